What follows belongs to an exercise in optimizing a design on an open flow for small area; a production flow would make more cautious choices.
RTL that was checked went through simulation tests only; none was proved equivalent to the original.
Runs are listed by start time; runs that overlapped did not see each other's results, and the first one shown may already differ from the original design.
Some runs may be left out. An edit can pass the tests and still lose a function that they never use.
Function not checked in runs 3 to 5: the RTL went through the layout flow alone.
No activity file was given, so power comes from the tool's default toggle rates.

[config.mk]
export PLATFORM = sky130hd
export DESIGN_NAME = xc3s_uart
export DESIGN_NICKNAME = xc3s_uart
export VERILOG_FILES = /design/flow/design.v
export SDC_FILE = /design/flow/constraint.sdc
export NUM_CORES = 4
export LEC_CHECK = 0
export CAP_MARGIN = 20
export CORE_MARGIN = 2
export CORE_UTILIZATION = 40
export SLEW_MARGIN = 20
[constraint.sdc]
create_clock -name core_clock -period 20.0 [get_ports {CLK_50M}]
set_input_delay 4.0000 -clock core_clock [delete_from_list [all_inputs] [get_ports {CLK_50M}]]
set_output_delay 4.0000 -clock core_clock [all_outputs]
set_load 0.01 [all_outputs]
[design.v]
`resetall
`timescale 1ns / 1ps
`default_nettype none
module uart #(
    parameter integer CLK_FREQ = 100000000,
    parameter integer BAUD_RATE = 115200,
    parameter [4:0] NR_BITS = 8,
    parameter PARITY = "NONE",  
    parameter [1:0] STOP_BITS = 1 )
    (
    input  wire clk,
    input  wire rst_n,  
    output wire [NR_BITS-1:0] uart_rx_d,
    output reg uart_rx_dv,
    output reg parity_ok,
    input  wire [NR_BITS-1:0] uart_tx_d,
    input  wire uart_tx_dv,
    output wire uart_tx_dr,
    input  wire uart_rx,
    output reg  uart_tx
    );
initial begin : parameter_check
    if ( BAUD_RATE < 50 || CLK_FREQ < 200 || ( CLK_FREQ / BAUD_RATE ) < 4 ) begin
        $display( "BAUD_RATE < 50 || CLK_FREQ < 200 || ( CLK_FREQ / BAUD_RATE ) < 4!" );
        $finish;
    end
    if ( NR_BITS < 2 || NR_BITS > 16 ) begin
        $display( "NR_BITS < 2 || NR_BITS > 16!" );
        $finish;
    end
    if (( "NONE" != PARITY ) && ( "EVEN" != PARITY ) && ( "ODD" != PARITY )) begin
        $display( "PARITY not defined!" );
        $finish;
    end
    if ( STOP_BITS < 1 || STOP_BITS > 2 ) begin
        $display( "STOP_BITS < 1 || STOP_BITS > 2!" );
        $finish;
    end
end  
function integer clog2( input [31:0] value );
    reg [31:0] depth;
begin
    clog2 = 1;  
    if ( value > 1 ) begin
        depth = value - 1;
        clog2 = 0;
        while ( depth > 0 ) begin
            depth = depth >> 1;
            clog2 = clog2 + 1;
        end
    end
end
endfunction  
localparam [0:0] START_BITS = 1;
localparam [0:0] PARITY_BITS = ( "NONE" == PARITY ) ? 0 : 1;
localparam [4:0] START_STOP_WIDTH = START_BITS + NR_BITS + PARITY_BITS + STOP_BITS;
localparam [4:0] STSTW = clog2( START_STOP_WIDTH );
localparam integer CLK_DIV_BAUD = (( CLK_FREQ + ( BAUD_RATE / 2 )) / BAUD_RATE );  
localparam CLK_COUNT_WIDTH = clog2( CLK_DIV_BAUD );
localparam CLKW = CLK_COUNT_WIDTH;
localparam [CLKW-1:0] RX_SAMPLE = ( CLK_DIV_BAUD >> 1 ) - 1;
reg [1:0] uart_rx_i;  
reg [CLKW-1:0] rx_clk_count;
reg [STSTW-1:0] rx_bit_count;
reg [NR_BITS-1:0] uart_rx_d_i;
reg [CLKW-1:0] tx_clk_count;
reg [STSTW-1:0] tx_bit_count;
reg [NR_BITS-1:0] uart_tx_d_i;
reg uart_tx_dr_i;
reg tx_d_parity;
assign uart_rx_d = uart_rx_d_i;
always @(posedge clk) begin : process_rx
    uart_rx_i <= {uart_rx_i[0], uart_rx};
    rx_clk_count <= rx_clk_count + 1;
    uart_rx_dv <= 0;
    if ( CLK_DIV_BAUD == rx_clk_count ) begin
        rx_clk_count <= 0;
    end
    if (( 0 == rx_bit_count ) && ( 2'b10 == uart_rx_i )) begin
        rx_clk_count <= 0;
    end else if ( RX_SAMPLE == rx_clk_count ) begin
        if (( 0 == rx_bit_count ) && ( 0 == uart_rx )) begin
            rx_bit_count <= 1;  
        end
        if ( rx_bit_count > 0 ) begin
            rx_bit_count <= rx_bit_count + 1;
            if ( rx_bit_count <= NR_BITS ) begin
                uart_rx_d_i <= {uart_rx, uart_rx_d_i[NR_BITS-1:1]};
            end
            if (( NR_BITS + 1 ) == rx_bit_count ) begin
                uart_rx_dv <= 1;
                if ( "EVEN" == PARITY ) begin  
                    parity_ok <= ( ^uart_rx_d_i == uart_rx );
                end else if ( "ODD" == PARITY ) begin  
                    parity_ok <= ( ^uart_rx_d_i != uart_rx );
                end
                rx_bit_count <= 0;
            end
        end
    end
    if ( !rst_n ) begin
        uart_rx_i <= ~0;
        uart_rx_d_i <= 0;
        uart_rx_dv <= 0;
        rx_clk_count <= 0;
        rx_bit_count <= 0;
        parity_ok <= 0;
    end
end
assign uart_tx_dr = uart_tx_dr_i & ~uart_tx_dv;
always @(posedge clk) begin : process_tx
    tx_clk_count <= tx_clk_count + 1;
    if ( CLK_DIV_BAUD == tx_clk_count ) begin
        tx_clk_count <= 0;
        if ( START_STOP_WIDTH == tx_bit_count ) begin
            tx_bit_count <= 0;
            uart_tx_dr_i <= 1;
        end
    end
    if ( uart_tx_dv && uart_tx_dr_i ) begin
        uart_tx_dr_i <= 0;
        uart_tx_d_i <= uart_tx_d;
        if ( "EVEN" == PARITY ) begin  
            tx_d_parity <= ^uart_tx_d;
        end else if ( "ODD" == PARITY ) begin  
            tx_d_parity <= ~( ^uart_tx_d );
        end
        tx_clk_count <= 0;
        tx_bit_count <= 0;
        uart_tx <= 1;
    end
    if ( !uart_tx_dr_i ) begin
        if ( 0 == tx_clk_count ) begin
            tx_bit_count <= tx_bit_count + 1;
            uart_tx <= 1;
            if ( 0 == tx_bit_count ) begin
                uart_tx <= 0;  
            end else if ( tx_bit_count <= NR_BITS ) begin
                uart_tx <= uart_tx_d_i[0];
                uart_tx_d_i <= uart_tx_d_i >> 1;
            end
            if (( NR_BITS + 1 ) == tx_bit_count ) begin
                if ( "NONE" != PARITY ) begin  
                    uart_tx <= tx_d_parity;
                end
            end
        end
    end
    if ( !rst_n ) begin
        uart_tx <= 1;
        uart_tx_d_i <= 0;
        uart_tx_dr_i <= 1;
        tx_clk_count <= 0;
        tx_bit_count <= 0;
        tx_d_parity <= 0;
    end
end
endmodule  
`resetall
`timescale 1ns / 1ps
`default_nettype none
module uart_io #(
    parameter PROMPT = "FDK>",  
    parameter [4:0] NR_BITS = 8,
    parameter [0:0] SKIP_SPACE = 0,  
    parameter RX_FIFO = 8 )
    (
    input  wire clk,
    input  wire rst_n,  
    output reg  [NR_BITS-1:0] uart_io_rx_d,
    output reg  uart_io_rx_dv,
    input  wire uart_io_rx_dr,
    output reg  parity_io_ok,
    output wire rx_fifo_nz,  
    input  wire [NR_BITS-1:0] uart_io_tx_d,
    input  wire uart_io_tx_dv,
    output wire uart_io_tx_dr,
    input  wire [NR_BITS-1:0] uart_rx_d,
    input  wire uart_rx_dv,
    input  wire parity_ok,
    output reg  [NR_BITS-1:0] uart_tx_d,
    output reg  uart_tx_dv,
    input  wire uart_tx_dr
    );
initial begin : parameter_check
    if ( NR_BITS != 8 ) begin
        $display( "NR_BITS = 8 expected for console interaction!" );
        $finish;
    end
    if ( RX_FIFO < 2 ) begin
        $display( "RX_FIFO < 2!" );
        $finish;
    end
end  
function integer clog2( input [31:0] value );
reg [31:0] depth;
begin
    clog2 = 1;  
    if ( value > 1 ) begin
        depth = value - 1;
        clog2 = 0;
        while ( depth > 0 ) begin
            depth = depth >> 1;
            clog2 = clog2 + 1;
        end
    end
end
endfunction  
function integer strlen( input [( 10 * 8 )-1:0] prompt );
begin
    strlen = 0;
    while (( prompt >> ( strlen * 8 )) != 0 ) begin
        strlen = strlen + 1;
    end
end
endfunction  
localparam [7:0] BS = 8'h08;
localparam [7:0] CR = 8'h0D;
localparam [7:0] LF = 8'h0A;
localparam [7:0] XON = 8'h11;
localparam [7:0] XOFF = 8'h13;
localparam [7:0] SPACE = 8'h20;
localparam PROMPT_SIZE = strlen( PROMPT );
localparam TX_PROMPT_SIZE = strlen( PROMPT ) + 1;  
localparam RXFW = clog2( RX_FIFO );
localparam TXCW = clog2(( RX_FIFO > TX_PROMPT_SIZE ) ? RX_FIFO : TX_PROMPT_SIZE );
reg [7:0] fifo [0:RX_FIFO-1];
reg [RXFW:0] rx_count;  
reg rx_enable;
reg [TXCW:0] tx_count;  
reg tx_prompt;
reg tx_bs;
reg tx_space;
reg tx_xon;
assign rx_fifo_nz = |rx_count;
assign uart_io_tx_dr = uart_tx_dr & tx_xon & ~( tx_prompt | tx_space | tx_bs );
reg [7:0] prompt [0:TX_PROMPT_SIZE-1];
reg [TXCW:0] i;
initial begin : init_prompt
    prompt[0] = LF;
    for ( i = 1; i < TX_PROMPT_SIZE; i = i + 1 ) begin
        prompt[i] = ( PROMPT >> (( PROMPT_SIZE - i ) * 8 ));
    end
end  
always @(posedge clk) begin : uart_handler
    uart_io_rx_dv <= 0;
    uart_tx_dv <= 0;
    if ( uart_rx_dv ) begin
        uart_tx_d <= uart_rx_d;  
        if ( |uart_rx_d[7:5] ) begin  
            if ( !( SKIP_SPACE && ( SPACE[4:0] == uart_rx_d[4:0] ))) begin
                if ( rx_count < RX_FIFO ) begin
                    fifo[rx_count] <= uart_rx_d;
                    rx_count <= rx_count + 1;
                end
            end
            uart_tx_dv <= 1;
        end
        if ( BS == uart_rx_d ) begin
            if ( rx_fifo_nz ) begin
                rx_count <= rx_count - 1;
                uart_tx_dv <= 1;
                tx_space <= 1;
            end
        end
        if ( CR == uart_rx_d ) begin
            rx_enable <= 1;
            tx_prompt <= 1;  
            tx_count <= 0;
            uart_tx_dv <= 1;
        end
        if ( XON == uart_rx_d ) begin
            tx_xon <= 1;
        end
        if ( XOFF == uart_rx_d ) begin
            tx_xon <= 0;
        end
        parity_io_ok <= rx_fifo_nz ? ( parity_io_ok & parity_ok ) : parity_ok;
    end else if ( uart_io_rx_dr ) begin
        if ( rx_fifo_nz ) begin
            if ( rx_enable ) begin
                uart_io_rx_d <= fifo[0];
                uart_io_rx_dv <= 1;
                for ( i = 0; i < ( RX_FIFO - 1 ); i = i + 1 ) begin
                    fifo[i] <= fifo[i+1];
                end
                rx_count <= rx_count - 1;
            end
        end else begin
            rx_enable <= 0;  
        end
    end
    if ( uart_tx_dr ) begin
        if ( tx_prompt ) begin
            uart_tx_d <= prompt[tx_count];
            uart_tx_dv <= 1;
            if (( TX_PROMPT_SIZE - 1 ) == tx_count ) begin
                tx_prompt <= 0;  
            end else begin
                tx_count <= tx_count + 1;
            end
        end
        if ( tx_space ) begin
            tx_space <= 0;
            tx_bs <= 1;
            uart_tx_d <= SPACE;
            uart_tx_dv <= 1;
        end
        if ( tx_bs ) begin
            tx_bs <= 0;
            uart_tx_d <= BS;
            uart_tx_dv <= 1;
        end
        if ( uart_io_tx_dr && uart_io_tx_dv ) begin
            uart_tx_d <= uart_io_tx_d;
            uart_tx_dv <= 1;
            if ( CR == uart_io_tx_d ) begin
                tx_prompt <= 1;  
                tx_count <= 0;
            end
        end
    end
    if ( !rst_n ) begin
        uart_io_rx_d <= 0;
        uart_io_rx_dv <= 0;
        parity_io_ok <= 0;
        uart_tx_d <= 0;
        uart_tx_dv <= 0;
        rx_count <= 0;
        rx_enable <= 0;
        tx_count <= 0;
        tx_prompt <= 0;
        tx_bs <= 0;
        tx_space <= 0;
        tx_xon <= 1;
    end
end
endmodule  
`resetall
`timescale 1ns / 1ps
`default_nettype none
module xc3s_uart(
    input  wire CLK_50M,  
    input  wire ARST,  
    input wire UART_RX,  
    output wire UART_TX,  
    input wire UART_RX_A,  
    output wire UART_TX_A,  
    input wire [2:0] BTN,
    input wire [7:0] SWT,
    output wire [7:0] LED,
    output wire [3:0] SSG_AN_n,  
    output wire [6:0] SSG_n,  
    output wire SSG_DP_n  
    );
function integer clog2( input [31:0] value );
    reg [31:0] depth;
begin
    clog2 = 1;  
    if ( value > 1 ) begin
        depth = value - 1;
        clog2 = 0;
        while ( depth > 0 ) begin
            depth = depth >> 1;
            clog2 = clog2 + 1;
        end
    end
end
endfunction  
localparam RSTW = 4;  
localparam NR_BITS = 8;
localparam RX_FIFO = 8;
wire clk;
wire rst_n;
reg [RSTW-1:0] rst_delay;
wire [7:0] uart1_rx_d;
wire uart1_rx_dv;
wire parity1_ok;
wire [7:0] uart1_tx_d;
wire uart1_tx_dv;
wire uart1_tx_dr;
uart #(
    .CLK_FREQ(50000000),
    .BAUD_RATE(115200),
    .NR_BITS(NR_BITS),
    .PARITY("NONE"),
    .STOP_BITS(1))
uart1(
    .clk(clk),
    .rst_n(rst_n),
    .uart_rx_d(uart1_rx_d),
    .uart_rx_dv(uart1_rx_dv),
    .parity_ok(parity1_ok),
    .uart_tx_d(uart1_tx_d),
    .uart_tx_dv(uart1_tx_dv),
    .uart_tx_dr(uart1_tx_dr),
    .uart_rx(UART_RX),
    .uart_tx(UART_TX)
    );
wire [7:0] uart2_rx_d;
wire uart2_rx_dv;
wire parity2_ok;
uart #(
    .CLK_FREQ(50000000),
    .BAUD_RATE(115200),
    .NR_BITS(NR_BITS),
    .PARITY("NONE"),
    .STOP_BITS(1))
uart2(
    .clk(clk),
    .rst_n(rst_n),
    .uart_rx_d(uart2_rx_d),
    .uart_rx_dv(uart2_rx_dv),
    .parity_ok(parity2_ok),
    .uart_tx_d(uart1_rx_d),
    .uart_tx_dv(uart1_rx_dv),
    .uart_tx_dr(),
    .uart_rx(UART_RX_A),
    .uart_tx(UART_TX_A)
    );
wire [7:0] uart_io_rx_d;
wire uart_io_rx_dv;
reg uart_io_rx_dr;
wire parity_io_ok;
wire rx_fifo_nz;
reg [7:0] uart_io_tx_d;
reg uart_io_tx_dv;
wire uart_io_tx_dr;
uart_io #(
    .PROMPT("XC3S>"),
    .NR_BITS(NR_BITS),
    .SKIP_SPACE(0),
    .RX_FIFO(RX_FIFO))
console (
    .clk(clk),
    .rst_n(rst_n),
    .uart_io_rx_d(uart_io_rx_d),
    .uart_io_rx_dv(uart_io_rx_dv),
    .uart_io_rx_dr(uart_io_rx_dr),
    .parity_io_ok(parity_io_ok),
    .rx_fifo_nz(rx_fifo_nz),
    .uart_io_tx_d(uart_io_tx_d),
    .uart_io_tx_dv(uart_io_tx_dv),
    .uart_io_tx_dr(uart_io_tx_dr),
    .uart_rx_d(uart1_rx_d),
    .uart_rx_dv(uart1_rx_dv),
    .parity_ok(parity1_ok),
    .uart_tx_d(uart1_tx_d),
    .uart_tx_dv(uart1_tx_dv),
    .uart_tx_dr(uart1_tx_dr)
    );
assign clk = CLK_50M;
assign rst_n = &rst_delay;
always @(posedge clk) begin : synchronized_reset
    rst_delay <= {rst_delay[RSTW-2:0], 1'b1};
    if ( ARST ) begin
        rst_delay <= 0;
    end
end  
localparam CCW = 13;
reg [CCW-1:0] clk_count;
always @(posedge clk) begin : clk_counter
    clk_count <= clk_count + 1;
    if ( !rst_n ) begin
        clk_count <= 0;
    end
end  
reg [6:0] ssg_disp[0:15];
initial begin : init_seven_segment
    ssg_disp[0]  = 7'b1000000;  
    ssg_disp[1]  = 7'b1111001;  
    ssg_disp[2]  = 7'b0100100;  
    ssg_disp[3]  = 7'b0110000;  
    ssg_disp[4]  = 7'b0011001;  
    ssg_disp[5]  = 7'b0010010;  
    ssg_disp[6]  = 7'b0000010;  
    ssg_disp[7]  = 7'b1111000;  
    ssg_disp[8]  = 7'b0000000;  
    ssg_disp[9]  = 7'b0010000;  
    ssg_disp[10] = 7'b0001000;  
    ssg_disp[11] = 7'b0000011;  
    ssg_disp[12] = 7'b1000110;  
    ssg_disp[13] = 7'b0100001;  
    ssg_disp[14] = 7'b0000110;  
    ssg_disp[15] = 7'b0001110;  
end  
reg [3:0] ssg_on;  
wire [1:0] ssg_an_sel;
assign ssg_an_sel = clk_count[CCW-1:CCW-2];
wire ssg_an_on;
assign ssg_an_on = ssg_on[ssg_an_sel];
assign SSG_AN_n[0] = ssg_an_on | ~( ssg_an_sel == 2'd0 );
assign SSG_AN_n[1] = ssg_an_on | ~( ssg_an_sel == 2'd1 );
assign SSG_AN_n[2] = ssg_an_on | ~( ssg_an_sel == 2'd2 );
assign SSG_AN_n[3] = ssg_an_on | ~( ssg_an_sel == 2'd3 );
reg [3:0] ssg_dp;  
assign SSG_DP_n = ssg_dp[ssg_an_sel];
reg [3:0] ssg_digit[0:3];
wire [3:0] ssg_digit_sel;
assign ssg_digit_sel = ssg_digit[ssg_an_sel];
assign SSG_n = ssg_dp[ssg_an_sel] ? ssg_disp[ssg_digit_sel] : 7'h7F;
assign LED[0] = uart2_rx_d[0] | ~rst_n;
assign LED[3:1] = uart2_rx_d[3:1];
assign LED[4] = uart2_rx_d[4] | BTN[0];
assign LED[5] = uart2_rx_d[5] | BTN[1];
assign LED[6] = uart2_rx_d[6] | BTN[2];
assign LED[7] = uart2_rx_d[7] | ARST;
localparam RXFW = clog2( RX_FIFO );
reg [RXFW:0] u_rx_count;  
reg [7:0] u_rxd;
reg [7:0] u_rxd_cmd;
reg [15:0] u_rxd_param;
reg [15:0] u_txd;
reg [2:0] u_tx_count;
reg u_rx_end;
reg u_tx_enable;
wire u_rxd_0_9;
assign u_rxd_0_9 = (( uart_io_rx_d >= "0" ) && ( uart_io_rx_d <= "9" ));
wire u_rxd_a_f;
assign u_rxd_a_f = (( uart_io_rx_d >= "a" ) && ( uart_io_rx_d <= "f" ));
wire u_rxd_A_F;
assign u_rxd_A_F = (( uart_io_rx_d >= "A" ) && ( uart_io_rx_d <= "F" ));
wire u_txd_0_9;
assign u_txd_0_9 = ( u_txd[15:12] < 4'hA );
always @(*) begin : atoi_uart_rxd
    u_rxd = 0;
    if ( u_rxd_0_9 ) begin
        u_rxd = uart_io_rx_d - "0";
    end
    if ( u_rxd_a_f ) begin
        u_rxd = uart_io_rx_d - "a" + 8'h0A;
    end
    if ( u_rxd_A_F ) begin
        u_rxd = uart_io_rx_d - "A" + 8'h0A;
    end
end  
localparam [7:0] CR = 8'h0D;
always @(posedge clk) begin : uart_cmd
    u_rx_end <= 0;
    if ( uart_io_rx_dv && uart_io_rx_dr ) begin
        ssg_dp <= {1'b0, ssg_dp[3:1]};
        if ( u_rxd_0_9 || u_rxd_a_f || u_rxd_A_F ) begin
            ssg_on <= {1'b0, ssg_on[3:1]};
            ssg_dp <= {1'b1, ssg_dp[3:1]};
            if ( 0 == u_rx_count ) begin
                u_rxd_cmd[7:4] <= u_rxd[3:0];  
            end
            if ( 1 == u_rx_count ) begin
                u_rxd_cmd[3:0] <= u_rxd[3:0];  
            end
            if ( 2 == u_rx_count ) begin
                u_rxd_param[15:12] <= u_rxd[3:0];  
            end
            if ( 3 == u_rx_count ) begin
                u_rxd_param[11:8] <= u_rxd[3:0];  
            end
            if ( 4 == u_rx_count ) begin
                u_rxd_param[7:4] <= u_rxd[3:0];  
            end
            if ( 5 == u_rx_count ) begin
                u_rxd_param[3:0] <= u_rxd[3:0];  
            end
            u_rx_count <= u_rx_count + 1;
        end
        u_rx_end <= ~rx_fifo_nz;
        ssg_digit[0] <= ssg_digit[1];
        ssg_digit[1] <= ssg_digit[2];
        ssg_digit[2] <= ssg_digit[3];
        ssg_digit[3] <= u_rxd[3:0];
    end
    if ( u_rx_end ) begin
        case ( u_rxd_cmd[7:4] )
        4'h0 : begin
            if ( 1 == u_rx_count ) begin
                u_txd <= {SWT, uart1_rx_d};
                u_tx_enable <= 1;
            end
            if ( 5 == u_rx_count ) begin
                ssg_on <= 4'b1111;  
                u_txd <= u_rxd_param;
                u_tx_enable <= 1;
            end
        end
        endcase
        u_rx_count <= 0;
        u_tx_count <= 0;
    end
    uart_io_tx_dv <= 0;
    if ( u_tx_enable ) begin
        if ( uart_io_tx_dr && !uart_io_tx_dv ) begin
            uart_io_tx_d <= {4'h0, u_txd[15:12]} + ( u_txd_0_9 ? "0" : ( "A" - 8'h0A ));
            uart_io_tx_dv <= 1;
            if ( 4 == u_tx_count ) begin
                uart_io_tx_d <= CR;
                u_tx_enable <= 0;
            end else begin
                u_tx_count <= u_tx_count + 1;
            end
            u_txd <= {u_txd[11:0], 4'h0};
        end
    end
    if ( !rst_n ) begin
        ssg_on <= 4'b1111;
        ssg_dp <= 4'b1111;
        ssg_digit[0] <= 0;
        ssg_digit[1] <= 0;
        ssg_digit[2] <= 0;
        ssg_digit[3] <= 0;
        u_rx_count <= 0;
        u_rxd_cmd <= 0;
        u_rxd_param <= 0;
        u_txd <= 0;
        u_tx_count <= 0;
        u_rx_end <= 0;
        uart_io_tx_d <= 0;
        uart_io_tx_dv <= 0;
        uart_io_rx_dr <= 1;
        u_tx_enable <= 0;
    end
end  
endmodule  
[run.sh]
#!/bin/bash
# synth_recipe.tcl (not shown) runs the flow's synth.tcl, then flattens the netlist and writes it again
# the make line also repeats each setting of config.mk as NAME=value (left out here)
make -C /OpenROAD-flow-scripts/flow DESIGN_CONFIG=/design/flow/config.mk WORK_HOME=/design/flow/orfs CLKGATE_MAP_FILE= SYNTH_SCRIPT=/design/flow/synth_recipe.tcl finish
==> qor.yml, run 1 <==
layout:
  nets: 1431
  layout_common_cells: "dfxtp_1, nor2_1, nand2_1, mux2i_1, edfxtp_1"
  final_common_cell: "dfxtp_1"
  stdcell_count: 1841
  drive_gt1_share_pct: 8.149
  antenna_cells: 0
  area_growth_pct: 14.33
synthesis:
  synth_top_family_by_area: "simple AND/OR/NAND/NOR gates"
  yosys_warnings: 4
  synthCells: 1361
  syn_area_per_cell_um2: 9.706
  netlist_area_um2: 13210
  synth_compound_area_share_pct: 13.11
  synthXorXnorAreaFrac_pct: 3.182
  async_reset_ff_share_pct: 0
  synth-edff-count: 64
  synth_top_cell_by_area: "dfxtp_1"
  ys_seq_area_share_pct: 48.65
  yosysUniqueCellTypes: 75
  yosys.area_share.simple_pct: 18.95
  yosys.area.top_type_share_pct: 34.10
  synth_nets: 1419
  synth_mux_area_share_pct: 7.653
  synthAdderAreaFrac_pct: 4.281
  synthTopCellsByArea: "dfxtp_1, edfxtp_1, mux2i_1"
  ys.flop_type: "dfxtp_1"
  synth_seq_cells: 289
setup_path:
  crit_family: "buffers and inverters"
  crit_required_ns: 16.00
  crit_type: "input port to output port"
  critPathLaunchType: "input port"
  arrival_ns: 5.29
  crit_start: "ARST"
  crit_path_max_fanout: 5
  cpMaxStageDelayCell: "clkdlybuf4s50_1"
  path_buf_inv: 2
  end_kind: "output port"
  reg2reg_from: "uart1.uart_tx_dr_i"
  crit_chain: "clkdlybuf4s50_1 -> or2_2 -> clkdlybuf4s50_1"
  critical-path-max-stage-delay_ns: 0.50
  critPathMostFrequentCell: "clkdlybuf4s50_1"
timing:
  setup_violations: 0
  layout_min_cycle_time_ns: 9.290
  worstMarginPinSlew_ns: 1.012
  final.setup.tns_ns: 0
  final-hold-violation-count: 0
  postLayoutSetupSlackWorst_ns: 10.71
  fmax_mhz: 107.6
  finalClockSkew_ns: 0.01641
  fin_crit_sh_pct: 46.45
  rsz0062_at_grt: "no"
  maxSlewHeadroom_pct: 32.47
  slew_viol_final: 0
detailed_routing:
  routed_wl_um: 26390
  drc: 0
  drt_iter0_markers: 623
  routedWlPerCell_um: 14.33
  vias_per_cell: 5.090
  dr.pass1.iters: 5
  via_count: 9371
  postRouteAntennaNets: 0
cts:
  root_buffer: "clkbuf_16"
  cts_setup_buffers: 0
  htree_levels: 2
  cts_tree: "yes"
  clk_latency_ns: 0.52
  cts_sinks: 289
  cts_buffers: 35
  clk_pin_slew_worst_paths_ns: 0.05
  cts_hold_buf: 0
  postCtsResizedCells: 0
  clk_path_buf_depth: 3
global_routing:
  grt_max_degree: 67
  grt_pass1_wl_um: 43990
  antenna_found_initial: 0
  overflow: 0
  grt_util_all_layers_pct: 15.42
  first_global_vias: 8747
placement:
  dp_slack_ns: 10.70
  routabilityCongestion: 0.8100
  portBuffers: 36
  post-place-cells: 1776
  place_hpwl_um: 17340
job:
  maxCapViolations: 0
min_path:
  hold_path_class: "flip-flop to flip-flop"
  hp-start: "uart1.uart_rx_i[0]"
die:
  die_w_um: 185.7
  fp-row-count: 66
  dieArea_um2: 34500
  start_util_pct: 40.60
  core_area_um2: 32540
  die_h_um: 185.7
  ios: 37
status:
  status: "timing/DRC/antenna clean"
[layer usage]
layer,vias to the layer above,routed length [um],GRT usage (%)
met5,-,0,0
met4,0,460,4.000
met3,36,938,2.583
met2,125,11710,24.43
met1,4397,13270,21.80
li1,4813,-,-
[worst paths after layout]
check / end / slack (ns) / cells after the start
worst min register to register: uart1.uart_rx_i[1] / 0.42 / 2
worst max register to register: flip-flop / 17.43 / 7
worst min-delay path: uart1.uart_rx_i[1] / 0.42 / 2
worst max-delay path: LED[7] / 10.71 / 3
[through the flow]
step	instance area (um2)	utilization, %	hold slack [ns]
2_1_floorplan	13210	-	0.4037
5_1_grt	15100	46.42	0.4598
3_5_place_dp	13880	42.67	0.4144
4_1_cts	15080	46.35	0.4271
3_3_place_gp	13880	42.67	0.4115
6_report	15100	46.42	0.4247
[final cells by class]
cell class	count	area [um2]
Sequential cell	289	6426
Fill cell	3110	17430
Timing Repair Buffer	52	488.0
Multi-Input combinational cell	942	6240
Clock inverter	15	171.4
Tap cell	442	553.0
Inverter	53	198.9
Clock buffer	48	1026
[kinds of logic after synthesis]
family	after synthesis
DFF	289
xor gates and xnor gates	48
and+or+nand+nor	512
AOI/OAI and AO/OA	243
muxes	94
adders and majority gates	45
buffers and inverters	130
[worst min-delay path, stage by stage (launching register included)]
cell and delay, ns:
dfxtp_1 0.30, inv_1 0.05, nand2_1 0.05
[state kept, by name, indices dropped and copies added (netlist names), 7 cells and up, named ones only]
| name | flops |
|---|---|
| clk_count | 13 |
| console.fifo | 64 |
| console.uart_io_rx_d | 8 |
| console.uart_tx_d | 8 |
| ssg_digit | 16 |
| u_rxd_param | 16 |
| u_txd | 16 |
| uart1.rx_clk_count | 9 |
| uart1.tx_clk_count | 9 |
| uart1.uart_rx_d_i | 8 |
| uart1.uart_tx_d_i | 8 |
| uart2.rx_clk_count | 9 |
| uart2.tx_clk_count | 9 |
| uart2.uart_rx_d_i | 8 |
| uart2.uart_tx_d_i | 8 |
| uart_io_tx_d | 7 |
[cell usage after synthesis (all sizes together) (17+ instances only)]
library cell  number
a21o              58
a21oi             56
buf               35
clkbuf            42
dfxtp            225
edfxtp            64
ha                42
inv               53
mux2i             83
nand2            128
nand2b            17
nand3             59
nand4             17
nor2             165
nor3              31
o211ai            24
o21ai             34
xnor2             28
xor2              20
Power of run 1 is not shown: the default activity estimate is doubtful for this run.
==> run 2: changes to the inputs <==
==> design.v (replaced) <==
`resetall
`timescale 1ns / 1ps
`default_nettype none
module uart_rx #(
    parameter [0:0] RESET_DATA = 1 )
    (
    input  wire clk,
    input  wire rst,  
    input  wire rx,
    output reg  [7:0] d,
    output reg  dv
    );
reg [1:0] rx_i;  
reg [8:0] clk_count;  
reg [3:0] bit_count;  
wire clk_wrap = clk_count[8] & clk_count[7] & clk_count[5] & clk_count[4] & clk_count[1];
wire clk_sample = ( 9'd216 == clk_count );
wire idle = ( 0 == bit_count );
always @(posedge clk) begin
    rx_i <= {rx_i[0], rx};
    clk_count <= clk_wrap ? 9'd0 : clk_count + 9'd1;
    dv <= 0;
    if ( idle && ( 2'b10 == rx_i )) begin
        clk_count <= 0;
    end else if ( clk_sample ) begin
        if ( idle ) begin
            if ( !rx ) begin
                bit_count <= 1;  
            end
        end else begin
            bit_count <= bit_count + 4'd1;
            if ( !bit_count[3] | ( 4'd8 == bit_count )) begin
                d <= {rx, d[7:1]};
            end
            if ( 4'd9 == bit_count ) begin
                dv <= 1;
                bit_count <= 0;
            end
        end
    end
    if ( rst ) begin
        rx_i <= 2'b11;
        clk_count <= 0;
        bit_count <= 0;
        if ( RESET_DATA ) begin
            d <= 0;
        end
    end
end
endmodule  
module uart_tx (
    input  wire clk,
    input  wire rst,  
    input  wire [7:0] din,
    input  wire ld,  
    input  wire dv,  
    output reg  dr,  
    output wire dr_next,  
    output reg  tx
    );
reg [8:0] clk_count;  
reg [3:0] bit_count;  
reg [7:0] d;
wire clk_wrap = clk_count[8] & clk_count[7] & clk_count[5] & clk_count[4] & clk_count[1];
wire frame_end = clk_wrap & ( 4'd10 == bit_count );
assign dr_next = ( dv & dr ) ? 1'b0 : ( frame_end | dr );
always @(posedge clk) begin
    clk_count <= clk_wrap ? 9'd0 : clk_count + 9'd1;
    if ( frame_end ) begin
        bit_count <= 0;
        dr <= 1;
    end
    if ( ld ) begin
        d <= din;
    end
    if ( dv && dr ) begin
        dr <= 0;
        clk_count <= 0;
        bit_count <= 0;
        tx <= 1;
    end
    if ( !dr && ( 0 == clk_count )) begin
        bit_count <= bit_count + 4'd1;
        tx <= 1;
        if ( 0 == bit_count ) begin
            tx <= 0;  
        end else if ( !bit_count[3] | ( 4'd8 == bit_count )) begin
            tx <= d[0];
            d <= d >> 1;
        end
    end
    if ( rst ) begin
        tx <= 1;
        dr <= 1;
    end
end
endmodule  
`resetall
`timescale 1ns / 1ps
`default_nettype none
module uart_io (
    input  wire clk,
    input  wire rst,  
    output reg  [4:0] io_rx_d,  
    output reg  io_rx_dv,
    output wire rx_fifo_nz,
    input  wire [7:0] io_tx_d,
    input  wire io_tx_dv,
    output wire io_tx_dr,
    input  wire [7:0] rx_d,
    input  wire rx_dv,
    output reg  [7:0] tx_d,  
    output reg  tx_ld,  
    output reg  tx_dv,
    input  wire tx_dr_i,  
    input  wire tx_dr_next  
    );
localparam [7:0] BS = 8'h08;
localparam [7:0] CR = 8'h0D;
localparam [7:0] LF = 8'h0A;
localparam [7:0] XON = 8'h11;
localparam [7:0] XOFF = 8'h13;
localparam [7:0] SPACE = 8'h20;
reg [4:0] fifo [0:7];
reg [3:0] rx_count;  
reg rx_enable;
reg [2:0] tx_count;  
reg tx_prompt;
reg tx_bs;
reg tx_space;
reg tx_xon;
reg tx_next;  
wire tx_dr = tx_dr_i & ~tx_dv;
assign rx_fifo_nz = |rx_count;
assign io_tx_dr = tx_dr & tx_xon & ~( tx_prompt | tx_space | tx_bs );
wire rx_0_9 = ( 4'h3 == rx_d[7:4] ) && ( rx_d[3:0] <= 4'h9 );
wire rx_a_f = ( 3'b010 == {rx_d[7:6], rx_d[4]} ) && ( rx_d[3:0] != 4'h0 ) && ( rx_d[3:0] <= 4'h6 );
wire [4:0] rx_hex = {rx_0_9 | rx_a_f, rx_d[6] ? rx_d[3:0] + 4'h9 : rx_d[3:0]};
reg [7:0] prompt_d;
always @(*) begin
    case ( tx_count )
    3'd0 : prompt_d = LF;
    3'd1 : prompt_d = "X";
    3'd2 : prompt_d = "C";
    3'd3 : prompt_d = "3";
    3'd4 : prompt_d = "S";
    default : prompt_d = ">";
    endcase
end
integer i;
always @(posedge clk) begin
    io_rx_dv <= 0;
    tx_dv <= 0;
    if ( rx_dv ) begin
        if ( |rx_d[7:5] ) begin  
            if ( !rx_count[3] ) begin
                fifo[rx_count[2:0]] <= rx_hex;
                rx_count <= rx_count + 4'd1;
            end
        end
        if ( BS == rx_d ) begin
            if ( rx_fifo_nz ) begin
                rx_count <= rx_count - 4'd1;
                tx_space <= 1;
            end
        end
        if ( CR == rx_d ) begin
            rx_enable <= 1;
            tx_prompt <= 1;
            tx_count <= 0;
        end
        if ( XON == rx_d ) begin
            tx_xon <= 1;
        end
        if ( XOFF == rx_d ) begin
            tx_xon <= 0;
        end
    end else if ( rx_fifo_nz ) begin
        if ( rx_enable ) begin
            io_rx_d <= fifo[0];
            io_rx_dv <= 1;
            for ( i = 0; i < 7; i = i + 1 ) begin
                fifo[i] <= fifo[i+1];
            end
            rx_count <= rx_count - 4'd1;
        end
    end else begin
        rx_enable <= 0;  
    end
    if ( tx_dr ) begin
        if ( tx_prompt ) begin
            if ( 3'd5 == tx_count ) begin
                tx_prompt <= 0;
            end else begin
                tx_count <= tx_count + 3'd1;
            end
        end
        if ( tx_space ) begin
            tx_space <= 0;
            tx_bs <= 1;
        end
        if ( tx_bs ) begin
            tx_bs <= 0;
        end
        if ( io_tx_dr && io_tx_dv ) begin
            if ( CR == io_tx_d ) begin
                tx_prompt <= 1;
                tx_count <= 0;
            end
        end
    end
    tx_dv <= tx_next;
    if ( rst ) begin
        io_rx_dv <= 0;
        tx_dv <= 0;
        rx_count <= 0;
        rx_enable <= 0;
        tx_prompt <= 0;
        tx_bs <= 0;
        tx_space <= 0;
        tx_xon <= 1;
    end
end
always @(*) begin
    tx_d = rx_d;  
    tx_next = 0;
    if ( rx_dv ) begin
        if ( |rx_d[7:5] ) begin
            tx_next = 1;
        end
        if (( BS == rx_d ) && rx_fifo_nz ) begin
            tx_next = 1;
        end
        if ( CR == rx_d ) begin
            tx_next = 1;
        end
    end
    if ( tx_dr ) begin
        if ( tx_prompt ) begin
            tx_d = prompt_d;
            tx_next = 1;
        end
        if ( tx_space ) begin
            tx_d = SPACE;
            tx_next = 1;
        end
        if ( tx_bs ) begin
            tx_d = BS;
            tx_next = 1;
        end
        if ( io_tx_dr && io_tx_dv ) begin
            tx_d = io_tx_d;
            tx_next = 1;
        end
    end
    tx_ld = tx_next & tx_dr_next;
end
endmodule  
`resetall
`timescale 1ns / 1ps
`default_nettype none
module xc3s_uart(
    input  wire CLK_50M,  
    input  wire ARST,  
    input wire UART_RX,  
    output wire UART_TX,  
    input wire UART_RX_A,  
    output wire UART_TX_A,  
    input wire [2:0] BTN,
    input wire [7:0] SWT,
    output wire [7:0] LED,
    output wire [3:0] SSG_AN_n,  
    output wire [6:0] SSG_n,  
    output wire SSG_DP_n  
    );
localparam [7:0] CR = 8'h0D;
wire clk = CLK_50M;
reg [3:0] rst_delay;
wire rst = ~&rst_delay;
always @(posedge clk) begin
    rst_delay <= {rst_delay[2:0], 1'b1};
    if ( ARST ) begin
        rst_delay <= 0;
    end
end
wire [7:0] uart1_rx_d;
wire uart1_rx_dv;
wire [7:0] uart1_tx_d;
wire uart1_tx_ld;
wire uart1_tx_dv;
wire uart1_tx_dr;
wire uart1_tx_dr_next;
uart_rx #(.RESET_DATA(0)) uart1_rx(
    .clk(clk),
    .rst(rst),
    .rx(UART_RX),
    .d(uart1_rx_d),
    .dv(uart1_rx_dv)
    );
uart_tx uart1_tx(
    .clk(clk),
    .rst(rst),
    .din(uart1_tx_d),
    .ld(uart1_tx_ld),
    .dv(uart1_tx_dv),
    .dr(uart1_tx_dr),
    .dr_next(uart1_tx_dr_next),
    .tx(UART_TX)
    );
wire [7:0] uart2_rx_d;
wire uart2_rx_dv;
wire uart2_tx_dr;
wire uart2_tx_dr_next;
uart_rx #(.RESET_DATA(1)) uart2_rx(
    .clk(clk),
    .rst(rst),
    .rx(UART_RX_A),
    .d(uart2_rx_d),
    .dv(uart2_rx_dv)
    );
uart_tx uart2_tx(
    .clk(clk),
    .rst(rst),
    .din(uart1_rx_d),
    .ld(uart1_rx_dv & uart2_tx_dr),
    .dv(uart1_rx_dv),
    .dr(uart2_tx_dr),
    .dr_next(uart2_tx_dr_next),
    .tx(UART_TX_A)
    );
wire [4:0] io_rx_d;
wire io_rx_dv;
wire rx_fifo_nz;
wire [7:0] io_tx_d;
reg io_tx_dv;
wire io_tx_dr;
uart_io console(
    .clk(clk),
    .rst(rst),
    .io_rx_d(io_rx_d),
    .io_rx_dv(io_rx_dv),
    .rx_fifo_nz(rx_fifo_nz),
    .io_tx_d(io_tx_d),
    .io_tx_dv(io_tx_dv),
    .io_tx_dr(io_tx_dr),
    .rx_d(uart1_rx_d),
    .rx_dv(uart1_rx_dv),
    .tx_d(uart1_tx_d),
    .tx_ld(uart1_tx_ld),
    .tx_dv(uart1_tx_dv),
    .tx_dr_i(uart1_tx_dr),
    .tx_dr_next(uart1_tx_dr_next)
    );
reg [12:0] clk_count;
always @(posedge clk) begin
    clk_count <= clk_count + 13'd1;
    if ( rst ) begin
        clk_count <= 0;
    end
end
reg [6:0] ssg_seg;
reg [3:0] ssg_on;  
reg [3:0] ssg_dp;  
reg [3:0] ssg_digit [0:3];
wire [1:0] ssg_an_sel = clk_count[12:11];
wire ssg_an_on = ssg_on[ssg_an_sel];
wire [3:0] ssg_digit_sel = ssg_digit[ssg_an_sel];
always @(*) begin
    case ( ssg_digit_sel )
    4'h0 : ssg_seg = 7'b1000000;
    4'h1 : ssg_seg = 7'b1111001;
    4'h2 : ssg_seg = 7'b0100100;
    4'h3 : ssg_seg = 7'b0110000;
    4'h4 : ssg_seg = 7'b0011001;
    4'h5 : ssg_seg = 7'b0010010;
    4'h6 : ssg_seg = 7'b0000010;
    4'h7 : ssg_seg = 7'b1111000;
    4'h8 : ssg_seg = 7'b0000000;
    4'h9 : ssg_seg = 7'b0010000;
    4'hA : ssg_seg = 7'b0001000;
    4'hB : ssg_seg = 7'b0000011;
    4'hC : ssg_seg = 7'b1000110;
    4'hD : ssg_seg = 7'b0100001;
    4'hE : ssg_seg = 7'b0000110;
    default : ssg_seg = 7'b0001110;
    endcase
end
assign SSG_AN_n[0] = ssg_an_on | ~( ssg_an_sel == 2'd0 );
assign SSG_AN_n[1] = ssg_an_on | ~( ssg_an_sel == 2'd1 );
assign SSG_AN_n[2] = ssg_an_on | ~( ssg_an_sel == 2'd2 );
assign SSG_AN_n[3] = ssg_an_on | ~( ssg_an_sel == 2'd3 );
assign SSG_DP_n = ssg_dp[ssg_an_sel];
assign SSG_n = ssg_dp[ssg_an_sel] ? ssg_seg : 7'h7F;
assign LED[0] = uart2_rx_d[0] | rst;
assign LED[3:1] = uart2_rx_d[3:1];
assign LED[4] = uart2_rx_d[4] | BTN[0];
assign LED[5] = uart2_rx_d[5] | BTN[1];
assign LED[6] = uart2_rx_d[6] | BTN[2];
assign LED[7] = uart2_rx_d[7] | ARST;
reg [2:0] u_rx_count;  
reg [3:0] u_rxd_cmd;  
reg [15:0] u_rxd_param;
reg [15:0] u_txd;  
reg [2:0] u_tx_count;  
reg u_rx_end;
reg u_tx_enable;
wire u_hex = io_rx_d[4];
wire [3:0] u_nib = io_rx_d[3:0];
wire [3:0] u_tx_nib = u_txd[15:12];
assign io_tx_d = !u_tx_enable ? CR :
    {4'h0, u_tx_nib} + (( u_tx_nib < 4'hA ) ? "0" : ( "A" - 8'h0A ));
wire u_tx_send = u_tx_enable && io_tx_dr && !io_tx_dv;
always @(posedge clk) begin
    u_rx_end <= 0;
    if ( io_rx_dv ) begin
        ssg_dp <= {u_hex, ssg_dp[3:1]};
        if ( u_hex ) begin
            ssg_on <= {1'b0, ssg_on[3:1]};
            if ( 3'd0 == u_rx_count ) begin
                u_rxd_cmd <= u_nib;
            end
            if ( 3'd2 == u_rx_count ) begin
                u_rxd_param[15:12] <= u_nib;
            end
            if ( 3'd3 == u_rx_count ) begin
                u_rxd_param[11:8] <= u_nib;
            end
            if ( 3'd4 == u_rx_count ) begin
                u_rxd_param[7:4] <= u_nib;
            end
            if ( 3'd5 == u_rx_count ) begin
                u_rxd_param[3:0] <= u_nib;
            end
            if ( 3'd6 != u_rx_count ) begin
                u_rx_count <= u_rx_count + 3'd1;
            end
        end
        u_rx_end <= ~rx_fifo_nz;
        ssg_digit[0] <= ssg_digit[1];
        ssg_digit[1] <= ssg_digit[2];
        ssg_digit[2] <= ssg_digit[3];
        ssg_digit[3] <= u_nib;
    end
    if ( u_rx_end ) begin
        if ( 4'h0 == u_rxd_cmd ) begin
            if ( 3'd1 == u_rx_count ) begin
                if ( !u_tx_send ) begin
                    u_txd <= {SWT, uart1_rx_d};
                end
                u_tx_enable <= 1;
            end
            if ( 3'd5 == u_rx_count ) begin
                ssg_on <= 4'b1111;  
                if ( !u_tx_send ) begin
                    u_txd <= u_rxd_param;
                end
                u_tx_enable <= 1;
            end
        end
        u_rx_count <= 0;
        u_tx_count <= 0;
    end
    if ( io_tx_dv && !( u_rx_end && ( 4'h0 == u_rxd_cmd ) &&
            (( 3'd1 == u_rx_count ) || ( 3'd5 == u_rx_count )))) begin
        u_txd <= {u_txd[11:0], 4'h0};
    end
    io_tx_dv <= 0;
    if ( u_tx_send ) begin
        io_tx_dv <= 1;
        if ( 3'd4 == u_tx_count ) begin
            u_tx_enable <= 0;
        end else begin
            u_tx_count <= u_tx_count + 3'd1;
        end
    end
    if ( rst ) begin
        ssg_on <= 4'b1111;
        ssg_dp <= 4'b1111;
        ssg_digit[0] <= 0;
        ssg_digit[1] <= 0;
        ssg_digit[2] <= 0;
        ssg_digit[3] <= 0;
        u_rx_count <= 0;
        u_rxd_param[3:0] <= 0;
        u_rx_end <= 0;
        io_tx_dv <= 0;
        u_tx_enable <= 0;
    end
end
endmodule  
==> run 2 against run 1 <==
Sequential share of layout area grew 2.6 points. Critical endpoint unchanged. Final area down 17%. Global-route usage fell by 0.86 points. Non-clock buffer count is 11 lower. Clock skew shrank 0.0037 ns. Critical path type unchanged. Synthesized cell count down 19%. Worst hold slack got worse by 0.013 ns. Highest routed layer unchanged.
==> qor.yml, run 2 <==
setup_path:
  crit_chain: "clkdlybuf4s50_1 -> or2_2 -> clkdlybuf4s50_1"
  critPathMostFrequentCell: "clkdlybuf4s50_1"
  crit_family: "buffers and inverters"
  arrival_ns: 5.24
  critical-path-max-stage-delay_ns: 0.48
  path_buf_inv: 2
  cpMaxStageDelayCell: "clkdlybuf4s50_1"
  critPathLaunchType: "input port"
  r2r_slack_ns: 16.88
  crit_required_ns: 16.00
  end_kind: "output port"
  crit_type: "input port to output port"
  crit_path_max_fanout: 5
synthesis:
  yosysUniqueCellTypes: 67
  synthCells: 1096
  synthTopCellsByArea: "dfxtp_1, edfxtp_1, mux2i_1"
  ys_seq_area_share_pct: 51.35
  synth_seq_cells: 238
  synth_nets: 1154
  netlist_area_um2: 11010
  synth_top_cell_by_area: "dfxtp_1"
  synth-edff-count: 89
  ys.flop_type: "dfxtp_1"
  syn_area_per_cell_um2: 10.05
  synth_common_cells: "dfxtp_1, nor2_1, edfxtp_1"
  synth.most_common_cell: "dfxtp_1"
  async_reset_ff_share_pct: 0
  yosys_warnings: 6
  yosys.area.top_type_share_pct: 27.08
placement:
  post-place-cells: 1432
  portBuffers: 36
  routabilityCongestion: 0.8406
  dpl-instance-area_um2: 11640
  place_hpwl_um: 14070
cts:
  root_buffer: "clkbuf_16"
  postCtsResizedCells: 0
  cts_setup_buffers: 0
  cts_buffers: 26
  clk_latency_ns: 0.54
  cts_tree: "yes"
  clk_pin_slew_worst_paths_ns: 0.06
  clk_path_buf_depth: 3
  htree_levels: 1
  cts_hold_buf: 0
  cts_sinks: 238
global_routing:
  busiest_layer: "met2"
  antenna_found_initial: 0
  grt_use_met3_pct: 2.419
  grt_pass1_wl_um: 35160
  gr-usage-met2_pct: 24.37
  met1_usage_pct: 19.60
  grt_util_all_layers_pct: 14.56
  first_global_vias: 7296
  grt_max_degree: 65
  overflow: 0
detailed_routing:
  via_count: 7645
  drt_iter0_markers: 420
  drc: 0
  routed_wl_um: 20890
  vias_per_cell: 5.166
  postRouteAntennaNets: 0
  dr.pass1.iters: 5
  routedWlPerCell_um: 14.11
timing:
  fin_crit_sh_pct: 46.18
  finalClockSkew_ns: 0.01276
  worstMarginPinSlew_ns: 0.9933
  final-hold-violation-count: 0
  final.setup.tns_ns: 0
  fmax_mhz: 108.3
  rsz0062_at_grt: "no"
  setup_violations: 0
  layout_min_cycle_time_ns: 9.236
  slew_viol_final: 0
  maxSlewHeadroom_pct: 33.78
layout:
  nets: 1177
  regMostFlops: "console.fifo"
  area_growth_pct: 13.86
  largest_reg_flops: 40
  drive_gt1_share_pct: 6.234
  antenna_cells: 0
  stdcell_count: 1480
  fin_area_um2: 12540
  layout_common_cells: "nor2_1, dfxtp_1, edfxtp_1, nand2_1, mux2i_1"
die:
  fp-row-count: 60
  dieArea_um2: 28880
  core_area_um2: 27030
  die_w_um: 169.9
  start_util_pct: 40.75
  ios: 37
  die_h_um: 169.9
status:
  status: "timing/DRC/antenna clean"
job:
  maxCapViolations: 0
min_path:
  hold_path_class: "flip-flop to flip-flop"
## run 2: path summary, 6_finish.rpt
kind	cells past startpoint	start	endpoint
setup / recovery	3	ARST	LED[7]
hold / removal	0	console.fifo[0][0]	console.io_rx_d[0]
setup reg to reg	8	console.rx_count[0]	console.fifo[7][4]
hold reg to reg	0	console.fifo[0][0]	console.io_rx_d[0]
## run 2: cell type report
| class | instances | area (um2) |
|---|---|---|
| clock buffers | 34 | 700.7 |
| clock inverters | 14 | 192.7 |
| fillers | 2529 | 14490 |
| inverters | 41 | 153.9 |
| multi-input cells | 771 | 5011 |
| flip-flops and latches | 238 | 5657 |
| well taps | 341 | 426.7 |
| repair buffers | 41 | 397.9 |
## run 2: kinds of logic after synthesis
kind of cell             Yosys count  synth area share, %
AND/OR/NAND/NOR                  411                18.00
flip-flops                       238                51.35
AO/OA/AOI/OAI                    195                11.45
buffers and inverters             87                3.147
multiplexers                      72                7.180
XOR/XNOR                          49                3.897
adder cells (fa/ha/maj)           44                4.976
## run 2: metrics by stage
| step | hold slack, ns | setup slack (ns) | util [%] |
|---|---|---|---|
| floorplan | 0.4003 | 11.71 | - |
| global placement | 0.4057 | 10.77 | 43.09 |
| detailed placement | 0.4045 | 10.75 | 43.09 |
| CTS | 0.4153 | 10.75 | 46.39 |
| global route | 0.4361 | 10.69 | 46.40 |
| finish | 0.4119 | 10.76 | 46.40 |
## run 2: per-layer routing
metal / wire, um / part of all wire, %
met2: 9667 / 46
met3: 813 / 3.9
met5: 0 / 0
met4: 346 / 1.7
met1: 10060 / 48
## run 2: worst register-to-register path: cells and delay by family, from the launching register on
family,cells,cell delay [ns]
adder cells (fa/ha/maj),1,0.20
buffers and inverters,3,1.10
AND/OR/NAND/NOR,2,0.17
flip-flops,1,0.34
AO/OA/AOI/OAI,2,1.17
Power of run 2 is not shown: the default activity estimate is doubtful for this run.
==> run 3: changes to the inputs <==
--- a/design.v
+++ b/design.v
@@ -14,10 +14,13 @@
 reg [8:0] clk_count;  
 reg [3:0] bit_count;  
-wire clk_wrap = clk_count[8] & clk_count[7] & clk_count[5] & clk_count[4] & clk_count[1];
-wire clk_sample = ( 9'd216 == clk_count );
-wire idle = ( 0 == bit_count );
+wire [8:0] clk_next = {clk_count[7:0], ~( clk_count[8] ^ clk_count[4] )};
+wire [3:0] bit_next = {bit_count[2:0], ~( bit_count[3] ^ bit_count[2] )};
+wire clk_wrap = ( 9'b101101100 == clk_count );  
+wire clk_sample = ( 9'b000100110 == clk_count );  
+wire idle = ~bit_count[2] & ~bit_count[0];  
+wire last = bit_count[3] & ~bit_count[2] & ~bit_count[1];  
 always @(posedge clk) begin
     rx_i <= {rx_i[0], rx};
-    clk_count <= clk_wrap ? 9'd0 : clk_count + 9'd1;
+    clk_count <= clk_wrap ? 9'd0 : clk_next;
     dv <= 0;
     if ( idle && ( 2'b10 == rx_i )) begin
@@ -26,12 +29,11 @@
         if ( idle ) begin
             if ( !rx ) begin
-                bit_count <= 1;  
+                bit_count <= 4'b0001;  
             end
         end else begin
-            bit_count <= bit_count + 4'd1;
-            if ( !bit_count[3] | ( 4'd8 == bit_count )) begin
+            bit_count <= bit_next;
+            if ( !last ) begin
                 d <= {rx, d[7:1]};
-            end
-            if ( 4'd9 == bit_count ) begin
+            end else begin
                 dv <= 1;
                 bit_count <= 0;
@@ -62,9 +64,15 @@
 reg [3:0] bit_count;  
 reg [7:0] d;
-wire clk_wrap = clk_count[8] & clk_count[7] & clk_count[5] & clk_count[4] & clk_count[1];
-wire frame_end = clk_wrap & ( 4'd10 == bit_count );
+wire [8:0] clk_next = {clk_count[7:0], ~( clk_count[8] ^ clk_count[4] )};
+wire [3:0] bit_next = {bit_count[2:0], ~( bit_count[3] ^ bit_count[2] )};
+wire clk_wrap = ( 9'b101101100 == clk_count );  
+wire clk_zero = ( 9'd0 == clk_count );
+wire bit_zero = ~bit_count[2] & ~bit_count[1] & ~bit_count[0];  
+wire bit_stop = bit_count[3] & ~bit_count[2] & ~bit_count[1];  
+wire bit_end = ~bit_count[2] & bit_count[1] & ~bit_count[0];  
+wire frame_end = clk_wrap & bit_end;
 assign dr_next = ( dv & dr ) ? 1'b0 : ( frame_end | dr );
 always @(posedge clk) begin
-    clk_count <= clk_wrap ? 9'd0 : clk_count + 9'd1;
+    clk_count <= clk_wrap ? 9'd0 : clk_next;
     if ( frame_end ) begin
         bit_count <= 0;
@@ -80,10 +88,10 @@
         tx <= 1;
     end
-    if ( !dr && ( 0 == clk_count )) begin
-        bit_count <= bit_count + 4'd1;
+    if ( !dr && clk_zero ) begin
+        bit_count <= bit_next;
         tx <= 1;
-        if ( 0 == bit_count ) begin
+        if ( bit_zero ) begin
             tx <= 0;  
-        end else if ( !bit_count[3] | ( 4'd8 == bit_count )) begin
+        end else if ( !bit_stop && !bit_end ) begin
             tx <= d[0];
             d <= d >> 1;
@@ -151,5 +159,4 @@
 always @(posedge clk) begin
     io_rx_dv <= 0;
-    tx_dv <= 0;
     if ( rx_dv ) begin
         if ( |rx_d[7:5] ) begin  
@@ -212,6 +219,4 @@
     tx_dv <= tx_next;
     if ( rst ) begin
-        io_rx_dv <= 0;
-        tx_dv <= 0;
         rx_count <= 0;
         rx_enable <= 0;
@@ -276,8 +281,10 @@
 localparam [7:0] CR = 8'h0D;
 wire clk = CLK_50M;
-reg [3:0] rst_delay;
-wire rst = ~&rst_delay;
+reg [2:0] rst_delay;  
+wire rst = ~rst_delay[2];
 always @(posedge clk) begin
-    rst_delay <= {rst_delay[2:0], 1'b1};
+    if ( !rst_delay[2] ) begin
+        rst_delay <= rst_delay + 3'd1;
+    end
     if ( ARST ) begin
         rst_delay <= 0;
@@ -352,9 +359,16 @@
     .tx_dr_next(uart1_tx_dr_next)
     );
-reg [12:0] clk_count;
+reg [10:0] clk_count;
+reg [1:0] ssg_an_sel;
+wire clk_ones = &clk_count[9:0];
+wire clk_tick = clk_ones & clk_count[10];  
 always @(posedge clk) begin
-    clk_count <= clk_count + 13'd1;
+    clk_count <= {clk_count[9:0], ~( clk_count[10] ^ clk_count[8] ) ^ clk_ones};
+    if ( clk_tick ) begin
+        ssg_an_sel <= ssg_an_sel + 2'd1;
+    end
     if ( rst ) begin
-        clk_count <= 0;
+        clk_count <= 11'b11111111110;
+        ssg_an_sel <= 0;
     end
 end
@@ -363,5 +377,4 @@
 reg [3:0] ssg_dp;  
 reg [3:0] ssg_digit [0:3];
-wire [1:0] ssg_an_sel = clk_count[12:11];
 wire ssg_an_on = ssg_on[ssg_an_sel];
 wire [3:0] ssg_digit_sel = ssg_digit[ssg_an_sel];
@@ -483,6 +496,4 @@
         u_rx_count <= 0;
         u_rxd_param[3:0] <= 0;
-        u_rx_end <= 0;
-        io_tx_dv <= 0;
         u_tx_enable <= 0;
     end
==> flow/run.sh (new file) <==
#!/bin/bash
# Standard layout, with buf_1 port buffers and a clock tree of small buffers
# without dummy loads.
set -euo pipefail
export BUFFER_PORTS_ARGS="-buffer_cell sky130_fd_sc_hd__buf_1"
export CTS_ARGS="-sink_clustering_enable -repair_clock_nets -dont_use_dummy_load -buf_list sky130_fd_sc_hd__clkbuf_8 -sink_clustering_size 16 -sink_clustering_max_diameter 100"
bash standard.sh > standard.log 2>&1
==> standard.sh (new file) <==
#!/bin/bash
# synth_recipe.tcl (not shown) runs the flow's synth.tcl, then flattens the netlist and writes it again
# the make line also repeats each setting of config.mk as NAME=value (left out here)
make -C /OpenROAD-flow-scripts/flow DESIGN_CONFIG=/design/flow/config.mk WORK_HOME=/design/flow/orfs CLKGATE_MAP_FILE= SYNTH_SCRIPT=/design/flow/synth_recipe.tcl "${@:-finish}"
--- a/config.mk
+++ b/config.mk
@@ -8,4 +8,4 @@
 export CAP_MARGIN = 20
 export CORE_MARGIN = 2
-export CORE_UTILIZATION = 40
+export CORE_UTILIZATION = 65
 export SLEW_MARGIN = 20
removed: run.sh
==> run 3 against run 2 <==
Still clean. Clock-buffer cell count is 16 lower. Flip-flop and latch count is 1 lower. Critical path depth stayed put. Register-to-register slack worse by 0.08 ns. Non-clock buffer count is 1 lower. Fmax is 8.6% higher. Final area is 12% lower. Sequential share of layout area is 6.0 points higher. Worst setup slack better by 0.73 ns. Routed wire length is 6.7% lower.
==> qor.yml, run 3 <==
synthesis:
  yosys.area_share.simple_pct: 16.92
  synth_nets: 1042
  synthXorXnorAreaFrac_pct: 1.083
  synthAdderAreaFrac_pct: 4.595
  yosys_warnings: 6
  synth_top_cell_by_area: "dfxtp_1"
  synth_common_cells: "dfxtp_1, edfxtp_1, nand2_1"
  synthCells: 989
  ys.flop_type: "dfxtp_1"
  synth-edff-count: 89
  syn_area_per_cell_um2: 10.63
  synth_mux_area_share_pct: 8.452
  synth.most_common_cell: "dfxtp_1"
  ys_seq_area_share_pct: 53.62
  yosys.area.top_type_share_pct: 28.19
  netlist_area_um2: 10510
  async_reset_ff_share_pct: 0
  synth_compound_area_share_pct: 12.18
  synth_seq_cells: 237
  synthTopCellsByArea: "dfxtp_1, edfxtp_1, mux2i_1"
  synth_top_family_by_area: "simple AND/OR/NAND/NOR gates"
  yosysUniqueCellTypes: 71
global_routing:
  first_global_vias: 7071
  grt_max_degree: 47
  overflow: 0
  antenna_found_initial: 0
  grt_util_all_layers_pct: 22.93
  grt_pass1_wl_um: 33380
setup_path:
  crit_path_max_fanout: 4
  critPathLaunchType: "input port"
  crit_chain: "buf_1 -> or2_2 -> buf_1"
  crit_family: "simple AND/OR/NAND/NOR gates"
  crit_required_ns: 16.00
  critPathMostFrequentCell: "buf_1"
  critical-path-max-stage-delay_ns: 0.27
  arrival_ns: 4.51
  cpMaxStageDelayCell: "or2_2"
  end_kind: "output port"
  crit_start: "ARST"
  crit_type: "input port to output port"
  reg2reg_from: "console.rx_count[0]"
  path_buf_inv: 2
die:
  start_util_pct: 66.40
  die_h_um: 131.2
  dieArea_um2: 17200
  ios: 37
  core_area_um2: 15830
  die_w_um: 131.2
  fp-row-count: 46
cts:
  clk_path_buf_depth: 3
  cts_sinks: 237
  clk_pin_slew_worst_paths_ns: 0.09
  postCtsResizedCells: 0
  cts_setup_buffers: 0
  cts_hold_buf: 0
  clk_latency_ns: 0.52
  cts_buffers: 18
  htree_levels: 1
  root_buffer: "clkbuf_8"
  cts_tree: "yes"
pwr:
  p_per_area_nw_per_um2: 70.24
  sw_frac_of_total_pct: 21.45
  intPower_uw: 608.1
  seq_power_share_pct: 67.3
  p_leak_nw: 4.092
  p_clk_share_pct: 28.3
  power_uw: 774.1
  p_comb_share_pct: 4.4
  switching_power_uw: 166.0
  ir_drop_mv: 0.05413
job:
  maxCapViolations: 0
layout:
  area_growth_pct: 4.857
  layout_common_cells: "dfxtp_1, edfxtp_1, nand2_1, nor2_1, mux2i_1"
  nets: 1060
  stdcell_count: 1221
  fin_util_pct: 69.63
  drive_gt1_share_pct: 5.771
  final_common_cell: "dfxtp_1"
  antenna_cells: 0
  largest_reg_flops: 40
  regMostFlops: "console.fifo"
timing:
  fmax_mhz: 117.6
  setup_violations: 0
  rsz0062_at_grt: "no"
  slew_viol_final: 0
  maxSlewHeadroom_pct: 35.00
  layout_min_cycle_time_ns: 8.505
  finalClockSkew_ns: 0.04570
  final.setup.tns_ns: 0
  final-hold-violation-count: 0
  whs_ns: 0.4266
  worstMarginPinSlew_ns: 0.9751
  fin_crit_sh_pct: 42.53
placement:
  post-place-cells: 1203
  routabilityCongestion: 0.8509
  portBuffers: 36
  place_hpwl_um: 13800
detailed_routing:
  routedWlPerCell_um: 15.97
  via_count: 7219
  drt_iter0_markers: 591
  vias_per_cell: 5.912
  dr.pass1.iters: 5
  postRouteAntennaNets: 0
  drc: 0
  routed_wl_um: 19500
min_path:
  hold_path_class: "flip-flop to flip-flop"
  hp-start: "console.fifo[0][2]"
status:
  status: "timing/DRC/antenna clean"
## run 3: area by class of cell
class                   count  area [um2]
inverters                  41       153.9
fillers                  1205        4807
flip-flops and latches    237        5635
multi-input cells         669        4548
well taps                 216       270.3
repair buffers             40       165.2
clock buffers              18       247.7
## run 3: final timing paths
kind	to	slack, ns	depth (start not counted)
max	LED[7]	11.50	3
min	console.io_rx_d[2]	0.43	0
max reg2reg	console.fifo[7][4]	16.80	9
min reg2reg	console.io_rx_d[2]	0.43	0
## run 3: cell families after synthesis
group | after synthesis
simple gates | 341
flops | 237
compound gates | 193
mux | 84
buf+inv | 83
fa+ha+maj | 38
xor+xnor | 13
## run 3: power by group through the flow
stage / logic (mW) / clock network, mW / registers [mW]
floorplan: 0.0262 / 0 / 0.529
global placement: 0.0319 / 0 / 0.531
detailed placement: 0.0341 / 0 / 0.532
CTS: 0.0343 / 0.227 / 0.521
global route: 0.0385 / 0.245 / 0.523
finish: 0.0338 / 0.219 / 0.521
## run 3: worst register-to-register path, delay by kind of cell (launching register included)
kind | cells | cell delay (ns)
compound gates | 2 | 1.00
fa+ha+maj | 1 | 0.16
buf+inv | 4 | 0.93
flops | 1 | 0.36
simple gates | 2 | 0.61
## run 3: metal layers
| metal | vias up | share of wire (%) | GRT usage (%) |
|---|---|---|---|
| met2 | 172 | 48 | 38.68 |
| met3 | 44 | 4.6 | 3.588 |
| met4 | 0 | 2.5 | 6.884 |
| met1 | 3472 | 45 | 30.80 |
| li1 | 3531 | - | - |
| met5 | - | 0 | 0 |
## run 3: metrics by stage
step	setup slack [ns]	instance area (um2)
5_1_grt	11.47	11020
3_3_place_gp	11.50	10770
4_1_cts	11.50	11020
2_1_floorplan	11.71	10510
6_report	11.50	11020
3_5_place_dp	11.50	10770
==> run 4: changes to the inputs <==
--- a/config.mk
+++ b/config.mk
@@ -8,4 +8,4 @@
 export CAP_MARGIN = 20
 export CORE_MARGIN = 2
-export CORE_UTILIZATION = 65
+export CORE_UTILIZATION = 40
 export SLEW_MARGIN = 20
==> run 4 against run 3 <==
Routed wire length is 0.81% higher. Utilization down 26 points. Total power rose by 0.62%. Final cell count is 9.8% higher. Non-clock buffer count grew 1. Combinational power about the same. First-iteration DRC count down 30%. Global-route usage fell by 8.7 points. Critical endpoint unchanged.
==> qor.yml, run 4 <==
synthesis:
  synthXorXnorAreaFrac_pct: 1.083
  syn_area_per_cell_um2: 10.63
  synth_common_cells: "dfxtp_1, edfxtp_1, nand2_1"
  synth_top_family_by_area: "simple AND/OR/NAND/NOR gates"
  async_reset_ff_share_pct: 0
  netlist_area_um2: 10510
  synth.most_common_cell: "dfxtp_1"
  synthTopCellsByArea: "dfxtp_1, edfxtp_1, mux2i_1"
  synth_top_cell_by_area: "dfxtp_1"
  synth_seq_cells: 237
  synthCells: 989
  yosys.area_share.simple_pct: 16.92
  yosysUniqueCellTypes: 71
  yosys_warnings: 6
  synth_compound_area_share_pct: 12.18
  yosys.area.top_type_share_pct: 28.19
  ys.flop_type: "dfxtp_1"
  synth-edff-count: 89
  synth_mux_area_share_pct: 8.452
  synth_nets: 1042
  ys_seq_area_share_pct: 53.62
  synthAdderAreaFrac_pct: 4.595
detailed_routing:
  vias_per_cell: 5.183
  routedWlPerCell_um: 14.66
  drc: 0
  via_count: 6951
  drt_iter0_markers: 412
  postRouteAntennaNets: 0
  dr.pass1.iters: 5
  routed_wl_um: 19650
job:
  maxCapViolations: 0
setup_path:
  crit_chain: "buf_1 -> or2_2 -> buf_1"
  crit_required_ns: 16.00
  crit_family: "simple AND/OR/NAND/NOR gates"
  cpMaxStageDelayCell: "or2_2"
  reg2reg_depth: 9
  path_buf_inv: 2
  critical-path-max-stage-delay_ns: 0.27
  arrival_ns: 4.50
  crit_path_max_fanout: 4
  critPathMostFrequentCell: "buf_1"
  crit_type: "input port to output port"
  path_depth: 3
  critPathLaunchType: "input port"
  end_kind: "output port"
global_routing:
  first_global_vias: 6818
  grt_util_all_layers_pct: 14.27
  grt_pass1_wl_um: 33750
  grt_max_degree: 34
  antenna_found_initial: 0
  overflow: 0
placement:
  post-place-cells: 1323
  portBuffers: 36
  routabilityCongestion: 0.8048
  place_hpwl_um: 13430
  dpl-instance-area_um2: 10920
timing:
  setup_violations: 0
  layout_min_cycle_time_ns: 8.499
  final.setup.tns_ns: 0
  fin_crit_sh_pct: 42.49
  whs_ns: 0.4317
  slew_viol_final: 0
  maxSlewHeadroom_pct: 34.80
  finalClockSkew_ns: 0.02813
  worstMarginPinSlew_ns: 0.9780
  final-hold-violation-count: 0
  fmax_mhz: 117.7
  rsz0062_at_grt: "no"
die:
  fp-row-count: 59
  die_h_um: 166.1
  core_area_um2: 25910
  ios: 37
  die_w_um: 166.1
  dieArea_um2: 27590
  start_util_pct: 40.56
layout:
  largest_reg_flops: 40
  layout_common_cells: "dfxtp_1, edfxtp_1, nand2_1, nor2_1, mux2i_1"
  fin_util_pct: 43.16
  stdcell_count: 1341
  nFillCells: 2505
  nets: 1061
  fin_area_um2: 11180
  drive_gt1_share_pct: 5.964
  final_common_cell: "dfxtp_1"
  regMostFlops: "console.fifo"
  area_growth_pct: 6.405
  antenna_cells: 0
cts:
  cts_tree: "yes"
  postCtsResizedCells: 0
  cts_sinks: 237
  root_buffer: "clkbuf_8"
  clk_path_buf_depth: 3
  cts_hold_buf: 0
  cts_setup_buffers: 0
  clk_pin_slew_worst_paths_ns: 0.10
  htree_levels: 1
  clk_latency_ns: 0.52
  cts_buffers: 18
pwr:
  p_leak_nw: 4.097
  p_per_area_nw_per_um2: 69.65
  ir_drop_mv: 0.03358
min_path:
  min_path_cells: 0
  hold_path_class: "flip-flop to flip-flop"
status:
  status: "timing/DRC/antenna clean"
run 4: cells by family after synthesis:
group,Yosys count
buffers and inverters,83
AND/OR/NAND/NOR,341
AO/OA/AOI/OAI,193
flip-flops,237
multiplexers,84
adder cells (fa/ha/maj),38
XOR/XNOR,13
run 4: final cells by class:
class	count	area [um2]	share of cell area [%]
clock buffers	18	247.7	2.215
inverters	41	153.9	1.376
multi-input cells	669	4554	40.73
flip-flops and latches	237	5635	50.39
well taps	335	419.2	3.748
repair buffers	41	172.7	1.544
run 4: final timing paths:
kind                       start            endpoint  slack, ns
min reg2reg   console.fifo[0][1]  console.io_rx_d[1]       0.43
max reg2reg  console.rx_count[0]  console.fifo[5][4]      16.69
min           console.fifo[0][1]  console.io_rx_d[1]       0.43
max                         ARST              LED[7]      11.50
run 4: report_power, final:
group	total, mW	switching, mW	internal, mW
clock	0.225	0.144	0.0814
combinational	0.0339	0.0179	0.0160
sequential	0.520	0.00907	0.511
total	0.779	0.171	0.608
run 4: through the flow:
step	setup slack (ns)	total power, mW
after floorplan	11.71	0.5547
after global placement	11.50	0.5647
after detailed placement	11.49	0.5650
after CTS	11.49	0.7918
after global routing	11.47	0.8157
final	11.50	0.7789
run 4: routing by layer:
metal / share of wire (%) / vias to the layer above / GRT usage [%]
met4: 1.4 / 0 / 3.138
met1: 50 / 3318 / 20.20
met5: 0 / - / 0
met2: 46 / 59 / 23.63
met3: 2.7 / 22 / 1.621
li1: - / 3552 / -
==> run 5: changes to the inputs <==
==> flow/run.sh (replaced) <==
#!/bin/bash
# The standard layout (standard.sh), with three changes to how it is made:
# - synthesis maps the logic with an area-oriented ABC script (flow/abc.script:
#   &deepsyn, then delay-relaxed &nf), in place of ORFS's abc_speed.script;
# - port buffers are buf_1 cells;
# - the clock tree uses clkbuf_8 cells in clusters of up to 16 sinks, without
#   dummy loads.
set -euo pipefail
rm -rf scripts_abc
cp -r "$FLOW_HOME/scripts" scripts_abc
cp flow/abc.script scripts_abc/abc_speed.script
export BUFFER_PORTS_ARGS="-buffer_cell sky130_fd_sc_hd__buf_1"
export CTS_ARGS="-sink_clustering_enable -repair_clock_nets -dont_use_dummy_load -buf_list sky130_fd_sc_hd__clkbuf_8 -sink_clustering_size 16 -sink_clustering_max_diameter 100"
SCRIPTS_DIR="$PWD/scripts_abc" bash standard.sh synth > synth.log 2>&1
bash standard.sh > layout.log 2>&1
==> flow/abc.script (new file) <==
&get -n
&st
&deepsyn -T 30
&dch -f
&nf -R 1000 -p -F 8 -A 4
&put
topo
stime -c
dnsize -c
==> run 5 against run 4 <==
Flip-flop and latch count unchanged. Worst hold slack worse by 0.0053 ns. Non-clock buffer count down 2. Largest cell class unchanged. Die area fell by 8.2%.
==> qor.yml, run 5 <==
synthesis:
  synth.most_common_cell: "dfxtp_1"
  yosys_warnings: 6
  yosys.area.top_type_share_pct: 30.77
  synth_nets: 930
  ys.flop_type: "dfxtp_1"
  syn_area_per_cell_um2: 10.98
  async_reset_ff_share_pct: 0
  synthTopCellsByArea: "dfxtp_1, edfxtp_1, ha_1"
  synth_seq_cells: 237
  netlist_area_um2: 9629
  synth_common_cells: "dfxtp_1, nand2_1, edfxtp_1"
  ys_seq_area_share_pct: 58.52
  synth_top_cell_by_area: "dfxtp_1"
  yosysUniqueCellTypes: 54
  synthCells: 877
  synth-edff-count: 89
min_path:
  hp-start: "console.fifo[0][2]"
  hold_path_class: "flip-flop to flip-flop"
  min_path_cells: 0
layout:
  nets: 986
  regMostFlops: "console.fifo"
  drive_gt1_share_pct: 2.578
  nFillCells: 2280
  final_common_cell: "dfxtp_1"
  largest_reg_flops: 40
  layout_common_cells: "dfxtp_1, nand2_1, edfxtp_1, nor2_1, clkinv_1"
  antenna_cells: 0
  area_growth_pct: 8.134
detailed_routing:
  via_count: 6516
  drt_iter0_markers: 533
  dr.pass1.iters: 7
  routedWlPerCell_um: 14.60
  vias_per_cell: 5.213
  routed_wl_um: 18260
  postRouteAntennaNets: 0
  drc: 0
setup_path:
  reg2reg_depth: 9
  crit_path_max_fanout: 4
  end_kind: "output port"
  crit_chain: "buf_1 -> or2_0 -> buf_1"
  arrival_ns: 4.43
  critPathMostFrequentCell: "buf_1"
  path_depth: 3
  crit_family: "buffers and inverters"
  reg2reg_from: "u_txd[14]"
  critPathLaunchType: "input port"
  crit_type: "input port to output port"
  cpMaxStageDelayCell: "or2_0"
  crit_start: "ARST"
  path_buf_inv: 2
  crit_required_ns: 16.00
  critical-path-max-stage-delay_ns: 0.20
timing:
  worstMarginPinSlew_ns: 1.083
  final.setup.tns_ns: 0
  fmax_mhz: 118.6
  postLayoutSetupSlackWorst_ns: 11.57
  setup_violations: 0
  layout_min_cycle_time_ns: 8.433
  finalClockSkew_ns: 0.01536
  slew_viol_final: 0
  rsz0062_at_grt: "no"
  final-hold-violation-count: 0
  fin_crit_sh_pct: 42.16
  maxSlewHeadroom_pct: 27.51
placement:
  routabilityCongestion: 0.8097
  portBuffers: 36
  place_hpwl_um: 12440
  dp_slack_ns: 11.57
cts:
  postCtsResizedCells: 0
  clk_pin_slew_worst_paths_ns: 0.10
  clk_latency_ns: 0.51
  htree_levels: 1
  cts_setup_buffers: 0
  cts_tree: "yes"
  cts_hold_buf: 0
  root_buffer: "clkbuf_8"
  clk_path_buf_depth: 3
  cts_buffers: 18
  cts_sinks: 237
die:
  die_w_um: 159.2
  die_h_um: 159.2
  ios: 37
  start_util_pct: 40.90
  core_area_um2: 23540
  dieArea_um2: 25330
  fp-row-count: 56
pwr:
  ir_drop_mv: 0.03050
  p_leak_nw: 3.807
  power_uw: 772.3
  p_per_area_nw_per_um2: 74.17
global_routing:
  overflow: 0
  antenna_found_initial: 0
  grt_pass1_wl_um: 30840
  grt_max_degree: 46
  grt_util_all_layers_pct: 14.39
  first_global_vias: 6126
status:
  status: "timing/DRC/antenna clean"
job:
  maxCapViolations: 0
==> run 5: worst paths after layout <==
kind / to / slack (ns)
setup / recovery: LED[7] / 11.57
hold reg to reg: console.io_rx_d[2] / 0.43
hold / removal: console.io_rx_d[2] / 0.43
setup reg to reg: uart1_tx.d[2] / 17.00
==> run 5: area by class of cell <==
| type | count | area [um2] | share of cell area [%] |
|---|---|---|---|
| clock buffer | 18 | 247.7 | 2.379 |
| tap | 319 | 399.1 | 3.833 |
| inverter | 44 | 165.2 | 1.586 |
| timing repair buffer | 39 | 157.7 | 1.514 |
| sequential | 237 | 5637 | 54.13 |
| multi-input combinational | 593 | 3806 | 36.55 |
==> run 5: layer usage <==
metal / global-route usage, % / share of wire [%]
met1: 20.80 / 50
met2: 22.77 / 44
met3: 2.188 / 4.1
met4: 3.512 / 1.4
met5: 0 / 0
==> run 5: per-stage QoR <==
| step | utilization [%] | instances | cell area (um2) | hold WS (ns) |
|---|---|---|---|---|
| after CTS | 44.23 | 1250 | 10410 | 0.4278 |
| final | 44.23 | 1250 | 10410 | 0.4263 |
| after floorplan | - | 877 | 9629 | 0.4003 |
| after detailed placement | 43.18 | 1232 | 10160 | 0.4045 |
| after global placement | 43.18 | 1232 | 10160 | 0.4014 |
| after global routing | 44.23 | 1250 | 10410 | 0.4497 |
==> run 5: logic make-up after synthesis <==
group / share of synthesized area (%)
AND/OR/NAND/NOR: 17.10
flip-flops: 58.52
AO/OA/AOI/OAI: 15.53
buffers and inverters: 1.949
adder cells (fa/ha/maj): 5.016
XOR/XNOR: 1.000
multiplexers: 0.8836
==> run 5: report_power, final <==
part	internal [mW]	switching [mW]	leakage, nW
registers	0.511	0.00838	1.97
clock network	0.0814	0.142	0.129
logic	0.0128	0.0172	1.70
total	0.605	0.167	3.81
==> run 6: changes to the inputs <==
--- a/design.v
+++ b/design.v
@@ -412,5 +412,5 @@
 assign LED[7] = uart2_rx_d[7] | ARST;
 reg [2:0] u_rx_count;  
-reg [3:0] u_rxd_cmd;  
+reg u_rxd_cmd_0;  
 reg [15:0] u_rxd_param;
 reg [15:0] u_txd;  
@@ -431,5 +431,5 @@
             ssg_on <= {1'b0, ssg_on[3:1]};
             if ( 3'd0 == u_rx_count ) begin
-                u_rxd_cmd <= u_nib;
+                u_rxd_cmd_0 <= ( 4'h0 == u_nib );
             end
             if ( 3'd2 == u_rx_count ) begin
@@ -456,5 +456,5 @@
     end
     if ( u_rx_end ) begin
-        if ( 4'h0 == u_rxd_cmd ) begin
+        if ( u_rxd_cmd_0 ) begin
             if ( 3'd1 == u_rx_count ) begin
                 if ( !u_tx_send ) begin
@@ -474,5 +474,5 @@
         u_tx_count <= 0;
     end
-    if ( io_tx_dv && !( u_rx_end && ( 4'h0 == u_rxd_cmd ) &&
+    if ( io_tx_dv && !( u_rx_end && u_rxd_cmd_0 &&
             (( 3'd1 == u_rx_count ) || ( 3'd5 == u_rx_count )))) begin
         u_txd <= {u_txd[11:0], 4'h0};
==> run 6 against run 5 <==
Clock-buffer cell count stayed put. Total power decreased by 5.2%. Global-route usage grew 0.063 points. Combinational power down 46%. Largest cell class unchanged. Largest power group unchanged.
==> qor.yml, run 6 <==
layout:
  stdcell_count: 1247
  fin_util_pct: 44.02
  nFillCells: 2191
  layout_common_cells: "dfxtp_1, nand2_1, edfxtp_1, nor2_1, clkinv_1"
  fin_area_um2: 10330
  regMostFlops: "console.fifo"
  ff_latch_area_um2: 5547
  largest_reg_flops: 40
  area_growth_pct: 8.202
  final_common_cell: "dfxtp_1"
  multiInputGateArea_um2: 3832
  drive_gt1_share_pct: 2.478
  antenna_cells: 0
  nets: 983
cts:
  postCtsResizedCells: 0
  clk_path_buf_depth: 3
  cts_sinks: 234
  cts_tree: "yes"
  htree_levels: 1
  cts_hold_buf: 0
  clk_latency_ns: 0.51
  root_buffer: "clkbuf_8"
  cts_buffers: 18
  cts_setup_buffers: 0
  clk_pin_slew_worst_paths_ns: 0.10
setup_path:
  critPathMostFrequentCell: "buf_1"
  crit_required_ns: 16.00
  crit_start: "ARST"
  critical-path-max-stage-delay_ns: 0.20
  crit_chain: "buf_1 -> or2_0 -> buf_1"
  crit_path_max_fanout: 4
  reg2reg_from: "uart1_tx.dr"
  cpMaxStageDelayCell: "or2_0"
  r2r_slack_ns: 16.89
  worstSetupEndpoint: "LED[7]"
  critPathLaunchType: "input port"
  end_kind: "output port"
  reg2reg_depth: 8
  r2r-end: "u_txd[14]"
  crit_type: "input port to output port"
  arrival_ns: 4.43
placement:
  routabilityCongestion: 0.7917
  dp_slack_ns: 11.56
  portBuffers: 36
  post-place-cells: 1229
  dpl-instance-area_um2: 10090
  place_hpwl_um: 12130
pwr:
  ir_drop_mv: 0.03472
  p_leak_nw: 3.796
  power_uw: 731.9
  p_per_area_nw_per_um2: 70.83
global_routing:
  grt_max_degree: 62
  overflow: 0
  grt_pass1_wl_um: 29840
  antenna_found_initial: 0
  first_global_vias: 6109
  grt_util_all_layers_pct: 14.45
synthesis:
  yosysUniqueCellTypes: 50
  yosys.area.top_type_share_pct: 31.02
  yosys_warnings: 6
  async_reset_ff_share_pct: 0
  synth.most_common_cell: "dfxtp_1"
  synth_top_cell_by_area: "dfxtp_1"
  netlist_area_um2: 9550
  synth_common_cells: "dfxtp_1, nand2_1, edfxtp_1"
  syn_area_per_cell_um2: 10.93
  synthCells: 874
  synth_seq_cells: 234
  synth-edff-count: 86
  synth_nets: 927
  ys.flop_type: "dfxtp_1"
  ys_seq_area_share_pct: 58.06
  synthTopCellsByArea: "dfxtp_1, edfxtp_1, ha_1"
timing:
  postLayoutSetupSlackWorst_ns: 11.57
  final.setup.tns_ns: 0
  fin_crit_sh_pct: 42.16
  slew_viol_final: 0
  layout_min_cycle_time_ns: 8.432
  finalClockSkew_ns: 0.01870
  worstMarginPinSlew_ns: 1.048
  rsz0062_at_grt: "no"
  final-hold-violation-count: 0
  whs_ns: 0.4265
  setup_violations: 0
  fmax_mhz: 118.6
  maxSlewHeadroom_pct: 29.90
job:
  maxCapViolations: 0
detailed_routing:
  drc: 0
  routedWlPerCell_um: 14.32
  dr.pass1.iters: 6
  via_count: 6462
  routed_wl_um: 17860
  drt_iter0_markers: 455
  postRouteAntennaNets: 0
  vias_per_cell: 5.182
die:
  die_w_um: 158.5
  fp-row-count: 56
  ios: 37
  die_h_um: 158.5
  dieArea_um2: 25130
  core_area_um2: 23470
  start_util_pct: 40.69
status:
  status: "timing/DRC/antenna clean"
min_path:
  min_path_cells: 0
  hold_path_class: "flip-flop to flip-flop"
-- run 6: cell types whose count changed after synthesis, sizes merged, moves of 8 or more --
cell and delta:
and2 +16, o21a +23, and3 +13, a21o -13, a21oi +8, nor2 -17
nor2b -18
-- run 6: where the power goes --
part           internal [mW]  total [mW]  leakage [nW]  switching [mW]
registers              0.492       0.493          1.99         0.00123
logic                0.00531      0.0162          1.68          0.0109
clock network         0.0814       0.223         0.129           0.141
total                  0.579       0.732          3.80           0.153
-- run 6: worst min path at each step --
stage	startpoint	end	slack [ns]
2_1_floorplan	console.fifo[0][0]	console.io_rx_d[0]	0.40
3_3_place_gp	console.fifo[0][2]	console.io_rx_d[2]	0.40
3_5_place_dp	console.fifo[0][1]	console.io_rx_d[1]	0.40
4_1_cts	console.fifo[0][1]	console.io_rx_d[1]	0.42
5_1_grt	console.fifo[0][2]	console.io_rx_d[2]	0.43
6_report	console.fifo[0][4]	console.io_rx_d[4]	0.43
-- run 6: kinds of logic after synthesis --
family / Yosys count / synth area share (%)
buf+inv: 43 / 1.808
compound gates: 221 / 16.65
xor+xnor: 10 / 0.9171
simple gates: 324 / 16.94
flops: 234 / 58.06
fa+ha+maj: 38 / 5.057
mux: 4 / 0.5633
-- run 6: cell type report --
type,instances,share of cell area [%]
Clock buffer,18,2.397
Inverter,40,1.453
Multi-Input combinational cell,597,37.09
Sequential cell,234,53.67
Tap cell,319,3.862
Timing Repair Buffer,39,1.526
-- run 6: critical path: cells and delay by family --
kind                   cells  cell delay, ns
and+or+nand+nor            1            0.20
buffers and inverters      2            0.23
-- run 6: metal layers --
metal	vias to the layer above	wire length, um	track usage [%]
li1	3307	-	-
met1	3063	9086	20.89
met2	79	7996	23.17
met3	13	593	2.014
met4	0	187	3.132
met5	-	0	0
==> run 7: changes to the inputs <==
==> flow/run.sh (replaced) <==
#!/bin/bash
# The standard layout (standard.sh), with three changes to how it is made:
# - synthesis leaves adders to ABC (no half/full adder cell extraction) and
#   maps the logic with an area-oriented ABC script (flow/abc.script: &deepsyn,
#   then delay-relaxed &nf), in place of ORFS's abc_speed.script;
# - port buffers are buf_1 cells;
# - the clock tree uses clkbuf_8 cells in clusters of up to 16 sinks, without
#   dummy loads.
set -euo pipefail
rm -rf scripts_abc
cp -r "$FLOW_HOME/scripts" scripts_abc
cp flow/abc.script scripts_abc/abc_speed.script
export BUFFER_PORTS_ARGS="-buffer_cell sky130_fd_sc_hd__buf_1"
export CTS_ARGS="-sink_clustering_enable -repair_clock_nets -dont_use_dummy_load -buf_list sky130_fd_sc_hd__clkbuf_8 -sink_clustering_size 16 -sink_clustering_max_diameter 100"
ADDER_MAP_FILE= SCRIPTS_DIR="$PWD/scripts_abc" bash standard.sh synth > synth.log 2>&1
bash standard.sh > layout.log 2>&1
==> run 7 against run 6 <==
Total power grew 2.7%. Clock skew rose by 0.040 ns. Non-clock buffer count fell by 1. Synthesized cell count fell by 8.2%. Routed wire length is 4.9% lower. Clock power about the same. Via count is 5.1% lower. Synthesized area decreased by 5.5%. Final area decreased by 5.4%. Largest power group unchanged.
==> qor.yml, run 7 <==
timing:
  final-hold-violation-count: 0
  maxSlewHeadroom_pct: 24.91
  layout_min_cycle_time_ns: 8.428
  worstMarginPinSlew_ns: 1.122
  fin_crit_sh_pct: 42.14
  finalClockSkew_ns: 0.05903
  whs_ns: 0.4273
  slew_viol_final: 0
  fmax_mhz: 118.7
  rsz0062_at_grt: "no"
  setup_violations: 0
  final.setup.tns_ns: 0
pwr:
  p_comb_share_pct: 2.6
  p_clk_share_pct: 29.8
  intPower_uw: 591.8
  ir_drop_mv: 0.04610
  sw_frac_of_total_pct: 21.28
  p_per_area_nw_per_um2: 76.92
  seq_power_share_pct: 67.6
  switching_power_uw: 160.0
  p_leak_nw: 3.537
min_path:
  hold_end: "console.io_rx_d[0]"
  hold_path_class: "flip-flop to flip-flop"
  min_path_cells: 0
  hp-start: "console.fifo[0][0]"
synthesis:
  async_reset_ff_share_pct: 0
  synthCells: 802
  ys_seq_area_share_pct: 61.47
  synth_seq_cells: 234
  netlist_area_um2: 9021
  ys.flop_type: "dfxtp_1"
  synth-edff-count: 86
  yosysUniqueCellTypes: 55
  syn_area_per_cell_um2: 11.25
  synth_nets: 817
  synth_top_cell_by_area: "dfxtp_1"
  yosys.area.top_type_share_pct: 32.84
  synth_common_cells: "dfxtp_1, edfxtp_1, nand2_1"
  synth.most_common_cell: "dfxtp_1"
  yosys_warnings: 6
  synthTopCellsByArea: "dfxtp_1, edfxtp_1, nand2_1"
detailed_routing:
  routedWlPerCell_um: 14.96
  vias_per_cell: 5.403
  via_count: 6132
  routed_wl_um: 16980
  dr.pass1.iters: 7
  postRouteAntennaNets: 0
  drt_iter0_markers: 464
  drc: 0
cts:
  cts_sinks: 234
  htree_levels: 1
  cts_buffers: 18
  cts_tree: "yes"
  clk_path_buf_depth: 3
  cts_setup_buffers: 0
  cts_hold_buf: 0
  clk_pin_slew_worst_paths_ns: 0.10
  postCtsResizedCells: 0
  root_buffer: "clkbuf_8"
  clk_latency_ns: 0.53
setup_path:
  reg2reg_depth: 7
  crit_type: "input port to output port"
  crit_path_max_fanout: 4
  r2r_slack_ns: 15.96
  critPathLaunchType: "input port"
  reg2reg_from: "console.rx_count[1]"
  end_kind: "output port"
  crit_required_ns: 16.00
  r2r-end: "console.fifo[4][4]"
  arrival_ns: 4.43
layout:
  stdcell_count: 1135
  regMostFlops: "console.fifo"
  nets: 872
  final_common_cell: "dfxtp_1"
  antenna_cells: 0
  fin_util_pct: 44.51
  nFillCells: 2091
  layout_common_cells: "dfxtp_1, edfxtp_1, nand2_1, nor2_1, o21ai_0"
  fin_area_um2: 9773
  drive_gt1_share_pct: 3.392
  area_growth_pct: 8.336
  largest_reg_flops: 40
global_routing:
  antenna_found_initial: 0
  grt_pass1_wl_um: 28660
  grt_max_degree: 63
  first_global_vias: 5839
  overflow: 0
  grt_util_all_layers_pct: 14.30
die:
  core_area_um2: 21960
  die_h_um: 154.2
  start_util_pct: 41.08
  die_w_um: 154.2
  dieArea_um2: 23770
  fp-row-count: 54
  ios: 37
placement:
  portBuffers: 36
  post-place-cells: 1117
  routabilityCongestion: 0.8083
  place_hpwl_um: 11150
  dpl-instance-area_um2: 9507
job:
  maxCapViolations: 0
status:
  status: "timing/DRC/antenna clean"
## run 7: cell types whose count changed in the layout (fill, tap and decap cells not counted), sizes merged, moves of 5 or more
| cell | before | now |
|---|---|---|
| and3 | 23 | 10 |
| nand2 | 100 | 81 |
| nor2b | 19 | 32 |
| clkinv | 40 | 23 |
| ha | 37 | 0 |
| xnor2 | 7 | 2 |
| nor2 | 58 | 45 |
| o21ai | 39 | 44 |
| a21o | 16 | 31 |
| a21oi | 36 | 30 |
| o21a | 27 | 12 |
## run 7: how the worst max path moves through the flow
stage           start  endpoint  slack (ns)  cells after the start
3_3_place_gp     ARST    LED[7]       11.58                      3
6_report         ARST    LED[7]       11.57                      3
2_1_floorplan  BTN[0]    LED[4]       11.76                      1
3_5_place_dp     ARST    LED[7]       11.56                      3
4_1_cts          ARST    LED[7]       11.57                      3
5_1_grt          ARST    LED[7]       11.54                      3
## run 7: power by group through the flow
| stage | combinational, mW | clock [mW] | sequential [mW] |
|---|---|---|---|
| 2_1_floorplan | 0.0135 | 0 | 0.519 |
| 4_1_cts | 0.0203 | 0.234 | 0.509 |
| 5_1_grt | 0.0229 | 0.253 | 0.510 |
| 3_3_place_gp | 0.0195 | 0 | 0.520 |
| 3_5_place_dp | 0.0202 | 0 | 0.519 |
| 6_report | 0.0196 | 0.224 | 0.508 |
## run 7: layer usage
layer	up-vias	global-route usage [%]	wire, um
met1	2920	20.55	8521
met2	103	22.61	7456
met5	-	0	0
met3	21	2.298	746
li1	3088	-	-
met4	0	3.783	256
## run 7: through the flow
stage	power [mW]	setup WS (ns)
after detailed placement	0.5397	11.56
final	0.7518	11.57
after global placement	0.5392	11.58
after floorplan	0.5324	11.76
after global routing	0.7858	11.54
after CTS	0.7630	11.57
## run 7: critical path, stage by stage
cell   delay, ns
buf_1       0.11
or2_0       0.20
buf_1       0.12
## run 7: cell families after synthesis
group,share of synthesized area [%]
AOI/OAI and AO/OA,17.07
xor gates and xnor gates,0.8738
buffers and inverters,1.207
DFF,61.47
muxes,0.9987
and+or+nand+nor,18.38
## run 7: area by class of cell
class,instances,area (um2),area share (%)
flip-flops and latches,234,5547,56.75
multi-input cells,542,3392,34.71
well taps,280,350.3,3.585
clock buffers,18,247.7,2.535
repair buffers,38,150.1,1.536
inverters,23,86.33,0.8834
==> run 8: changes to the inputs <==
--- a/design.v
+++ b/design.v
@@ -9,5 +9,5 @@
     input  wire rx,
     output reg  [7:0] d,
-    output reg  dv
+    output wire dv
     );
 reg [1:0] rx_i;  
@@ -20,8 +20,8 @@
 wire idle = ~bit_count[2] & ~bit_count[0];  
 wire last = bit_count[3] & ~bit_count[2] & ~bit_count[1];  
+assign dv = ~bit_count[2] & bit_count[1] & ~bit_count[0];  
 always @(posedge clk) begin
     rx_i <= {rx_i[0], rx};
     clk_count <= clk_wrap ? 9'd0 : clk_next;
-    dv <= 0;
     if ( idle && ( 2'b10 == rx_i )) begin
         clk_count <= 0;
@@ -32,13 +32,13 @@
             end
         end else begin
-            bit_count <= bit_next;
+            bit_count <= bit_next;  
             if ( !last ) begin
                 d <= {rx, d[7:1]};
-            end else begin
-                dv <= 1;
-                bit_count <= 0;
             end
         end
     end
+    if ( dv ) begin
+        bit_count <= 0;
+    end
     if ( rst ) begin
         rx_i <= 2'b11;
@@ -57,25 +57,27 @@
     input  wire ld,  
     input  wire dv,  
-    output reg  dr,  
+    output wire dr,  
     output wire dr_next,  
-    output reg  tx
+    output wire tx
     );
 reg [8:0] clk_count;  
 reg [3:0] bit_count;  
-reg [7:0] d;
+reg [7:0] d;  
 wire [8:0] clk_next = {clk_count[7:0], ~( clk_count[8] ^ clk_count[4] )};
 wire [3:0] bit_next = {bit_count[2:0], ~( bit_count[3] ^ bit_count[2] )};
 wire clk_wrap = ( 9'b101101100 == clk_count );  
 wire clk_zero = ( 9'd0 == clk_count );
-wire bit_zero = ~bit_count[2] & ~bit_count[1] & ~bit_count[0];  
+assign dr = &bit_count;
+wire bit_start = ~bit_count[3] & ~bit_count[2] & ~bit_count[1] & bit_count[0];  
 wire bit_stop = bit_count[3] & ~bit_count[2] & ~bit_count[1];  
 wire bit_end = ~bit_count[2] & bit_count[1] & ~bit_count[0];  
+wire bit_zero = ~bit_count[2] & ~bit_count[1] & ~bit_count[0];  
 wire frame_end = clk_wrap & bit_end;
 assign dr_next = ( dv & dr ) ? 1'b0 : ( frame_end | dr );
+assign tx = bit_start ? 1'b0 : ( dr | bit_zero | bit_end | d[0] );
 always @(posedge clk) begin
     clk_count <= clk_wrap ? 9'd0 : clk_next;
     if ( frame_end ) begin
-        bit_count <= 0;
-        dr <= 1;
+        bit_count <= 4'b1111;
     end
     if ( ld ) begin
@@ -83,22 +85,15 @@
     end
     if ( dv && dr ) begin
-        dr <= 0;
         clk_count <= 0;
         bit_count <= 0;
-        tx <= 1;
     end
     if ( !dr && clk_zero ) begin
         bit_count <= bit_next;
-        tx <= 1;
-        if ( bit_zero ) begin
-            tx <= 0;  
-        end else if ( !bit_stop && !bit_end ) begin
-            tx <= d[0];
-            d <= d >> 1;
+        if ( !bit_zero && !bit_start && !bit_stop && !bit_end ) begin
+            d <= d >> 1;  
         end
     end
     if ( rst ) begin
-        tx <= 1;
-        dr <= 1;
+        bit_count <= 4'b1111;
     end
 end
@@ -134,9 +129,9 @@
 reg rx_enable;
 reg [2:0] tx_count;  
-reg tx_prompt;
 reg tx_bs;
 reg tx_space;
 reg tx_xon;
 reg tx_next;  
+wire tx_prompt = ~( tx_count[2] & tx_count[1] );
 wire tx_dr = tx_dr_i & ~tx_dv;
 assign rx_fifo_nz = |rx_count;
@@ -174,5 +169,4 @@
         if ( CR == rx_d ) begin
             rx_enable <= 1;
-            tx_prompt <= 1;
             tx_count <= 0;
         end
@@ -197,6 +191,6 @@
     if ( tx_dr ) begin
         if ( tx_prompt ) begin
-            if ( 3'd5 == tx_count ) begin
-                tx_prompt <= 0;
+            if ( tx_count[2] & tx_count[0] ) begin  
+                tx_count <= 3'd7;
             end else begin
                 tx_count <= tx_count + 3'd1;
@@ -212,5 +206,4 @@
         if ( io_tx_dr && io_tx_dv ) begin
             if ( CR == io_tx_d ) begin
-                tx_prompt <= 1;
                 tx_count <= 0;
             end
@@ -221,5 +214,5 @@
         rx_count <= 0;
         rx_enable <= 0;
-        tx_prompt <= 0;
+        tx_count <= 3'd7;
         tx_bs <= 0;
         tx_space <= 0;
@@ -417,5 +410,5 @@
 reg [2:0] u_tx_count;  
 reg u_rx_end;
-reg u_tx_enable;
+wire u_tx_enable = ~( u_tx_count[2] & u_tx_count[0] );
 wire u_hex = io_rx_d[4];
 wire [3:0] u_nib = io_rx_d[3:0];
@@ -424,4 +417,5 @@
     {4'h0, u_tx_nib} + (( u_tx_nib < 4'hA ) ? "0" : ( "A" - 8'h0A ));
 wire u_tx_send = u_tx_enable && io_tx_dr && !io_tx_dv;
+wire u_reply = u_rxd_cmd_0 && (( 3'd1 == u_rx_count ) || ( 3'd5 == u_rx_count ));
 always @(posedge clk) begin
     u_rx_end <= 0;
@@ -461,5 +455,4 @@
                     u_txd <= {SWT, uart1_rx_d};
                 end
-                u_tx_enable <= 1;
             end
             if ( 3'd5 == u_rx_count ) begin
@@ -468,12 +461,12 @@
                     u_txd <= u_rxd_param;
                 end
-                u_tx_enable <= 1;
             end
         end
         u_rx_count <= 0;
-        u_tx_count <= 0;
+        if ( u_tx_enable || u_reply ) begin
+            u_tx_count <= 0;
+        end
     end
-    if ( io_tx_dv && !( u_rx_end && u_rxd_cmd_0 &&
-            (( 3'd1 == u_rx_count ) || ( 3'd5 == u_rx_count )))) begin
+    if ( io_tx_dv && !( u_rx_end && u_reply )) begin
         u_txd <= {u_txd[11:0], 4'h0};
     end
@@ -481,6 +474,6 @@
     if ( u_tx_send ) begin
         io_tx_dv <= 1;
-        if ( 3'd4 == u_tx_count ) begin
-            u_tx_enable <= 0;
+        if ( u_tx_count[2] ) begin  
+            u_tx_count <= 3'd7;
         end else begin
             u_tx_count <= u_tx_count + 3'd1;
@@ -496,5 +489,5 @@
         u_rx_count <= 0;
         u_rxd_param[3:0] <= 0;
-        u_tx_enable <= 0;
+        u_tx_count <= 3'd7;
     end
 end
==> run 8 against run 7 <==
Critical path type unchanged. Largest cell class unchanged. Largest power group unchanged. First-iteration DRC count grew 14%. Clock skew shrank 0.0052 ns. Combinational power grew 65%. Fmax is essentially flat. Highest routed layer unchanged. Sequential share of layout area shrank 0.97 points. Still clean. Final cell count grew 1.4%. Register-to-register slack gained 0.24 ns. Via count grew 1.3%. Worst setup slack lost 0.0039 ns. Total power grew 1.3%.
==> qor.yml, run 8 <==
status:
  status: "timing/DRC/antenna clean"
setup_path:
  critPathMostFrequentCell: "buf_1"
  cpMaxStageDelayCell: "or2_0"
  arrival_ns: 4.43
  crit_required_ns: 16.00
  crit_chain: "buf_1 -> or2_0 -> buf_1"
  end_kind: "output port"
  critical-path-max-stage-delay_ns: 0.20
  crit_path_max_fanout: 4
  critPathLaunchType: "input port"
  crit_type: "input port to output port"
layout:
  largest_reg_flops: 40
  drive_gt1_share_pct: 2.985
  nFillCells: 2045
  regMostFlops: "console.fifo"
  area_growth_pct: 8.503
  fin_util_pct: 44.02
  nets: 888
  layout_common_cells: "dfxtp_1, nand2_1, edfxtp_1, nor2_1, a21oi_1"
  final_common_cell: "dfxtp_1"
  antenna_cells: 0
  ff_latch_area_um2: 5326
  multiInputGateArea_um2: 3383
job:
  maxCapViolations: 0
synthesis:
  synth_nets: 831
  ys_seq_area_share_pct: 60.51
  synth_common_cells: "dfxtp_1, nand2_1, edfxtp_1"
  synthAdderAreaFrac_pct: 0
  synth_seq_cells: 227
  synthTopCellsByArea: "dfxtp_1, edfxtp_1, nand2_1"
  yosysUniqueCellTypes: 52
  netlist_area_um2: 8800
  synth-edff-count: 78
  async_reset_ff_share_pct: 0
  synthXorXnorAreaFrac_pct: 1.095
  yosys.area.top_type_share_pct: 33.90
  yosys_warnings: 6
  synth_mux_area_share_pct: 0.6256
  synth_compound_area_share_pct: 17.39
  ys.flop_type: "dfxtp_1"
  syn_area_per_cell_um2: 10.78
  synth.most_common_cell: "dfxtp_1"
  synth_top_family_by_area: "simple AND/OR/NAND/NOR gates"
  yosys.area_share.simple_pct: 19.27
  synthCells: 816
  synth_top_cell_by_area: "dfxtp_1"
detailed_routing:
  routedWlPerCell_um: 14.92
  via_count: 6211
  dr.pass1.iters: 7
  drt_iter0_markers: 528
  routed_wl_um: 17170
  vias_per_cell: 5.396
  postRouteAntennaNets: 0
  drc: 0
timing:
  setup_violations: 0
  fmax_mhz: 118.6
  finalClockSkew_ns: 0.05384
  slew_viol_final: 0
  layout_min_cycle_time_ns: 8.432
  worstMarginPinSlew_ns: 1.092
  maxSlewHeadroom_pct: 27.05
  final-hold-violation-count: 0
  rsz0062_at_grt: "no"
  fin_crit_sh_pct: 42.16
  final.setup.tns_ns: 0
  postLayoutSetupSlackWorst_ns: 11.57
cts:
  cts_buffers: 18
  clk_path_buf_depth: 3
  clk_pin_slew_worst_paths_ns: 0.09
  clk_latency_ns: 0.52
  root_buffer: "clkbuf_8"
  cts_sinks: 227
  cts_tree: "yes"
  htree_levels: 1
  cts_hold_buf: 0
  cts_setup_buffers: 0
  postCtsResizedCells: 0
die:
  start_util_pct: 40.57
  fp-row-count: 54
  ios: 37
  core_area_um2: 21690
  die_h_um: 152.3
  die_w_um: 152.3
  dieArea_um2: 23200
global_routing:
  grt_pass1_wl_um: 28840
  overflow: 0
  grt_util_all_layers_pct: 14.46
  first_global_vias: 5720
  antenna_found_initial: 0
  grt_max_degree: 50
placement:
  portBuffers: 36
  routabilityCongestion: 0.8287
  place_hpwl_um: 11620
  dp_slack_ns: 11.58
pwr:
  p_leak_nw: 3.459
  power_uw: 761.8
  ir_drop_mv: 0.04525
  p_per_area_nw_per_um2: 79.78
min_path:
  hold_path_class: "flip-flop to flip-flop"
## run 8: final cells by class
cell class,count,share of cell area [%]
Multi-Input combinational cell,566,35.43
Tap cell,280,3.669
Clock buffer,18,2.595
Inverter,20,0.7863
Sequential cell,227,55.79
Timing Repair Buffer,40,1.730
## run 8: worst paths after layout
path,start,to,slack (ns),cells past startpoint
worst max register to register,console.rx_count[1],console.fifo[7][4],16.20,5
worst max-delay path,ARST,LED[7],11.57,3
worst min-delay path,clk_count[9],clk_count[10],0.43,1
worst min register to register,clk_count[9],clk_count[10],0.43,1
## run 8: worst max-delay path: cells and delay by family
kind          cells  cell delay [ns]
buf+inv           2             0.23
simple gates      1             0.20
## run 8: power by group
part	leakage (nW)	internal (mW)	switching, mW	total, mW
clock network	0.129	0.0811	0.135	0.217
logic	1.44	0.0170	0.0155	0.0324
registers	1.89	0.497	0.0153	0.513
total	3.46	0.595	0.166	0.762
## run 8: kinds of logic after synthesis
family | Yosys count
flip-flops | 227
buffers and inverters | 23
XOR/XNOR | 11
AO/OA/AOI/OAI | 219
AND/OR/NAND/NOR | 333
multiplexers | 3
## run 8: layer usage
layer / GRT usage, % / routed length, um / vias to the layer above
met2: 22.80 / 7607 / 110
met4: 3.427 / 289 / 0
met3: 2.332 / 708 / 20
met1: 20.96 / 8566 / 2936
met5: 0 / 0 / -
li1: - / - / 3145
## run 8: per-stage QoR
step                      instance area (um2)  std cells  hold WS [ns]
after floorplan                          8800        816        0.4003
after global placement                   9300       1133        0.4008
after detailed placement                 9300       1133        0.4045
after CTS                                9548       1151        0.4133
after global routing                     9548       1151        0.4289
final                                    9548       1151        0.4255
==> run 9: changes to the inputs <==
--- a/design.v
+++ b/design.v
@@ -51,10 +51,11 @@
 end
 endmodule  
-module uart_tx (
+module uart_tx #(
+    parameter [0:0] EARLY = 0 )
+    (
     input  wire clk,
     input  wire rst,  
     input  wire [7:0] din,
     input  wire ld,  
-    input  wire dv,  
     output wire dr,  
     output wire dr_next,  
@@ -69,11 +70,12 @@
 wire clk_zero = ( 9'd0 == clk_count );
 assign dr = &bit_count;
-wire bit_start = ~bit_count[3] & ~bit_count[2] & ~bit_count[1] & bit_count[0];  
+wire bit_acc = EARLY & ( 4'b0101 == bit_count );
+wire bit_start = ( 4'b0001 == bit_count );  
 wire bit_stop = bit_count[3] & ~bit_count[2] & ~bit_count[1];  
 wire bit_end = ~bit_count[2] & bit_count[1] & ~bit_count[0];  
 wire bit_zero = ~bit_count[2] & ~bit_count[1] & ~bit_count[0];  
 wire frame_end = clk_wrap & bit_end;
-assign dr_next = ( dv & dr ) ? 1'b0 : ( frame_end | dr );
-assign tx = bit_start ? 1'b0 : ( dr | bit_zero | bit_end | d[0] );
+assign dr_next = frame_end | dr;
+assign tx = bit_start ? 1'b0 : ( dr | bit_zero | bit_end | bit_acc | d[0] );
 always @(posedge clk) begin
     clk_count <= clk_wrap ? 9'd0 : clk_next;
@@ -83,15 +85,21 @@
     if ( ld ) begin
         d <= din;
-    end
-    if ( dv && dr ) begin
-        clk_count <= 0;
-        bit_count <= 0;
+        if ( EARLY ) begin
+            bit_count <= 4'b0101;
+        end else begin
+            clk_count <= 0;
+            bit_count <= 0;
+        end
     end
     if ( !dr && clk_zero ) begin
         bit_count <= bit_next;
-        if ( !bit_zero && !bit_start && !bit_stop && !bit_end ) begin
+        if ( !bit_zero && !bit_start && !bit_stop && !bit_end && !bit_acc ) begin
             d <= d >> 1;  
         end
     end
+    if ( bit_acc ) begin
+        clk_count <= 0;
+        bit_count <= 0;
+    end
     if ( rst ) begin
         bit_count <= 4'b1111;
@@ -115,6 +123,5 @@
     output reg  [7:0] tx_d,  
     output reg  tx_ld,  
-    output reg  tx_dv,
-    input  wire tx_dr_i,  
+    input  wire tx_dr,  
     input  wire tx_dr_next  
     );
@@ -134,5 +141,4 @@
 reg tx_next;  
 wire tx_prompt = ~( tx_count[2] & tx_count[1] );
-wire tx_dr = tx_dr_i & ~tx_dv;
 assign rx_fifo_nz = |rx_count;
 assign io_tx_dr = tx_dr & tx_xon & ~( tx_prompt | tx_space | tx_bs );
@@ -210,5 +216,4 @@
         end
     end
-    tx_dv <= tx_next;
     if ( rst ) begin
         rx_count <= 0;
@@ -288,5 +293,4 @@
 wire [7:0] uart1_tx_d;
 wire uart1_tx_ld;
-wire uart1_tx_dv;
 wire uart1_tx_dr;
 wire uart1_tx_dr_next;
@@ -298,10 +302,9 @@
     .dv(uart1_rx_dv)
     );
-uart_tx uart1_tx(
+uart_tx #(.EARLY(1)) uart1_tx(
     .clk(clk),
     .rst(rst),
     .din(uart1_tx_d),
     .ld(uart1_tx_ld),
-    .dv(uart1_tx_dv),
     .dr(uart1_tx_dr),
     .dr_next(uart1_tx_dr_next),
@@ -319,10 +322,9 @@
     .dv(uart2_rx_dv)
     );
-uart_tx uart2_tx(
+uart_tx #(.EARLY(0)) uart2_tx(
     .clk(clk),
     .rst(rst),
     .din(uart1_rx_d),
     .ld(uart1_rx_dv & uart2_tx_dr),
-    .dv(uart1_rx_dv),
     .dr(uart2_tx_dr),
     .dr_next(uart2_tx_dr_next),
@@ -348,6 +350,5 @@
     .tx_d(uart1_tx_d),
     .tx_ld(uart1_tx_ld),
-    .tx_dv(uart1_tx_dv),
-    .tx_dr_i(uart1_tx_dr),
+    .tx_dr(uart1_tx_dr),
     .tx_dr_next(uart1_tx_dr_next)
     );
==> run 9 against run 8 <==
Synthesized cell count fell by 2.5%. Final area shrank 0.13%. Flip-flop and latch count decreased by 1. Die area shrank 0.36%. Critical endpoint unchanged.
==> qor.yml, run 9 <==
timing:
  rsz0062_at_grt: "no"
  finalClockSkew_ns: 0.05754
  fin_crit_sh_pct: 42.16
  worstMarginPinSlew_ns: 1.035
  whs_ns: 0.4250
  layout_min_cycle_time_ns: 8.432
  maxSlewHeadroom_pct: 30.73
  slew_viol_final: 0
  final.setup.tns_ns: 0
  fmax_mhz: 118.6
  final-hold-violation-count: 0
  setup_violations: 0
min_path:
  hold_path_class: "flip-flop to flip-flop"
  min_path_cells: 0
layout:
  antenna_cells: 0
  drive_gt1_share_pct: 3.517
  nFillCells: 2042
  regMostFlops: "console.fifo"
  largest_reg_flops: 40
  multiInputGateArea_um2: 3373
  stdcell_count: 1133
  fin_area_um2: 9535
  nets: 870
  final_common_cell: "dfxtp_1"
  area_growth_pct: 8.763
  ff_latch_area_um2: 5305
  layout_common_cells: "dfxtp_1, nand2_1, edfxtp_1, nor2_1, a21oi_1"
synthesis:
  yosysUniqueCellTypes: 54
  synth.most_common_cell: "dfxtp_1"
  async_reset_ff_share_pct: 0
  ys.flop_type: "dfxtp_1"
  synth_nets: 811
  syn_area_per_cell_um2: 11.01
  synthTopCellsByArea: "dfxtp_1, edfxtp_1, nand2_1"
  yosys_warnings: 7
  synth-edff-count: 78
  synth_seq_cells: 226
  synth_common_cells: "dfxtp_1, nand2_1, edfxtp_1"
  synthCells: 796
  ys_seq_area_share_pct: 60.51
  netlist_area_um2: 8767
  yosys.area.top_type_share_pct: 33.79
  synth_top_cell_by_area: "dfxtp_1"
pwr:
  ir_drop_mv: 0.04264
  p_leak_nw: 3.421
  p_per_area_nw_per_um2: 78.73
cts:
  clk_path_buf_depth: 3
  root_buffer: "clkbuf_8"
  cts_setup_buffers: 0
  cts_hold_buf: 0
  htree_levels: 1
  cts_buffers: 18
  clk_latency_ns: 0.49
  cts_sinks: 226
  postCtsResizedCells: 0
  cts_tree: "yes"
  clk_pin_slew_worst_paths_ns: 0.09
placement:
  routabilityCongestion: 0.8305
  dpl-instance-area_um2: 9283
  portBuffers: 36
  post-place-cells: 1115
  place_hpwl_um: 11390
global_routing:
  grt_pass1_wl_um: 28920
  overflow: 0
  antenna_found_initial: 0
  first_global_vias: 5830
  grt_max_degree: 44
  grt_util_all_layers_pct: 14.64
detailed_routing:
  drt_iter0_markers: 372
  dr.pass1.iters: 5
  routed_wl_um: 17190
  routedWlPerCell_um: 15.17
  drc: 0
  vias_per_cell: 5.394
  postRouteAntennaNets: 0
  via_count: 6111
die:
  ios: 37
  core_area_um2: 21690
  fp-row-count: 54
  die_w_um: 152.0
  dieArea_um2: 23120
  die_h_um: 152.0
  start_util_pct: 40.42
setup_path:
  crit_type: "input port to output port"
  crit_chain: "buf_1 -> or2_0 -> buf_1"
  crit_path_max_fanout: 4
  arrival_ns: 4.43
  crit_required_ns: 16.00
  critPathMostFrequentCell: "buf_1"
  reg2reg_depth: 9
  critical-path-max-stage-delay_ns: 0.20
  cpMaxStageDelayCell: "or2_0"
  end_kind: "output port"
  critPathLaunchType: "input port"
job:
  maxCapViolations: 0
status:
  status: "timing/DRC/antenna clean"
## run 9: per-stage QoR
| step | total power [mW] | util [%] | setup slack, ns |
|---|---|---|---|
| 6_report | 0.7507 | 43.97 | 11.57 |
| 5_1_grt | 0.7852 | 43.97 | 11.49 |
| 4_1_cts | 0.7599 | 43.94 | 11.57 |
| 3_5_place_dp | 0.5431 | 42.80 | 11.57 |
| 3_3_place_gp | 0.5427 | 42.80 | 11.57 |
| 2_1_floorplan | 0.5331 | - | 11.76 |
## run 9: layout make-up
cell class,count,area share [%]
clock buffers,18,2.598
inverters,21,0.8267
multi-input cells,546,35.38
flip-flops and latches,226,55.64
well taps,280,3.674
repair buffers,42,1.890
## run 9: worst max-delay path, delay by kind of cell
kind / cells / cell delay, ns
buf+inv: 2 / 0.23
simple gates: 1 / 0.20
## run 9: worst paths after layout
kind	slack (ns)	startpoint	endpoint
max	11.57	ARST	LED[7]
max reg2reg	16.51	uart1_tx.bit_count[2]	u_txd[5]
min	0.42	console.fifo[0][2]	console.io_rx_d[2]
min reg2reg	0.42	console.fifo[0][2]	console.io_rx_d[2]
## run 9: layer usage
| metal | up-vias | wire, um | global-route usage, % |
|---|---|---|---|
| met1 | 2873 | 8481 | 20.55 |
| met3 | 24 | 694 | 2.367 |
| met5 | - | 0 | 0 |
| met2 | 115 | 7722 | 24.00 |
| li1 | 3099 | - | - |
| met4 | 0 | 288 | 3.204 |
## run 9: logic make-up (layout without fill, tap and decap cells)
logic type	after synthesis	in the layout	share of synthesized area, %
buffers and inverters	24	81	1.156
flip-flops	226	226	60.51
AO/OA/AOI/OAI	227	227	18.42
AND/OR/NAND/NOR	307	307	18.08
XOR/XNOR	8	8	0.7992
multiplexers	4	4	1.028
## run 9: report_power, final
part / switching [mW] / total [mW] / internal, mW
registers: 0.0124 / 0.504 / 0.491
logic: 0.0144 / 0.0290 / 0.0146
clock network: 0.137 / 0.218 / 0.0812
==> run 10: changes to the inputs <==
==> flow/run.sh (replaced) <==
#!/bin/bash
# The standard layout (standard.sh), with three changes to how it is made:
# - synthesis leaves adders to ABC (no half/full adder cell extraction) and
#   maps the logic with an area-oriented ABC script (flow/abc.script: &deepsyn,
#   then delay-relaxed &nf), in place of ORFS's abc_speed.script;
# - port buffers are buf_1 cells;
# - the clock tree uses clkbuf_4 cells in clusters of up to 10 sinks, without
#   dummy loads.
set -euo pipefail
rm -rf scripts_abc
cp -r "$FLOW_HOME/scripts" scripts_abc
cp flow/abc.script scripts_abc/abc_speed.script
export BUFFER_PORTS_ARGS="-buffer_cell sky130_fd_sc_hd__buf_1"
export CTS_ARGS="-sink_clustering_enable -repair_clock_nets -dont_use_dummy_load -buf_list sky130_fd_sc_hd__clkbuf_4 -sink_clustering_size 10 -sink_clustering_max_diameter 60"
ADDER_MAP_FILE= SCRIPTS_DIR="$PWD/scripts_abc" bash standard.sh synth > synth.log 2>&1
bash standard.sh > layout.log 2>&1
==> run 10 against run 9 <==
Non-clock buffer count shrank 1. Final cell count grew 2.0%. Die area grew 0.30%. Clock power shrank 8%. Worst hold slack gained 0.0064 ns. Worst setup slack gained 0.0014 ns. Fmax is essentially flat. Synthesized cell count grew 1.8%. Sequential power shrank 4.8%. Global-route usage grew 0.24 points. Total power shrank 7.2%.
==> qor.yml, run 10 <==
layout:
  final_common_cell: "dfxtp_1"
  nets: 892
  layout_common_cells: "dfxtp_1, nand2_1, edfxtp_1, nor2_1, a21oi_1"
  multiInputGateArea_um2: 3407
  regMostFlops: "console.fifo"
  area_growth_pct: 8.125
  largest_reg_flops: 40
  nFillCells: 2051
  ff_latch_area_um2: 5305
  drive_gt1_share_pct: 3.886
die:
  core_area_um2: 21690
  die_w_um: 152.3
  die_h_um: 152.3
  start_util_pct: 40.54
  fp-row-count: 54
  dieArea_um2: 23190
  ios: 37
global_routing:
  antenna_found_initial: 1
  overflow: 0
  grt_util_all_layers_pct: 14.87
  first_global_vias: 5810
  grt_pass1_wl_um: 29440
  grt_max_degree: 48
synthesis:
  syn_area_per_cell_um2: 10.86
  netlist_area_um2: 8793
  ys.flop_type: "dfxtp_1"
  synthCells: 810
  synth_seq_cells: 226
  synth_top_family_by_area: "simple AND/OR/NAND/NOR gates"
  synth_top_cell_by_area: "dfxtp_1"
  synth_compound_area_share_pct: 18.61
  yosys.area.top_type_share_pct: 33.69
  yosys.area_share.simple_pct: 18.77
  synth_mux_area_share_pct: 0.4696
  yosys_warnings: 7
  synthAdderAreaFrac_pct: 0
  synth_nets: 825
  synth-edff-count: 78
  synthXorXnorAreaFrac_pct: 0.7968
  async_reset_ff_share_pct: 0
  ys_seq_area_share_pct: 60.33
  synthTopCellsByArea: "dfxtp_1, edfxtp_1, nand2_1"
  synth.most_common_cell: "dfxtp_1"
  synth_common_cells: "dfxtp_1, nand2_1, edfxtp_1"
  yosysUniqueCellTypes: 55
job:
  maxCapViolations: 0
setup_path:
  crit_path_max_fanout: 4
  critPathLaunchType: "input port"
  crit_required_ns: 16.00
  cpMaxStageDelayCell: "or2_0"
  arrival_ns: 4.43
  crit_type: "input port to output port"
  crit_chain: "buf_1 -> or2_0 -> buf_1"
  end_kind: "output port"
  critPathMostFrequentCell: "buf_1"
  critical-path-max-stage-delay_ns: 0.20
placement:
  routabilityCongestion: 0.8133
  place_hpwl_um: 11640
  dp_slack_ns: 11.57
  portBuffers: 36
detailed_routing:
  routedWlPerCell_um: 15.13
  via_count: 6282
  postRouteAntennaNets: 0
  routed_wl_um: 17490
  drt_iter0_markers: 534
  vias_per_cell: 5.434
  dr.pass1.iters: 12
  drc: 0
cts:
  clk_latency_ns: 0.65
  clk_pin_slew_worst_paths_ns: 0.09
  postCtsResizedCells: 0
  cts_buffers: 27
  root_buffer: "clkbuf_4"
  cts_hold_buf: 0
  cts_sinks: 226
  cts_tree: "yes"
  clk_path_buf_depth: 3
  htree_levels: 1
  cts_setup_buffers: 0
timing:
  setup_violations: 0
  finalClockSkew_ns: 0.04818
  slew_viol_final: 0
  layout_min_cycle_time_ns: 8.430
  postLayoutSetupSlackWorst_ns: 11.57
  fin_crit_sh_pct: 42.15
  maxSlewHeadroom_pct: 32.69
  fmax_mhz: 118.6
  worstMarginPinSlew_ns: 1.006
  final.setup.tns_ns: 0
  final-hold-violation-count: 0
  whs_ns: 0.4314
  rsz0062_at_grt: "no"
pwr:
  p_leak_nw: 3.443
  p_per_area_nw_per_um2: 73.25
  power_uw: 696.5
  ir_drop_mv: 0.03393
min_path:
  hold_path_class: "flip-flop to flip-flop"
status:
  status: "timing/DRC/antenna clean"
run 10: cell count changes in the layout (fill, tap and decap cells not counted), moves of 8 or more:
| cell | delta |
|---|---|
| clkbuf_8 | -18 |
| a21o_1 | -15 |
| o21a_1 | +14 |
| clkbuf_4 | +27 |
| nand2_1 | +8 |
run 10: kinds of logic (layout without fill, tap and decap cells):
family,count (synthesis),in the layout
AOI/OAI and AO/OA,229,229
xor gates and xnor gates,8,8
buffers and inverters,21,86
DFF,226,226
muxes,4,4
other,0,1
and+or+nand+nor,322,322
run 10: critical path: cells and delay by family:
| family | cells | cell delay (ns) |
|---|---|---|
| buffers and inverters | 2 | 0.24 |
| and+or+nand+nor | 1 | 0.20 |
run 10: metal layers:
layer / track usage [%] / part of all wire, % / up-vias
met5: 0 / 0 / -
li1: - / - / 3182
met4: 4.495 / 2.2 / 0
met1: 21.27 / 50 / 2962
met3: 2.474 / 3.7 / 35
met2: 23.25 / 44 / 103
run 10: report_power, final:
group / switching [mW] / internal, mW / total, mW
sequential: 0.00346 / 0.477 / 0.480
clock: 0.139 / 0.0620 / 0.201
combinational: 0.00898 / 0.00619 / 0.0152
total: 0.151 / 0.545 / 0.696
run 10: final timing paths:
| path | start | endpoint | slack [ns] | cells after the start |
|---|---|---|---|---|
| min | console.fifo[0][1] | console.io_rx_d[1] | 0.43 | 0 |
| max | ARST | LED[7] | 11.57 | 3 |
| min reg2reg | console.fifo[0][1] | console.io_rx_d[1] | 0.43 | 0 |
| max reg2reg | console.rx_count[1] | console.fifo[5][3] | 16.04 | 6 |
run 10: final cells by class:
class                   count  share of cell area [%]
multi-input cells         563                   35.83
well taps                 280                   3.685
flip-flops and latches    226                   55.80
diodes                      1                 0.02632
inverters                  18                  0.7106
repair buffers             41                   1.816
clock buffers              27                   2.132
run 10: through the flow:
stage | utilization [%] | cell area [um2] | cells
after CTS | 43.82 | 9503 | 1155
after global routing | 43.84 | 9508 | 1156
after global placement | 42.88 | 9300 | 1128
after floorplan | - | 8793 | 810
after detailed placement | 42.88 | 9300 | 1128
final | 43.84 | 9508 | 1156
==> run 11: changes to the inputs <==
--- a/config.mk
+++ b/config.mk
@@ -9,3 +9,4 @@
 export CORE_MARGIN = 2
 export CORE_UTILIZATION = 40
+export PLACE_DENSITY = 0.85
 export SLEW_MARGIN = 20
==> run 11 against run 10 <==
Still clean. Clock power is 4% lower. Sequential power about the same. First-iteration DRC count increased by 0.75%. Synthesized area did not move. Critical path depth stayed put. Flip-flop and latch count unchanged. Worst setup slack about the same. Die area did not move. Via count grew 1.9%. Critical endpoint unchanged. Largest cell class unchanged.
==> qor.yml, run 11 <==
setup_path:
  critPathLaunchType: "input port"
  crit_required_ns: 16.00
  crit_start: "ARST"
  crit_type: "input port to output port"
  reg2reg_from: "console.rx_count[1]"
  reg2reg_depth: 6
  end_kind: "output port"
  arrival_ns: 4.43
  crit_path_max_fanout: 4
timing:
  postLayoutSetupSlackWorst_ns: 11.57
  rsz0062_at_grt: "no"
  slew_viol_final: 0
  worstMarginPinSlew_ns: 0.9877
  fin_crit_sh_pct: 42.15
  finalClockSkew_ns: 0.03024
  fmax_mhz: 118.6
  final-hold-violation-count: 0
  whs_ns: 0.4289
  setup_violations: 0
  layout_min_cycle_time_ns: 8.430
  final.setup.tns_ns: 0
  maxSlewHeadroom_pct: 33.91
layout:
  final_common_cell: "dfxtp_1"
  largest_reg_flops: 40
  area_growth_pct: 8.011
  drive_gt1_share_pct: 3.666
  stdcell_count: 1154
  layout_common_cells: "dfxtp_1, nand2_1, edfxtp_1, nor2_1, a21oi_1"
  nets: 890
  regMostFlops: "console.fifo"
detailed_routing:
  routed_wl_um: 16790
  via_count: 6404
  dr.pass1.iters: 6
  highest_layer: "met4"
  routedWlPerCell_um: 14.55
  drc: 0
  postRouteAntennaNets: 0
  drt_iter0_markers: 538
  route.met2.wl_um: 8072
  wl_met3_um: 865
  vias_per_cell: 5.549
  met1Wirelength_um: 7556
cts:
  cts_hold_buf: 0
  cts_sinks: 226
  clk_latency_ns: 0.64
  cts_setup_buffers: 0
  clk_pin_slew_worst_paths_ns: 0.11
  cts_buffers: 26
  htree_levels: 1
  clk_path_buf_depth: 3
  root_buffer: "clkbuf_4"
  postCtsResizedCells: 0
  cts_tree: "yes"
pwr:
  power_uw: 688.3
  p_clk_share_pct: 28.0
  p_comb_share_pct: 2.2
  sw_frac_of_total_pct: 21.14
  ir_drop_mv: 0.03290
  p_per_area_nw_per_um2: 72.47
  seq_power_share_pct: 69.8
  intPower_uw: 542.8
  p_leak_nw: 3.438
  switching_power_uw: 145.5
synthesis:
  synth_top_cell_by_area: "dfxtp_1"
  yosysUniqueCellTypes: 55
  synthTopCellsByArea: "dfxtp_1, edfxtp_1, nand2_1"
  synth-edff-count: 78
  synth.most_common_cell: "dfxtp_1"
  syn_area_per_cell_um2: 10.86
  yosys_warnings: 7
  yosys.area.top_type_share_pct: 33.69
  netlist_area_um2: 8793
  ys.flop_type: "dfxtp_1"
  synth_nets: 825
  synth_common_cells: "dfxtp_1, nand2_1, edfxtp_1"
  synthCells: 810
  async_reset_ff_share_pct: 0
  synth_seq_cells: 226
  ys_seq_area_share_pct: 60.33
global_routing:
  grt_pass1_wl_um: 28400
  grt_util_all_layers_pct: 14.17
  overflow: 0
  first_global_vias: 6119
  grt_max_degree: 48
  antenna_found_initial: 1
die:
  ios: 37
  die_h_um: 152.3
  core_area_um2: 21690
  start_util_pct: 40.54
  dieArea_um2: 23190
  die_w_um: 152.3
  fp-row-count: 54
placement:
  place_hpwl_um: 11440
  routabilityCongestion: 0.8520
  portBuffers: 36
  post-place-cells: 1126
  dp_slack_ns: 11.56
min_path:
  hp-start: "console.fifo[0][0]"
  hold_path_class: "flip-flop to flip-flop"
  min_path_cells: 0
status:
  status: "timing/DRC/antenna clean"
job:
  maxCapViolations: 0
[run 11: final timing paths]
kind                        end  slack, ns
max reg2reg  console.fifo[5][4]      16.07
max                      LED[7]      11.57
min          console.io_rx_d[0]       0.43
min reg2reg  console.io_rx_d[0]       0.43
[run 11: cell type report]
| cell class | instances | area, um2 |
|---|---|---|
| diodes | 1 | 2.502 |
| clock buffers | 26 | 195.2 |
| fillers | 1952 | 12190 |
| inverters | 18 | 67.56 |
| multi-input cells | 563 | 3412 |
| flip-flops and latches | 226 | 5305 |
| well taps | 280 | 350.3 |
| repair buffers | 40 | 165.2 |
[run 11: stage by stage]
stage / area [um2] / utilization [%]
finish: 9498 / 43.79
global route: 9498 / 43.79
CTS: 9480 / 43.71
detailed placement: 9285 / 42.81
global placement: 9285 / 42.81
floorplan: 8793 / -
[run 11: cells by family (layout without fill, tap and decap cells)]
kind of cell / Yosys count / count (layout) / share of synthesized area, %
simple gates: 322 / 322 / 18.77
mux: 4 / 4 / 0.4696
other cells: 0 / 1 / 0
buf+inv: 21 / 84 / 1.024
compound gates: 229 / 229 / 18.61
xor+xnor: 8 / 8 / 0.7968
flops: 226 / 226 / 60.33
[run 11: power groups by stage]
stage	registers (mW)	clock network, mW	logic (mW)
6_report	0.480	0.193	0.0151
2_1_floorplan	0.491	0	0.00949
3_3_place_gp	0.491	0	0.0146
4_1_cts	0.480	0.199	0.0152
3_5_place_dp	0.491	0	0.0152
5_1_grt	0.481	0.215	0.0173
[run 11: layer usage]
metal	vias to the layer above	GRT usage, %
met4	0	4.450
met3	34	2.645
met5	-	0
met1	3027	18.52
met2	160	23.92
li1	3183	-
[run 11: critical path, stage by stage]
cell,delay [ns]
buf_1,0.10
or2_0,0.20
buf_1,0.13
==> run 12: changes to the inputs <==
--- a/design.v
+++ b/design.v
@@ -490,4 +490,5 @@
         u_rx_count <= 0;
         u_rxd_param[3:0] <= 0;
+        u_txd <= 0;
         u_tx_count <= 3'd7;
     end
==> run 12 against run 11 <==
Total power fell by 0.75%. Clock skew rose by 0.029 ns. Still clean on timing, DRC and antenna. Flip-flop and latch count did not move. Die area fell by 0.86%. Combinational power barely moved. Non-clock buffer count did not move. Fmax barely moved. Final area fell by 0.94%. Routed wire length fell by 0.80%. Via count fell by 0.42%. Worst setup slack got worse by 0.0048 ns.
==> qor.yml, run 12 <==
status:
  status: "timing/DRC/antenna clean"
global_routing:
  grt_util_all_layers_pct: 14.13
  overflow: 0
  first_global_vias: 5841
  grt_pass1_wl_um: 26950
  antenna_found_initial: 1
  grt_max_degree: 57
setup_path:
  critPathLaunchType: "input port"
  crit_start: "ARST"
  r2r_slack_ns: 16.31
  r2r-end: "console.fifo[7][1]"
  crit_chain: "buf_1 -> or2_0 -> buf_1"
  crit_path_max_fanout: 4
  critical-path-max-stage-delay_ns: 0.20
  crit_required_ns: 16.00
  reg2reg_from: "console.rx_count[1]"
  arrival_ns: 4.44
  cpMaxStageDelayCell: "or2_0"
  end_kind: "output port"
  crit_type: "input port to output port"
  critPathMostFrequentCell: "buf_1"
  reg2reg_depth: 5
cts:
  clk_pin_slew_worst_paths_ns: 0.10
  cts_tree: "yes"
  clk_path_buf_depth: 3
  postCtsResizedCells: 0
  cts_buffers: 26
  htree_levels: 1
  clk_latency_ns: 0.64
  cts_hold_buf: 0
  cts_sinks: 226
  cts_setup_buffers: 0
  root_buffer: "clkbuf_4"
layout:
  final_common_cell: "dfxtp_1"
  multiInputGateArea_um2: 3438
  drive_gt1_share_pct: 3.729
  nets: 902
  area_growth_pct: 7.953
  largest_reg_flops: 40
  ff_latch_area_um2: 5186
  layout_common_cells: "dfxtp_1, nand2_1, edfxtp_1, nor2_1, a21oi_1"
  regMostFlops: "console.fifo"
  fin_area_um2: 9409
  nFillCells: 1997
  fin_util_pct: 43.52
timing:
  layout_min_cycle_time_ns: 8.435
  final-hold-violation-count: 0
  slew_viol_final: 0
  fin_crit_sh_pct: 42.18
  maxSlewHeadroom_pct: 30.21
  setup_violations: 0
  finalClockSkew_ns: 0.05883
  final.setup.tns_ns: 0
  rsz0062_at_grt: "no"
  whs_ns: 0.4300
  fmax_mhz: 118.6
  worstMarginPinSlew_ns: 1.043
synthesis:
  synthTopCellsByArea: "dfxtp_1, edfxtp_1, nand2_1"
  synthCells: 822
  synth_top_cell_by_area: "dfxtp_1"
  async_reset_ff_share_pct: 0
  yosys.area.top_type_share_pct: 36.75
  synth.most_common_cell: "dfxtp_1"
  synth_seq_cells: 226
  synth-edff-count: 66
  synth_common_cells: "dfxtp_1, nand2_1, edfxtp_1"
  synth_nets: 837
  ys_seq_area_share_pct: 59.49
  netlist_area_um2: 8716
  yosysUniqueCellTypes: 54
  yosys_warnings: 7
  ys.flop_type: "dfxtp_1"
  syn_area_per_cell_um2: 10.60
detailed_routing:
  drt_iter0_markers: 411
  routedWlPerCell_um: 14.29
  routed_wl_um: 16660
  dr.pass1.iters: 7
  drc: 0
  vias_per_cell: 5.469
  postRouteAntennaNets: 0
  via_count: 6377
placement:
  dpl-instance-area_um2: 9211
  portBuffers: 36
  place_hpwl_um: 11190
  routabilityCongestion: 0.8975
die:
  start_util_pct: 40.31
  die_h_um: 151.6
  fp-row-count: 54
  dieArea_um2: 22990
  ios: 37
  core_area_um2: 21620
  die_w_um: 151.6
min_path:
  min_path_cells: 0
  hold_path_class: "flip-flop to flip-flop"
  hp-start: "console.fifo[0][4]"
  hold_end: "console.io_rx_d[4]"
job:
  maxCapViolations: 0
pwr:
  ir_drop_mv: 0.03418
  p_leak_nw: 3.452
  p_per_area_nw_per_um2: 72.60
[run 12: cell count changes after synthesis, moves of 5 or more]
cell      delta
edfxtp_1    -12
xor2_1       +5
o21a_1      -15
or2_0        +5
a21o_1      +15
dfxtp_1     +12
nor2_1      +13
[run 12: per-stage QoR]
| stage | total power [mW] | cells | setup slack [ns] |
|---|---|---|---|
| 6_report | 0.6831 | 1166 | 11.56 |
| 5_1_grt | 0.7120 | 1166 | 11.54 |
| 4_1_cts | 0.6905 | 1165 | 11.56 |
| 3_5_place_dp | 0.5006 | 1139 | 11.56 |
| 3_3_place_gp | 0.5000 | 1139 | 11.59 |
| 2_1_floorplan | 0.4951 | 822 | 11.76 |
[run 12: critical path: cells and delay by family]
family / cells / cell delay [ns]
buf+inv: 2 / 0.24
simple gates: 1 / 0.20
[run 12: cells by family (layout without fill, tap and decap cells)]
group	count (synthesis)	in the layout	synth area share [%]
multiplexers	2	2	0.5168
other	0	1	0
flip-flops	226	226	59.49
XOR/XNOR	12	12	1.206
AO/OA/AOI/OAI	219	219	17.82
buffers and inverters	22	85	1.077
AND/OR/NAND/NOR	341	341	19.90
[run 12: worst max-delay path by stage]
stage | slack [ns] | endpoint | cells after the start
5_1_grt | 11.54 | LED[7] | 3
6_report | 11.56 | LED[7] | 3
2_1_floorplan | 11.76 | LED[4] | 1
4_1_cts | 11.56 | LED[7] | 3
3_5_place_dp | 11.56 | LED[7] | 3
3_3_place_gp | 11.59 | LED[7] | 3
[run 12: layout make-up]
| type | count | share of cell area [%] |
|---|---|---|
| Antenna cell | 1 | 0.02660 |
| Tap cell | 280 | 3.723 |
| Sequential cell | 226 | 55.12 |
| Multi-Input combinational cell | 574 | 36.54 |
| Timing Repair Buffer | 40 | 1.755 |
| Clock buffer | 26 | 2.074 |
| Inverter | 19 | 0.7580 |
[run 12: where the power goes]
group | switching, mW | internal [mW]
registers | 0.00252 | 0.472
clock network | 0.133 | 0.0599
logic | 0.00989 | 0.00553
[run 12: layer usage]
metal,vias to the layer above,GRT usage (%),wire [um]
li1,3189,-,-
met1,3019,18.91,7677
met2,141,23.08,7888
met3,28,2.335,713
met4,0,5.324,380
met5,-,0,0
==> run 13: changes to the inputs <==
--- a/design.v
+++ b/design.v
@@ -113,5 +113,5 @@
     input  wire clk,
     input  wire rst,  
-    output reg  [4:0] io_rx_d,  
+    output wire [4:0] io_rx_d,  
     output reg  io_rx_dv,
     output wire rx_fifo_nz,
@@ -134,4 +134,5 @@
 reg [4:0] fifo [0:7];
 reg [3:0] rx_count;  
+assign io_rx_d = fifo[0];
 reg rx_enable;
 reg [2:0] tx_count;  
@@ -160,4 +161,9 @@
 always @(posedge clk) begin
     io_rx_dv <= 0;
+    if ( io_rx_dv ) begin
+        for ( i = 0; i < 7; i = i + 1 ) begin
+            fifo[i] <= fifo[i+1];
+        end
+    end
     if ( rx_dv ) begin
         if ( |rx_d[7:5] ) begin  
@@ -185,9 +191,5 @@
     end else if ( rx_fifo_nz ) begin
         if ( rx_enable ) begin
-            io_rx_d <= fifo[0];
             io_rx_dv <= 1;
-            for ( i = 0; i < 7; i = i + 1 ) begin
-                fifo[i] <= fifo[i+1];
-            end
             rx_count <= rx_count - 4'd1;
         end
@@ -279,10 +281,8 @@
 localparam [7:0] CR = 8'h0D;
 wire clk = CLK_50M;
-reg [2:0] rst_delay;  
-wire rst = ~rst_delay[2];
+reg [3:0] rst_delay;
+wire rst = ~&rst_delay;
 always @(posedge clk) begin
-    if ( !rst_delay[2] ) begin
-        rst_delay <= rst_delay + 3'd1;
-    end
+    rst_delay <= {rst_delay[2:0], 1'b1};
     if ( ARST ) begin
         rst_delay <= 0;
==> run 13 against run 12 <==
Still clean. Clock skew up 0.043 ns. Synthesized cell count increased by 5.1%. Clock-buffer cell count stayed put. Register-to-register slack improved by 0.60 ns. Critical path type unchanged. Largest cell class unchanged.
==> qor.yml, run 13 <==
synthesis:
  async_reset_ff_share_pct: 0
  yosys.area.top_type_share_pct: 37.34
  netlist_area_um2: 8631
  synth_nets: 879
  synth-edff-count: 61
  ys.flop_type: "dfxtp_1"
  ys_seq_area_share_pct: 58.57
  syn_area_per_cell_um2: 9.989
  synthCells: 864
  yosysUniqueCellTypes: 49
  synth.most_common_cell: "dfxtp_1"
  synthTopCellsByArea: "dfxtp_1, edfxtp_1, nand2_1"
  synth_top_cell_by_area: "dfxtp_1"
  synth_common_cells: "dfxtp_1, nand2_1, nor2_1"
  yosys_warnings: 7
  synth_seq_cells: 222
cts:
  clk_path_buf_depth: 3
  postCtsResizedCells: 0
  cts_setup_buffers: 0
  cts_tree: "yes"
  cts_hold_buf: 0
  htree_levels: 1
  clk_latency_ns: 0.64
  clk_pin_slew_worst_paths_ns: 0.10
  cts_sinks: 222
  cts_buffers: 26
  root_buffer: "clkbuf_4"
die:
  fp-row-count: 53
  die_h_um: 150.9
  ios: 37
  core_area_um2: 21090
  start_util_pct: 40.93
  dieArea_um2: 22770
  die_w_um: 150.9
setup_path:
  critPathLaunchType: "input port"
  cpMaxStageDelayCell: "or2_0"
  arrival_ns: 4.47
  end_kind: "output port"
  crit_chain: "buf_1 -> or2_0 -> buf_1"
  critical-path-max-stage-delay_ns: 0.21
  crit_path_max_fanout: 5
  crit_required_ns: 16.00
  crit_type: "input port to output port"
  critPathMostFrequentCell: "buf_1"
global_routing:
  first_global_vias: 6143
  grt_pass1_wl_um: 28140
  overflow: 0
  grt_util_all_layers_pct: 14.72
  antenna_found_initial: 1
  grt_max_degree: 37
timing:
  final-hold-violation-count: 0
  slew_viol_final: 0
  maxSlewHeadroom_pct: 33.42
  setup_violations: 0
  fmax_mhz: 118.1
  postLayoutSetupSlackWorst_ns: 11.53
  rsz0062_at_grt: "no"
  worstMarginPinSlew_ns: 0.9883
  finalClockSkew_ns: 0.1015
  layout_min_cycle_time_ns: 8.467
  final.setup.tns_ns: 0
  fin_crit_sh_pct: 42.33
status:
  status: "timing/DRC/antenna clean"
detailed_routing:
  via_count: 6620
  vias_per_cell: 5.503
  drt_iter0_markers: 481
  dr.pass1.iters: 5
  routed_wl_um: 16960
  drc: 0
  postRouteAntennaNets: 0
  routedWlPerCell_um: 14.10
placement:
  dp_slack_ns: 11.53
  portBuffers: 36
  routabilityCongestion: 0.9094
  place_hpwl_um: 11390
job:
  maxCapViolations: 0
layout:
  fin_util_pct: 44.20
  nets: 944
  final_common_cell: "dfxtp_1"
  area_growth_pct: 8.002
  largest_reg_flops: 40
  regMostFlops: "console.fifo"
  layout_common_cells: "dfxtp_1, nand2_1, nor2_1, edfxtp_1, o21ai_0"
  drive_gt1_share_pct: 3.344
min_path:
  hold_path_class: "flip-flop to flip-flop"
==> run 13: changes by cell type after synthesis, sizes merged, moves of 4 or more <==
cell,before,now
a21o,37,2
a22oi,10,40
nor2,61,84
o21ai,35,54
a222oi,16,1
a21oi,40,51
nand2,94,105
edfxtp,66,61
o22ai,8,12
==> run 13: cell families (layout without fill, tap and decap cells) <==
kind of cell | after synthesis | in the layout | synth area share, %
AOI/OAI and AO/OA | 225 | 225 | 16.96
and+or+nand+nor | 385 | 385 | 22.19
buffers and inverters | 19 | 82 | 0.9568
other | 0 | 1 | 0
xor gates and xnor gates | 13 | 13 | 1.319
DFF | 222 | 222 | 58.57
==> run 13: layout make-up <==
class,instances,area [um2]
Fill cell,1940,11770
Antenna cell,1,2.502
Inverter,16,60.06
Timing Repair Buffer,40,165.2
Tap cell,275,344.1
Sequential cell,222,5055
Clock buffer,26,195.2
Multi-Input combinational cell,623,3500
==> run 13: worst max-delay path, delay by kind of cell <==
kind / cells / cell delay, ns
buffers and inverters: 2 / 0.26
AND/OR/NAND/NOR: 1 / 0.21
==> run 13: metal layers <==
metal	vias to the layer above	global-route usage [%]	wire, um
met1	3116	19.24	7619
met3	30	3.072	1046
met5	-	0	0
met4	0	3.972	311
li1	3286	-	-
met2	188	24.84	7983
==> run 13: path summary, 6_finish.rpt <==
| kind | start | to | slack (ns) | cells after the start |
|---|---|---|---|---|
| worst max-delay path | ARST | LED[7] | 11.53 | 3 |
| worst min-delay path | uart1_rx.clk_count[2] | uart1_rx.clk_count[3] | 0.40 | 1 |
| worst max register to register | uart1_rx.d[6] | uart1_tx.d[5] | 16.91 | 9 |
| worst min register to register | uart1_rx.clk_count[2] | uart1_rx.clk_count[3] | 0.40 | 1 |
==> run 13: stage by stage <==
| step | hold WS [ns] | instance area (um2) | instances |
|---|---|---|---|
| 6_report | 0.3966 | 9321 | 1203 |
| 3_5_place_dp | 0.4248 | 9117 | 1176 |
| 4_1_cts | 0.3993 | 9313 | 1202 |
| 5_1_grt | 0.3953 | 9319 | 1202 |
| 3_3_place_gp | 0.4134 | 9117 | 1176 |
| 2_1_floorplan | 0.4105 | 8631 | 864 |
Power of run 13 is not shown: the default activity estimate is doubtful for this run.
==> run 14: changes to the inputs <==
--- a/config.mk
+++ b/config.mk
@@ -6,7 +6,7 @@
 export NUM_CORES = 4
 export LEC_CHECK = 0
-export CAP_MARGIN = 20
+export CAP_MARGIN = 0
 export CORE_MARGIN = 2
 export CORE_UTILIZATION = 40
 export PLACE_DENSITY = 0.85
-export SLEW_MARGIN = 20
+export SLEW_MARGIN = 0
==> run 14 against run 13 <==
Via count is 0.56% lower. Final cell count did not move. Fmax about the same. Clock skew shrank 0.0046 ns. Utilization is essentially flat. First-iteration DRC count decreased by 0.62%. Critical path type unchanged. Routed wire length fell by 0.72%. Non-clock buffer count stayed put. Flip-flop and latch count unchanged. Synthesized cell count stayed put. Clock-buffer cell count did not move. Largest cell class unchanged. Global-route usage stayed put.
==> qor.yml, run 14 <==
die:
  ios: 37
  core_area_um2: 21090
  start_util_pct: 40.93
  fp-row-count: 53
  die_w_um: 150.9
  dieArea_um2: 22770
  die_h_um: 150.9
min_path:
  hold_path_class: "flip-flop to flip-flop"
  min_path_cells: 1
  hp-start: "uart1_rx.clk_count[2]"
  hold_end: "uart1_rx.clk_count[3]"
setup_path:
  crit_path_max_fanout: 5
  crit_required_ns: 16.00
  reg2reg_depth: 8
  critPathLaunchType: "input port"
  arrival_ns: 4.47
  end_kind: "output port"
  reg2reg_from: "uart1_tx.bit_count[0]"
  crit_type: "input port to output port"
  r2r-end: "uart1_tx.d[5]"
  r2r_slack_ns: 16.84
synthesis:
  synthTopCellsByArea: "dfxtp_1, edfxtp_1, nand2_1"
  synthCells: 864
  netlist_area_um2: 8631
  ys_seq_area_share_pct: 58.57
  yosysUniqueCellTypes: 49
  async_reset_ff_share_pct: 0
  synth_nets: 879
  synth_seq_cells: 222
  synth_common_cells: "dfxtp_1, nand2_1, nor2_1"
  synth-edff-count: 61
  yosys_warnings: 7
  synth.most_common_cell: "dfxtp_1"
  synth_top_cell_by_area: "dfxtp_1"
  syn_area_per_cell_um2: 9.989
  yosys.area.top_type_share_pct: 37.34
  ys.flop_type: "dfxtp_1"
timing:
  rsz0062_at_grt: "no"
  final-hold-violation-count: 0
  worstMarginPinSlew_ns: 1.102
  final.setup.tns_ns: 0
  setup_violations: 0
  finalClockSkew_ns: 0.09692
  slew_viol_final: 0
  maxSlewHeadroom_pct: 25.85
  fin_crit_sh_pct: 42.33
  layout_min_cycle_time_ns: 8.467
  fmax_mhz: 118.1
detailed_routing:
  dr.pass1.iters: 5
  routed_wl_um: 16840
  vias_per_cell: 5.472
  via_count: 6583
  drt_iter0_markers: 478
  drc: 0
  postRouteAntennaNets: 0
  routedWlPerCell_um: 14.00
cts:
  clk_latency_ns: 0.64
  cts_buffers: 26
  postCtsResizedCells: 0
  root_buffer: "clkbuf_4"
  clk_pin_slew_worst_paths_ns: 0.10
  cts_tree: "yes"
  htree_levels: 1
  cts_sinks: 222
  cts_setup_buffers: 0
  clk_path_buf_depth: 3
  cts_hold_buf: 0
global_routing:
  first_global_vias: 6143
  grt_max_degree: 37
  grt_pass1_wl_um: 28140
  grt_util_all_layers_pct: 14.72
  antenna_found_initial: 1
  overflow: 0
layout:
  layout_common_cells: "dfxtp_1, nand2_1, nor2_1, edfxtp_1, o21ai_0"
  final_common_cell: "dfxtp_1"
  area_growth_pct: 7.930
  regMostFlops: "console.fifo"
  drive_gt1_share_pct: 3.236
  largest_reg_flops: 40
  nets: 944
placement:
  place_hpwl_um: 11390
  routabilityCongestion: 0.9094
  portBuffers: 36
job:
  maxCapViolations: 0
status:
  status: "timing/DRC/antenna clean"
## run 14: changes by cell type in the layout (fill, tap and decap cells not counted)
cell	delta
nor4_2	-1
nor4_1	+1
## run 14: how the worst max path moves through the flow
stage | from | to | slack (ns) | cells after the start
floorplan | BTN[0] | LED[4] | 11.76 | 1
global placement | ARST | LED[7] | 11.55 | 3
detailed placement | ARST | LED[7] | 11.53 | 3
CTS | ARST | LED[7] | 11.53 | 3
global route | ARST | LED[7] | 11.45 | 3
finish | ARST | LED[7] | 11.53 | 3
## run 14: worst max-delay path: stages
cell and delay (ns):
buf_1 0.13, or2_0 0.21, buf_1 0.13
## run 14: metal layers
metal  track usage (%)  wire length (um)  vias up  part of all wire (%)
met5                 0                 0        -                     0
met4             3.972               281        0                   1.7
met3             3.072               936       27                   5.6
met2             24.84              7918      163                    47
met1             19.24              7702     3104                    46
li1                  -                 -     3289                     -
## run 14: kinds of logic (layout without fill, tap and decap cells)
kind of cell | Yosys count | count (layout) | share of synthesized area (%)
AO/OA/AOI/OAI | 225 | 225 | 16.96
buffers and inverters | 19 | 82 | 0.9568
XOR/XNOR | 13 | 13 | 1.319
other | 0 | 1 | 0
flip-flops | 222 | 222 | 58.57
AND/OR/NAND/NOR | 385 | 385 | 22.19
## run 14: through the flow
step	cells	utilization, %	hold slack [ns]	setup slack [ns]	cell area, um2
detailed placement	1176	43.24	0.4248	11.53	9117
CTS	1202	44.16	0.3993	11.53	9313
floorplan	864	-	0.4105	11.76	8631
global route	1202	44.16	0.3953	11.45	9313
global placement	1176	43.24	0.4134	11.55	9117
finish	1203	44.17	0.3967	11.53	9315
## run 14: cell type report
type / count / area [um2]
inverters: 16 / 60.06
clock buffers: 26 / 195.2
repair buffers: 40 / 165.2
multi-input cells: 623 / 3493
flip-flops and latches: 222 / 5055
fillers: 1940 / 11770
diodes: 1 / 2.502
well taps: 275 / 344.1
Power of run 14 is not shown: the default activity estimate is doubtful for this run.
==> run 15: changes to the inputs <==
--- a/design.v
+++ b/design.v
@@ -116,5 +116,6 @@
     output reg  io_rx_dv,
     output wire rx_fifo_nz,
-    input  wire [7:0] io_tx_d,
+    input  wire [3:0] io_tx_nib,  
+    input  wire io_tx_cr,  
     input  wire io_tx_dv,
     output wire io_tx_dr,
@@ -147,13 +148,19 @@
 wire rx_a_f = ( 3'b010 == {rx_d[7:6], rx_d[4]} ) && ( rx_d[3:0] != 4'h0 ) && ( rx_d[3:0] <= 4'h6 );
 wire [4:0] rx_hex = {rx_0_9 | rx_a_f, rx_d[6] ? rx_d[3:0] + 4'h9 : rx_d[3:0]};
-reg [7:0] prompt_d;
+reg [4:0] tx_code;
+reg [7:0] tx_char;
 always @(*) begin
-    case ( tx_count )
-    3'd0 : prompt_d = LF;
-    3'd1 : prompt_d = "X";
-    3'd2 : prompt_d = "C";
-    3'd3 : prompt_d = "3";
-    3'd4 : prompt_d = "S";
-    default : prompt_d = ">";
+    case ( tx_code )
+    5'd16 : tx_char = LF;
+    5'd17 : tx_char = "X";
+    5'd18 : tx_char = "C";
+    5'd19 : tx_char = "3";
+    5'd20 : tx_char = "S";
+    5'd21 : tx_char = ">";
+    5'd22 : tx_char = SPACE;
+    5'd23 : tx_char = BS;
+    5'd24 : tx_char = CR;
+    default : tx_char = ( tx_code[3:0] < 4'hA ) ? {4'h3, tx_code[3:0]} :
+                                                  {4'h4, tx_code[3:0] - 4'h9};
     endcase
 end
@@ -213,5 +220,5 @@
         end
         if ( io_tx_dr && io_tx_dv ) begin
-            if ( CR == io_tx_d ) begin
+            if ( io_tx_cr ) begin
                 tx_count <= 0;
             end
@@ -228,4 +235,16 @@
 end
 always @(*) begin
+    tx_code = {2'b10, tx_count};
+    if ( tx_space ) begin
+        tx_code = 5'd22;
+    end
+    if ( tx_bs ) begin
+        tx_code = 5'd23;
+    end
+    if ( io_tx_dr && io_tx_dv ) begin
+        tx_code = io_tx_cr ? 5'd24 : {1'b0, io_tx_nib};
+    end
+end
+always @(*) begin
     tx_d = rx_d;  
     tx_next = 0;
@@ -241,21 +260,7 @@
         end
     end
-    if ( tx_dr ) begin
-        if ( tx_prompt ) begin
-            tx_d = prompt_d;
-            tx_next = 1;
-        end
-        if ( tx_space ) begin
-            tx_d = SPACE;
-            tx_next = 1;
-        end
-        if ( tx_bs ) begin
-            tx_d = BS;
-            tx_next = 1;
-        end
-        if ( io_tx_dr && io_tx_dv ) begin
-            tx_d = io_tx_d;
-            tx_next = 1;
-        end
+    if ( tx_dr && ( tx_prompt || tx_space || tx_bs || ( io_tx_dr && io_tx_dv ))) begin
+        tx_d = tx_char;
+        tx_next = 1;
     end
     tx_ld = tx_next & tx_dr_next;
@@ -334,5 +339,4 @@
 wire io_rx_dv;
 wire rx_fifo_nz;
-wire [7:0] io_tx_d;
 reg io_tx_dv;
 wire io_tx_dr;
@@ -343,5 +347,6 @@
     .io_rx_dv(io_rx_dv),
     .rx_fifo_nz(rx_fifo_nz),
-    .io_tx_d(io_tx_d),
+    .io_tx_nib(u_txd[15:12]),
+    .io_tx_cr(!u_tx_enable),
     .io_tx_dv(io_tx_dv),
     .io_tx_dr(io_tx_dr),
@@ -414,7 +419,4 @@
 wire u_hex = io_rx_d[4];
 wire [3:0] u_nib = io_rx_d[3:0];
-wire [3:0] u_tx_nib = u_txd[15:12];
-assign io_tx_d = !u_tx_enable ? CR :
-    {4'h0, u_tx_nib} + (( u_tx_nib < 4'hA ) ? "0" : ( "A" - 8'h0A ));
 wire u_tx_send = u_tx_enable && io_tx_dr && !io_tx_dv;
 wire u_reply = u_rxd_cmd_0 && (( 3'd1 == u_rx_count ) || ( 3'd5 == u_rx_count ));
==> flow/run.sh (replaced) <==
#!/bin/bash
# The standard layout (standard.sh), with three changes to how it is made:
# - synthesis leaves adders to ABC (no half/full adder cell extraction) and
#   maps the logic with an area-oriented ABC script (flow/abc.script: &deepsyn,
#   then delay-relaxed &nf), in place of ORFS's abc_speed.script;
# - port buffers are buf_1 cells;
# - the clock tree uses clkbuf_4 cells in clusters of up to 8 sinks, without
#   dummy loads.
set -euo pipefail
rm -rf scripts_abc
cp -r "$FLOW_HOME/scripts" scripts_abc
cp flow/abc.script scripts_abc/abc_speed.script
export BUFFER_PORTS_ARGS="-buffer_cell sky130_fd_sc_hd__buf_1"
export CTS_ARGS="-sink_clustering_enable -repair_clock_nets -dont_use_dummy_load -buf_list sky130_fd_sc_hd__clkbuf_4 -sink_clustering_size 8 -sink_clustering_max_diameter 60"
ADDER_MAP_FILE= SCRIPTS_DIR="$PWD/scripts_abc" bash standard.sh synth > synth.log 2>&1
bash standard.sh > layout.log 2>&1
--- a/config.mk
+++ b/config.mk
@@ -6,7 +6,7 @@
 export NUM_CORES = 4
 export LEC_CHECK = 0
-export CAP_MARGIN = 0
+export CAP_MARGIN = 20
 export CORE_MARGIN = 2
 export CORE_UTILIZATION = 40
 export PLACE_DENSITY = 0.85
-export SLEW_MARGIN = 0
+export SLEW_MARGIN = 20
==> run 15 against run 14 <==
Sequential share of layout area decreased by 0.14 points. Global-route usage increased by 0.54 points. Synthesized area fell by 0.20%. Non-clock buffer count unchanged. Clock skew fell by 0.065 ns. Worst hold slack better by 0.046 ns. Final cell count about the same. Final area grew 0.26%. Die area fell by 0.20%. Register-to-register slack got worse by 0.48 ns. Critical path type unchanged. Critical endpoint unchanged.
==> qor.yml, run 15 <==
status:
  status: "timing/DRC/antenna clean"
cts:
  clk_latency_ns: 0.63
  cts_setup_buffers: 0
  clk_pin_slew_worst_paths_ns: 0.09
  htree_levels: 1
  cts_hold_buf: 0
  cts_sinks: 222
  root_buffer: "clkbuf_4"
  clk_path_buf_depth: 3
  cts_tree: "yes"
  postCtsResizedCells: 0
  cts_buffers: 31
global_routing:
  overflow: 0
  antenna_found_initial: 1
  first_global_vias: 6335
  grt_util_all_layers_pct: 15.26
  grt_pass1_wl_um: 28950
  grt_max_degree: 44
setup_path:
  end_kind: "output port"
  critPathMostFrequentCell: "buf_1"
  arrival_ns: 4.46
  critical-path-max-stage-delay_ns: 0.21
  reg2reg_from: "uart1_tx.bit_count[2]"
  r2r_slack_ns: 16.36
  crit_path_max_fanout: 5
  crit_chain: "buf_1 -> or2_0 -> buf_1"
  crit_required_ns: 16.00
  crit_start: "ARST"
  reg2reg_depth: 8
  worstSetupEndpoint: "LED[7]"
  r2r-end: "u_txd[6]"
  crit_type: "input port to output port"
  cpMaxStageDelayCell: "or2_0"
  critPathLaunchType: "input port"
timing:
  worstMarginPinSlew_ns: 1.061
  rsz0062_at_grt: "no"
  postLayoutSetupSlackWorst_ns: 11.54
  slew_viol_final: 0
  final-hold-violation-count: 0
  final.setup.tns_ns: 0
  fin_crit_sh_pct: 42.31
  finalClockSkew_ns: 0.03230
  setup_violations: 0
  layout_min_cycle_time_ns: 8.463
  maxSlewHeadroom_pct: 28.98
  fmax_mhz: 118.2
die:
  dieArea_um2: 22720
  start_util_pct: 40.84
  die_h_um: 150.7
  die_w_um: 150.7
  ios: 37
  core_area_um2: 21090
  fp-row-count: 53
synthesis:
  async_reset_ff_share_pct: 0
  synth_seq_cells: 222
  yosysUniqueCellTypes: 48
  synthTopCellsByArea: "dfxtp_1, edfxtp_1, nand2_1"
  yosys.area.top_type_share_pct: 37.42
  synth.most_common_cell: "dfxtp_1"
  synth_nets: 873
  yosys_warnings: 7
  synth_common_cells: "dfxtp_1, nand2_1, nor2_1"
  syn_area_per_cell_um2: 10.04
  synth_top_cell_by_area: "dfxtp_1"
  synth-edff-count: 61
  netlist_area_um2: 8613
  ys.flop_type: "dfxtp_1"
  synthCells: 858
  ys_seq_area_share_pct: 58.69
detailed_routing:
  drt_iter0_markers: 489
  via_count: 6614
  dr.pass1.iters: 5
  postRouteAntennaNets: 0
  routed_wl_um: 17090
  routedWlPerCell_um: 14.22
  vias_per_cell: 5.502
  drc: 0
min_path:
  hp-start: "uart2_tx.d[4]"
  hold_path_class: "flip-flop to flip-flop"
placement:
  place_hpwl_um: 11740
  routabilityCongestion: 0.8402
  portBuffers: 36
  dp_slack_ns: 11.54
layout:
  layout_common_cells: "dfxtp_1, nand2_1, nor2_1, a21oi_1, edfxtp_1"
  drive_gt1_share_pct: 3.996
  nFillCells: 1989
  nets: 943
  area_growth_pct: 8.425
  ff_latch_area_um2: 5055
  regMostFlops: "console.fifo"
  fin_util_pct: 44.29
  final_common_cell: "dfxtp_1"
  multiInputGateArea_um2: 3490
  largest_reg_flops: 40
job:
  maxCapViolations: 0
-- run 15: cell types whose count changed after synthesis, sizes merged, moves of 6 or more --
cell,before,now
and2,30,20
and3,6,16
a21oi,51,61
a31oi,8,2
a22oi,40,18
nand2b,35,27
nor3,27,18
a222oi,1,14
nand2,105,121
o22ai,12,5
-- run 15: per-stage QoR --
| stage | hold slack (ns) | cell area (um2) | std cells |
|---|---|---|---|
| after floorplan | 0.4081 | 8613 | 858 |
| after global placement | 0.4187 | 9099 | 1169 |
| after detailed placement | 0.4267 | 9099 | 1169 |
| after CTS | 0.4443 | 9331 | 1200 |
| after global routing | 0.4621 | 9339 | 1202 |
| final | 0.4428 | 9339 | 1202 |
-- run 15: cell families after synthesis --
kind of cell	count (synthesis)	share of synthesized area (%)
AND/OR/NAND/NOR	384	21.94
AO/OA/AOI/OAI	222	17.02
flip-flops	222	58.69
buffers and inverters	17	0.8716
XOR/XNOR	12	1.220
multiplexers	1	0.2615
-- run 15: final cells by class --
cell class	instances	area share [%]
flip-flops and latches	222	54.13
multi-input cells	619	37.37
repair buffers	40	1.742
inverters	14	0.5627
clock buffers	31	2.492
well taps	275	3.684
diodes	1	0.02680
-- run 15: how the worst min path moves through the flow --
stage                     cells after the start               end
after floorplan                               2          u_txd[4]
after global placement                        1  uart2_rx.rx_i[1]
after detailed placement                      1      clk_count[4]
after CTS                                     2     uart2_tx.d[4]
after global routing                          2     uart2_tx.d[4]
final                                         2     uart2_tx.d[4]
-- run 15: critical path, delay by kind of cell --
| kind | cells | cell delay [ns] |
|---|---|---|
| buf+inv | 2 | 0.25 |
| simple gates | 1 | 0.21 |
-- run 15: routing by layer --
layer,vias up,wire [um],global-route usage (%)
li1,3302,-,-
met1,3107,7880,20.32
met2,179,8061,25.50
met3,26,850,2.727
met4,0,303,4.393
met5,-,0,0
Power of run 15 is not shown: the default activity estimate is doubtful for this run.
==> run 16: changes to the inputs <==
==> flow/run.sh (replaced) <==
#!/bin/bash
# The standard layout (standard.sh), with three changes to how it is made:
# - synthesis leaves adders to ABC (no half/full adder cell extraction) and
#   maps the logic with an area-oriented ABC script (flow/abc.script: &deepsyn,
#   then delay-relaxed &nf), in place of ORFS's abc_speed.script;
# - port buffers are buf_1 cells;
# - the clock tree uses clkbuf_8 cells in clusters of up to 16 sinks, without
#   dummy loads.
set -euo pipefail
rm -rf scripts_abc
cp -r "$FLOW_HOME/scripts" scripts_abc
cp flow/abc.script scripts_abc/abc_speed.script
export BUFFER_PORTS_ARGS="-buffer_cell sky130_fd_sc_hd__buf_1"
export CTS_ARGS="-sink_clustering_enable -repair_clock_nets -dont_use_dummy_load -buf_list sky130_fd_sc_hd__clkbuf_8 -sink_clustering_size 16 -sink_clustering_max_diameter 100"
ADDER_MAP_FILE= SCRIPTS_DIR="$PWD/scripts_abc" bash standard.sh synth > synth.log 2>&1
bash standard.sh > layout.log 2>&1
==> run 16 against run 15 <==
Clock skew up 0.0043 ns. Worst hold slack got worse by 0.00058 ns. Final cell count shrank 1.3%.
==> qor.yml, run 16 <==
status:
  status: "timing/DRC/antenna clean"
global_routing:
  grt_pass1_wl_um: 28620
  overflow: 0
  first_global_vias: 6222
  grt_max_degree: 44
  grt_util_all_layers_pct: 15.11
  antenna_found_initial: 0
synthesis:
  netlist_area_um2: 8613
  synth_seq_cells: 222
  ys.flop_type: "dfxtp_1"
  syn_area_per_cell_um2: 10.04
  synthCells: 858
  synth_common_cells: "dfxtp_1, nand2_1, nor2_1"
  async_reset_ff_share_pct: 0
  yosysUniqueCellTypes: 48
  synthTopCellsByArea: "dfxtp_1, edfxtp_1, nand2_1"
  synth_nets: 873
  ys_seq_area_share_pct: 58.69
  synth-edff-count: 61
  yosys.area.top_type_share_pct: 37.42
  yosys_warnings: 7
  synth.most_common_cell: "dfxtp_1"
  synth_top_cell_by_area: "dfxtp_1"
detailed_routing:
  drt_iter0_markers: 557
  dr.pass1.iters: 6
  routed_wl_um: 17010
  drc: 0
  vias_per_cell: 5.518
  routedWlPerCell_um: 14.34
  postRouteAntennaNets: 0
  via_count: 6544
timing:
  slew_viol_final: 0
  final.setup.tns_ns: 0
  final-hold-violation-count: 0
  layout_min_cycle_time_ns: 8.460
  rsz0062_at_grt: "no"
  fmax_mhz: 118.2
  worstMarginPinSlew_ns: 1.056
  finalClockSkew_ns: 0.03662
  maxSlewHeadroom_pct: 29.32
  setup_violations: 0
  fin_crit_sh_pct: 42.30
placement:
  post-place-cells: 1169
  place_hpwl_um: 11740
  portBuffers: 36
  routabilityCongestion: 0.8402
setup_path:
  critical-path-max-stage-delay_ns: 0.21
  crit_family: "buffers and inverters"
  crit_required_ns: 16.00
  critPathMostFrequentCell: "buf_1"
  path_buf_inv: 2
  cpMaxStageDelayCell: "or2_0"
  crit_chain: "buf_1 -> or2_0 -> buf_1"
  critPathLaunchType: "input port"
  end_kind: "output port"
  reg2reg_depth: 8
  path_depth: 3
  crit_type: "input port to output port"
  crit_path_max_fanout: 5
  arrival_ns: 4.46
layout:
  nets: 928
  antenna_cells: 0
  largest_reg_flops: 40
  layout_common_cells: "dfxtp_1, nand2_1, nor2_1, a21oi_1, edfxtp_1"
  area_growth_pct: 8.353
  final_common_cell: "dfxtp_1"
  fin_util_pct: 44.26
  stdcell_count: 1186
  regMostFlops: "console.fifo"
  drive_gt1_share_pct: 2.415
cts:
  cts_hold_buf: 0
  cts_tree: "yes"
  clk_pin_slew_worst_paths_ns: 0.09
  clk_latency_ns: 0.50
  postCtsResizedCells: 0
  htree_levels: 1
  clk_path_buf_depth: 3
  cts_buffers: 17
  cts_sinks: 222
  cts_setup_buffers: 0
  root_buffer: "clkbuf_8"
die:
  fp-row-count: 53
  core_area_um2: 21090
  die_h_um: 150.7
  die_w_um: 150.7
  dieArea_um2: 22720
  start_util_pct: 40.84
  ios: 37
min_path:
  hold_path_class: "flip-flop to flip-flop"
  min_path_cells: 2
job:
  maxCapViolations: 0
-- run 16: cell counts after synthesis --
Identical to the previous run, type by type.
-- run 16: worst register-to-register path: cells and delay by family (launching register included) --
family             cells  cell delay, ns
AOI/OAI and AO/OA      2            0.50
DFF                    1            0.45
and+or+nand+nor        6            2.68
-- run 16: through the flow --
stage | hold WS (ns) | worst slack [ns] | instance area (um2)
finish | 0.4422 | 11.54 | 9333
global route | 0.4631 | 11.44 | 9333
CTS | 0.4447 | 11.54 | 9333
detailed placement | 0.4267 | 11.54 | 9099
global placement | 0.4187 | 11.55 | 9099
floorplan | 0.4081 | 11.76 | 8613
-- run 16: metal layers --
metal,up-vias,part of all wire (%),GRT usage [%]
li1,3263,-,-
met1,3100,46,20.39
met2,156,47,25.41
met3,25,4.7,2.030
met4,0,1.8,4.439
met5,-,0,0
-- run 16: cells by family after synthesis --
logic type	after synthesis	synth area share (%)
and+or+nand+nor	384	21.94
AOI/OAI and AO/OA	222	17.02
DFF	222	58.69
buffers and inverters	17	0.8716
xor gates and xnor gates	12	1.220
muxes	1	0.2615
-- run 16: layout make-up --
cell class / instances / area [um2]
fillers: 1973 / 11760
inverters: 14 / 52.55
well taps: 275 / 344.1
multi-input cells: 619 / 3490
flip-flops and latches: 222 / 5055
clock buffers: 17 / 234.0
repair buffers: 39 / 157.7
-- run 16: path summary, 6_finish.rpt --
check	start	to	slack [ns]
worst max-delay path	ARST	LED[7]	11.54
worst min-delay path	uart2_tx.d[4]	uart2_tx.d[4]	0.44
worst max register to register	uart1_tx.bit_count[0]	u_txd[6]	16.32
worst min register to register	uart2_tx.d[4]	uart2_tx.d[4]	0.44
Power of run 16 is not shown: the default activity estimate is doubtful for this run.
==> run 17: changes to the inputs <==
==> flow/run.sh (replaced) <==
#!/bin/bash
# The standard layout (standard.sh), with three changes to how it is made:
# - synthesis leaves adders to ABC (no half/full adder cell extraction) and
#   maps the logic with an area-oriented ABC script (flow/abc.script: &deepsyn,
#   then delay-relaxed &nf), in place of ORFS's abc_speed.script;
# - port buffers are buf_1 cells;
# - the clock tree uses clkbuf_4 cells in clusters of up to 9 sinks, without
#   dummy loads.
set -euo pipefail
rm -rf scripts_abc
cp -r "$FLOW_HOME/scripts" scripts_abc
cp flow/abc.script scripts_abc/abc_speed.script
export BUFFER_PORTS_ARGS="-buffer_cell sky130_fd_sc_hd__buf_1"
export CTS_ARGS="-sink_clustering_enable -repair_clock_nets -dont_use_dummy_load -buf_list sky130_fd_sc_hd__clkbuf_4 -sink_clustering_size 9 -sink_clustering_max_diameter 60"
ADDER_MAP_FILE= SCRIPTS_DIR="$PWD/scripts_abc" bash standard.sh synth > synth.log 2>&1
bash standard.sh > layout.log 2>&1
==> run 17 against run 16 <==
First-iteration DRC count increased by 0.18%. Non-clock buffer count increased by 1. Critical path depth unchanged. Via count increased by 0.40%. Flip-flop and latch count unchanged. Largest cell class unchanged. Fmax decreased by 0.25%. Routed wire length increased by 1.4%. Synthesized cell count unchanged. Global-route usage increased by 0.20 points. Still clean. Clock skew decreased by 0.0062 ns.
==> qor.yml, run 17 <==
status:
  status: "timing/DRC/antenna clean"
global_routing:
  overflow: 0
  grt_pass1_wl_um: 28930
  grt_max_degree: 44
  first_global_vias: 6306
  grt_util_all_layers_pct: 15.31
  antenna_found_initial: 0
cts:
  cts_sinks: 222
  clk_path_buf_depth: 3
  cts_buffers: 28
  clk_pin_slew_worst_paths_ns: 0.09
  root_buffer: "clkbuf_4"
  cts_hold_buf: 0
  clk_latency_ns: 0.64
  cts_setup_buffers: 0
  cts_tree: "yes"
  htree_levels: 1
  postCtsResizedCells: 0
timing:
  fin_crit_sh_pct: 42.41
  slew_viol_final: 0
  final.setup.tns_ns: 0
  finalClockSkew_ns: 0.03046
  maxSlewHeadroom_pct: 29.62
  setup_violations: 0
  worstMarginPinSlew_ns: 1.052
  fmax_mhz: 117.9
  final-hold-violation-count: 0
  layout_min_cycle_time_ns: 8.481
  rsz0062_at_grt: "no"
synthesis:
  synth_common_cells: "dfxtp_1, nand2_1, nor2_1"
  yosysUniqueCellTypes: 48
  yosys_warnings: 7
  synth_seq_cells: 222
  netlist_area_um2: 8613
  synth_nets: 873
  synthCells: 858
  synth_top_cell_by_area: "dfxtp_1"
  ys_seq_area_share_pct: 58.69
  ys.flop_type: "dfxtp_1"
  synth-edff-count: 61
  async_reset_ff_share_pct: 0
  syn_area_per_cell_um2: 10.04
  yosys.area.top_type_share_pct: 37.42
  synthTopCellsByArea: "dfxtp_1, edfxtp_1, nand2_1"
  synth.most_common_cell: "dfxtp_1"
setup_path:
  crit_path_max_fanout: 5
  crit_type: "input port to output port"
  critPathLaunchType: "input port"
  crit_required_ns: 16.00
  end_kind: "output port"
  arrival_ns: 4.48
detailed_routing:
  routed_wl_um: 17240
  routedWlPerCell_um: 14.39
  via_count: 6570
  postRouteAntennaNets: 0
  dr.pass1.iters: 6
  vias_per_cell: 5.484
  drt_iter0_markers: 558
  drc: 0
die:
  die_w_um: 150.7
  fp-row-count: 53
  die_h_um: 150.7
  start_util_pct: 40.84
  ios: 37
  core_area_um2: 21090
  dieArea_um2: 22720
layout:
  nets: 940
  layout_common_cells: "dfxtp_1, nand2_1, nor2_1, a21oi_1, edfxtp_1"
  regMostFlops: "console.fifo"
  drive_gt1_share_pct: 3.684
  antenna_cells: 0
  largest_reg_flops: 40
  final_common_cell: "dfxtp_1"
  area_growth_pct: 8.135
placement:
  routabilityCongestion: 0.8402
  portBuffers: 36
  place_hpwl_um: 11740
job:
  maxCapViolations: 0
min_path:
  hold_path_class: "flip-flop to flip-flop"
-- run 17: routing by layer --
metal	share of wire (%)	wire length [um]	GRT usage [%]	vias to the layer above
met3	5.2	900	2.636	28
met1	45	7830	20.18	3074
met4	2.0	342	5.187	0
met5	0	0	0	-
met2	47	8162	25.55	172
li1	-	-	-	3296
-- run 17: final cells by class --
type / count / area (um2)
clock buffers: 28 / 210.2
well taps: 275 / 344.1
inverters: 14 / 52.55
fillers: 1989 / 11770
flip-flops and latches: 222 / 5055
multi-input cells: 619 / 3490
repair buffers: 40 / 162.7
-- run 17: per-stage QoR --
stage,cell area (um2),instances,setup slack (ns),utilization (%),hold WS [ns]
floorplan,8613,858,11.76,-,0.4081
global placement,9099,1169,11.55,43.15,0.4187
detailed placement,9099,1169,11.54,43.15,0.4267
CTS,9309,1197,11.53,44.14,0.4453
global route,9314,1198,11.43,44.17,0.4625
finish,9314,1198,11.52,44.17,0.4414
-- run 17: worst paths after layout --
| kind | from | end | slack (ns) | cells past startpoint |
|---|---|---|---|---|
| worst max register to register | uart1_tx.bit_count[2] | u_txd[6] | 16.39 | 8 |
| worst max-delay path | ARST | LED[7] | 11.52 | 3 |
| worst min register to register | uart2_tx.d[4] | uart2_tx.d[4] | 0.44 | 2 |
| worst min-delay path | uart2_tx.d[4] | uart2_tx.d[4] | 0.44 | 2 |
-- run 17: critical path: stages --
cell and delay (ns):
buf_1 0.20, or2_0 0.14, buf_1 0.15
-- run 17: cell families (layout without fill, tap and decap cells) --
| logic type | Yosys count | in the layout | share of synthesized area (%) |
|---|---|---|---|
| AND/OR/NAND/NOR | 384 | 384 | 21.94 |
| buffers and inverters | 17 | 82 | 0.8716 |
| AO/OA/AOI/OAI | 222 | 222 | 17.02 |
| flip-flops | 222 | 222 | 58.69 |
| multiplexers | 1 | 1 | 0.2615 |
| XOR/XNOR | 12 | 12 | 1.220 |
Power of run 17 is not shown: the default activity estimate is doubtful for this run.
==> run 18: changes to the inputs <==
--- a/config.mk
+++ b/config.mk
@@ -8,5 +8,5 @@
 export CAP_MARGIN = 20
 export CORE_MARGIN = 2
-export CORE_UTILIZATION = 40
-export PLACE_DENSITY = 0.85
+export CORE_UTILIZATION = 60
+export PLACE_DENSITY = 0.9
 export SLEW_MARGIN = 20
==> run 18 against run 17 <==
Register-to-register slack lost 0.04 ns. Sequential share of layout area grew 0.72 points. Non-clock buffer count shrank 1. Worst setup slack gained 0.019 ns. Final cell count shrank 7.9%. Utilization grew 22 points. Final area shrank 1.3%. Synthesized area is the same. Critical path type unchanged. Die area shrank 33%.
==> qor.yml, run 18 <==
min_path:
  min_path_cells: 1
  hold_end: "clk_count[5]"
  hp-start: "clk_count[4]"
  hold_path_class: "flip-flop to flip-flop"
detailed_routing:
  via_count: 6707
  drc: 0
  routed_wl_um: 16900
  drt_iter0_markers: 731
  postRouteAntennaNets: 0
  vias_per_cell: 6.081
  routedWlPerCell_um: 15.32
  dr.pass1.iters: 6
cts:
  root_buffer: "clkbuf_4"
  cts_tree: "yes"
  postCtsResizedCells: 0
  cts_setup_buffers: 0
  htree_levels: 1
  cts_buffers: 28
  clk_latency_ns: 0.64
  clk_path_buf_depth: 3
  cts_hold_buf: 0
  cts_sinks: 222
  clk_pin_slew_worst_paths_ns: 0.09
layout:
  stdcell_count: 1103
  fin_util_pct: 65.97
  area_growth_pct: 6.726
  layout_common_cells: "dfxtp_1, nand2_1, nor2_1, a21oi_1, edfxtp_1"
  largest_reg_flops: 40
  final_common_cell: "dfxtp_1"
  drive_gt1_share_pct: 3.579
  nets: 939
  regMostFlops: "console.fifo"
timing:
  setup_violations: 0
  fmax_mhz: 118.2
  postLayoutSetupSlackWorst_ns: 11.54
  final.setup.tns_ns: 0
  rsz0062_at_grt: "no"
  layout_min_cycle_time_ns: 8.463
  slew_viol_final: 0
  fin_crit_sh_pct: 42.31
  worstMarginPinSlew_ns: 0.9905
  maxSlewHeadroom_pct: 33.72
  finalClockSkew_ns: 0.04094
  final-hold-violation-count: 0
placement:
  routabilityCongestion: 0.8900
  post-place-cells: 1074
  portBuffers: 36
  dp_slack_ns: 11.54
  place_hpwl_um: 11350
die:
  core_area_um2: 13930
  die_w_um: 123.8
  die_h_um: 123.8
  start_util_pct: 61.81
  ios: 37
  fp-row-count: 43
  dieArea_um2: 15330
setup_path:
  reg2reg_from: "uart1_tx.bit_count[0]"
  crit_family: "buffers and inverters"
  end_kind: "output port"
  r2r-end: "u_txd[4]"
  crit_required_ns: 16.00
  path_buf_inv: 2
  arrival_ns: 4.46
  cpMaxStageDelayCell: "or2_0"
  reg2reg_depth: 8
  critPathMostFrequentCell: "buf_1"
  crit_chain: "buf_1 -> or2_0 -> buf_1"
  r2r_slack_ns: 16.35
  critical-path-max-stage-delay_ns: 0.21
  critPathLaunchType: "input port"
  crit_type: "input port to output port"
  crit_path_max_fanout: 5
synthesis:
  synth_top_cell_by_area: "dfxtp_1"
  synth.most_common_cell: "dfxtp_1"
  synthCells: 858
  synth_seq_cells: 222
  netlist_area_um2: 8613
  synth_common_cells: "dfxtp_1, nand2_1, nor2_1"
  yosys.area.top_type_share_pct: 37.42
  synth-edff-count: 61
  synthTopCellsByArea: "dfxtp_1, edfxtp_1, nand2_1"
  ys.flop_type: "dfxtp_1"
  async_reset_ff_share_pct: 0
  yosysUniqueCellTypes: 48
  syn_area_per_cell_um2: 10.04
  yosys_warnings: 7
  ys_seq_area_share_pct: 58.69
  synth_nets: 873
status:
  status: "timing/DRC/antenna clean"
global_routing:
  grt_pass1_wl_um: 28080
  first_global_vias: 6046
  antenna_found_initial: 1
  grt_util_all_layers_pct: 22.52
  overflow: 0
  grt_max_degree: 43
job:
  maxCapViolations: 0
[run 18: layout make-up]
class,instances,area [um2]
flip-flops and latches,222,5055
fillers,1052,4742
multi-input cells,619,3490
well taps,180,225.2
clock buffers,28,210.2
repair buffers,39,157.7
inverters,14,52.55
diodes,1,2.502
[run 18: cells by family after synthesis]
kind of cell / count (synthesis) / share of synthesized area [%]
simple gates: 384 / 21.94
mux: 1 / 0.2615
buf+inv: 17 / 0.8716
compound gates: 222 / 17.02
xor+xnor: 12 / 1.220
flops: 222 / 58.69
[run 18: stage by stage]
| step | instance area (um2) | hold WS, ns |
|---|---|---|
| after floorplan | 8613 | 0.4081 |
| after global placement | 8980 | 0.4158 |
| after detailed placement | 8980 | 0.4282 |
| after CTS | 9190 | 0.4432 |
| after global routing | 9193 | 0.4614 |
| final | 9193 | 0.4265 |
[run 18: worst max path at each step]
stage / from / end / slack [ns] / cells past startpoint
finish: ARST / LED[7] / 11.54 / 3
global route: ARST / LED[7] / 11.49 / 3
CTS: ARST / LED[7] / 11.54 / 3
detailed placement: ARST / LED[7] / 11.54 / 3
global placement: ARST / LED[7] / 11.56 / 3
floorplan: BTN[0] / LED[4] / 11.76 / 1
[run 18: worst register-to-register path: cells and delay by family, from the launching register on]
family          cells  cell delay (ns)
compound gates      2             0.47
flops               1             0.46
simple gates        6             2.68
[run 18: layer usage]
metal | share of wire (%) | global-route usage, % | vias up | wire, um
met5 | 0 | 0 | - | 0
met4 | 1.8 | 6.889 | 0 | 299
met3 | 6.3 | 4.762 | 28 | 1068
met2 | 47 | 37.02 | 216 | 8014
met1 | 44 | 30.06 | 3172 | 7521
li1 | - | - | 3291 | -
Power of run 18 is not shown: the default activity estimate is doubtful for this run.

[port drivers added, routing unchanged]
The results above use ideal ports. As a check the final layouts listed here were re-extracted and re-timed, cells and wires unchanged. Step 1 sets driving cells, clkbuf_16 on the clock port and buf_2 on the other inputs (assumed; they add their load-dependent delay and slew). Step 2 moves the port delays by t, midway between the first and last clock arrival at a register: inputs arrive t later, outputs are due t later. That takes back most of the time a late clock gives input paths. Slacks: no drivers / after step 1 / after step 2; pairs: no drivers / after step 1.
| run | t (ns) | slack for setup (ns) | worst hold slack (ns) | worst setup path at the end | worst slew at a driven data input, ns |
|---|---|---|---|---|---|
| run 1 | 0.560 | 10.710 / 10.678 / 10.678 | 0.425 / 0.425 / 0.425 | input to output | 0.04 |
| run 2 | 0.578 | 10.764 / 10.743 / 10.743 | 0.412 / 0.412 / 0.412 | input to output | 0.04 |
| run 3 | 0.538 | 11.495 / 11.476 / 11.476 | 0.427 / 0.427 / 0.427 | input to output | 0.03 |
| run 4 | 0.554 | 11.502 / 11.482 / 11.482 | 0.432 / 0.432 / 0.432 | input to output | 0.05 |
| run 5 | 0.547 | 11.567 / 11.547 / 11.547 | 0.426 / 0.426 / 0.426 | input to output | 0.03 |
| run 6 | 0.540 | 11.568 / 11.546 / 11.546 | 0.426 / 0.426 / 0.426 | input to output | 0.03 |
| run 7 | 0.537 | 11.572 / 11.551 / 11.551 | 0.427 / 0.427 / 0.427 | input to output | 0.04 |
| run 8 | 0.530 | 11.568 / 11.544 / 11.544 | 0.425 / 0.425 / 0.425 | input to output | 0.03 |
| run 9 | 0.513 | 11.568 / 11.547 / 11.547 | 0.425 / 0.425 / 0.425 | input to output | 0.03 |
| run 10 | 0.662 | 11.570 / 11.550 / 11.550 | 0.431 / 0.431 / 0.431 | input to output | 0.03 |
| run 11 | 0.661 | 11.570 / 11.550 / 11.550 | 0.429 / 0.429 / 0.429 | input to output | 0.04 |
| run 12 | 0.651 | 11.565 / 11.542 / 11.542 | 0.430 / 0.430 / 0.430 | input to output | 0.05 |
| run 13 | 0.633 | 11.533 / 11.513 / 11.513 | 0.397 / 0.397 / 0.397 | input to output | 0.06 |
| run 14 | 0.634 | 11.533 / 11.513 / 11.513 | 0.397 / 0.397 / 0.397 | input to output | 0.06 |
| run 15 | 0.655 | 11.537 / 11.515 / 11.515 | 0.443 / 0.443 / 0.443 | input to output | 0.05 |
| run 16 | 0.522 | 11.540 / 11.518 / 11.518 | 0.442 / 0.442 / 0.442 | input to output | 0.05 |
| run 17 | 0.665 | 11.519 / 11.494 / 11.494 | 0.441 / 0.441 / 0.441 | input to output | 0.05 |
| run 18 | 0.663 | 11.537 / 11.517 / 11.517 | 0.427 / 0.427 / 0.427 | input to output | 0.03 |
After both steps every run listed still meets setup and hold. The setup slack of run 1, which loses most, moves by -0.032 ns with the drivers and by -0.032 ns with both steps.
